This design comes from an exercise in tuning for low power on the open sky130 flow, not from production work. Where RTL was checked, it was by simulation tests only, not by an equivalence proof against the original. Runs are listed by start time; runs that overlapped did not see each other's results, and the first one shown may already differ from the original design. The series may have gaps, and a smaller design here may also do less where the tests do not look. Only the layout flow was run in runs 6 and 7; the RTL was not checked for function there. In runs 3 to 22 the design's own scripts or RTL, not TritonCTS, make the clock network. The clock port is modelled as an ideal driver, which makes a skipped or thinned clock tree look cheaper than it is; a real chip needs a root buffer or a tree.

### flow/run.sh
#!/bin/bash
# synth_recipe.tcl (not shown) runs the flow's synth.tcl, then flattens the netlist and writes it again
# the make line also repeats each setting of config.mk as NAME=value (left out here)
make -C /OpenROAD-flow-scripts/flow DESIGN_CONFIG=/design/flow/config.mk WORK_HOME=/design/flow/orfs CLKGATE_MAP_FILE= SYNTH_SCRIPT=/design/flow/synth_recipe.tcl finish
### flow/config.mk
export PLATFORM = sky130hd
export DESIGN_NAME = fifo
export DESIGN_NICKNAME = fifo
export VERILOG_FILES = /design/flow/design.v
export SDC_FILE = /design/flow/constraint.sdc
export NUM_CORES = 4
export LEC_CHECK = 0
export CAP_MARGIN = 20
export CORE_MARGIN = 2
export CORE_UTILIZATION = 40
export PLACE_DENSITY = 0.6
export SLEW_MARGIN = 20
### flow/constraint.sdc
create_clock -name core_clock -period 3.3 [get_ports {clk}]
set_input_delay 0.6600 -clock core_clock [delete_from_list [all_inputs] [get_ports {clk}]]
set_output_delay 0.6600 -clock core_clock [all_outputs]
set_load 0.01 [all_outputs]
### flow/design.v
`timescale 1ns / 1ps
module fifo #(
    parameter DATA_WIDTH = 16,
    parameter DEPTH = 64, 
    parameter ALMOST_FULL_THRESH = 56,
    parameter ALMOST_EMPTY_THRESH = 8
)(
    input                   clk,
    input                   rst_n,        
    input                   wr_en,
    input  [DATA_WIDTH-1:0] wr_data,
    input                   rd_en,
    output reg [DATA_WIDTH-1:0] rd_data,
    output                  full,
    output                  empty,
    output                  almost_full,
    output                  almost_empty,
    output                  overflow_err,
    output                  underflow_err,
    output [DATA_WIDTH-1:0] fifo_count
);
    function integer clog2;
        input integer value;
        integer i;
        begin
            clog2 = 0;
            for (i = value-1; i > 0; i = i >> 1)
                clog2 = clog2 + 1;
        end
    endfunction
    localparam ADDR_WIDTH = clog2(DEPTH);
    reg [DATA_WIDTH-1:0] mem [0:DEPTH-1];
    reg [ADDR_WIDTH-1:0] write_pointer;    
    reg [ADDR_WIDTH-1:0] read_pointer;     
    reg [clog2(DEPTH+1)-1:0] count;        
    reg overflow_flag, underflow_flag;
    assign full         = (count == DEPTH);
    assign empty        = (count == 0);
    assign almost_full  = (count >= ALMOST_FULL_THRESH);
    assign almost_empty = (count <= ALMOST_EMPTY_THRESH);
    assign overflow_err = overflow_flag;
    assign underflow_err= underflow_flag;
    assign fifo_count   = count;
    always @(posedge clk) begin
        if (wr_en && !full)
            mem[write_pointer] <= wr_data;
    end
    always @(posedge clk or negedge rst_n) begin
        if (!rst_n) begin
            write_pointer <= 0;
        end else if (wr_en) begin
            if (!full) begin
                write_pointer <= write_pointer + 1'b1;
            end
        end
    end
    always @(posedge clk or negedge rst_n) begin
        if (!rst_n) begin
            read_pointer <= 0;
            rd_data <= 0;
        end else if (rd_en) begin
            if (!empty) begin
                rd_data <= mem[read_pointer];
                read_pointer <= read_pointer + 1'b1;
            end
        end
    end
    always @(posedge clk or negedge rst_n) begin
        if (!rst_n) begin
            count <= 0;
        end else begin
            case ({wr_en && !full, rd_en && !empty})
                2'b10: count <= count + 1'b1; 
                2'b01: count <= count - 1'b1;
                default: count <= count;      
            endcase
        end
    end
    always @(posedge clk or negedge rst_n) begin
        if (!rst_n) begin
            overflow_flag  <= 1'b0;
            underflow_flag <= 1'b0;
        end else begin
            if (wr_en && full)
                overflow_flag <= 1'b1;
            else if (overflow_flag && rd_en && !empty)
                overflow_flag <= 1'b0;
            if (rd_en && empty)
                underflow_flag <= 1'b1;
            else if (underflow_flag && wr_en && !full)
                underflow_flag <= 1'b0;
        end
    end
endmodule
==> run summary, run 1 <==
* GPL Wtd Cong at ~0.87
* Pin slew with the least headroom to its limit at 926 ps
* Arrival @ worst endpoint at approximately 2500 ps
* Die area at around 0.11 mm^2
* # Max-Cap Violations at 0
* Final setup violating endpoints at 0
* Largest net degree at the start of global routing at 65
* Post-cts hold buffer count at 0
* Post-synthesis sequential area ratio at 0.772
* GRT Util Overall at 0.195
* Worst hold-check slack at 96.4 ps
* Endpoint class of the critical path: output port
* Initial Util at 0.403
* Die X at 324 um
* Number of global-route vias before repair at 20.9k
* Floorplan core area at about 0.10 mm^2
* Number of core rows at 117
* Post-synth ARST share at 0.0349
* Drt via density at 5.61
* Crit Path Class: register to output port
* Cell at the root of the clock tree: sky130_fd_sc_hd__clkbuf_16
* Time the final worst path needs with I/O delays and setup at approximately 3100 ps
* Area overhead of the layout relative to synthesis at 17.2%
* Outcome: no timing/DRC/antenna violations
* Proportion of layout cells with a drive suffix above 1 at 0.268
* Register bit count reported by yosys at 1061
* Level count of the clock H-tree at 3
* Global-route met1 utilization at 0.278
* Unrepaired setup endpoints after global routing: no
* Worst-path maximum fanout at 7
* Count of nets left with antenna violations after detail routing at 0
* Resize count post-CTS at 1
* Die Y at approximately 320 um
* DRC violation count after routing at 0
* Routed vias at 20.6k
* Achievable Freq at roughly 320 MHz
* Clock Sinks at 1061
* Cell total after placement at about 3.5k
* Number of endpoints with negative hold slack in the final report at 0
* Max-slew violation count at 0
* Drt first pass iters at 5
* Post-DR wirelength/cell at 27.9 um
* Portion of the clock cycle consumed by the worst path in the final layout at 0.952
* Count of placed standard cells in the final layout, fillers left out at 3678
* Post-CTS clock slew at the launch and capture registers of the worst setup and hold paths at 60 ps
* Post-synthesis instance area at 0.0410 mm^2
* Wire length of the first global-routing pass at 150 mm
* Grt met3 use at 0.0363
* Routing layer with the top usage in global route: met2
* EDFF count, synth at 1024
* Filler instances at 8264
* Gate count of the mapped netlist at between 1.5k and 2k
* Count of boundary I/O pins at 58
* Slew HR at 0.383
* Overflow left after global routing at 0
* TritonCTS buffer count at 105
* Detailed placement HPWL at 65.0 mm
* TritonCTS clock tree: yes
* Maximum clock insertion buffer count at 3
* Class of the tightest hold or removal check: primary input to async pin
* Detailed router's first-iteration violation count at 2426
* Post-route setup TNS at 0 ps
* Warnings, synthesis at 1
* Met2 Resource Use GR at 0.312
* Number of port buffers at 48
* Setup fix buffers added after clock tree synthesis at 0
* Final Net Count at about 2.2k
* Later-pin clock latency in the skew report at about 700 ps
* Synth unique cells at 58
* Total wirelength of the detailed-routed design at 103 mm
* Worst path required time at ~2600 ps
* Most common flop cell mapped by yosys: sky130_fd_sc_hd__edfxtp_1
* Mean cell area of the mapped netlist at a little over 20 um^2
* Startpoint kind of the worst setup timing path: register
* Initial antenna violation count at 3
* Worst clock skew at 40.6 ps
[critical path: stages, from the launching register on]
cell	delay, ps
sky130_fd_sc_hd__dfrtp_1	370
sky130_fd_sc_hd__or4_4	610
sky130_fd_sc_hd__nor2_1	330
sky130_fd_sc_hd__dlygate4sd2_1	490
[stage by stage]
stage | instance area (um^2) | util | setup slack [ps]
2_1_floorplan | 41100 | - | 15.7
3_3_place_gp | 44600 | 0.439 | 165
3_5_place_dp | 44600 | 0.439 | 247
4_1_cts | 48100 | 0.473 | 46.6
5_1_grt | 48100 | 0.473 | 29.0
6_report | 48100 | 0.473 | 157
[cells by family after synthesis]
family / share of synthesized area
flip-flops: 0.772
multiplexers: 0.141
AO/OA/AOI/OAI: 0.0420
AND/OR/NAND/NOR: 0.0229
buffers and inverters: 0.0168
XOR/XNOR: 0.00384
adder cells (fa/ha/maj): 0.00152
other: 0.0000914
[flip-flops by register name (all words and copies together), names as in the netlist]
name,cells
count,7
mem,1024
overflow_flag,1
rd_data,16
read_pointer,6
underflow_flag,1
write_pointer,6
[worst paths after layout]
check / startpoint / to / slack, ps / cells past startpoint
max in group asynchronous: rst_n / read_pointer[1] / 2510 / 1
setup reg to reg: read_pointer[0] / rd_data[4] / 250 / 7
hold reg to reg: overflow_flag / overflow_flag / 500 / 1
setup / recovery: count[3] / empty / 160 / 3
hold / removal: rst_n / count[6] / 100 / 1
min in group core_clock: wr_data[7] / mem[63][7] / 260 / 1
[layer usage]
| metal | vias to the layer above | wire (um) |
|---|---|---|
| li1 | 8751 | - |
| met1 | 11000 | 44400 |
| met2 | 771 | 49100 |
| met3 | 123 | 7380 |
| met4 | 6 | 1770 |
| met5 | - | 41 |
[cells in the final DEF (no fill, tap or decap), types with 14 or more instances in the layout]
cell type,count
sky130_fd_sc_hd__a2bb2oi_1,16
sky130_fd_sc_hd__mux2_2,49
sky130_fd_sc_hd__clkinv_2,20
sky130_fd_sc_hd__a21oi_1,23
sky130_fd_sc_hd__a22oi_1,37
sky130_fd_sc_hd__mux4_2,176
sky130_fd_sc_hd__buf_2,17
sky130_fd_sc_hd__buf_4,149
sky130_fd_sc_hd__a211oi_1,32
sky130_fd_sc_hd__nor2_1,71
sky130_fd_sc_hd__clkbuf_1,17
sky130_fd_sc_hd__mux2i_1,128
sky130_fd_sc_hd__buf_12,48
sky130_fd_sc_hd__o22ai_1,51
sky130_fd_sc_hd__edfxtp_1,1024
sky130_fd_sc_hd__o31ai_1,14
sky130_fd_sc_hd__nand2_1,29
sky130_fd_sc_hd__nand4_1,20
sky130_fd_sc_hd__dfrtp_1,33
sky130_fd_sc_hd__clkdlybuf4s50_1,30
sky130_fd_sc_hd__a22o_1,31
sky130_fd_sc_hd__clkinv_1,26
sky130_fd_sc_hd__clkbuf_16,107
[cells in the mapped netlist, types with 9 or more instances]
cell,n,area (um^2)
sky130_fd_sc_hd__edfxtp_1,1024,30700
sky130_fd_sc_hd__mux4_2,176,3960
sky130_fd_sc_hd__mux2i_1,128,1280
sky130_fd_sc_hd__nor2_1,72,270
sky130_fd_sc_hd__clkbuf_1,51,191
sky130_fd_sc_hd__o22ai_1,51,319
sky130_fd_sc_hd__mux2_2,49,552
sky130_fd_sc_hd__buf_2,44,220
sky130_fd_sc_hd__a22oi_1,37,278
sky130_fd_sc_hd__dfrtp_1,37,926
sky130_fd_sc_hd__a211oi_1,32,240
sky130_fd_sc_hd__a22o_1,31,272
sky130_fd_sc_hd__nand2_1,29,109
sky130_fd_sc_hd__a21oi_1,23,115
sky130_fd_sc_hd__nand4_1,20,125
sky130_fd_sc_hd__buf_4,19,143
sky130_fd_sc_hd__buf_1,17,63.8
sky130_fd_sc_hd__a2bb2oi_1,16,140
sky130_fd_sc_hd__nor4_1,14,87.6
sky130_fd_sc_hd__o31ai_1,14,105
sky130_fd_sc_hd__o221ai_1,13,114
sky130_fd_sc_hd__xnor2_1,13,114
sky130_fd_sc_hd__o21ai_0,9,45.0
[final cells by class]
class / count / area (um^2) / share of cell area
sequential: 1061 / 31700 / 0.659
multi-input combinational: 799 / 8750 / 0.182
clock buffer: 124 / 2740 / 0.0570
timing repair buffer: 245 / 2470 / 0.0514
tap: 1368 / 1710 / 0.0356
clock inverter: 73 / 717 / 0.0149
inverter: 6 / 25.0 / 0.000520
antenna: 2 / 5.00 / 0.000104
Power of run 1 is not shown: the default activity estimate is doubtful for this run.
==> inputs of run 2 (changes only) <==
==> flow/design.v (replaced) <==
`timescale 1ns / 1ps
module fifo #(
    parameter DATA_WIDTH = 16,
    parameter DEPTH = 64,
    parameter ALMOST_FULL_THRESH = 56,
    parameter ALMOST_EMPTY_THRESH = 8
)(
    input                   clk,
    input                   rst_n,
    input                   wr_en,
    input  [DATA_WIDTH-1:0] wr_data,
    input                   rd_en,
    output [DATA_WIDTH-1:0] rd_data,
    output                  full,
    output                  empty,
    output                  almost_full,
    output                  almost_empty,
    output                  overflow_err,
    output                  underflow_err,
    output [DATA_WIDTH-1:0] fifo_count
);
    localparam AW = 6;
    reg [DATA_WIDTH-1:0] mem [0:DEPTH-1];
    reg [AW-1:0] wp;
    reg [AW-1:0] rp;
    reg [AW:0]   cnt_r;
    reg [DATA_WIDTH-1:0] rd_r;
    reg alive;
    reg rd_valid;
    reg overflow_flag, underflow_flag;
    wire [AW:0] count = cnt_r & {(AW+1){alive}};
    assign full         = count[AW];
    assign empty        = (count == 0);
    assign almost_full  = (count >= ALMOST_FULL_THRESH);
    assign almost_empty = (count <= ALMOST_EMPTY_THRESH);
    assign overflow_err = overflow_flag;
    assign underflow_err= underflow_flag;
    assign fifo_count   = {{(DATA_WIDTH-AW-1){1'b0}}, count};
    assign rd_data      = rd_r & {DATA_WIDTH{rd_valid}};
    wire wr_acc = wr_en & ~full;
    wire rd_acc = rd_en & ~empty;
    always @(posedge clk or negedge rst_n) begin
        if (!rst_n) begin
            alive    <= 1'b0;
            rd_valid <= 1'b0;
        end else begin
            alive    <= alive | wr_en | rd_en;
            rd_valid <= rd_valid | rd_acc;
        end
    end
    always @(posedge clk) begin
        if (wr_acc)
            mem[wp] <= wr_data;
    end
    always @(posedge clk) begin
        if (rd_acc)
            rd_r <= mem[rp];
    end
    genvar k;
    generate
        for (k = 0; k < AW; k = k + 1) begin : g_ptr
            wire wcarry, rcarry;
            if (k == 0) begin : g_c0
                assign wcarry = 1'b1;
                assign rcarry = 1'b1;
            end else begin : g_ck
                assign wcarry = &wp[k-1:0];
                assign rcarry = &rp[k-1:0];
            end
            always @(posedge clk)
                if (wr_acc && wcarry)
                    wp[k] <= ~wp[k];
            always @(posedge clk)
                if (empty && wr_en)
                    rp[k] <= wp[k];
                else if (rd_acc && rcarry)
                    rp[k] <= ~rp[k];
        end
    endgenerate
    wire inc = wr_acc & ~rd_acc;
    wire dec = rd_acc & ~wr_acc;
    genvar j;
    generate
        for (j = 0; j <= AW; j = j + 1) begin : g_cnt
            wire tog;
            if (j == 0) begin : g_t0
                assign tog = inc | dec;
            end else begin : g_tj
                assign tog = (inc & (&count[j-1:0])) | (dec & ~(|count[j-1:0]));
            end
            always @(posedge clk)
                if (!alive || tog)
                    cnt_r[j] <= count[j] ^ tog;
        end
    endgenerate
    always @(posedge clk or negedge rst_n) begin
        if (!rst_n) begin
            overflow_flag  <= 1'b0;
            underflow_flag <= 1'b0;
        end else begin
            if (wr_en && full)
                overflow_flag <= 1'b1;
            else if (rd_acc)
                overflow_flag <= 1'b0;
            if (rd_en && empty)
                underflow_flag <= 1'b1;
            else if (wr_acc)
                underflow_flag <= 1'b0;
        end
    end
endmodule
==> flow/config.mk (replaced) <==
export PLATFORM = sky130hd
export DESIGN_NAME = fifo
export DESIGN_NICKNAME = fifo
export VERILOG_FILES = /design/flow/design.v
export SDC_FILE = /design/flow/constraint.sdc
export NUM_CORES = 4
export LEC_CHECK = 0
export CAP_MARGIN = 0
export CORE_MARGIN = 2
export CORE_UTILIZATION = 60
export CTS_BUF_LIST = sky130_fd_sc_hd__clkbuf_16
export CTS_CLUSTER_DIAMETER = 50
export CTS_CLUSTER_SIZE = 50
export PLACE_DENSITY = 0.8
export SLEW_MARGIN = 0
==> run 2 against run 1 <==
Flip-flop and latch count is 2 higher; register-to-register slack worse by 110 ps; fmax is 2.6% lower; non-clock buffer count is 25 lower; critical endpoint unchanged; die area is 33% lower; cell count is 16% lower; core utilization is 22 points higher; clock-buffer cell count is 36 lower; cell area is 3.2% lower; critical path type unchanged; clock skew is 1.8 ps higher; first-iteration DRC count is 52% higher; global-route usage is 9.4 points higher.
==> run summary, run 2 <==
* Most common flop cell mapped by yosys: sky130_fd_sc_hd__edfxtp_1 (unchanged)
* Count of boundary I/O pins at 58 (unchanged)
* Post-Synth Adder-Cell Area at 0.000609 (was 0.00152)
* Drt via density at 6.84 (was 5.61)
* Area overhead of the layout relative to synthesis at 13.3% (was 17.2%)
* Largest net degree at the start of global routing at 65 (unchanged)
* Cell at the root of the clock tree: sky130_fd_sc_hd__clkbuf_16 (unchanged)
* GRT Util Overall at 0.289 (was 0.195)
* Detailed placement HPWL at 60.6 mm (was 65.0 mm)
* Pin slew with the least headroom to its limit at 1080 ps (was 926 ps)
* Portion of the clock cycle consumed by the worst path in the final layout at 0.978 (was 0.952)
* TritonCTS clock tree: yes (unchanged)
* Post-synthesis sequential area ratio at 0.776 (was 0.772)
* Achievable Freq at 310 MHz (was 318 MHz)
* Die Y at 266 um (was 324 um)
* Gate count of the mapped netlist at 1944 (was 1993)
* Slew HR at 0.280 (was 0.383)
* Outcome: no timing/DRC/antenna violations (unchanged)
* Total wirelength of the detailed-routed design at 99.4 mm (was 103 mm)
* Crit path buffers/inverters at 1 (unchanged)
* Number of core rows at 95 (was 117)
* Flip-flop count of the largest register, all copies and words added at 1024 (unchanged)
* Post-DR wirelength/cell at 32.1 um (was 27.9 um)
* Mean cell area of the mapped netlist at 21.1 um^2 (was 20.6 um^2)
* GPL Wtd Cong at 0.909 (was 0.869)
* Startpoint kind of the worst setup timing path: register (unchanged)
* Max-slew violation count at 0 (unchanged)
* Fraction of the mapped netlist area in compound gates at 0.0294 (was 0.0420)
* Proportion of layout cells with a drive suffix above 1 at 0.265 (was 0.268)
* Largest cells by area after synthesis: sky130_fd_sc_hd__edfxtp_1, sky130_fd_sc_hd__mux4_2, sky130_fd_sc_hd__mux2i_1 (unchanged)
* Clock Sinks at 1063 (was 1061)
* # Max-Cap Violations at 0 (unchanged)
* FF-to-FF setup slack at 140 ps (was 250 ps)
* Worst path required time at 2640 ps (about the same)
* Floorplan core area at 0.0675 mm^2 (was 0.102 mm^2)
* Multiplexer share of the synthesized area at 0.147 (was 0.141)
* Post-cts hold buffer count at 0 (unchanged)
* EDFF count, synth at 1059 (was 1024)
* Max stage delay cell, worst path: sky130_fd_sc_hd__or4_4 (unchanged)
* Overflow left after global routing at 0 (unchanged)
* Proportion of netlist area held by the largest area contributor at 0.774 (was 0.749)
* Fraction of synthesized cell area in xor and xnor cells at 0.000640 (was 0.00384)
* Initial Util at 0.609 (was 0.403)
* Unrepaired setup endpoints after global routing: no (unchanged)
* Number of port buffers at 48 (unchanged)
* Detailed router's first-iteration violation count at 3686 (was 2426)
* Level count of the clock H-tree at 3 (unchanged)
* Leading cell type in the layout, fill and taps excluded: sky130_fd_sc_hd__edfxtp_1 (unchanged)
* Later-pin clock latency in the skew report at 670 ps (was 680 ps)
* Synth unique cells at 47 (was 58)
* Post-synth ARST share at 0.00376 (was 0.0349)
* Simple-gate share of the synthesized area at 0.0293 (was 0.0229)
* Crit Path Class: register to output port (unchanged)
* Worst clock skew at 42.4 ps (was 40.6 ps)
* Commonest cells after routing, fill and taps aside: sky130_fd_sc_hd__edfxtp_1, sky130_fd_sc_hd__mux4_2, sky130_fd_sc_hd__buf_4 (unchanged)
* Warnings, synthesis at 1 (unchanged)
* Library cell with the largest summed area after synthesis: sky130_fd_sc_hd__edfxtp_1 (unchanged)
* Class of the tightest hold or removal check: primary input to async pin (unchanged)
* Top reg by flops: mem (unchanged)
* Count of nets left with antenna violations after detail routing at 0 (unchanged)
* Cell chain of the critical path: or4_4 -> o21ai_2 -> clkdlybuf4s50_1 (was or4_4 -> nor2_1 -> dlygate4sd2_1)
* Number of endpoints with negative hold slack in the final report at 0 (unchanged)
* Routed vias at 21.2k (was 20.6k)
* Wire length of the first global-routing pass at 145 mm (was 150 mm)
* Die area at 0.0706 mm^2 (was 0.105 mm^2)
* Maximum clock insertion buffer count at 3 (unchanged)
* Number of global-route vias before repair at 21.0k (was 20.9k)
* Time the final worst path needs with I/O delays and setup at 3230 ps (was 3140 ps)
* Final Net Count at 2172 (was 2243)
* Cell class contributing the biggest share of worst-path delay: simple AND/OR/NAND/NOR gates (unchanged)
* Endpoint class of the critical path: output port (unchanged)
* Die X at 266 um (was 324 um)
* Initial antenna violation count at 6 (was 3)
* Most common cell in the netlist: sky130_fd_sc_hd__edfxtp_1 (unchanged)
* Largest incremental delay on the critical path at 590 ps (was 610 ps)
* Post-route setup TNS at 0 ps (unchanged)
* Largest regs: mem: 1024 flops, rd_r: 16 flops, cnt_r: 7 flops (was mem: 1024 flops, rd_data: 16 flops, count: 7 flops)
* Final setup violating endpoints at 0 (unchanged)
* Worst-path maximum fanout at 7 (unchanged)
* Register bit count reported by yosys at 1063 (was 1061)
* TritonCTS buffer count at 85 (was 105)
* Largest family of logic cells by synthesized area: multiplexers (unchanged)
* Drt first pass iters at 8 (was 5)
* DRC violation count after routing at 0 (unchanged)
* Post-synthesis instance area at 0.0411 mm^2 (was 0.0410 mm^2)
* Synth top cells by count: sky130_fd_sc_hd__edfxtp_1, sky130_fd_sc_hd__mux4_2, sky130_fd_sc_hd__nor2_1, sky130_fd_sc_hd__mux2i_1, sky130_fd_sc_hd__a22oi_1 (was sky130_fd_sc_hd__edfxtp_1, sky130_fd_sc_hd__mux4_2, sky130_fd_sc_hd__mux2i_1, sky130_fd_sc_hd__nor2_1)
* Arrival @ worst endpoint at 2570 ps (was 2480 ps)
* Post-CTS clock slew at the launch and capture registers of the worst setup and hold paths at 80 ps (was 60 ps)
==> run 2: layout make-up <==
| type | instances | area [um^2] |
|---|---|---|
| inverters | 17 | 63.8 |
| diodes | 1 | 2.50 |
| multi-input cells | 763 | 8560 |
| clock buffers | 88 | 2200 |
| clock inverters | 72 | 833 |
| fillers | 3872 | 21000 |
| flip-flops and latches | 1063 | 31900 |
| well taps | 873 | 1090 |
| repair buffers | 220 | 1900 |
==> run 2: worst paths after layout <==
path,startpoint,end,depth (start not counted)
worst min register to register,alive,alive,1
min in group core_clock,wr_data[14],mem[16][14],1
worst min-delay path,rst_n,overflow_flag,1
worst max-delay path,cnt_r[3],empty,3
worst max register to register,rp[2],rd_r[10],6
max in group asynchronous,rst_n,rd_valid,1
==> run 2: metrics by stage <==
stage / util / instances / instance area (um^2) / setup slack, ps / hold WS (ps)
global placement: 0.644 / 2935 / 43500 / 302 / 492
global route: 0.690 / 3097 / 46600 / 14.3 / 214
detailed placement: 0.644 / 2935 / 43500 / 224 / 506
CTS: 0.689 / 3095 / 46500 / 25.5 / 186
finish: 0.690 / 3097 / 46600 / 72.2 / 195
floorplan: - / 1952 / 41100 / 239 / 364
==> run 2: cell families after synthesis <==
family                     after synthesis
AOI/OAI and AO/OA                      181
xor gates and xnor gates                 3
adders and majority gates                2
buffers and inverters                  126
DFF                                   1063
muxes                                  301
other                                    1
and+or+nand+nor                        267
==> run 2: timing repair <==
action / in CTS / in global routing
resized for setup: 1 / 1
buffers inserted: 0 / 1
pin swaps: 0 / 0
endpoints found under the setup margin: 1 / 1
==> run 2: per-layer routing <==
metal,track usage,up-vias,wire [um],part of all wire
met5,0,-,28,0.00028
met4,0.117,4,4500,0.045
met3,0.0575,276,12500,0.13
met2,0.439,1579,46500,0.47
met1,0.421,10900,35800,0.36
li1,-,8484,-,-
Power of run 2 is not shown: the default activity estimate is doubtful for this run.
==> inputs of run 3 (changes only) <==
==> flow/flow/run.sh (new file) <==
#!/bin/bash
# Standard layout (standard.sh) with a custom clock tree: ORFS's cts step
# sources flow/custom_cts.tcl (PRE_CTS_TCL), which builds the tree and stands in
# for TritonCTS. Everything else is the standard flow.
set -euo pipefail
export PRE_CTS_TCL="$(pwd)/flow/custom_cts.tcl"
export CCTS_CLK=clk
export CCTS_LEAF_MAX=24
export CCTS_MID_MAX=6
bash standard.sh > standard.log 2>&1
==> flow/flow/custom_cts.tcl (new file) <==
# Custom clock tree, sourced by ORFS's cts step (PRE_CTS_TCL) before its call to
# clock_tree_synthesis, which it then replaces with a no-op.
# The flip-flops are split into compact groups of at most LEAF_MAX by recursive
# balanced bisection of their placement; each group gets a clkbuf_16 at its centre.
# The leaf buffers are grouped the same way (at most MID_MAX per group) up to one
# root buffer, which is the only cell the clock port drives.
set leaf_max [expr {[info exists ::env(CCTS_LEAF_MAX)] ? $::env(CCTS_LEAF_MAX) : 28}]
set mid_max  [expr {[info exists ::env(CCTS_MID_MAX)] ? $::env(CCTS_MID_MAX) : 6}]
set bufname  [expr {[info exists ::env(CCTS_BUF)] ? $::env(CCTS_BUF) : "sky130_fd_sc_hd__clkbuf_16"}]

set ::ccts_block [ord::get_db_block]
set ::ccts_master [[ord::get_db] findMaster $bufname]
set clk_net [$::ccts_block findNet $::env(CCTS_CLK)]

# items: list of {x y iterm}
proc ccts_split {items nparts} {
  if {$nparts <= 1} { return [list $items] }
  set xs [lmap it $items {lindex $it 0}]
  set ys [lmap it $items {lindex $it 1}]
  set dx [expr {[tcl::mathfunc::max {*}$xs] - [tcl::mathfunc::min {*}$xs]}]
  set dy [expr {[tcl::mathfunc::max {*}$ys] - [tcl::mathfunc::min {*}$ys]}]
  set key [expr {$dx >= $dy ? 0 : 1}]
  set sorted [lsort -real -index $key $items]
  set na [expr {$nparts / 2}]
  set nb [expr {$nparts - $na}]
  set n [llength $sorted]
  set cut [expr {int(round(double($n) * $na / $nparts))}]
  set a [lrange $sorted 0 [expr {$cut - 1}]]
  set b [lrange $sorted $cut end]
  return [concat [ccts_split $a $na] [ccts_split $b $nb]]
}

proc ccts_center {items} {
  set sx 0.0; set sy 0.0
  foreach it $items { set sx [expr {$sx + [lindex $it 0]}]; set sy [expr {$sy + [lindex $it 1]}] }
  set n [llength $items]
  return [list [expr {int($sx / $n)}] [expr {int($sy / $n)}]]
}

set ::ccts_count 0
proc ccts_add_buffer {level x y loads} {
  set name "ccts_${level}_$::ccts_count"
  incr ::ccts_count
  set inst [odb::dbInst_create $::ccts_block $::ccts_master $name]
  set net [odb::dbNet_create $::ccts_block "clknet_$name"]
  $net setSigType CLOCK
  [$inst findITerm X] connect $net
  foreach it $loads {
    set iterm [lindex $it 2]
    $iterm disconnect
    $iterm connect $net
  }
  set w [[$inst getMaster] getWidth]
  set h [[$inst getMaster] getHeight]
  $inst setLocation [expr {$x - $w / 2}] [expr {$y - $h / 2}]
  $inst setPlacementStatus PLACED
  return [list $x $y [$inst findITerm A]]
}

set sinks {}
foreach iterm [$clk_net getITerms] {
  set bb [[$iterm getInst] getBBox]
  lappend sinks [list [expr {([$bb xMin] + [$bb xMax]) / 2}] [expr {([$bb yMin] + [$bb yMax]) / 2}] $iterm]
}
puts "custom cts: [llength $sinks] sinks on [$clk_net getName]"

set level 0
set nodes $sinks
set maxn $leaf_max
while {[llength $nodes] > 1} {
  set ngroups [expr {int(ceil(double([llength $nodes]) / $maxn))}]
  set groups [ccts_split $nodes $ngroups]
  set next {}
  foreach g $groups {
    lassign [ccts_center $g] x y
    lappend next [ccts_add_buffer $level $x $y $g]
  }
  puts "custom cts: level $level: [llength $nodes] loads in [llength $groups] groups"
  set nodes $next
  set maxn $mid_max
  incr level
}
# the clock port now drives only the root buffer
[lindex $nodes 0 2] connect $clk_net
proc ::clock_tree_synthesis {args} { puts "custom clock tree already built; clock_tree_synthesis skipped" }
==> flow/standard.sh (new file) <==
#!/bin/bash
# synth_recipe.tcl (not shown) runs the flow's synth.tcl, then flattens the netlist and writes it again
# the make line also repeats each setting of config.mk as NAME=value (left out here)
make -C /OpenROAD-flow-scripts/flow DESIGN_CONFIG=/design/flow/config.mk WORK_HOME=/design/flow/orfs CLKGATE_MAP_FILE= SYNTH_SCRIPT=/design/flow/synth_recipe.tcl "${@:-finish}"
--- a/flow/config.mk
+++ b/flow/config.mk
@@ -8,8 +8,5 @@
 export CAP_MARGIN = 0
 export CORE_MARGIN = 2
 export CORE_UTILIZATION = 60
-export CTS_BUF_LIST = sky130_fd_sc_hd__clkbuf_16
-export CTS_CLUSTER_DIAMETER = 50
-export CTS_CLUSTER_SIZE = 50
 export PLACE_DENSITY = 0.8
 export SLEW_MARGIN = 0
removed: flow/run.sh
==> run 3 against run 2 <==
Still clean; setup slack worse by 18 ps; cell area decreased by 3.5%; sequential share of layout area increased by 2.5 points; critical path depth is the same; cell count is 3.4% lower; die area did not move; flip-flop and latch count unchanged; synthesized cell count unchanged; fmax fell by 0.56%; synthesized area unchanged; register-to-register slack improved by 60 ps; global-route usage is 1.3 points lower; highest routed layer is now met4.
==> run summary, run 3 <==
* Post-route setup TNS at 0 ps (unchanged)
* Largest regs: mem: 1024 flops, rd_r: 16 flops, cnt_r: 7 flops (unchanged)
* Most common cell in the netlist: sky130_fd_sc_hd__edfxtp_1 (unchanged)
* Die area at 0.0706 mm^2 (unchanged)
* Pin slew with the least headroom to its limit at 1040 ps (was 1080 ps)
* Cell chain of the critical path: or4_1 -> o21ai_2 -> clkdlybuf4s50_1 (was or4_4 -> o21ai_2 -> clkdlybuf4s50_1)
* Endpoint class of the critical path: output port (unchanged)
* Drt first pass iters at 6 (was 8)
* Detailed router's first-iteration violation count at 3561 (was 3686)
* Routed vias at 20.6k (was 21.2k)
* Flip-flop count of the largest register, all copies and words added at 1024 (unchanged)
* Later-pin clock latency in the skew report at 700 ps (was 670 ps)
* Achievable Freq at 308 MHz (was 310 MHz)
* Register bit count reported by yosys at 1063 (unchanged)
* Post-synthesis sequential area ratio at 0.776 (unchanged)
* Post-synthesis instance area at 0.0411 mm^2 (unchanged)
* Overflow left after global routing at 0 (unchanged)
* Post-cts hold buffer count at 0 (unchanged)
* Floorplan core area at 0.0675 mm^2 (unchanged)
* Arrival @ worst endpoint at 2590 ps (was 2570 ps)
* Diode insertion count for antenna repair at 0 (was 1)
* Total wirelength of the detailed-routed design at 96.7 mm (was 99.4 mm)
* Final setup violating endpoints at 0 (unchanged)
* Post-DR wirelength/cell at 32.3 um (was 32.1 um)
* Proportion of layout cells with a drive suffix above 1 at 0.233 (was 0.265)
* Gate count of the mapped netlist at 1944 (unchanged)
* Warnings, synthesis at 1 (unchanged)
* Largest net degree at the start of global routing at 65 (unchanged)
* Commonest cells after routing, fill and taps aside: sky130_fd_sc_hd__edfxtp_1, sky130_fd_sc_hd__mux4_2, sky130_fd_sc_hd__buf_4 (unchanged)
* Post-synth ARST share at 0.00376 (unchanged)
* Final standard cell utilization of the core at 0.665 (was 0.690)
* Max-slew violation count at 0 (unchanged)
* Critical path origin: cnt_r[3] (unchanged)
* Drt via density at 6.89 (was 6.84)
* Startpoint kind of the worst setup timing path: register (unchanged)
* # Max-Cap Violations at 0 (unchanged)
* Die Y at 266 um (unchanged)
* Final Net Count at 2144 (was 2172)
* GPL Wtd Cong at 0.909 (unchanged)
* Initial Util at 0.609 (unchanged)
* Mean cell area of the mapped netlist at 21.1 um^2 (unchanged)
* Detailed placement HPWL at 60.6 mm (unchanged)
* Worst hold-check slack at 188 ps (was 195 ps)
* GRT Util Overall at 0.276 (was 0.289)
* Proportion of netlist area held by the largest area contributor at 0.774 (unchanged)
* Number of core rows at 95 (unchanged)
* Worst r2r path cells at 6 (unchanged)
* Worst clock skew at 37.1 ps (was 42.4 ps)
* Initial antenna violation count at 1 (was 6)
* Die X at 266 um (unchanged)
* Number of global-route vias before repair at 20.3k (was 21.0k)
* Logic depth of the worst path, buffers included at 3 (unchanged)
* Cell area after placement at 0.0435 mm^2 (unchanged)
* Worst flop-to-flop path startpoint: rp[2] (unchanged)
* Crit Path Class: register to output port (unchanged)
* Synth top cells by count: sky130_fd_sc_hd__edfxtp_1, sky130_fd_sc_hd__mux4_2, sky130_fd_sc_hd__nor2_1, sky130_fd_sc_hd__mux2i_1, sky130_fd_sc_hd__a22oi_1 (unchanged)
* Post-CTS clock slew at the launch and capture registers of the worst setup and hold paths at 90 ps (was 80 ps)
* Worst-path maximum fanout at 7 (unchanged)
* Cell class contributing the biggest share of worst-path delay: simple AND/OR/NAND/NOR gates (unchanged)
* Largest cells by area after synthesis: sky130_fd_sc_hd__edfxtp_1, sky130_fd_sc_hd__mux4_2, sky130_fd_sc_hd__mux2i_1 (unchanged)
* Outcome: no timing/DRC/antenna violations (unchanged)
* Synth unique cells at 47 (unchanged)
* Filler instances at 4087 (was 3872)
* DRC violation count after routing at 0 (unchanged)
* Largest incremental delay on the critical path at 610 ps (was 590 ps)
* Library cell with the largest summed area after synthesis: sky130_fd_sc_hd__edfxtp_1 (unchanged)
* Wire length of the first global-routing pass at 140 mm (was 145 mm)
* Crit path buffers/inverters at 1 (unchanged)
* Count of boundary I/O pins at 58 (unchanged)
* EDFF count, synth at 1059 (unchanged)
* Max stage delay cell, worst path: sky130_fd_sc_hd__or4_1 (was sky130_fd_sc_hd__or4_4)
* Top reg by flops: mem (unchanged)
* Leading cell type in the layout, fill and taps excluded: sky130_fd_sc_hd__edfxtp_1 (unchanged)
* Time the final worst path needs with I/O delays and setup at 3250 ps (was 3230 ps)
* Number of port buffers at 48 (unchanged)
* Unrepaired setup endpoints after global routing: no (unchanged)
* Class of the tightest hold or removal check: primary input to async pin (unchanged)
* Number of endpoints with negative hold slack in the final report at 0 (unchanged)
* Portion of the clock cycle consumed by the worst path in the final layout at 0.984 (was 0.978)
* Worst path required time at 2640 ps (about the same)
* Count of nets left with antenna violations after detail routing at 0 (unchanged)
* Slew HR at 0.304 (was 0.280)
* Finished layout cell area at 0.0449 mm^2 (was 0.0466 mm^2)
* Most common flop cell mapped by yosys: sky130_fd_sc_hd__edfxtp_1 (unchanged)
* Area overhead of the layout relative to synthesis at 9.35% (was 13.3%)
run 3: cell counts after synthesis:
No cell type changed its count.
run 3: logic make-up after synthesis:
logic type	Yosys count	synth area share
compound gates	181	0.0294
xor+xnor	3	0.000640
fa+ha+maj	2	0.000609
buf+inv	126	0.0163
flops	1063	0.776
mux	301	0.147
other cells	1	0.0000913
simple gates	267	0.0293
run 3: per-stage QoR:
step	instances	worst slack, ps
floorplan	1952	239
global placement	2935	302
detailed placement	2935	224
CTS	2991	208
global route	2993	6.87
finish	2993	54.1
run 3: final timing paths:
check                      slack, ps             end
setup / recovery                  50           empty
hold / removal                   190  underflow_flag
setup reg to reg                 200         rd_r[1]
hold reg to reg                  520           alive
max in group asynchronous       2930        rd_valid
min in group core_clock          400     mem[27][14]
run 3: what timing repair did:
action	CTS	global route
endpoints found under the hold margin	0	0
endpoints found under the setup margin	0	1
setup buffers	0	2
resized for setup	0	1
run 3: layout make-up:
type | count | area (um^2) | share of cell area
sequential | 1063 | 31900 | 0.710
multi-input combinational | 763 | 8560 | 0.190
timing repair buffer | 221 | 1910 | 0.0426
buffer | 56 | 1400 | 0.0312
tap | 873 | 1090 | 0.0243
inverter | 17 | 63.8 | 0.00142
run 3: per-layer routing:
metal / vias up / global-route usage / part of all wire
met5: - / 0 / 0
met4: 0 / 0.0670 / 0.033
met3: 181 / 0.0471 / 0.12
met2: 1415 / 0.438 / 0.48
met1: 10700 / 0.410 / 0.37
li1: 8317 / - / -
run 3: worst reg2reg max path, stage by stage (launching register included):
cell and delay (ps):
sky130_fd_sc_hd__edfxtp_1 870, sky130_fd_sc_hd__inv_1 130, sky130_fd_sc_hd__nor2_1 830, sky130_fd_sc_hd__buf_4 340
sky130_fd_sc_hd__a22oi_1 140, sky130_fd_sc_hd__a21oi_1 480, sky130_fd_sc_hd__or4_1 190
Power of run 3 is not shown: the default activity estimate is doubtful for this run.
==> inputs of run 4 (changes only) <==
--- a/flow/flow/run.sh
+++ b/flow/flow/run.sh
@@ -5,6 +5,6 @@
 set -euo pipefail
 export PRE_CTS_TCL="$(pwd)/flow/custom_cts.tcl"
 export CCTS_CLK=clk
-export CCTS_LEAF_MAX=24
+export CCTS_LEAF_MAX=28
 export CCTS_MID_MAX=6
 bash standard.sh > standard.log 2>&1
==> run 4 against run 3 <==
Core utilization down 0.24 points; global-route usage down 0.072 points; cell count about the same; synthesized cell count unchanged; critical path type unchanged; critical endpoint unchanged; synthesized area unchanged; fmax up 0.45%; register-to-register slack worse by 70 ps; largest cell class unchanged; setup slack better by 15 ps; die area unchanged; routed wire length down 0.52%; still clean.
==> run summary, run 4 <==
* Outcome: no timing/DRC/antenna violations (unchanged)
* Drt first pass iters at 5 (was 6)
* GRT Util Overall at 0.275 (was 0.276)
* Achievable Freq at 309 MHz (was 308 MHz)
* Die area at 0.0706 mm^2 (unchanged)
* Post-CTS clock slew at the launch and capture registers of the worst setup and hold paths at 100 ps (was 90 ps)
* Finished layout cell area at 0.0448 mm^2 (was 0.0449 mm^2)
* Endpoint class of the critical path: output port (unchanged)
* EDFF count, synth at 1059 (unchanged)
* Crit Path Class: register to output port (unchanged)
* Most common cell in the netlist: sky130_fd_sc_hd__edfxtp_1 (unchanged)
* Post-cts hold buffer count at 0 (unchanged)
* Overflow left after global routing at 0 (unchanged)
* DRC violation count after routing at 0 (unchanged)
* Detailed router's first-iteration violation count at 3423 (was 3561)
* Portion of the clock cycle consumed by the worst path in the final layout at 0.979 (was 0.984)
* Cell chain of the critical path: or4_1 -> o21ai_2 -> clkdlybuf4s50_1 (unchanged)
* Count of boundary I/O pins at 58 (unchanged)
* Largest regs: mem: 1024 flops, rd_r: 16 flops, cnt_r: 7 flops (unchanged)
* # Max-Cap Violations at 0 (unchanged)
* Number of global-route vias before repair at 20.2k (was 20.3k)
* Time the final worst path needs with I/O delays and setup at 3230 ps (was 3250 ps)
* Largest cells by area after synthesis: sky130_fd_sc_hd__edfxtp_1, sky130_fd_sc_hd__mux4_2, sky130_fd_sc_hd__mux2i_1 (unchanged)
* Startpoint kind of the worst setup timing path: register (unchanged)
* Top reg by flops: mem (unchanged)
* Drt via density at 6.87 (was 6.89)
* Count of nets left with antenna violations after detail routing at 0 (unchanged)
* Max-slew violation count at 0 (unchanged)
* Initial Util at 0.609 (unchanged)
* Area overhead of the layout relative to synthesis at 8.95% (was 9.35%)
* Initial antenna violation count at 4 (was 1)
* Post-route setup TNS at 0 ps (unchanged)
* Floorplan core area at 0.0675 mm^2 (unchanged)
* Proportion of layout cells with a drive suffix above 1 at 0.232 (was 0.233)
* Register bit count reported by yosys at 1063 (unchanged)
* Routed vias at 20.5k (was 20.6k)
* Unrepaired setup endpoints after global routing: no (unchanged)
* Final Net Count at 2140 (was 2144)
* Number of port buffers at 48 (unchanged)
* Worst path required time at 2640 ps (about the same)
* Post-synth ARST share at 0.00376 (unchanged)
* Worst-path maximum fanout at 6 (was 7)
* Commonest cells after routing, fill and taps aside: sky130_fd_sc_hd__edfxtp_1, sky130_fd_sc_hd__mux4_2, sky130_fd_sc_hd__buf_4 (unchanged)
* Pin slew with the least headroom to its limit at 1130 ps (was 1040 ps)
* Later-pin clock latency in the skew report at 720 ps (was 700 ps)
* Max stage delay cell, worst path: sky130_fd_sc_hd__or4_1 (unchanged)
* Largest incremental delay on the critical path at 600 ps (was 610 ps)
* Library cell with the largest summed area after synthesis: sky130_fd_sc_hd__edfxtp_1 (unchanged)
* Wire length of the first global-routing pass at 140 mm (about the same)
* Gate count of the mapped netlist at 1944 (unchanged)
* Die Y at 266 um (unchanged)
* Post-synthesis instance area at 0.0411 mm^2 (unchanged)
* Class of the tightest hold or removal check: primary input to async pin (unchanged)
* Slew HR at 0.246 (was 0.304)
* Synth top cells by count: sky130_fd_sc_hd__edfxtp_1, sky130_fd_sc_hd__mux4_2, sky130_fd_sc_hd__nor2_1, sky130_fd_sc_hd__mux2i_1, sky130_fd_sc_hd__a22oi_1 (unchanged)
* Final setup violating endpoints at 0 (unchanged)
* Leading cell type in the layout, fill and taps excluded: sky130_fd_sc_hd__edfxtp_1 (unchanged)
* Proportion of netlist area held by the largest area contributor at 0.774 (unchanged)
* Most common flop cell mapped by yosys: sky130_fd_sc_hd__edfxtp_1 (unchanged)
* Flip-flop count of the largest register, all copies and words added at 1024 (unchanged)
* Arrival @ worst endpoint at 2570 ps (was 2590 ps)
* GPL Wtd Cong at 0.909 (unchanged)
* Total wirelength of the detailed-routed design at 96.2 mm (was 96.7 mm)
* Warnings, synthesis at 1 (unchanged)
* Cell area after placement at 0.0435 mm^2 (unchanged)
* Detailed placement HPWL at 60.6 mm (unchanged)
* Post-synthesis sequential area ratio at 0.776 (unchanged)
* Worst clock skew at 60.2 ps (was 37.1 ps)
* Post-DR wirelength/cell at 32.2 um (was 32.3 um)
* Die X at 266 um (unchanged)
* Number of endpoints with negative hold slack in the final report at 0 (unchanged)
* Number of core rows at 95 (unchanged)
* Largest net degree at the start of global routing at 65 (unchanged)
* Synth unique cells at 47 (unchanged)
* Mean cell area of the mapped netlist at 21.1 um^2 (unchanged)
run 4: cell types whose count changed in the layout (fill, tap and decap cells not counted):
cell                        change
sky130_fd_sc_hd__clkbuf_16      -8
sky130_fd_sc_hd__buf_4          +4
sky130_fd_sc_hd__diode_2        +2
run 4: path summary, 6_finish.rpt:
| check | endpoint | slack, ps | startpoint | cells after the start |
|---|---|---|---|---|
| max | empty | 70 | cnt_r[3] | 3 |
| min | underflow_flag | 160 | rst_n | 1 |
| max reg2reg | rd_r[1] | 130 | rp[2] | 6 |
| min reg2reg | alive | 530 | alive | 1 |
| max in group asynchronous | rd_valid | 2970 | rst_n | 1 |
| min in group core_clock | mem[27][14] | 390 | wr_data[14] | 1 |
run 4: cells by family (layout without fill, tap and decap cells):
group                    count (synthesis)  count (layout)  synth area share
flip-flops                            1063            1063             0.776
adder cells (fa/ha/maj)                  2               2          0.000609
buffers and inverters                  126             290            0.0163
other                                    1              11         0.0000913
AND/OR/NAND/NOR                        267             267            0.0293
multiplexers                           301             301             0.147
XOR/XNOR                                 3               3          0.000640
AO/OA/AOI/OAI                          181             181            0.0294
run 4: layout make-up:
cell class              instances  area (um^2)
diodes                          2         5.00
plain buffers                  48         1200
fillers                      4121        22800
repair buffers                225         1940
multi-input cells             763         8560
well taps                     873         1090
inverters                      17         63.8
flip-flops and latches       1063        31900
run 4: per-layer routing:
metal / vias up / part of all wire / GRT usage
li1: 8314 / - / -
met1: 10700 / 0.37 / 0.411
met2: 1346 / 0.47 / 0.431
met3: 177 / 0.12 / 0.0514
met4: 4 / 0.032 / 0.0665
met5: - / 0.00023 / 0
run 4: what timing repair did:
item                                    in CTS  in global routing
endpoints found under the setup margin       0                  1
gates resized for setup                      0                  1
buffers inserted                             0                  6
run 4: critical path: cells and delay by family, from the launching register on:
kind | cells | cell delay [ps]
DFF | 1 | 470
AOI/OAI and AO/OA | 1 | 220
buffers and inverters | 1 | 590
and+or+nand+nor | 1 | 600
run 4: through the flow:
step	setup slack (ps)	instances	hold WS, ps	utilization
global route	21.5	2989	164	0.663
global placement	302	2935	492	0.644
CTS	217	2983	507	0.662
finish	68.7	2991	160	0.663
detailed placement	224	2935	506	0.644
floorplan	239	1952	364	-
Power of run 4 is not shown: the default activity estimate is doubtful for this run.
==> inputs of run 5 (changes only) <==
--- a/flow/flow/run.sh
+++ b/flow/flow/run.sh
@@ -7,4 +7,6 @@
 export CCTS_CLK=clk
 export CCTS_LEAF_MAX=28
 export CCTS_MID_MAX=6
+export CCTS_MID_BUF=sky130_fd_sc_hd__clkbuf_8
+export MIN_CLK_ROUTING_LAYER=met1
 bash standard.sh > standard.log 2>&1
--- a/flow/flow/custom_cts.tcl
+++ b/flow/flow/custom_cts.tcl
@@ -2,7 +2,7 @@
 # clock_tree_synthesis, which it then replaces with a no-op.
 # The flip-flops are split into compact groups of at most LEAF_MAX by recursive
 # balanced bisection of their placement; each group gets a clkbuf_16 at its centre.
-# The leaf buffers are grouped the same way (at most MID_MAX per group) up to one
+# The leaf buffers are grouped (buffers CCTS_MID_BUF above the leaves) the same way (at most MID_MAX per group) up to one
 # root buffer, which is the only cell the clock port drives.
 set leaf_max [expr {[info exists ::env(CCTS_LEAF_MAX)] ? $::env(CCTS_LEAF_MAX) : 28}]
 set mid_max  [expr {[info exists ::env(CCTS_MID_MAX)] ? $::env(CCTS_MID_MAX) : 6}]
@@ -10,6 +10,8 @@
 
 set ::ccts_block [ord::get_db_block]
 set ::ccts_master [[ord::get_db] findMaster $bufname]
+set midname [expr {[info exists ::env(CCTS_MID_BUF)] ? $::env(CCTS_MID_BUF) : $bufname}]
+set ::ccts_mid_master [[ord::get_db] findMaster $midname]
 set clk_net [$::ccts_block findNet $::env(CCTS_CLK)]
 
 # items: list of {x y iterm}
@@ -41,7 +43,8 @@
 proc ccts_add_buffer {level x y loads} {
   set name "ccts_${level}_$::ccts_count"
   incr ::ccts_count
-  set inst [odb::dbInst_create $::ccts_block $::ccts_master $name]
+  set m [expr {$level == 0 ? $::ccts_master : $::ccts_mid_master}]
+  set inst [odb::dbInst_create $::ccts_block $m $name]
   set net [odb::dbNet_create $::ccts_block "clknet_$name"]
   $net setSigType CLOCK
   [$inst findITerm X] connect $net
==> run 5 against run 4 <==
Worst hold slack lost 83 ps; critical path depth shrank 1; synthesized cell count stayed put; die area stayed put; flip-flop and latch count did not move; core utilization decreased by 0.17 points; largest cell class unchanged.
==> run summary, run 5 <==
* Outcome: no timing/DRC/antenna violations (unchanged)
* Area overhead of the layout relative to synthesis at 8.67% (was 8.95%)
* Largest regs: mem: 1024 flops, rd_r: 16 flops, cnt_r: 7 flops (unchanged)
* Diode insertion count for antenna repair at 0 (was 2)
* Filler instances at 4137 (was 4121)
* Cell chain of the critical path: and2_1 -> clkdlybuf4s50_1 (was or4_1 -> o21ai_2 -> clkdlybuf4s50_1)
* Pin slew with the least headroom to its limit at 1110 ps (was 1130 ps)
* GRT Util Overall at 0.274 (was 0.275)
* Post-synthesis sequential area ratio at 0.776 (unchanged)
* Total wirelength of the detailed-routed design at 96.0 mm (was 96.2 mm)
* Flip-flop count of the largest register, all copies and words added at 1024 (unchanged)
* # Max-Cap Violations at 0 (unchanged)
* Largest cells by area after synthesis: sky130_fd_sc_hd__edfxtp_1, sky130_fd_sc_hd__mux4_2, sky130_fd_sc_hd__mux2i_1 (unchanged)
* Commonest cells after routing, fill and taps aside: sky130_fd_sc_hd__edfxtp_1, sky130_fd_sc_hd__mux4_2, sky130_fd_sc_hd__buf_4 (unchanged)
* Number of core rows at 95 (unchanged)
* Detailed placement HPWL at 60.6 mm (unchanged)
* Overflow left after global routing at 0 (unchanged)
* Slew HR at 0.259 (was 0.246)
* FF-to-FF setup slack at 140 ps (was 130 ps)
* Count of boundary I/O pins at 58 (unchanged)
* Final setup violating endpoints at 0 (unchanged)
* Largest incremental delay on the critical path at 750 ps (was 600 ps)
* Proportion of netlist area held by the largest area contributor at 0.774 (unchanged)
* Die Y at 266 um (unchanged)
* Number of global-route vias before repair at 20.1k (was 20.2k)
* Post-CTS clock slew at the launch and capture registers of the worst setup and hold paths at 100 ps (about the same)
* Startpoint kind of the worst setup timing path: register (unchanged)
* Initial Util at 0.609 (unchanged)
* Final Net Count at 2140 (unchanged)
* Later-pin clock latency in the skew report at 810 ps (was 720 ps)
* Final standard cell utilization of the core at 0.661 (was 0.663)
* Detailed router's first-iteration violation count at 3563 (was 3423)
* Largest net degree at the start of global routing at 65 (unchanged)
* Max-slew violation count at 0 (unchanged)
* DRC violation count after routing at 0 (unchanged)
* Post-synthesis instance area at 0.0411 mm^2 (unchanged)
* Drt via density at 6.85 (was 6.87)
* Worst-path maximum fanout at 17 (was 6)
* Routed vias at 20.5k (about the same)
* Leading cell type in the layout, fill and taps excluded: sky130_fd_sc_hd__edfxtp_1 (unchanged)
* Warnings, synthesis at 1 (unchanged)
* Register bit count reported by yosys at 1063 (unchanged)
* Number of endpoints with negative hold slack in the final report at 0 (unchanged)
* Proportion of layout cells with a drive suffix above 1 at 0.232 (unchanged)
* Crit Path Class: register to output port (unchanged)
* Worst clock skew at 69.7 ps (was 60.2 ps)
* Post-cts hold buffer count at 0 (unchanged)
* Worst path required time at 2640 ps (about the same)
* EDFF count, synth at 1059 (unchanged)
* Portion of the clock cycle consumed by the worst path in the final layout at 0.979 (about the same)
* Wire length of the first global-routing pass at 140 mm (about the same)
* Mean cell area of the mapped netlist at 21.1 um^2 (unchanged)
* Max stage delay cell, worst path: sky130_fd_sc_hd__dfrtp_1 (was sky130_fd_sc_hd__or4_1)
* Time the final worst path needs with I/O delays and setup at 3230 ps (about the same)
* Die X at 266 um (unchanged)
* Count of nets left with antenna violations after detail routing at 0 (unchanged)
* Top reg by flops: mem (unchanged)
* Post-DR wirelength/cell at 32.1 um (was 32.2 um)
* Number of port buffers at 48 (unchanged)
* Die area at 0.0706 mm^2 (unchanged)
* Most common flop cell mapped by yosys: sky130_fd_sc_hd__edfxtp_1 (unchanged)
* Gate count of the mapped netlist at 1944 (unchanged)
* Synth top cells by count: sky130_fd_sc_hd__edfxtp_1, sky130_fd_sc_hd__mux4_2, sky130_fd_sc_hd__nor2_1, sky130_fd_sc_hd__mux2i_1, sky130_fd_sc_hd__a22oi_1 (unchanged)
* Library cell with the largest summed area after synthesis: sky130_fd_sc_hd__edfxtp_1 (unchanged)
* Synth unique cells at 47 (unchanged)
* Achievable Freq at 309 MHz (about the same)
* Endpoint class of the critical path: output port (unchanged)
* Most common cell in the netlist: sky130_fd_sc_hd__edfxtp_1 (unchanged)
* Drt first pass iters at 5 (unchanged)
* Floorplan core area at 0.0675 mm^2 (unchanged)
* GPL Wtd Cong at 0.909 (unchanged)
* Initial antenna violation count at 0 (was 4)
* Post-synth ARST share at 0.00376 (unchanged)
* Arrival @ worst endpoint at 2570 ps (about the same)
* Class of the tightest hold or removal check: primary input to async pin (unchanged)
-- run 5: cell counts after synthesis --
No cell type changed its count.
-- run 5: final cells by class --
cell class | count | area (um^2) | share of cell area
multi-input combinational | 763 | 8560 | 0.192
sequential | 1063 | 31900 | 0.715
tap | 873 | 1090 | 0.0245
buffer | 48 | 1090 | 0.0244
inverter | 17 | 63.8 | 0.00143
timing repair buffer | 225 | 1940 | 0.0436
-- run 5: metal layers --
metal  GRT usage  part of all wire  vias up
met5           0                 0        -
met4      0.0489             0.026        0
met3      0.0379              0.11      137
met2       0.437              0.48     1340
met1       0.420              0.38    10700
li1            -                 -     8308
-- run 5: through the flow --
stage	setup TNS [ps]	hold WS [ps]	area (um^2)	worst slack, ps	cells
finish	0	76.6	44600	67.9	2989
global route	-1.70	91.2	44600	-1.70	2989
CTS	0	507	44600	217	2983
detailed placement	0	506	43500	224	2935
global placement	0	492	43500	302	2935
floorplan	0	364	41100	239	1952
-- run 5: kinds of logic (layout without fill, tap and decap cells) --
kind of cell             Yosys count  after routing  synth area share
AND/OR/NAND/NOR                  267            267            0.0293
AO/OA/AOI/OAI                    181            181            0.0294
buffers and inverters            126            290            0.0163
XOR/XNOR                           3              3          0.000640
flip-flops                      1063           1063             0.776
other                              1              9         0.0000913
adder cells (fa/ha/maj)            2              2          0.000609
multiplexers                     301            301             0.147
-- run 5: worst paths after layout --
check | to | depth (start not counted) | startpoint
worst min-delay path | overflow_flag | 1 | rst_n
worst max register to register | rd_r[10] | 6 | rp[2]
worst min register to register | alive | 1 | alive
max in group asynchronous | alive | 1 | rst_n
worst max-delay path | rd_data[10] | 2 | rd_valid
min in group core_clock | mem[27][14] | 1 | wr_data[14]
-- run 5: worst max-delay path, delay by kind of cell (launching register included) --
| family | cells | cell delay (ps) |
|---|---|---|
| DFF | 1 | 750 |
| buffers and inverters | 1 | 610 |
| and+or+nand+nor | 1 | 420 |
-- run 5: what timing repair did --
item                                    4_1_cts  5_1_grt
setup buffers                                 0        6
endpoints found under the setup margin        0        1
gates resized for setup                       0        2
Power of run 5 is not shown: the default activity estimate is doubtful for this run.
==> inputs of run 6 (changes only) <==
--- a/flow/design.v
+++ b/flow/design.v
@@ -48,13 +48,15 @@
             rd_valid <= rd_valid | rd_acc;
         end
     end
+    wire [AW-1:0] wa = {wp[0], wp[1], wp[2], wp[3], wp[4], wp[5]};
+    wire [AW-1:0] ra = {rp[0], rp[1], rp[2], rp[3], rp[4], rp[5]};
     always @(posedge clk) begin
         if (wr_acc)
-            mem[wp] <= wr_data;
+            mem[wa] <= wr_data;
     end
     always @(posedge clk) begin
         if (rd_acc)
-            rd_r <= mem[rp];
+            rd_r <= mem[ra];
     end
     genvar k;
     generate
--- a/flow/flow/run.sh
+++ b/flow/flow/run.sh
@@ -8,5 +8,4 @@
 export CCTS_LEAF_MAX=28
 export CCTS_MID_MAX=6
 export CCTS_MID_BUF=sky130_fd_sc_hd__clkbuf_8
-export MIN_CLK_ROUTING_LAYER=met1
 bash standard.sh > standard.log 2>&1
==> run 6 against run 5 <==
Clock skew is 29 ps higher; synthesized cell count is 1.6% higher; critical path depth is 2 higher; register-to-register slack better by 50 ps; worst hold slack worse by 44 ps; sequential share of layout area is 0.21 points lower.
==> run summary, run 6 <==
* GPL Wtd Cong at 0.961 (was 0.909)
* Flip-flop count of the largest register, all copies and words added at 1024 (unchanged)
* Most common cell in the netlist: sky130_fd_sc_hd__edfxtp_1 (unchanged)
* Crit Path Class: register to output port (unchanged)
* # Max-Cap Violations at 0 (unchanged)
* Synth top cells by count: sky130_fd_sc_hd__edfxtp_1, sky130_fd_sc_hd__mux4_2, sky130_fd_sc_hd__mux2i_1, sky130_fd_sc_hd__nor2_1, sky130_fd_sc_hd__a22oi_1 (was sky130_fd_sc_hd__edfxtp_1, sky130_fd_sc_hd__mux4_2, sky130_fd_sc_hd__nor2_1, sky130_fd_sc_hd__mux2i_1, sky130_fd_sc_hd__a22oi_1)
* Commonest cells after routing, fill and taps aside: sky130_fd_sc_hd__edfxtp_1, sky130_fd_sc_hd__mux4_2, sky130_fd_sc_hd__buf_4 (unchanged)
* FF-to-FF setup slack at 190 ps (was 140 ps)
* Worst flop-to-flop path startpoint: rp[5] (was rp[2])
* Global-route met1 utilization at 0.387 (was 0.420)
* Outcome: no timing/DRC/antenna violations (unchanged)
* Class of the tightest hold or removal check: primary input to async pin (unchanged)
* Startpoint kind of the worst setup timing path: register (unchanged)
* Initial Util at 0.609 (about the same)
* Largest cells by area after synthesis: sky130_fd_sc_hd__edfxtp_1, sky130_fd_sc_hd__mux4_2, sky130_fd_sc_hd__mux2i_1 (unchanged)
* Area overhead of the layout relative to synthesis at 8.93% (was 8.67%)
* Largest net degree at the start of global routing at 65 (unchanged)
* Post-synthesis sequential area ratio at 0.776 (about the same)
* Max stage delay cell, worst path: sky130_fd_sc_hd__clkdlybuf4s50_1 (was sky130_fd_sc_hd__dfrtp_1)
* Initial antenna violation count at 3 (was 0)
* Top reg by flops: mem (unchanged)
* Number of port buffers at 48 (unchanged)
* Wire length of the first global-routing pass at 135 mm (was 140 mm)
* Final setup violating endpoints at 0 (unchanged)
* Portion of the clock cycle consumed by the worst path in the final layout at 0.969 (was 0.979)
* Proportion of netlist area held by the largest area contributor at 0.774 (about the same)
* Slew HR at 0.270 (was 0.259)
* Finished layout cell area at 0.0448 mm^2 (was 0.0446 mm^2)
* Cell chain of the critical path: nor3_1 -> nor2_1 -> o21ai_0 -> clkdlybuf4s50_1 (was and2_1 -> clkdlybuf4s50_1)
* Arrival @ worst endpoint at 2540 ps (was 2570 ps)
* Largest incremental delay on the critical path at 550 ps (was 750 ps)
* Mean cell area of the mapped netlist at 20.8 um^2 (was 21.1 um^2)
* Capturing point of the worst reg2reg path: rd_r[6] (was rd_r[10])
* Endpoint class of the critical path: output port (unchanged)
* Met2 Resource Use GR at 0.408 (was 0.437)
* Proportion of layout cells with a drive suffix above 1 at 0.211 (was 0.232)
* Cell total after placement at 2951 (was 2935)
* Achievable Freq at 313 MHz (was 309 MHz)
* Die Y at 266 um (about the same)
* Post-synthesis instance area at 0.0411 mm^2 (about the same)
* Routing layer with the top usage in global route: met2 (unchanged)
* Floorplan core area at 0.0675 mm^2 (unchanged)
* Register bit count reported by yosys at 1063 (unchanged)
* Most common flop cell mapped by yosys: sky130_fd_sc_hd__edfxtp_1 (unchanged)
* Max-slew violation count at 0 (unchanged)
* Unrepaired setup endpoints after global routing: yes
* Total wirelength of the detailed-routed design at 92.5 mm (was 96.0 mm)
* Detailed placement HPWL at 58.4 mm (was 60.6 mm)
* Post-DR wirelength/cell at 30.8 um (was 32.1 um)
* Drt via density at 6.82 (was 6.85)
* Routed vias at 20.5k (about the same)
* Time the final worst path needs with I/O delays and setup at 3200 ps (was 3230 ps)
* Worst clock skew at 98.2 ps (was 69.7 ps)
* Number of core rows at 95 (unchanged)
* Gate count of the mapped netlist at 1975 (was 1944)
* Die area at 0.0706 mm^2 (about the same)
* Worst r2r path cells at 8 (was 6)
* Pin slew with the least headroom to its limit at 1090 ps (was 1110 ps)
* Number of endpoints with negative hold slack in the final report at 0 (unchanged)
* Final Net Count at 2152 (was 2140)
* Drt first pass iters at 8 (was 5)
* Largest regs: mem: 1024 flops, rd_r: 16 flops, cnt_r: 7 flops (unchanged)
* Post-synth ARST share at 0.00376 (unchanged)
* Count of boundary I/O pins at 58 (unchanged)
* EDFF count, synth at 1059 (unchanged)
* Count of nets left with antenna violations after detail routing at 0 (unchanged)
* Worst-path maximum fanout at 8 (was 17)
* Synth unique cells at 49 (was 47)
* Overflow left after global routing at 0 (unchanged)
* Die X at 266 um (about the same)
* Warnings, synthesis at 1 (unchanged)
* GRT Util Overall at 0.261 (was 0.274)
* Post-CTS clock slew at the launch and capture registers of the worst setup and hold paths at 110 ps (was 100 ps)
* Cell area after placement at 0.0437 mm^2 (was 0.0435 mm^2)
* Grt met3 use at 0.0435 (was 0.0379)
* Post-route setup TNS at 0 ps (unchanged)
* Leading cell type in the layout, fill and taps excluded: sky130_fd_sc_hd__edfxtp_1 (unchanged)
* Later-pin clock latency in the skew report at 810 ps (about the same)
* Count of placed standard cells in the final layout, fillers left out at 3002 (was 2989)
* Detailed router's first-iteration violation count at 3341 (was 3563)
* Number of global-route vias before repair at 20.2k (was 20.1k)
* Worst path required time at 2640 ps (about the same)
* Library cell with the largest summed area after synthesis: sky130_fd_sc_hd__edfxtp_1 (unchanged)
* DRC violation count after routing at 0 (unchanged)
run 6: cell count changes after synthesis, moves of 14 or more:
cell,delta
sky130_fd_sc_hd__buf_4,-16
sky130_fd_sc_hd__mux4_2,-30
sky130_fd_sc_hd__clkbuf_1,+20
sky130_fd_sc_hd__nor3_1,-14
sky130_fd_sc_hd__a21oi_1,+28
sky130_fd_sc_hd__a22oi_1,+35
sky130_fd_sc_hd__o21ai_0,-19
sky130_fd_sc_hd__mux2i_1,+34
sky130_fd_sc_hd__nor2_1,-47
run 6: cells by family after synthesis:
family	after synthesis	synth area share
compound gates	234	0.0401
buf+inv	134	0.0166
other cells	1	0.0000912
simple gates	236	0.0279
mux	302	0.138
flops	1063	0.776
fa+ha+maj	2	0.000609
xor+xnor	3	0.000639
run 6: worst max path at each step:
stage,from,to,slack [ps],depth (start not counted)
2_1_floorplan,cnt_r[0],cnt_r[2],390,11
3_3_place_gp,wr_en,mem[17][8],280,6
3_5_place_dp,wr_en,mem[17][8],140,6
4_1_cts,wr_en,mem[25][11],110,6
5_1_grt,cnt_r[2],almost_empty,-60,4
6_report,cnt_r[1],almost_empty,100,4
run 6: what timing repair did:
item                                   CTS  global route
hold buffers                             0             0
setup buffers                            0             2
gates resized for setup                  0             3
setup endpoints to repair                0             2
endpoints found under the hold margin    0             0
run 6: layout make-up:
class	count	area [um^2]
buffer	48	1090
sequential	1063	31900
timing repair buffer	214	2040
multi-input combinational	786	8590
tap	873	1090
inverter	17	63.8
antenna	1	2.50
fill	4092	22700
run 6: metrics by stage:
stage          hold WS [ps]   util  setup WS [ps]
6_report               32.8  0.663            101
5_1_grt                47.4  0.663          -60.4
4_1_cts                 480  0.663            105
3_5_place_dp            480  0.647            142
3_3_place_gp            475  0.647            278
2_1_floorplan           364      -            394
run 6: worst max-delay path, delay by kind of cell (launching register included):
family,cells,cell delay [ps]
AND/OR/NAND/NOR,2,480
buffers and inverters,1,550
AO/OA/AOI/OAI,1,160
flip-flops,1,530
run 6: layer usage:
layer  routed length (um)  part of all wire  up-vias
met1                35600              0.39    10600
met3                 9830              0.11      170
met4                 3440             0.037        4
met2                43600              0.47     1297
li1                     -                 -     8422
met5                   23           0.00025        -
Power of run 6 is not shown: the default activity estimate is doubtful for this run.
==> inputs of run 7 (changes only) <==
--- a/flow/flow/run.sh
+++ b/flow/flow/run.sh
@@ -5,7 +5,7 @@
 set -euo pipefail
 export PRE_CTS_TCL="$(pwd)/flow/custom_cts.tcl"
 export CCTS_CLK=clk
-export CCTS_LEAF_MAX=28
+export CCTS_LEAF_MAX=31
 export CCTS_MID_MAX=6
 export CCTS_MID_BUF=sky130_fd_sc_hd__clkbuf_8
 bash standard.sh > standard.log 2>&1
==> run 7 against run 6 <==
Core utilization is 0.16 points lower; sequential share of layout area is 0.17 points higher; setup slack better by 30 ps; register-to-register slack worse by 40 ps; critical path type unchanged; critical endpoint is now empty.
==> run summary, run 7 <==
* Proportion of netlist area held by the largest area contributor at 0.774 (unchanged)
* Largest family of logic cells by synthesized area: multiplexers (unchanged)
* Post-CTS clock slew at the launch and capture registers of the worst setup and hold paths at 110 ps (about the same)
* Top reg by flops: mem (unchanged)
* Area overhead of the layout relative to synthesis at 8.67% (was 8.93%)
* Cell class contributing the biggest share of worst-path delay: simple AND/OR/NAND/NOR gates (was buffers and inverters)
* Startpoint kind of the worst setup timing path: register (unchanged)
* Area of the multi-input gates at 0.00859 mm^2 (about the same)
* Flip-flop count of the largest register, all copies and words added at 1024 (unchanged)
* Wire length of the first global-routing pass at 133 mm (was 135 mm)
* Fraction of synthesized cell area in xor and xnor cells at 0.000639 (unchanged)
* Worst-path maximum fanout at 7 (was 8)
* Proportion of layout cells with a drive suffix above 1 at 0.210 (was 0.211)
* Leading cell type in the layout, fill and taps excluded: sky130_fd_sc_hd__edfxtp_1 (unchanged)
* Endpoint class of the critical path: output port (unchanged)
* Overflow left after global routing at 0 (unchanged)
* Largest cells by area after synthesis: sky130_fd_sc_hd__edfxtp_1, sky130_fd_sc_hd__mux4_2, sky130_fd_sc_hd__mux2i_1 (unchanged)
* Arrival @ worst endpoint at 2510 ps (was 2540 ps)
* Most common cell in the netlist: sky130_fd_sc_hd__edfxtp_1 (unchanged)
* Crit path buffers/inverters at 1 (unchanged)
* GRT Util Overall at 0.257 (was 0.261)
* Post-Synth Adder-Cell Area at 0.000609 (unchanged)
* Post-layout worst setup margin at 131 ps (was 101 ps)
* Portion of the clock cycle consumed by the worst path in the final layout at 0.960 (was 0.969)
* Synth unique cells at 49 (unchanged)
* Final setup violating endpoints at 0 (unchanged)
* Unrepaired setup endpoints after global routing: no (was yes)
* Post-synthesis sequential area ratio at 0.776 (unchanged)
* Post-DR wirelength/cell at 30.3 um (was 30.8 um)
* Total wirelength of the detailed-routed design at 91.0 mm (was 92.5 mm)
* Max-slew violation count at 0 (unchanged)
* Detailed router's first-iteration violation count at 3140 (was 3341)
* Number of core rows at 95 (unchanged)
* Commonest cells after routing, fill and taps aside: sky130_fd_sc_hd__edfxtp_1, sky130_fd_sc_hd__mux4_2, sky130_fd_sc_hd__buf_4 (unchanged)
* # Max-Cap Violations at 0 (unchanged)
* Worst flop-to-flop path startpoint: rp[5] (unchanged)
* Routed vias at 20.5k (about the same)
* Number of port buffers at 48 (unchanged)
* Time the final worst path needs with I/O delays and setup at 3170 ps (was 3200 ps)
* Initial Util at 0.609 (unchanged)
* GPL Wtd Cong at 0.961 (unchanged)
* Cell chain of the critical path: or4_1 -> o21ai_2 -> clkdlybuf4s50_1 (was nor3_1 -> nor2_1 -> o21ai_0 -> clkdlybuf4s50_1)
* Drt via density at 6.82 (about the same)
* Largest incremental delay on the critical path at 610 ps (was 550 ps)
* Detailed placement HPWL at 58.4 mm (unchanged)
* Capturing point of the worst reg2reg path: rd_r[6] (unchanged)
* Gate count of the mapped netlist at 1975 (unchanged)
* Mean cell area of the mapped netlist at 20.8 um^2 (unchanged)
* Die X at 266 um (unchanged)
* Later-pin clock latency in the skew report at 720 ps (was 810 ps)
* Worst r2r path cells at 8 (unchanged)
* Simple-gate share of the synthesized area at 0.0279 (unchanged)
* Crit Path Class: register to output port (unchanged)
* Count of nets left with antenna violations after detail routing at 0 (unchanged)
* Cell total after placement at 2951 (unchanged)
* Most common flop cell mapped by yosys: sky130_fd_sc_hd__edfxtp_1 (unchanged)
* Count of placed standard cells in the final layout, fillers left out at 2999 (was 3002)
* Die Y at 266 um (unchanged)
* Library cell with the largest summed area after synthesis: sky130_fd_sc_hd__edfxtp_1 (unchanged)
* Warnings, synthesis at 1 (unchanged)
* Number of global-route vias before repair at 20.1k (was 20.2k)
* Max stage delay cell, worst path: sky130_fd_sc_hd__or4_1 (was sky130_fd_sc_hd__clkdlybuf4s50_1)
* Setup Slack @ Placement at 142 ps (unchanged)
* Initial antenna violation count at 3 (unchanged)
* EDFF count, synth at 1059 (unchanged)
* Synth top cells by count: sky130_fd_sc_hd__edfxtp_1, sky130_fd_sc_hd__mux4_2, sky130_fd_sc_hd__mux2i_1, sky130_fd_sc_hd__nor2_1, sky130_fd_sc_hd__a22oi_1 (unchanged)
* Floorplan core area at 0.0675 mm^2 (unchanged)
* Multiplexer share of the synthesized area at 0.138 (unchanged)
* FF-to-FF setup slack at 150 ps (was 190 ps)
* Largest regs: mem: 1024 flops, rd_r: 16 flops, cnt_r: 7 flops (unchanged)
* DRC violation count after routing at 0 (unchanged)
* Outcome: no timing/DRC/antenna violations (unchanged)
* Filler instances at 4124 (was 4092)
* Class of the tightest hold or removal check: primary input to async pin (unchanged)
* Worst hold-check slack at 178 ps (was 32.8 ps)
* Die area at 0.0706 mm^2 (unchanged)
* Number of endpoints with negative hold slack in the final report at 0 (unchanged)
* Largest net degree at the start of global routing at 65 (unchanged)
* Achievable Freq at 316 MHz (was 313 MHz)
* Worst path required time at 2640 ps (about the same)
* Final Net Count at 2148 (was 2152)
* Drt first pass iters at 6 (was 8)
* Worst clock skew at 56.5 ps (was 98.2 ps)
* Post-synth ARST share at 0.00376 (unchanged)
* Count of boundary I/O pins at 58 (unchanged)
* Post-synthesis instance area at 0.0411 mm^2 (unchanged)
* Pin slew with the least headroom to its limit at 1120 ps (was 1090 ps)
* Post-route setup TNS at 0 ps (unchanged)
* Sequential standard cell area at 0.0319 mm^2 (unchanged)
* Register bit count reported by yosys at 1063 (unchanged)
* Fraction of the mapped netlist area in compound gates at 0.0401 (unchanged)
* Slew HR at 0.249 (was 0.270)
[run 7: cell types whose count changed in the layout (fill, tap and decap cells not counted)]
cell / change
sky130_fd_sc_hd__buf_4: +2
sky130_fd_sc_hd__or4_1: +1
sky130_fd_sc_hd__clkdlybuf4s50_1: +1
sky130_fd_sc_hd__diode_2: +1
sky130_fd_sc_hd__clkbuf_16: -3
sky130_fd_sc_hd__dlymetal6s2s_1: -1
sky130_fd_sc_hd__or4_4: -1
sky130_fd_sc_hd__clkbuf_8: -3
[run 7: repair_timing]
item                                   in CTS  in global routing
resized for setup                           0                  1
endpoints found under the hold margin       0                  0
hold buffers                                0                  0
setup endpoints to repair                   0                  1
buffers inserted                            0                  4
[run 7: logic make-up after synthesis]
group                    Yosys count
adder cells (fa/ha/maj)            2
multiplexers                     302
XOR/XNOR                           3
AND/OR/NAND/NOR                  236
buffers and inverters            134
AO/OA/AOI/OAI                    234
flip-flops                      1063
other                              1
[run 7: metrics by stage]
step                area [um^2]  utilization
detailed placement        43700        0.647
global placement          43700        0.647
CTS                       44600        0.661
global route              44700        0.662
floorplan                 41100            -
finish                    44700        0.662
[run 7: metal layers]
| metal | GRT usage | vias up | part of all wire |
|---|---|---|---|
| met5 | 0 | - | 0.00011 |
| met4 | 0.0761 | 2 | 0.036 |
| met3 | 0.0408 | 156 | 0.11 |
| met2 | 0.401 | 1346 | 0.47 |
| met1 | 0.384 | 10600 | 0.38 |
| li1 | - | 8412 | - |
[run 7: layout make-up]
type,count,share of cell area
antenna,2,0.000112
tap,873,0.0245
buffer,42,0.0218
multi-input combinational,786,0.192
inverter,17,0.00143
timing repair buffer,216,0.0459
sequential,1063,0.714
[run 7: worst max path at each step]
stage,from,end,depth (start not counted)
3_5_place_dp,wr_en,mem[17][8],6
2_1_floorplan,cnt_r[0],cnt_r[2],11
6_report,cnt_r[2],empty,3
5_1_grt,cnt_r[2],empty,3
3_3_place_gp,wr_en,mem[17][8],6
4_1_cts,wr_en,mem[17][6],6
Power of run 7 is not shown: the default activity estimate is doubtful for this run.
==> inputs of run 8 (changes only) <==
--- a/flow/design.v
+++ b/flow/design.v
@@ -21,14 +21,16 @@
 );
     localparam AW = 6;
     reg [DATA_WIDTH-1:0] mem [0:DEPTH-1];
-    reg [AW-1:0] wp;
-    reg [AW-1:0] rp;
+    reg [AW-1:0] wp_r;
+    reg [AW-1:0] rp_r;
     reg [AW:0]   cnt_r;
     reg [DATA_WIDTH-1:0] rd_r;
     reg alive;
     reg rd_valid;
     reg overflow_flag, underflow_flag;
-    wire [AW:0] count = cnt_r & {(AW+1){alive}};
+    wire [AW:0]   count = cnt_r & {(AW+1){alive}};
+    wire [AW-1:0] wp    = wp_r & {AW{alive}};
+    wire [AW-1:0] rp    = rp_r & {AW{alive}};
     assign full         = count[AW];
     assign empty        = (count == 0);
     assign almost_full  = (count >= ALMOST_FULL_THRESH);
@@ -58,25 +60,26 @@
         if (rd_acc)
             rd_r <= mem[ra];
     end
+    wire rp_load = empty & (wr_en | ~alive);
     genvar k;
     generate
         for (k = 0; k < AW; k = k + 1) begin : g_ptr
-            wire wcarry, rcarry;
+            wire wtog, rtog;
             if (k == 0) begin : g_c0
-                assign wcarry = 1'b1;
-                assign rcarry = 1'b1;
+                assign wtog = wr_acc;
+                assign rtog = rd_acc;
             end else begin : g_ck
-                assign wcarry = &wp[k-1:0];
-                assign rcarry = &rp[k-1:0];
+                assign wtog = wr_acc & (&wp[k-1:0]);
+                assign rtog = rd_acc & (&rp[k-1:0]);
             end
             always @(posedge clk)
-                if (wr_acc && wcarry)
-                    wp[k] <= ~wp[k];
+                if (!alive || wtog)
+                    wp_r[k] <= wp[k] ^ wtog;
             always @(posedge clk)
-                if (empty && wr_en)
-                    rp[k] <= wp[k];
-                else if (rd_acc && rcarry)
-                    rp[k] <= ~rp[k];
+                if (rp_load)
+                    rp_r[k] <= wp[k];
+                else if (rtog)
+                    rp_r[k] <= ~rp[k];
         end
     endgenerate
     wire inc = wr_acc & ~rd_acc;
==> run 8 against run 7 <==
Still clean on timing, DRC and antenna; first-iteration DRC count is 31% higher; global-route usage up 3.4 points; fmax down 3.3%; cell count up 20%; core utilization decreased by 0.23 points; via count rose by 19%; register-to-register slack improved by 40 ps; clock skew is 9.8 ps lower; flip-flop and latch count unchanged; routed wire length rose by 18%; critical path type unchanged.
==> run summary, run 8 <==
* Overflow left after global routing at 0 (unchanged)
* Total wirelength of the detailed-routed design at 108 mm (was 91.0 mm)
* Finished layout cell area at 0.0463 mm^2 (was 0.0447 mm^2)
* Largest cells by area after synthesis: sky130_fd_sc_hd__edfxtp_1, sky130_fd_sc_hd__mux2_2, sky130_fd_sc_hd__mux4_2 (was sky130_fd_sc_hd__edfxtp_1, sky130_fd_sc_hd__mux4_2, sky130_fd_sc_hd__mux2i_1)
* Die Y at 271 um (was 266 um)
* Initial antenna violation count at 3 (unchanged)
* Largest regs: mem: 1024 flops, rd_r: 16 flops, cnt_r: 7 flops (unchanged)
* Number of port buffers at 48 (unchanged)
* Post-cts hold buffer count at 0 (unchanged)
* Post-DR wirelength/cell at 30.0 um (was 30.3 um)
* Post-CTS clock slew at the launch and capture registers of the worst setup and hold paths at 110 ps (about the same)
* Post-route setup TNS at 0 ps (unchanged)
* GPL Wtd Cong at 0.940 (was 0.961)
* Drt via density at 6.80 (was 6.82)
* Max-slew violation count at 0 (unchanged)
* Synth unique cells at 69 (was 49)
* Final standard cell utilization of the core at 0.659 (was 0.662)
* Post-synthesis instance area at 0.0427 mm^2 (was 0.0411 mm^2)
* Most common cell in the netlist: sky130_fd_sc_hd__edfxtp_1 (unchanged)
* Detailed placement HPWL at 69.9 mm (was 58.4 mm)
* Library cell with the largest summed area after synthesis: sky130_fd_sc_hd__edfxtp_1 (unchanged)
* Largest net degree at the start of global routing at 85 (was 65)
* Slew HR at 0.224 (was 0.249)
* Register bit count reported by yosys at 1063 (unchanged)
* Proportion of netlist area held by the largest area contributor at 0.745 (was 0.774)
* Gate count of the mapped netlist at 2510 (was 1975)
* Final Net Count at 2677 (was 2148)
* Area overhead of the layout relative to synthesis at 8.52% (was 8.67%)
* Worst clock skew at 46.6 ps (was 56.5 ps)
* Worst-path maximum fanout at 5 (was 7)
* Initial Util at 0.608 (was 0.609)
* Wire length of the first global-routing pass at 158 mm (was 133 mm)
* Detailed router's first-iteration violation count at 4117 (was 3140)
* Number of global-route vias before repair at 23.8k (was 20.1k)
* Max stage delay cell, worst path: sky130_fd_sc_hd__or4_1 (unchanged)
* Top reg by flops: mem (unchanged)
* Leading cell type in the layout, fill and taps excluded: sky130_fd_sc_hd__edfxtp_1 (unchanged)
* Outcome: no timing/DRC/antenna violations (unchanged)
* Largest incremental delay on the critical path at 590 ps (was 610 ps)
* Cell chain of the critical path: or4_1 -> a21oi_2 -> clkdlybuf4s50_1 (was or4_1 -> o21ai_2 -> clkdlybuf4s50_1)
* GRT Util Overall at 0.291 (was 0.257)
* Commonest cells after routing, fill and taps aside: sky130_fd_sc_hd__edfxtp_1, sky130_fd_sc_hd__buf_4, sky130_fd_sc_hd__nor2_1 (was sky130_fd_sc_hd__edfxtp_1, sky130_fd_sc_hd__mux4_2, sky130_fd_sc_hd__buf_4)
* Proportion of layout cells with a drive suffix above 1 at 0.222 (was 0.210)
* Crit Path Class: register to output port (unchanged)
* Endpoint class of the critical path: output port (unchanged)
* Post-synthesis sequential area ratio at 0.747 (was 0.776)
* Routed vias at 24.4k (was 20.5k)
* Number of endpoints with negative hold slack in the final report at 0 (unchanged)
* Achievable Freq at 305 MHz (was 316 MHz)
* Mean cell area of the mapped netlist at 17.0 um^2 (was 20.8 um^2)
* Synth top cells by count: sky130_fd_sc_hd__edfxtp_1, sky130_fd_sc_hd__nor2_1, sky130_fd_sc_hd__mux2_2, sky130_fd_sc_hd__o21ai_0, sky130_fd_sc_hd__a21oi_1 (was sky130_fd_sc_hd__edfxtp_1, sky130_fd_sc_hd__mux4_2, sky130_fd_sc_hd__mux2i_1, sky130_fd_sc_hd__nor2_1, sky130_fd_sc_hd__a22oi_1)
* Most common flop cell mapped by yosys: sky130_fd_sc_hd__edfxtp_1 (unchanged)
* Unrepaired setup endpoints after global routing: yes (was no)
* EDFF count, synth at 1059 (unchanged)
* Class of the tightest hold or removal check: primary input to async pin (unchanged)
* Post-synth ARST share at 0.00376 (unchanged)
* Floorplan core area at 0.0703 mm^2 (was 0.0675 mm^2)
* Portion of the clock cycle consumed by the worst path in the final layout at 0.993 (was 0.960)
* Pin slew with the least headroom to its limit at 1160 ps (was 1120 ps)
* # Max-Cap Violations at 0 (unchanged)
* Count of nets left with antenna violations after detail routing at 0 (unchanged)
* Warnings, synthesis at 1 (unchanged)
* Arrival @ worst endpoint at 2620 ps (was 2510 ps)
* Count of boundary I/O pins at 58 (unchanged)
* DRC violation count after routing at 0 (unchanged)
* Final setup violating endpoints at 0 (unchanged)
* Number of core rows at 97 (was 95)
* Die X at 271 um (was 266 um)
* Die area at 0.0733 mm^2 (was 0.0706 mm^2)
* Cell area after placement at 0.0453 mm^2 (was 0.0437 mm^2)
* Later-pin clock latency in the skew report at 730 ps (was 720 ps)
* Time the final worst path needs with I/O delays and setup at 3280 ps (was 3170 ps)
* Worst path required time at 2640 ps (about the same)
* Drt first pass iters at 6 (unchanged)
* Flip-flop count of the largest register, all copies and words added at 1024 (unchanged)
* Startpoint kind of the worst setup timing path: register (unchanged)
run 8: worst paths after layout:
kind	start	endpoint	slack, ps	cells past startpoint
worst max-delay path	cnt_r[5]	empty	20	3
worst min-delay path	rst_n	underflow_flag	150	1
worst max register to register	rp_r[5]	rd_r[2]	190	7
worst min register to register	underflow_flag	underflow_flag	550	1
max in group asynchronous	rst_n	alive	2940	1
min in group core_clock	wr_data[9]	mem[17][9]	350	1
run 8: layer usage:
layer,global-route usage,share of wire,up-vias
met5,0,0.00023,-
met2,0.456,0.47,1650
met4,0.103,0.047,4
li1,-,-,10200
met1,0.419,0.37,12300
met3,0.0486,0.12,251
run 8: layout make-up:
class	count	area, um^2
plain buffers	42	972
fillers	4496	23900
diodes	1	2.50
well taps	940	1180
inverters	12	45.0
flip-flops and latches	1063	31900
multi-input cells	1267	9950
repair buffers	268	2280
run 8: critical path: cells and delay by family, from the launching register on:
family | cells | cell delay (ps)
and+or+nand+nor | 1 | 590
buffers and inverters | 1 | 580
DFF | 1 | 490
AOI/OAI and AO/OA | 1 | 230
run 8: metrics by stage:
step	instances	hold WS, ps	worst slack (ps)
CTS	3582	526	325
global route	3593	151	-25.5
global placement	3540	503	387
finish	3593	146	22.5
floorplan	2518	364	-145
detailed placement	3540	517	293
run 8: kinds of logic (layout without fill, tap and decap cells):
family / Yosys count / after routing / synth area share
AO/OA/AOI/OAI: 455 / 455 / 0.0709
XOR/XNOR: 9 / 9 / 0.00185
adder cells (fa/ha/maj): 3 / 3 / 0.000879
buffers and inverters: 188 / 322 / 0.0217
flip-flops: 1063 / 1063 / 0.747
multiplexers: 273 / 273 / 0.0927
other: 1 / 10 / 0.0000878
AND/OR/NAND/NOR: 518 / 518 / 0.0648
run 8: timing repair:
action,in CTS,in global routing
resized for setup,0,1
endpoints found under the setup margin,0,3
buffers inserted,0,10
Power of run 8 is not shown: the default activity estimate is doubtful for this run.
==> inputs of run 9 (changes only) <==
--- a/flow/flow/run.sh
+++ b/flow/flow/run.sh
@@ -5,7 +5,7 @@
 set -euo pipefail
 export PRE_CTS_TCL="$(pwd)/flow/custom_cts.tcl"
 export CCTS_CLK=clk
-export CCTS_LEAF_MAX=31
+export CCTS_LEAF_MAX=33
 export CCTS_MID_MAX=6
 export CCTS_MID_BUF=sky130_fd_sc_hd__clkbuf_8
 bash standard.sh > standard.log 2>&1
==> run 9 against run 8 <==
Synthesized area unchanged; critical path depth did not move; first-iteration DRC count decreased by 0.22%; cell area about the same; global-route usage fell by 0.069 points; flip-flop and latch count stayed put; register-to-register slack better by 70 ps; worst hold slack lost 10 ps; setup slack gained 4.6 ps; fmax up 0.14%; largest cell class unchanged.
==> run summary, run 9 <==
* Initial Util at 0.608 (unchanged)
* Mean cell area of the mapped netlist at 17.0 um^2 (unchanged)
* Wire length of the first global-routing pass at 158 mm (about the same)
* Most common cell in the netlist: sky130_fd_sc_hd__edfxtp_1 (unchanged)
* Portion of the clock cycle consumed by the worst path in the final layout at 0.992 (was 0.993)
* Post-layout worst setup margin at 27.0 ps (was 22.5 ps)
* Cell area after placement at 0.0453 mm^2 (unchanged)
* GRT Util Overall at 0.290 (was 0.291)
* Leading cell type in the layout, fill and taps excluded: sky130_fd_sc_hd__edfxtp_1 (unchanged)
* Startpoint kind of the worst setup timing path: register (unchanged)
* Arrival @ worst endpoint at 2610 ps (was 2620 ps)
* Number of global-route vias before repair at 23.7k (was 23.8k)
* Die Y at 271 um (unchanged)
* Detailed placement HPWL at 69.9 mm (unchanged)
* Post-synth ARST share at 0.00376 (unchanged)
* Library cell with the largest summed area after synthesis: sky130_fd_sc_hd__edfxtp_1 (unchanged)
* Post-CTS clock slew at the launch and capture registers of the worst setup and hold paths at 120 ps (was 110 ps)
* Time the final worst path needs with I/O delays and setup at 3270 ps (was 3280 ps)
* Post-synthesis sequential area ratio at 0.747 (unchanged)
* Drt first pass iters at 6 (unchanged)
* Proportion of netlist area held by the largest area contributor at 0.745 (unchanged)
* Gate count of the mapped netlist at 2510 (unchanged)
* Crit Path Class: register to output port (unchanged)
* Number of endpoints with negative hold slack in the final report at 0 (unchanged)
* Worst r2r path cells at 7 (unchanged)
* DRC violation count after routing at 0 (unchanged)
* Most common flop cell mapped by yosys: sky130_fd_sc_hd__edfxtp_1 (unchanged)
* Finished layout cell area at 0.0463 mm^2 (about the same)
* Drt via density at 6.81 (was 6.80)
* Later-pin clock latency in the skew report at 740 ps (was 730 ps)
* Achievable Freq at 306 MHz (was 305 MHz)
* Post-synthesis instance area at 0.0427 mm^2 (unchanged)
* Routed vias at 24.5k (was 24.4k)
* Proportion of layout cells with a drive suffix above 1 at 0.222 (unchanged)
* Area overhead of the layout relative to synthesis at 8.45% (was 8.52%)
* Worst path required time at 2640 ps (about the same)
* FF-to-FF setup slack at 260 ps (was 190 ps)
* Worst clock skew at 42.2 ps (was 46.6 ps)
* Register bit count reported by yosys at 1063 (unchanged)
* Synth unique cells at 69 (unchanged)
* Flip-flop count of the largest register, all copies and words added at 1024 (unchanged)
* Worst flop-to-flop path startpoint: rp_r[5] (unchanged)
* Outcome: no timing/DRC/antenna violations (unchanged)
* Max-slew violation count at 0 (unchanged)
* Total wirelength of the detailed-routed design at 107 mm (was 108 mm)
* Final Net Count at 2677 (unchanged)
* Endpoint class of the critical path: output port (unchanged)
* Die area at 0.0733 mm^2 (unchanged)
* Floorplan core area at 0.0703 mm^2 (unchanged)
* Count of boundary I/O pins at 58 (unchanged)
* GPL Wtd Cong at 0.940 (unchanged)
* Warnings, synthesis at 1 (unchanged)
* # Max-Cap Violations at 0 (unchanged)
* Largest regs: mem: 1024 flops, rd_r: 16 flops, cnt_r: 7 flops (unchanged)
* Largest cells by area after synthesis: sky130_fd_sc_hd__edfxtp_1, sky130_fd_sc_hd__mux2_2, sky130_fd_sc_hd__mux4_2 (unchanged)
* Filler instances at 4514 (was 4496)
* Number of core rows at 97 (unchanged)
* Initial antenna violation count at 3 (unchanged)
* Pin slew with the least headroom to its limit at 1190 ps (was 1160 ps)
* Top reg by flops: mem (unchanged)
* Class of the tightest hold or removal check: primary input to async pin (unchanged)
* Detailed router's first-iteration violation count at 4108 (was 4117)
* Largest net degree at the start of global routing at 85 (unchanged)
* Setup Slack @ Placement at 293 ps (unchanged)
* Overflow left after global routing at 0 (unchanged)
* Post-DR wirelength/cell at 29.9 um (was 30.0 um)
* Worst-path maximum fanout at 4 (was 5)
* EDFF count, synth at 1059 (unchanged)
* Capturing point of the worst reg2reg path: rd_r[2] (unchanged)
* Slew HR at 0.206 (was 0.224)
* Die X at 271 um (unchanged)
* Commonest cells after routing, fill and taps aside: sky130_fd_sc_hd__edfxtp_1, sky130_fd_sc_hd__buf_4, sky130_fd_sc_hd__nor2_1 (unchanged)
* Number of port buffers at 48 (unchanged)
* Final setup violating endpoints at 0 (unchanged)
* Count of nets left with antenna violations after detail routing at 0 (unchanged)
* Synth top cells by count: sky130_fd_sc_hd__edfxtp_1, sky130_fd_sc_hd__nor2_1, sky130_fd_sc_hd__mux2_2, sky130_fd_sc_hd__o21ai_0, sky130_fd_sc_hd__a21oi_1 (unchanged)
==> run 9: changes by cell type in the layout (fill, tap and decap cells not counted), sizes merged <==
cell | previous run | this run
buf | 236 | 238
diode | 1 | 3
clkbuf | 42 | 40
==> run 9: final cells by class <==
cell class | count | area, um^2 | area share
tap | 940 | 1180 | 0.0254
multi-input combinational | 1267 | 9950 | 0.215
antenna | 3 | 7.51 | 0.000162
inverter | 12 | 45.0 | 0.000973
timing repair buffer | 270 | 2300 | 0.0497
buffer | 40 | 922 | 0.0199
sequential | 1063 | 31900 | 0.689
==> run 9: what timing repair did <==
action	in CTS	in global routing
setup endpoints to repair	0	3
resized for setup	0	1
hold buffers	0	0
buffers inserted	0	12
==> run 9: logic make-up (layout without fill, tap and decap cells) <==
family / count (synthesis) / after routing / share of synthesized area
xor gates and xnor gates: 9 / 9 / 0.00185
adders and majority gates: 3 / 3 / 0.000879
and+or+nand+nor: 518 / 518 / 0.0648
DFF: 1063 / 1063 / 0.747
buffers and inverters: 188 / 322 / 0.0217
other: 1 / 12 / 0.0000878
muxes: 273 / 273 / 0.0927
AOI/OAI and AO/OA: 455 / 455 / 0.0709
==> run 9: how the worst max path moves through the flow <==
stage / startpoint / end / slack (ps)
global placement: wr_en / cnt_r[6] / 390
floorplan: alive / mem[49][0] / -140
CTS: wr_en / cnt_r[6] / 300
detailed placement: rp_r[5] / rd_r[2] / 290
finish: cnt_r[4] / empty / 30
global route: cnt_r[0] / almost_empty / -30
==> run 9: per-layer routing <==
metal	wire length, um	vias to the layer above	part of all wire	GRT usage
met1	40000	12300	0.37	0.422
met5	39	-	0.00036	0
met4	5230	6	0.049	0.106
met2	49600	1719	0.46	0.451
met3	12600	252	0.12	0.0463
li1	-	10200	-	-
==> run 9: metrics by stage <==
stage | cells | utilization | setup TNS [ps] | hold slack [ps]
detailed placement | 3540 | 0.644 | 0 | 517
finish | 3595 | 0.659 | 0 | 136
global placement | 3540 | 0.644 | 0 | 503
CTS | 3580 | 0.657 | 0 | 526
floorplan | 2518 | - | -4620 | 364
global route | 3593 | 0.659 | -54.7 | 144
==> run 9: critical path: stages, from the launching register on <==
cell and delay (ps):
sky130_fd_sc_hd__edfxtp_1 480, sky130_fd_sc_hd__or4_1 600, sky130_fd_sc_hd__a21oi_2 250, sky130_fd_sc_hd__clkdlybuf4s50_1 590
Power of run 9 is not shown: the default activity estimate is doubtful for this run.
==> inputs of run 10 (changes only) <==
--- a/flow/flow/run.sh
+++ b/flow/flow/run.sh
@@ -5,7 +5,7 @@
 set -euo pipefail
 export PRE_CTS_TCL="$(pwd)/flow/custom_cts.tcl"
 export CCTS_CLK=clk
-export CCTS_LEAF_MAX=33
+export CCTS_LEAF_MAX=31
 export CCTS_MID_MAX=6
-export CCTS_MID_BUF=sky130_fd_sc_hd__clkbuf_8
+export CCTS_MID_BUF=sky130_fd_sc_hd__clkbuf_16
 bash standard.sh > standard.log 2>&1
==> run 10 against run 9 <==
Routed wire length about the same; clock skew down 3.6 ps; worst hold slack better by 110 ps; die area unchanged; first-iteration DRC count down 0.93%; synthesized area unchanged; global-route usage up 0.12 points; via count down 0.19%; synthesized cell count unchanged; setup slack better by 45 ps; critical path depth unchanged; core utilization up 0.085 points; critical path type unchanged; critical endpoint unchanged.
==> run summary, run 10 <==
* Final Net Count at 2672 (was 2677)
* Arrival @ worst endpoint at 2570 ps (was 2610 ps)
* # Max-Cap Violations at 0 (unchanged)
* Cell chain of the critical path: or4_1 -> a21oi_1 -> clkdlybuf4s50_1 (was or4_1 -> a21oi_2 -> clkdlybuf4s50_1)
* Total wirelength of the detailed-routed design at 108 mm (was 107 mm)
* Cell total after placement at 3540 (unchanged)
* GPL Wtd Cong at 0.940 (unchanged)
* Routed vias at 24.4k (was 24.5k)
* Number of core rows at 97 (unchanged)
* Pin slew with the least headroom to its limit at 1180 ps (was 1190 ps)
* Library cell with the largest summed area after synthesis: sky130_fd_sc_hd__edfxtp_1 (unchanged)
* Achievable Freq at 310 MHz (was 306 MHz)
* Proportion of netlist area held by the largest area contributor at 0.745 (unchanged)
* Count of placed standard cells in the final layout, fillers left out at 3588 (was 3595)
* Detailed router's first-iteration violation count at 4070 (was 4108)
* Max stage delay cell, worst path: sky130_fd_sc_hd__clkdlybuf4s50_1 (was sky130_fd_sc_hd__or4_1)
* Setup Slack @ Placement at 293 ps (unchanged)
* Die X at 271 um (unchanged)
* Resize count post-CTS at 0 (unchanged)
* Die Y at 271 um (unchanged)
* Outcome: no timing/DRC/antenna violations (unchanged)
* Proportion of layout cells with a drive suffix above 1 at 0.220 (was 0.222)
* Max-slew violation count at 0 (unchanged)
* Class of the tightest hold or removal check: primary input to async pin (unchanged)
* Number of global-route vias before repair at 23.8k (was 23.7k)
* Detailed placement HPWL at 69.9 mm (unchanged)
* Critical path origin: cnt_r[4] (unchanged)
* Post-synthesis sequential area ratio at 0.747 (unchanged)
* Area overhead of the layout relative to synthesis at 8.59% (was 8.45%)
* FF-to-FF setup slack at 220 ps (was 260 ps)
* Largest cells by area after synthesis: sky130_fd_sc_hd__edfxtp_1, sky130_fd_sc_hd__mux2_2, sky130_fd_sc_hd__mux4_2 (unchanged)
* Initial Util at 0.608 (unchanged)
* GRT Util Overall at 0.291 (was 0.290)
* Final standard cell utilization of the core at 0.660 (was 0.659)
* Wire length of the first global-routing pass at 159 mm (was 158 mm)
* Mean cell area of the mapped netlist at 17.0 um^2 (unchanged)
* Drt via density at 6.81 (about the same)
* Gate count of the mapped netlist at 2510 (unchanged)
* Worst flop-to-flop path startpoint: alive (was rp_r[5])
* Top reg by flops: mem (unchanged)
* Worst clock skew at 38.7 ps (was 42.2 ps)
* Post-DR wirelength/cell at 30.0 um (was 29.9 um)
* Top routing layer used: met4 (was met5)
* Synth top cells by count: sky130_fd_sc_hd__edfxtp_1, sky130_fd_sc_hd__nor2_1, sky130_fd_sc_hd__mux2_2, sky130_fd_sc_hd__o21ai_0, sky130_fd_sc_hd__a21oi_1 (unchanged)
* Endpoint class of the critical path: output port (unchanged)
* Worst r2r path cells at 6 (was 7)
* Most common flop cell mapped by yosys: sky130_fd_sc_hd__edfxtp_1 (unchanged)
* Unrepaired setup endpoints after global routing: no
* Largest net degree at the start of global routing at 85 (unchanged)
* Met3 routed WL at 12.1 mm (was 12.6 mm)
* Largest incremental delay on the critical path at 600 ps (about the same)
* Count of nets left with antenna violations after detail routing at 0 (unchanged)
* Overflow left after global routing at 0 (unchanged)
* Filler instances at 4500 (was 4514)
* Post-CTS clock slew at the launch and capture registers of the worst setup and hold paths at 110 ps (was 120 ps)
* Most common cell in the netlist: sky130_fd_sc_hd__edfxtp_1 (unchanged)
* Number of endpoints with negative hold slack in the final report at 0 (unchanged)
* Warnings, synthesis at 1 (unchanged)
* Die area at 0.0733 mm^2 (unchanged)
* Final setup violating endpoints at 0 (unchanged)
* Initial antenna violation count at 1 (was 3)
* Commonest cells after routing, fill and taps aside: sky130_fd_sc_hd__edfxtp_1, sky130_fd_sc_hd__buf_4, sky130_fd_sc_hd__nor2_1 (unchanged)
* Drt first pass iters at 6 (unchanged)
* Post-layout worst setup margin at 72.3 ps (was 27.0 ps)
* Met1 wire length at 40.6 mm (was 40.0 mm)
* Time the final worst path needs with I/O delays and setup at 3230 ps (was 3270 ps)
* EDFF count, synth at 1059 (unchanged)
* Post-cts hold buffer count at 0 (unchanged)
* Portion of the clock cycle consumed by the worst path in the final layout at 0.978 (was 0.992)
* Floorplan core area at 0.0703 mm^2 (unchanged)
* Flip-flop count of the largest register, all copies and words added at 1024 (unchanged)
* Register bit count reported by yosys at 1063 (unchanged)
* Post-synth ARST share at 0.00376 (unchanged)
* Number of port buffers at 48 (unchanged)
* Capturing point of the worst reg2reg path: rd_r[4] (was rd_r[2])
* Post-synthesis instance area at 0.0427 mm^2 (unchanged)
* Sum of met2 wire segment lengths after detailed routing at 50.1 mm (was 49.6 mm)
* Later-pin clock latency in the skew report at 630 ps (was 740 ps)
* Synth unique cells at 69 (unchanged)
* Startpoint kind of the worst setup timing path: register (unchanged)
* Count of boundary I/O pins at 58 (unchanged)
* Leading cell type in the layout, fill and taps excluded: sky130_fd_sc_hd__edfxtp_1 (unchanged)
* Worst-path maximum fanout at 4 (unchanged)
* Worst path required time at 2640 ps (about the same)
* Crit Path Class: register to output port (unchanged)
* Slew HR at 0.210 (was 0.206)
* Worst hold-check slack at 249 ps (was 136 ps)
* Largest regs: mem: 1024 flops, rd_r: 16 flops, cnt_r: 7 flops (unchanged)
* DRC violation count after routing at 0 (unchanged)
run 10: changes by cell type in the layout (fill, tap and decap cells not counted):
cell	previous run	this run
sky130_fd_sc_hd__buf_8	1	0
sky130_fd_sc_hd__a21oi_2	1	0
sky130_fd_sc_hd__diode_2	3	1
sky130_fd_sc_hd__a21oi_1	83	84
sky130_fd_sc_hd__buf_4	203	197
sky130_fd_sc_hd__clkbuf_16	33	42
sky130_fd_sc_hd__clkbuf_8	7	0
run 10: layout make-up:
class | instances | area, um^2 | area share
Tap cell | 940 | 1180 | 0.0254
Antenna cell | 1 | 2.50 | 0.0000540
Sequential cell | 1063 | 31900 | 0.688
Multi-Input combinational cell | 1267 | 9950 | 0.215
Inverter | 12 | 45.0 | 0.000971
Timing Repair Buffer | 263 | 2240 | 0.0483
Buffer | 42 | 1050 | 0.0227
run 10: worst max path at each step:
stage / slack (ps) / end / cells past startpoint
2_1_floorplan: -140 / mem[49][0] / 7
3_3_place_gp: 390 / cnt_r[6] / 9
3_5_place_dp: 290 / rd_r[2] / 7
4_1_cts: 330 / rd_r[2] / 7
5_1_grt: 40 / empty / 3
6_report: 70 / empty / 3
run 10: cell families (layout without fill, tap and decap cells):
kind of cell | count (synthesis) | count (layout) | share of synthesized area
DFF | 1063 | 1063 | 0.747
and+or+nand+nor | 518 | 518 | 0.0648
AOI/OAI and AO/OA | 455 | 455 | 0.0709
muxes | 273 | 273 | 0.0927
buffers and inverters | 188 | 317 | 0.0217
xor gates and xnor gates | 9 | 9 | 0.00185
adders and majority gates | 3 | 3 | 0.000879
other | 1 | 10 | 0.0000878
run 10: repair_timing:
action,4_1_cts,5_1_grt
hold endpoints to repair,0,0
endpoints found under the setup margin,0,1
setup buffers,0,5
run 10: critical path: cells and delay by family (launching register included):
| kind | cells | cell delay [ps] |
|---|---|---|
| flip-flops | 1 | 480 |
| AO/OA/AOI/OAI | 1 | 290 |
| AND/OR/NAND/NOR | 1 | 580 |
| buffers and inverters | 1 | 600 |
run 10: layer usage:
metal | up-vias | track usage
met2 | 1696 | 0.459
met5 | - | 0
met3 | 226 | 0.0451
li1 | 10200 | -
met1 | 12300 | 0.423
met4 | 0 | 0.0978
run 10: through the flow:
stage / TNS, ps / cell area, um^2
2_1_floorplan: -4620 / 42700
4_1_cts: 0 / 46300
6_report: 0 / 46400
3_3_place_gp: 0 / 45300
3_5_place_dp: 0 / 45300
5_1_grt: 0 / 46400
Power of run 10 is not shown: the default activity estimate is doubtful for this run.
==> inputs of run 11 (changes only) <==
==> flow/flow/run.sh (replaced) <==
#!/bin/bash
# Standard layout (standard.sh) with a custom clock tree: ORFS's cts step
# sources flow/custom_cts.tcl (PRE_CTS_TCL), which builds the tree, gives the
# output ports plain buffers instead of delay cells, and stands in for
# repair_clock_inverters and TritonCTS. Everything else is the standard flow.
set -euo pipefail
export PRE_CTS_TCL="$(pwd)/flow/custom_cts.tcl"
export CCTS_CLK=clk
export CCTS_LEVELS="sky130_fd_sc_hd__clkinv_8:30 sky130_fd_sc_hd__clkinv_16:5 sky130_fd_sc_hd__clkbuf_16:4"
export CCTS_OUTBUF=sky130_fd_sc_hd__buf_2
bash standard.sh > standard.log 2>&1
==> flow/flow/custom_cts.tcl (replaced) <==
# Custom clock tree, sourced by ORFS's cts step (PRE_CTS_TCL) before its calls to
# repair_clock_inverters and clock_tree_synthesis, which it then replaces with
# no-ops.
# CCTS_LEVELS lists, from the flip-flops up, "cell:max_loads" for each level of
# the tree; the last entry repeats until one cell remains, and that cell is the
# only load of the clock port. At each level the loads are split into compact
# groups by recursive balanced bisection of their placement, and each group gets
# one cell at its centre. Inverting levels must come in pairs, so every
# flip-flop sees the clock port's polarity.
set ::ccts_block [ord::get_db_block]
set ::ccts_db [ord::get_db]
set clk_net [$::ccts_block findNet $::env(CCTS_CLK)]

proc ccts_split {items nparts} {
  if {$nparts <= 1} { return [list $items] }
  set xs [lmap it $items {lindex $it 0}]
  set ys [lmap it $items {lindex $it 1}]
  set dx [expr {[tcl::mathfunc::max {*}$xs] - [tcl::mathfunc::min {*}$xs]}]
  set dy [expr {[tcl::mathfunc::max {*}$ys] - [tcl::mathfunc::min {*}$ys]}]
  set key [expr {$dx >= $dy ? 0 : 1}]
  set sorted [lsort -real -index $key $items]
  set na [expr {$nparts / 2}]
  set nb [expr {$nparts - $na}]
  set n [llength $sorted]
  set cut [expr {int(round(double($n) * $na / $nparts))}]
  set a [lrange $sorted 0 [expr {$cut - 1}]]
  set b [lrange $sorted $cut end]
  return [concat [ccts_split $a $na] [ccts_split $b $nb]]
}

proc ccts_center {items} {
  set sx 0.0; set sy 0.0
  foreach it $items { set sx [expr {$sx + [lindex $it 0]}]; set sy [expr {$sy + [lindex $it 1]}] }
  set n [llength $items]
  return [list [expr {int($sx / $n)}] [expr {int($sy / $n)}]]
}

proc ccts_pin {master dir} {
  foreach mt [$master getMTerms] {
    if {[$mt getSigType] ne "SIGNAL"} continue
    if {[$mt getIoType] eq $dir} { return [$mt getName] }
  }
  error "custom cts: no $dir pin on [$master getName]"
}

set ::ccts_count 0
proc ccts_add_cell {level master x y loads} {
  set name "ccts_${level}_$::ccts_count"
  incr ::ccts_count
  set inst [odb::dbInst_create $::ccts_block $master $name]
  set net [odb::dbNet_create $::ccts_block "clknet_$name"]
  $net setSigType CLOCK
  [$inst findITerm [ccts_pin $master OUTPUT]] connect $net
  foreach it $loads {
    set iterm [lindex $it 2]
    $iterm disconnect
    $iterm connect $net
  }
  set w [$master getWidth]
  set h [$master getHeight]
  $inst setLocation [expr {$x - $w / 2}] [expr {$y - $h / 2}]
  $inst setPlacementStatus PLACED
  return [list $x $y [$inst findITerm [ccts_pin $master INPUT]]]
}

set sinks {}
foreach iterm [$clk_net getITerms] {
  set bb [[$iterm getInst] getBBox]
  lappend sinks [list [expr {([$bb xMin] + [$bb xMax]) / 2}] [expr {([$bb yMin] + [$bb yMax]) / 2}] $iterm]
}
puts "custom cts: [llength $sinks] sinks on [$clk_net getName]"

set specs $::env(CCTS_LEVELS)
set level 0
set nodes $sinks
set inversions 0
while {1} {
  set spec [lindex $specs [expr {min($level, [llength $specs] - 1)}]]
  lassign [split $spec :] cell maxn
  set master [$::ccts_db findMaster $cell]
  if {$master eq "NULL" || $master eq ""} { error "custom cts: no cell $cell" }
  set ngroups [expr {int(ceil(double([llength $nodes]) / $maxn))}]
  if {$level >= [llength $specs] - 1 && [llength $nodes] > 1 && $ngroups == 1} { set ngroups 1 }
  set groups [ccts_split $nodes $ngroups]
  set next {}
  foreach g $groups {
    lassign [ccts_center $g] x y
    lappend next [ccts_add_cell $level $master $x $y $g]
  }
  if {[string match "*inv*" $cell]} { incr inversions }
  puts "custom cts: level $level: [llength $nodes] loads in [llength $groups] groups of $cell"
  set nodes $next
  incr level
  if {[llength $nodes] == 1 && $level >= [llength $specs]} break
}
if {$inversions % 2} { error "custom cts: odd number of inverting levels" }
[lindex $nodes 0 2] connect $clk_net

# Optionally give the output ports faster buffers than the delay cells the
# standard flow's port buffering picked (CCTS_OUTBUF, same function: a buffer).
if {[info exists ::env(CCTS_OUTBUF)]} {
  set outbuf [$::ccts_db findMaster $::env(CCTS_OUTBUF)]
  set nswap 0
  foreach bt [$::ccts_block getBTerms] {
    if {[$bt getIoType] ne "OUTPUT"} continue
    set net [$bt getNet]
    if {$net eq "NULL"} continue
    foreach it [$net getITerms] {
      if {![$it isOutputSignal]} continue
      set inst [$it getInst]
      if {[[$inst getMaster] getName] eq "sky130_fd_sc_hd__clkdlybuf4s50_1"} {
        $inst swapMaster $outbuf
        incr nswap
      }
    }
  }
  puts "custom cts: $nswap output port buffers now [$outbuf getName]"
}

proc ::repair_clock_inverters {args} { puts "custom clock tree: repair_clock_inverters skipped" }
proc ::clock_tree_synthesis {args} { puts "custom clock tree: clock_tree_synthesis skipped" }
==> run 11 against run 10 <==
Clock skew increased by 7.8 ps; sequential share of layout area is 0.50 points higher; fmax up 3.5%; cell count about the same; critical path type is now register to register; first-iteration DRC count decreased by 1.5%; register-to-register slack worse by 40 ps; flip-flop and latch count is the same; critical endpoint is now rd_r[4]; still clean on timing, DRC and antenna.
==> run summary, run 11 <==
* Outcome: no timing/DRC/antenna violations (unchanged)
* Number of core rows at 97 (unchanged)
* Slew HR at 0.212 (was 0.210)
* Detailed placement HPWL at 69.9 mm (unchanged)
* Leading cell type in the layout, fill and taps excluded: sky130_fd_sc_hd__edfxtp_1 (unchanged)
* Resize count post-CTS at 0 (unchanged)
* Detailed router's first-iteration violation count at 4008 (was 4070)
* Setup fix buffers added after clock tree synthesis at 0 (unchanged)
* Synth unique cells at 69 (unchanged)
* Largest regs: mem: 1024 flops, rd_r: 16 flops, cnt_r: 7 flops (unchanged)
* Unrepaired setup endpoints after global routing: no (unchanged)
* # Max-Cap Violations at 0 (unchanged)
* GRT Util Overall at 0.290 (was 0.291)
* Warnings, synthesis at 1 (unchanged)
* Time the final worst path needs with I/O delays and setup at 3120 ps (was 3230 ps)
* Pin slew with the least headroom to its limit at 1180 ps (about the same)
* Worst flop-to-flop path startpoint: alive (unchanged)
* Cell total after placement at 3540 (unchanged)
* Cell area after placement at 0.0453 mm^2 (unchanged)
* Worst clock skew at 46.5 ps (was 38.7 ps)
* Critical path origin: alive (was cnt_r[4])
* Initial Util at 0.608 (unchanged)
* DRC violation count after routing at 0 (unchanged)
* Class of the tightest hold or removal check: primary input to async pin (unchanged)
* Number of endpoints with negative hold slack in the final report at 0 (unchanged)
* Post-synthesis instance area at 0.0427 mm^2 (unchanged)
* Count of boundary I/O pins at 58 (unchanged)
* Total wirelength of the detailed-routed design at 107 mm (was 108 mm)
* Overflow left after global routing at 0 (unchanged)
* Most common flop cell mapped by yosys: sky130_fd_sc_hd__edfxtp_1 (unchanged)
* Routed vias at 24.4k (about the same)
* Die area at 0.0733 mm^2 (unchanged)
* Register bit count reported by yosys at 1063 (unchanged)
* Post-synth ARST share at 0.00376 (unchanged)
* Most common cell in the netlist: sky130_fd_sc_hd__edfxtp_1 (unchanged)
* Die X at 271 um (unchanged)
* Endpoint class of the critical path: register (was output port)
* Arrival @ worst endpoint at 3660 ps (was 2570 ps)
* Largest cells by area after synthesis: sky130_fd_sc_hd__edfxtp_1, sky130_fd_sc_hd__mux2_2, sky130_fd_sc_hd__mux4_2 (unchanged)
* Final setup violating endpoints at 0 (unchanged)
* Crit Path Class: register to register (was register to output port)
* Count of placed standard cells in the final layout, fillers left out at 3587 (was 3588)
* EDFF count, synth at 1059 (unchanged)
* Filler instances at 4550 (was 4500)
* Commonest cells after routing, fill and taps aside: sky130_fd_sc_hd__edfxtp_1, sky130_fd_sc_hd__nor2_1, sky130_fd_sc_hd__buf_4 (was sky130_fd_sc_hd__edfxtp_1, sky130_fd_sc_hd__buf_4, sky130_fd_sc_hd__nor2_1)
* Final standard cell utilization of the core at 0.655 (was 0.660)
* Count of nets left with antenna violations after detail routing at 0 (unchanged)
* Mean cell area of the mapped netlist at 17.0 um^2 (unchanged)
* Max-slew violation count at 0 (unchanged)
* Wire length of the first global-routing pass at 158 mm (was 159 mm)
* Post-CTS clock slew at the launch and capture registers of the worst setup and hold paths at 110 ps (about the same)
* Library cell with the largest summed area after synthesis: sky130_fd_sc_hd__edfxtp_1 (unchanged)
* Sequential standard cell area at 0.0319 mm^2 (unchanged)
* Proportion of layout cells with a drive suffix above 1 at 0.231 (was 0.220)
* Finished layout cell area at 0.0460 mm^2 (was 0.0464 mm^2)
* Post-DR wirelength/cell at 29.8 um (was 30.0 um)
* Worst path required time at 3840 ps (was 2640 ps)
* Largest net degree at the start of global routing at 85 (unchanged)
* Synth top cells by count: sky130_fd_sc_hd__edfxtp_1, sky130_fd_sc_hd__nor2_1, sky130_fd_sc_hd__mux2_2, sky130_fd_sc_hd__o21ai_0, sky130_fd_sc_hd__a21oi_1 (unchanged)
* Top reg by flops: mem (unchanged)
* Startpoint kind of the worst setup timing path: register (unchanged)
* Worst-path maximum fanout at 27 (was 4)
* Portion of the clock cycle consumed by the worst path in the final layout at 0.945 (was 0.978)
* Die Y at 271 um (unchanged)
* Area overhead of the layout relative to synthesis at 7.81% (was 8.59%)
* Worst hold-check slack at 194 ps (was 249 ps)
* Post-cts hold buffer count at 0 (unchanged)
* Post-synthesis sequential area ratio at 0.747 (unchanged)
* Number of port buffers at 48 (unchanged)
* Drt first pass iters at 6 (unchanged)
* GPL Wtd Cong at 0.940 (unchanged)
* Area of the multi-input gates at 0.00995 mm^2 (unchanged)
* Gate count of the mapped netlist at 2510 (unchanged)
* Achievable Freq at 321 MHz (was 310 MHz)
* Number of global-route vias before repair at 23.7k (was 23.8k)
* Later-pin clock latency in the skew report at 690 ps (was 630 ps)
* Flip-flop count of the largest register, all copies and words added at 1024 (unchanged)
* Final Net Count at 2672 (unchanged)
* Drt via density at 6.79 (was 6.81)
* Proportion of netlist area held by the largest area contributor at 0.745 (unchanged)
* Floorplan core area at 0.0703 mm^2 (unchanged)
* Diode insertion count for antenna repair at 0 (was 1)
* Initial antenna violation count at 2 (was 1)
run 11: cell counts after synthesis:
No cell type changed its count.
run 11: final timing paths:
kind                                   to  slack, ps  cells after the start
max                               rd_r[4]        180                      6
min                        underflow_flag        190                      1
max reg2reg                       rd_r[4]        180                      6
min reg2reg                underflow_flag        550                      1
max in group asynchronous           alive       2890                      1
min in group core_clock        mem[20][9]        420                      1
run 11: cell families after synthesis:
group,share of synthesized area
AO/OA/AOI/OAI,0.0709
XOR/XNOR,0.00185
buffers and inverters,0.0217
AND/OR/NAND/NOR,0.0648
flip-flops,0.747
adder cells (fa/ha/maj),0.000879
multiplexers,0.0927
other,0.0000878
run 11: area by class of cell:
| type | count | share of cell area |
|---|---|---|
| plain buffers | 3 | 0.00163 |
| flip-flops and latches | 1063 | 0.693 |
| repair buffers | 258 | 0.0447 |
| inverters | 56 | 0.0189 |
| well taps | 940 | 0.0256 |
| multi-input cells | 1267 | 0.216 |
run 11: metal layers:
layer  track usage  vias up  share of wire
met5             0        -        0.00022
met4        0.0932        4          0.043
met2         0.459     1644           0.47
met1         0.420    12300           0.38
li1              -    10200              -
met3        0.0470      233           0.11
run 11: per-stage QoR:
stage	setup slack (ps)	TNS, ps
after floorplan	-145	-4620
after global placement	387	0
after detailed placement	293	0
after CTS	313	0
after global routing	128	0
final	181	0
run 11: worst max-delay path: stages (launching register included):
cell	delay, ps
sky130_fd_sc_hd__dfrtp_4	720
sky130_fd_sc_hd__buf_4	250
sky130_fd_sc_hd__and4b_1	710
sky130_fd_sc_hd__o21ai_0	400
sky130_fd_sc_hd__o22ai_1	570
sky130_fd_sc_hd__a221oi_2	160
sky130_fd_sc_hd__nand4b_1	140
Power of run 11 is not shown: the default activity estimate is doubtful for this run.
==> inputs of run 12 (changes only) <==
--- a/flow/flow/run.sh
+++ b/flow/flow/run.sh
@@ -6,6 +6,6 @@
 set -euo pipefail
 export PRE_CTS_TCL="$(pwd)/flow/custom_cts.tcl"
 export CCTS_CLK=clk
-export CCTS_LEVELS="sky130_fd_sc_hd__clkinv_8:30 sky130_fd_sc_hd__clkinv_16:5 sky130_fd_sc_hd__clkbuf_16:4"
+export CCTS_LEVELS="sky130_fd_sc_hd__clkinv_8:30 sky130_fd_sc_hd__clkinv_16:6 sky130_fd_sc_hd__clkbuf_8:3"
 export CCTS_OUTBUF=sky130_fd_sc_hd__buf_2
 bash standard.sh > standard.log 2>&1
==> run 12 against run 11 <==
Still clean; die area stayed put; synthesized area stayed put; flip-flop and latch count stayed put; fmax hardly changed; cell count stayed put; critical path type unchanged; highest routed layer unchanged.
==> run summary, run 12 <==
* Outcome: no timing/DRC/antenna violations (unchanged)
* Post-synthesis sequential area ratio at 0.747 (unchanged)
* Routing layer with the top usage in global route: met2 (unchanged)
* Die Y at 271 um (unchanged)
* Post-layout worst setup margin at 178 ps (was 181 ps)
* Warnings, synthesis at 1 (unchanged)
* Count of nets left with antenna violations after detail routing at 0 (unchanged)
* Overflow left after global routing at 0 (unchanged)
* Final Net Count at 2670 (was 2672)
* Most common flop cell mapped by yosys: sky130_fd_sc_hd__edfxtp_1 (unchanged)
* Largest net degree at the start of global routing at 85 (unchanged)
* Gate count of the mapped netlist at 2510 (unchanged)
* Register bit count reported by yosys at 1063 (unchanged)
* Total wirelength of the detailed-routed design at 107 mm (about the same)
* Startpoint kind of the worst setup timing path: register (unchanged)
* Detailed placement HPWL at 69.9 mm (unchanged)
* Floorplan core area at 0.0703 mm^2 (unchanged)
* Initial Util at 0.608 (unchanged)
* Initial antenna violation count at 2 (unchanged)
* Mean cell area of the mapped netlist at 17.0 um^2 (unchanged)
* Setup fix buffers added after clock tree synthesis at 0 (unchanged)
* Number of port buffers at 48 (unchanged)
* EDFF count, synth at 1059 (unchanged)
* Commonest cells after routing, fill and taps aside: sky130_fd_sc_hd__edfxtp_1, sky130_fd_sc_hd__nor2_1, sky130_fd_sc_hd__buf_4 (unchanged)
* Worst path required time at 3960 ps (was 3840 ps)
* Cell chain of the critical path: buf_4 -> and4b_1 -> o21ai_0 -> o22ai_1 -> a221oi_2 -> nand4b_1 (unchanged)
* Grt met3 use at 0.0465 (was 0.0470)
* Worst-path maximum fanout at 27 (unchanged)
* Time the final worst path needs with I/O delays and setup at 3120 ps (about the same)
* Critical path origin: alive (unchanged)
* Post-synth ARST share at 0.00376 (unchanged)
* Cell class contributing the biggest share of worst-path delay: compound AO/OA/AOI/OAI gates (unchanged)
* Die X at 271 um (unchanged)
* Number of core rows at 97 (unchanged)
* Count of boundary I/O pins at 58 (unchanged)
* Worst r2r path cells at 6 (unchanged)
* Synth unique cells at 69 (unchanged)
* Met2 Resource Use GR at 0.451 (was 0.459)
* Max-slew violation count at 0 (unchanged)
* Filler instances at 4563 (was 4550)
* Achievable Freq at 320 MHz (was 321 MHz)
* Die area at 0.0733 mm^2 (unchanged)
* Global-route met1 utilization at 0.422 (was 0.420)
* Detailed router's first-iteration violation count at 4081 (was 4008)
* # Max-Cap Violations at 0 (unchanged)
* Post-synthesis instance area at 0.0427 mm^2 (unchanged)
* Largest regs: mem: 1024 flops, rd_r: 16 flops, cnt_r: 7 flops (unchanged)
* Most common cell in the netlist: sky130_fd_sc_hd__edfxtp_1 (unchanged)
* Max stage delay cell, worst path: sky130_fd_sc_hd__and4b_1 (was sky130_fd_sc_hd__dfrtp_4)
* GRT Util Overall at 0.290 (about the same)
* Slew HR at 0.200 (was 0.212)
* Wire length of the first global-routing pass at 158 mm (about the same)
* DRC violation count after routing at 0 (unchanged)
* Drt via density at 6.82 (was 6.79)
* Worst flop-to-flop path startpoint: alive (unchanged)
* Drt first pass iters at 6 (unchanged)
* Capturing point of the worst reg2reg path: rd_r[4] (unchanged)
* Class of the tightest hold or removal check: primary input to async pin (unchanged)
* Pin slew with the least headroom to its limit at 1200 ps (was 1180 ps)
* Number of endpoints with negative hold slack in the final report at 0 (unchanged)
* Critical Path End: rd_r[4] (unchanged)
* Post-CTS clock slew at the launch and capture registers of the worst setup and hold paths at 110 ps (about the same)
* Library cell with the largest summed area after synthesis: sky130_fd_sc_hd__edfxtp_1 (unchanged)
* Top reg by flops: mem (unchanged)
* Post-cts hold buffer count at 0 (unchanged)
* Synth top cells by count: sky130_fd_sc_hd__edfxtp_1, sky130_fd_sc_hd__nor2_1, sky130_fd_sc_hd__mux2_2, sky130_fd_sc_hd__o21ai_0, sky130_fd_sc_hd__a21oi_1 (unchanged)
* Routed vias at 24.5k (was 24.4k)
* FF-to-FF setup slack at 180 ps (about the same)
* Crit path buffers/inverters at 1 (unchanged)
* Post-DR wirelength/cell at 29.8 um (about the same)
* Worst clock skew at 28.5 ps (was 46.5 ps)
* Unrepaired setup endpoints after global routing: no (unchanged)
* Largest incremental delay on the critical path at 730 ps (was 720 ps)
* Number of global-route vias before repair at 23.8k (was 23.7k)
* Leading cell type in the layout, fill and taps excluded: sky130_fd_sc_hd__edfxtp_1 (unchanged)
* Final setup violating endpoints at 0 (unchanged)
* GPL Wtd Cong at 0.940 (unchanged)
* Area overhead of the layout relative to synthesis at 7.60% (was 7.81%)
* Proportion of layout cells with a drive suffix above 1 at 0.231 (about the same)
* Proportion of netlist area held by the largest area contributor at 0.745 (unchanged)
* Setup Slack @ Placement at 293 ps (unchanged)
* Worst hold-check slack at 68.9 ps (was 194 ps)
* Arrival @ worst endpoint at 3780 ps (was 3660 ps)
* Resize count post-CTS at 0 (unchanged)
* Crit Path Class: register to register (unchanged)
* Later-pin clock latency in the skew report at 800 ps (was 690 ps)
* Largest cells by area after synthesis: sky130_fd_sc_hd__edfxtp_1, sky130_fd_sc_hd__mux2_2, sky130_fd_sc_hd__mux4_2 (unchanged)
* Endpoint class of the critical path: register (unchanged)
* Post-route setup TNS at 0 ps (unchanged)
* Portion of the clock cycle consumed by the worst path in the final layout at 0.946 (was 0.945)
* Logic depth of the worst path, buffers included at 6 (unchanged)
* Flip-flop count of the largest register, all copies and words added at 1024 (unchanged)
## run 12: cell counts after synthesis
Identical to the previous run, type by type.
## run 12: through the flow
stage | std cells | utilization | area [um^2]
4_1_cts | 3585 | 0.654 | 45900
3_5_place_dp | 3540 | 0.644 | 45300
5_1_grt | 3586 | 0.654 | 45900
6_report | 3587 | 0.654 | 45900
3_3_place_gp | 3540 | 0.644 | 45300
2_1_floorplan | 2518 | - | 42700
## run 12: cell type report
| cell class | instances | area (um^2) | share of cell area |
|---|---|---|---|
| Sequential cell | 1063 | 31900 | 0.694 |
| Buffer | 3 | 41.3 | 0.000899 |
| Antenna cell | 2 | 5.00 | 0.000109 |
| Tap cell | 940 | 1180 | 0.0256 |
| Timing Repair Buffer | 258 | 2060 | 0.0448 |
| Inverter | 54 | 811 | 0.0176 |
| Multi-Input combinational cell | 1267 | 9950 | 0.217 |
## run 12: cell families (layout without fill, tap and decap cells)
group,count (synthesis),in the layout,synth area share
xor+xnor,9,9,0.00185
mux,273,273,0.0927
buf+inv,188,315,0.0217
fa+ha+maj,3,3,0.000879
simple gates,518,518,0.0648
compound gates,455,455,0.0709
other cells,1,11,0.0000878
flops,1063,1063,0.747
## run 12: worst min path at each step
| stage | to | slack (ps) | depth (start not counted) |
|---|---|---|---|
| after floorplan | alive | 360 | 0 |
| after global placement | overflow_flag | 500 | 2 |
| after detailed placement | underflow_flag | 520 | 1 |
| after CTS | underflow_flag | 520 | 1 |
| after global routing | alive | 80 | 1 |
| final | underflow_flag | 70 | 1 |
## run 12: routing by layer
layer,part of all wire,vias up
li1,-,10200
met3,0.11,239
met5,0.00030,-
met1,0.37,12400
met4,0.045,4
met2,0.47,1654
Power of run 12 is not shown: the default activity estimate is doubtful for this run.
==> inputs of run 13 (changes only) <==
==> flow/flow/run.sh (replaced) <==
#!/bin/bash
# Standard layout (standard.sh) with a custom clock tree: ORFS's cts step
# sources flow/custom_cts.tcl (PRE_CTS_TCL), which pulls each group of flip-flops
# together around its clock driver, builds the tree, gives the output ports
# plain buffers instead of delay cells, and stands in for repair_clock_inverters
# and TritonCTS. Everything else is the standard flow.
set -euo pipefail
export PRE_CTS_TCL="$(pwd)/flow/custom_cts.tcl"
export CCTS_CLK=clk
export CCTS_LEVELS="sky130_fd_sc_hd__clkinv_8:32 sky130_fd_sc_hd__clkinv_16:6 sky130_fd_sc_hd__clkbuf_8:3"
export CCTS_OUTBUF=sky130_fd_sc_hd__buf_2
export CCTS_SHRINK=0.1
bash standard.sh > standard.log 2>&1
--- a/flow/flow/custom_cts.tcl
+++ b/flow/flow/custom_cts.tcl
@@ -85,6 +85,18 @@
   set next {}
   foreach g $groups {
     lassign [ccts_center $g] x y
+    if {$level == 0 && [info exists ::env(CCTS_SHRINK)]} {
+      # pull the group's flip-flops towards its centre (detailed placement
+      # legalises them afterwards)
+      set a $::env(CCTS_SHRINK)
+      foreach it $g {
+        set inst [[lindex $it 2] getInst]
+        lassign [$inst getLocation] lx ly
+        set nx [expr {int($x + $a * ([lindex $it 0] - $x)) - ([lindex $it 0] - $lx)}]
+        set ny [expr {int($y + $a * ([lindex $it 1] - $y)) - ([lindex $it 1] - $ly)}]
+        $inst setLocation $nx $ny
+      }
+    }
     lappend next [ccts_add_cell $level $master $x $y $g]
   }
   if {[string match "*inv*" $cell]} { incr inversions }
==> run 13 against run 12 <==
First-iteration DRC count up 50%; synthesized cell count did not move; register-to-register slack worse by 130 ps; still clean on timing, DRC and antenna; critical path depth up 2; flip-flop and latch count unchanged.
==> run summary, run 13 <==
* Warnings, synthesis at 1 (unchanged)
* Final Net Count at 2668 (was 2670)
* Largest regs: mem: 1024 flops, rd_r: 16 flops, cnt_r: 7 flops (unchanged)
* Largest family of logic cells by synthesized area: multiplexers (unchanged)
* Overflow left after global routing at 0 (unchanged)
* Floorplan core area at 0.0703 mm^2 (unchanged)
* Crit path buffers/inverters at 3 (was 1)
* Simple-gate share of the synthesized area at 0.0648 (unchanged)
* Global-route met1 utilization at 0.477 (was 0.422)
* Outcome: no timing/DRC/antenna violations (unchanged)
* Register bit count reported by yosys at 1063 (unchanged)
* Total wirelength of the detailed-routed design at 134 mm (was 107 mm)
* Crit-path most repeated cell: sky130_fd_sc_hd__buf_4
* DRC violation count after routing at 0 (unchanged)
* Number of global-route vias before repair at 25.9k (was 23.8k)
* Proportion of layout cells with a drive suffix above 1 at 0.230 (was 0.231)
* Arrival @ worst endpoint at 3770 ps (was 3780 ps)
* Post-Synth Adder-Cell Area at 0.000879 (unchanged)
* Fraction of synthesized cell area in xor and xnor cells at 0.00185 (unchanged)
* Leading cell type in the layout, fill and taps excluded: sky130_fd_sc_hd__edfxtp_1 (unchanged)
* Setup fix buffers added after clock tree synthesis at 0 (unchanged)
* Filler instances at 4313 (was 4563)
* Library cell with the largest summed area after synthesis: sky130_fd_sc_hd__edfxtp_1 (unchanged)
* Finished layout cell area at 0.0459 mm^2 (about the same)
* Top reg by flops: mem (unchanged)
* Slew HR at 0.0891 (was 0.200)
* Logic depth of the worst path, buffers included at 8 (was 6)
* Drt via density at 7.52 (was 6.82)
* Initial antenna violation count at 5 (was 2)
* Final setup violating endpoints at 0 (unchanged)
* Critical Path End: rd_r[9] (was rd_r[4])
* Count of nets left with antenna violations after detail routing at 0 (unchanged)
* Achievable Freq at 308 MHz (was 320 MHz)
* Die area at 0.0733 mm^2 (unchanged)
* Post-synthesis sequential area ratio at 0.747 (unchanged)
* Max-slew violation count at 0 (unchanged)
* Detailed router's first-iteration violation count at 6125 (was 4081)
* Cell chain of the critical path: buf_12 -> nand3b_2 -> buf_4 -> buf_4 -> o22ai_1 -> nor2_1 -> a221oi_2 -> nand4b_1 (was buf_4 -> and4b_1 -> o21ai_0 -> o22ai_1 -> a221oi_2 -> nand4b_1)
* Capturing point of the worst reg2reg path: rd_r[9] (was rd_r[4])
* Worst clock skew at 29.9 ps (was 28.5 ps)
* Class of the tightest hold or removal check: primary input to async pin (unchanged)
* Detailed placement HPWL at 69.9 mm (unchanged)
* Most common flop cell mapped by yosys: sky130_fd_sc_hd__edfxtp_1 (unchanged)
* Mean cell area of the mapped netlist at 17.0 um^2 (unchanged)
* Unrepaired setup endpoints after global routing: no (unchanged)
* Flip-flop count of the largest register, all copies and words added at 1024 (unchanged)
* Drt first pass iters at 8 (was 6)
* GPL Wtd Cong at 0.940 (unchanged)
* Die Y at 271 um (unchanged)
* Multiplexer share of the synthesized area at 0.0927 (unchanged)
* # Max-Cap Violations at 0 (unchanged)
* Time the final worst path needs with I/O delays and setup at 3250 ps (was 3120 ps)
* Die X at 271 um (unchanged)
* Count of boundary I/O pins at 58 (unchanged)
* Worst hold-check slack at 77.6 ps (was 68.9 ps)
* Proportion of netlist area held by the largest area contributor at 0.745 (unchanged)
* Synth top cells by count: sky130_fd_sc_hd__edfxtp_1, sky130_fd_sc_hd__nor2_1, sky130_fd_sc_hd__mux2_2, sky130_fd_sc_hd__o21ai_0, sky130_fd_sc_hd__a21oi_1 (unchanged)
* Met2 Resource Use GR at 0.572 (was 0.451)
* Initial Util at 0.608 (unchanged)
* Worst r2r path cells at 8 (was 6)
* Gate count of the mapped netlist at 2510 (unchanged)
* Area overhead of the layout relative to synthesis at 7.54% (was 7.60%)
* Number of port buffers at 48 (unchanged)
* Post-route setup TNS at 0 ps (unchanged)
* Cell area after placement at 0.0453 mm^2 (unchanged)
* Routed vias at 27.0k (was 24.5k)
* Post-DR wirelength/cell at 37.3 um (was 29.8 um)
* Portion of the clock cycle consumed by the worst path in the final layout at 0.984 (was 0.946)
* Post-synth ARST share at 0.00376 (unchanged)
* Largest incremental delay on the critical path at 670 ps (was 730 ps)
* Worst path required time at 3820 ps (was 3960 ps)
* EDFF count, synth at 1059 (unchanged)
* Later-pin clock latency in the skew report at 810 ps (was 800 ps)
* Largest net degree at the start of global routing at 85 (unchanged)
* Cell class contributing the biggest share of worst-path delay: compound AO/OA/AOI/OAI gates (unchanged)
* Endpoint class of the critical path: register (unchanged)
* Fraction of the mapped netlist area in compound gates at 0.0709 (unchanged)
* Max stage delay cell, worst path: sky130_fd_sc_hd__a221oi_2 (was sky130_fd_sc_hd__and4b_1)
* GRT Util Overall at 0.361 (was 0.290)
* Most common cell in the netlist: sky130_fd_sc_hd__edfxtp_1 (unchanged)
* Commonest cells after routing, fill and taps aside: sky130_fd_sc_hd__edfxtp_1, sky130_fd_sc_hd__nor2_1, sky130_fd_sc_hd__buf_4 (unchanged)
* Routing layer with the top usage in global route: met2 (unchanged)
* Crit Path Class: register to register (unchanged)
* Pin slew with the least headroom to its limit at 1370 ps (was 1200 ps)
* Area of the multi-input gates at 0.00995 mm^2 (about the same)
* Largest cells by area after synthesis: sky130_fd_sc_hd__edfxtp_1, sky130_fd_sc_hd__mux2_2, sky130_fd_sc_hd__mux4_2 (unchanged)
* Number of core rows at 97 (unchanged)
* Critical path origin: rp_r[3] (was alive)
* Sequential standard cell area at 0.0319 mm^2 (unchanged)
* Worst flop-to-flop path startpoint: rp_r[3] (was alive)
* Synth unique cells at 69 (unchanged)
* Number of endpoints with negative hold slack in the final report at 0 (unchanged)
* Wire length of the first global-routing pass at 191 mm (was 158 mm)
* Startpoint kind of the worst setup timing path: register (unchanged)
* FF-to-FF setup slack at 50 ps (was 180 ps)
* Worst-path maximum fanout at 36 (was 27)
* Post-synthesis instance area at 0.0427 mm^2 (unchanged)
* Post-CTS clock slew at the launch and capture registers of the worst setup and hold paths at 120 ps (was 110 ps)
* Grt met3 use at 0.0828 (was 0.0465)
## run 13: cell counts after synthesis
Identical to the previous run, type by type.
## run 13: how the worst min path moves through the flow
stage	start	end	slack [ps]	depth (start not counted)
global route	rst_n	underflow_flag	80	1
finish	rst_n	alive	80	1
floorplan	rst_n	alive	360	0
global placement	overflow_flag	overflow_flag	500	2
detailed placement	underflow_flag	underflow_flag	520	1
CTS	underflow_flag	underflow_flag	560	1
## run 13: layout make-up
type,instances,area share
tap,940,0.0256
buffer,3,0.000899
timing repair buffer,258,0.0448
sequential,1063,0.695
multi-input combinational,1267,0.217
inverter,52,0.0169
antenna,4,0.000218
## run 13: through the flow
step,instances,setup slack [ps],utilization
2_1_floorplan,2518,-145,-
3_5_place_dp,3540,293,0.644
5_1_grt,3584,41.1,0.653
6_report,3587,51.6,0.653
4_1_cts,3583,148,0.653
3_3_place_gp,3540,387,0.644
## run 13: what timing repair did
| action | 4_1_cts | 5_1_grt |
|---|---|---|
| hold buffers | 0 | 0 |
| setup endpoints to repair | 0 | 1 |
| endpoints found under the hold margin | 0 | 0 |
| gates resized for setup | 0 | 1 |
## run 13: logic make-up after synthesis
group                    Yosys count
multiplexers                     273
adder cells (fa/ha/maj)            3
XOR/XNOR                           9
flip-flops                      1063
other                              1
AO/OA/AOI/OAI                    455
buffers and inverters            188
AND/OR/NAND/NOR                  518
## run 13: layer usage
metal	routed length [um]	vias up
met5	27	-
met4	9400	4
met3	20900	585
met2	61500	3245
met1	42000	13000
li1	-	10200
Power of run 13 is not shown: the default activity estimate is doubtful for this run.
==> inputs of run 14 (changes only) <==
--- a/flow/flow/run.sh
+++ b/flow/flow/run.sh
@@ -7,7 +7,7 @@
 set -euo pipefail
 export PRE_CTS_TCL="$(pwd)/flow/custom_cts.tcl"
 export CCTS_CLK=clk
-export CCTS_LEVELS="sky130_fd_sc_hd__clkinv_8:32 sky130_fd_sc_hd__clkinv_16:6 sky130_fd_sc_hd__clkbuf_8:3"
+export CCTS_LEVELS="sky130_fd_sc_hd__clkinv_8:30 sky130_fd_sc_hd__clkinv_16:6 sky130_fd_sc_hd__clkbuf_8:3"
 export CCTS_OUTBUF=sky130_fd_sc_hd__buf_2
 export CCTS_SHRINK=0.1
 bash standard.sh > standard.log 2>&1
==> run 14 against run 13 <==
Synthesized area stayed put; global-route usage down 0.53 points; largest cell class unchanged; worst hold slack better by 35 ps; sequential share of layout area is essentially flat; clock skew grew 15 ps; flip-flop and latch count stayed put; via count shrank 1.4%; critical path depth is 2 lower; register-to-register slack improved by 20 ps; fmax rose by 0.75%; routed wire length fell by 1.4%; cell count hardly changed.
==> run summary, run 14 <==
* Cell area after placement at 0.0453 mm^2 (unchanged)
* Drt first pass iters at 6 (was 8)
* Post-synthesis instance area at 0.0427 mm^2 (unchanged)
* Number of endpoints with negative hold slack in the final report at 0 (unchanged)
* GPL Wtd Cong at 0.940 (unchanged)
* Number of core rows at 97 (unchanged)
* Proportion of layout cells with a drive suffix above 1 at 0.231 (was 0.230)
* Startpoint kind of the worst setup timing path: register (unchanged)
* Class of the tightest hold or removal check: primary input to async pin (unchanged)
* EDFF count, synth at 1059 (unchanged)
* Synth top cells by count: sky130_fd_sc_hd__edfxtp_1, sky130_fd_sc_hd__nor2_1, sky130_fd_sc_hd__mux2_2, sky130_fd_sc_hd__o21ai_0, sky130_fd_sc_hd__a21oi_1 (unchanged)
* Area overhead of the layout relative to synthesis at 7.59% (was 7.54%)
* Outcome: no timing/DRC/antenna violations (unchanged)
* Area of the multi-input gates at 0.00995 mm^2 (about the same)
* FF-to-FF setup slack at 80 ps (was 50 ps)
* Worst r2r path cells at 6 (was 8)
* Crit Path Class: register to register (unchanged)
* Post-cts hold buffer count at 0 (unchanged)
* Warnings, synthesis at 1 (unchanged)
* Post-route setup TNS at 0 ps (unchanged)
* Final setup violating endpoints at 0 (unchanged)
* # Max-Cap Violations at 0 (unchanged)
* Wire length of the first global-routing pass at 189 mm (was 191 mm)
* Max-slew violation count at 0 (unchanged)
* Post-CTS clock slew at the launch and capture registers of the worst setup and hold paths at 110 ps (was 120 ps)
* Cell total after placement at 3540 (unchanged)
* Commonest cells after routing, fill and taps aside: sky130_fd_sc_hd__edfxtp_1, sky130_fd_sc_hd__nor2_1, sky130_fd_sc_hd__buf_4 (unchanged)
* Initial Util at 0.608 (unchanged)
* Overflow left after global routing at 0 (unchanged)
* Achievable Freq at 310 MHz (was 308 MHz)
* GRT Util Overall at 0.356 (was 0.361)
* Critical path origin: alive (was rp_r[3])
* Unrepaired setup endpoints after global routing: no (unchanged)
* Largest regs: mem: 1024 flops, rd_r: 16 flops, cnt_r: 7 flops (unchanged)
* Sequential standard cell area at 0.0319 mm^2 (unchanged)
* Die X at 271 um (unchanged)
* Post-synth ARST share at 0.00376 (unchanged)
* Post-DR wirelength/cell at 36.8 um (was 37.3 um)
* Worst hold-check slack at 112 ps (was 77.6 ps)
* Later-pin clock latency in the skew report at 820 ps (was 810 ps)
* Initial antenna violation count at 3 (was 5)
* Pin slew with the least headroom to its limit at 1390 ps (was 1370 ps)
* Count of boundary I/O pins at 58 (unchanged)
* Endpoint class of the critical path: register (unchanged)
* Filler instances at 4438 (was 4313)
* Die area at 0.0733 mm^2 (unchanged)
* Most common flop cell mapped by yosys: sky130_fd_sc_hd__edfxtp_1 (unchanged)
* Portion of the clock cycle consumed by the worst path in the final layout at 0.977 (was 0.984)
* Top reg by flops: mem (unchanged)
* Arrival @ worst endpoint at 3770 ps (about the same)
* Gate count of the mapped netlist at 2510 (unchanged)
* Mean cell area of the mapped netlist at 17.0 um^2 (unchanged)
* Final Net Count at 2670 (was 2668)
* Library cell with the largest summed area after synthesis: sky130_fd_sc_hd__edfxtp_1 (unchanged)
* Proportion of netlist area held by the largest area contributor at 0.745 (unchanged)
* Time the final worst path needs with I/O delays and setup at 3220 ps (was 3250 ps)
* Resize count post-CTS at 0 (unchanged)
* Finished layout cell area at 0.0459 mm^2 (about the same)
* Worst path required time at 3840 ps (was 3820 ps)
* Setup fix buffers added after clock tree synthesis at 0 (unchanged)
* Register bit count reported by yosys at 1063 (unchanged)
* DRC violation count after routing at 0 (unchanged)
* Detailed placement HPWL at 69.9 mm (unchanged)
* Worst flop-to-flop path startpoint: alive (was rp_r[3])
* Worst clock skew at 44.9 ps (was 29.9 ps)
* Drt via density at 7.41 (was 7.52)
* Largest cells by area after synthesis: sky130_fd_sc_hd__edfxtp_1, sky130_fd_sc_hd__mux2_2, sky130_fd_sc_hd__mux4_2 (unchanged)
* Number of global-route vias before repair at 25.9k (about the same)
* Count of placed standard cells in the final layout, fillers left out at 3586 (was 3587)
* Leading cell type in the layout, fill and taps excluded: sky130_fd_sc_hd__edfxtp_1 (unchanged)
* Total wirelength of the detailed-routed design at 132 mm (was 134 mm)
* Detailed router's first-iteration violation count at 6306 (was 6125)
* Post-synthesis sequential area ratio at 0.747 (unchanged)
* Worst-path maximum fanout at 27 (was 36)
* Capturing point of the worst reg2reg path: rd_r[6] (was rd_r[9])
* Die Y at 271 um (unchanged)
* Most common cell in the netlist: sky130_fd_sc_hd__edfxtp_1 (unchanged)
* Routed vias at 26.6k (was 27.0k)
* Count of nets left with antenna violations after detail routing at 0 (unchanged)
* Largest net degree at the start of global routing at 85 (unchanged)
* Floorplan core area at 0.0703 mm^2 (unchanged)
* Number of port buffers at 48 (unchanged)
* Synth unique cells at 69 (unchanged)
* Slew HR at 0.0722 (was 0.0891)
* Flip-flop count of the largest register, all copies and words added at 1024 (unchanged)
==> run 14: cell type report <==
| class | count | share of cell area |
|---|---|---|
| antenna | 1 | 0.0000545 |
| sequential | 1063 | 0.694 |
| timing repair buffer | 258 | 0.0448 |
| multi-input combinational | 1267 | 0.217 |
| inverter | 54 | 0.0176 |
| buffer | 3 | 0.000899 |
| tap | 940 | 0.0256 |
==> run 14: per-layer routing <==
metal	wire (um)	up-vias	global-route usage
met5	29	-	0
met4	8900	4	0.168
met3	19700	522	0.0714
met2	61400	3012	0.572
met1	41800	12900	0.472
li1	-	10200	-
==> run 14: how the worst max path moves through the flow <==
stage	to	slack [ps]
detailed placement	rd_r[2]	290
global route	rd_r[4]	40
floorplan	mem[49][0]	-140
CTS	rd_r[4]	220
finish	rd_r[6]	80
global placement	cnt_r[6]	390
==> run 14: cells by family after synthesis <==
group,Yosys count,synth area share
simple gates,518,0.0648
xor+xnor,9,0.00185
flops,1063,0.747
other cells,1,0.0000878
compound gates,455,0.0709
buf+inv,188,0.0217
mux,273,0.0927
fa+ha+maj,3,0.000879
==> run 14: per-stage QoR <==
| step | worst slack [ps] | util |
|---|---|---|
| 3_3_place_gp | 387 | 0.644 |
| 4_1_cts | 217 | 0.654 |
| 3_5_place_dp | 293 | 0.644 |
| 6_report | 75.9 | 0.654 |
| 2_1_floorplan | -145 | - |
| 5_1_grt | 38.5 | 0.654 |
==> run 14: worst max-delay path, stage by stage (launching register included) <==
cell and delay (ps):
sky130_fd_sc_hd__dfrtp_4 740, sky130_fd_sc_hd__o21ai_1 520, sky130_fd_sc_hd__a22oi_1 480, sky130_fd_sc_hd__a211oi_1 230, sky130_fd_sc_hd__buf_4 220, sky130_fd_sc_hd__a221oi_1 560
sky130_fd_sc_hd__nand4b_1 190
Power of run 14 is not shown: the default activity estimate is doubtful for this run.
==> inputs of run 15 (changes only) <==
--- a/flow/flow/run.sh
+++ b/flow/flow/run.sh
@@ -7,7 +7,7 @@
 set -euo pipefail
 export PRE_CTS_TCL="$(pwd)/flow/custom_cts.tcl"
 export CCTS_CLK=clk
-export CCTS_LEVELS="sky130_fd_sc_hd__clkinv_8:30 sky130_fd_sc_hd__clkinv_16:6 sky130_fd_sc_hd__clkbuf_8:3"
+export CCTS_LEVELS="sky130_fd_sc_hd__clkinv_8:32 sky130_fd_sc_hd__clkinv_16:6 sky130_fd_sc_hd__clkbuf_8:3"
 export CCTS_OUTBUF=sky130_fd_sc_hd__buf_2
 export CCTS_SHRINK=0.1
 bash standard.sh > standard.log 2>&1
--- a/flow/flow/custom_cts.tcl
+++ b/flow/flow/custom_cts.tcl
@@ -7,6 +7,11 @@
 # groups by recursive balanced bisection of their placement, and each group gets
 # one cell at its centre. Inverting levels must come in pairs, so every
 # flip-flop sees the clock port's polarity.
+# With CCTS_SHRINK set (0..1), each flip-flop group is first pulled towards its
+# centre, every flip-flop's offset from the centre scaled by CCTS_SHRINK; the
+# cts step's detailed placement then legalises them.
+# With CCTS_OUTBUF set, the delay cells the standard flow put on the output
+# ports are swapped for that buffer.
 set ::ccts_block [ord::get_db_block]
 set ::ccts_db [ord::get_db]
 set clk_net [$::ccts_block findNet $::env(CCTS_CLK)]
==> run 15 against run 14 <==
Still clean on timing, DRC and antenna; sequential share of layout area hardly changed; register-to-register slack worse by 20 ps; clock skew is 15 ps lower; die area stayed put; core utilization hardly changed; cell count hardly changed; routed wire length is 1.5% higher; critical endpoint is now rd_r[9].
==> run summary, run 15 <==
* Worst-path maximum fanout at 36 (was 27)
* Library cell with the largest summed area after synthesis: sky130_fd_sc_hd__edfxtp_1 (unchanged)
* Worst clock skew at 29.9 ps (was 44.9 ps)
* Worst path required time at 3820 ps (was 3840 ps)
* Crit Path Class: register to register (unchanged)
* Floorplan core area at 0.0703 mm^2 (unchanged)
* Post-synth ARST share at 0.00376 (unchanged)
* Count of nets left with antenna violations after detail routing at 0 (unchanged)
* GRT Util Overall at 0.361 (was 0.356)
* Final setup violating endpoints at 0 (unchanged)
* Achievable Freq at 308 MHz (was 310 MHz)
* Later-pin clock latency in the skew report at 810 ps (was 820 ps)
* Endpoint class of the critical path: register (unchanged)
* Initial antenna violation count at 5 (was 3)
* Drt first pass iters at 8 (was 6)
* Largest cells by area after synthesis: sky130_fd_sc_hd__edfxtp_1, sky130_fd_sc_hd__mux2_2, sky130_fd_sc_hd__mux4_2 (unchanged)
* Filler instances at 4313 (was 4438)
* Overflow left after global routing at 0 (unchanged)
* Area of the multi-input gates at 0.00995 mm^2 (about the same)
* Area overhead of the layout relative to synthesis at 7.54% (was 7.59%)
* Leading cell type in the layout, fill and taps excluded: sky130_fd_sc_hd__edfxtp_1 (unchanged)
* Outcome: no timing/DRC/antenna violations (unchanged)
* Number of port buffers at 48 (unchanged)
* Simple-gate share of the synthesized area at 0.0648 (unchanged)
* GPL Wtd Cong at 0.940 (unchanged)
* Portion of the clock cycle consumed by the worst path in the final layout at 0.984 (was 0.977)
* Largest net degree at the start of global routing at 85 (unchanged)
* Wire length of the first global-routing pass at 191 mm (was 189 mm)
* Largest regs: mem: 1024 flops, rd_r: 16 flops, cnt_r: 7 flops (unchanged)
* Number of core rows at 97 (unchanged)
* Unrepaired setup endpoints after global routing: no (unchanged)
* Warnings, synthesis at 1 (unchanged)
* Arrival @ worst endpoint at 3770 ps (about the same)
* Drt via density at 7.52 (was 7.41)
* Synth top cells by count: sky130_fd_sc_hd__edfxtp_1, sky130_fd_sc_hd__nor2_1, sky130_fd_sc_hd__mux2_2, sky130_fd_sc_hd__o21ai_0, sky130_fd_sc_hd__a21oi_1 (unchanged)
* Class of the tightest hold or removal check: primary input to async pin (unchanged)
* Post-layout worst setup margin at 51.6 ps (was 75.9 ps)
* Startpoint kind of the worst setup timing path: register (unchanged)
* Post-DR wirelength/cell at 37.3 um (was 36.8 um)
* Proportion of netlist area held by the largest area contributor at 0.745 (unchanged)
* Post-synthesis sequential area ratio at 0.747 (unchanged)
* Fraction of synthesized cell area in xor and xnor cells at 0.00185 (unchanged)
* Time the final worst path needs with I/O delays and setup at 3250 ps (was 3220 ps)
* Number of global-route vias before repair at 25.9k (about the same)
* Flip-flop count of the largest register, all copies and words added at 1024 (unchanged)
* Pin slew with the least headroom to its limit at 1370 ps (was 1390 ps)
* Post-CTS clock slew at the launch and capture registers of the worst setup and hold paths at 120 ps (was 110 ps)
* Fraction of the mapped netlist area in compound gates at 0.0709 (unchanged)
* Top reg by flops: mem (unchanged)
* Multiplexer share of the synthesized area at 0.0927 (unchanged)
* Count of boundary I/O pins at 58 (unchanged)
* Proportion of layout cells with a drive suffix above 1 at 0.230 (was 0.231)
* Routed vias at 27.0k (was 26.6k)
* Die area at 0.0733 mm^2 (unchanged)
* DRC violation count after routing at 0 (unchanged)
* Die Y at 271 um (unchanged)
* Setup Slack @ Placement at 293 ps (unchanged)
* Largest family of logic cells by synthesized area: multiplexers (unchanged)
* Number of endpoints with negative hold slack in the final report at 0 (unchanged)
* Slew HR at 0.0891 (was 0.0722)
* Post-synthesis instance area at 0.0427 mm^2 (unchanged)
* # Max-Cap Violations at 0 (unchanged)
* Sequential standard cell area at 0.0319 mm^2 (unchanged)
* Synth unique cells at 69 (unchanged)
* Initial Util at 0.608 (unchanged)
* Commonest cells after routing, fill and taps aside: sky130_fd_sc_hd__edfxtp_1, sky130_fd_sc_hd__nor2_1, sky130_fd_sc_hd__buf_4 (unchanged)
* Total wirelength of the detailed-routed design at 134 mm (was 132 mm)
* Gate count of the mapped netlist at 2510 (unchanged)
* Detailed placement HPWL at 69.9 mm (unchanged)
* Max-slew violation count at 0 (unchanged)
* Mean cell area of the mapped netlist at 17.0 um^2 (unchanged)
* EDFF count, synth at 1059 (unchanged)
* Final Net Count at 2668 (was 2670)
* Most common flop cell mapped by yosys: sky130_fd_sc_hd__edfxtp_1 (unchanged)
* Most common cell in the netlist: sky130_fd_sc_hd__edfxtp_1 (unchanged)
* Detailed router's first-iteration violation count at 6125 (was 6306)
* Post-cts hold buffer count at 0 (unchanged)
* Post-Synth Adder-Cell Area at 0.000879 (unchanged)
* Register bit count reported by yosys at 1063 (unchanged)
* Die X at 271 um (unchanged)
-- run 15: cell counts after synthesis --
Identical to the previous run, type by type.
-- run 15: area by class of cell --
type / instances / area share
Sequential cell: 1063 / 0.695
Multi-Input combinational cell: 1267 / 0.217
Timing Repair Buffer: 258 / 0.0448
Tap cell: 940 / 0.0256
Inverter: 52 / 0.0169
Buffer: 3 / 0.000899
Antenna cell: 4 / 0.000218
-- run 15: through the flow --
stage	setup TNS, ps	std cells	util	hold WS (ps)	instance area [um^2]
floorplan	-4620	2518	-	364	42700
global placement	0	3540	0.644	503	45300
detailed placement	0	3540	0.644	517	45300
CTS	0	3583	0.653	558	45900
global route	0	3584	0.653	80.1	45900
finish	0	3587	0.653	77.6	45900
-- run 15: logic make-up after synthesis --
group | count (synthesis)
flip-flops | 1063
AND/OR/NAND/NOR | 518
AO/OA/AOI/OAI | 455
multiplexers | 273
buffers and inverters | 188
XOR/XNOR | 9
adder cells (fa/ha/maj) | 3
other | 1
-- run 15: path summary, 6_finish.rpt --
path | start | depth (start not counted) | to | slack, ps
max reg2reg | rp_r[3] | 8 | rd_r[9] | 50
max | rp_r[3] | 8 | rd_r[9] | 50
max in group asynchronous | rst_n | 1 | alive | 2990
min | rst_n | 1 | alive | 80
min reg2reg | underflow_flag | 1 | underflow_flag | 610
min in group core_clock | wr_data[9] | 1 | mem[16][9] | 310
-- run 15: routing by layer --
metal  GRT usage  vias to the layer above  wire [um]
met5           0                        -         27
met4       0.176                        4       9400
li1            -                    10200          -
met1       0.477                    13000      42000
met2       0.572                     3245      61500
met3      0.0828                      585      20900
-- run 15: what timing repair did --
item                                   in CTS  in global routing
setup endpoints to repair                   0                  1
endpoints found under the hold margin       0                  0
resized for setup                           0                  1
buffers inserted                            0                  0
-- run 15: worst max-delay path: stages (launching register included) --
cell and delay [ps]:
sky130_fd_sc_hd__edfxtp_1 490, sky130_fd_sc_hd__buf_12 230, sky130_fd_sc_hd__nand3b_2 230, sky130_fd_sc_hd__buf_4 290
sky130_fd_sc_hd__buf_4 310, sky130_fd_sc_hd__o22ai_1 380, sky130_fd_sc_hd__nor2_1 110, sky130_fd_sc_hd__a221oi_2 670
sky130_fd_sc_hd__nand4b_1 220
Power of run 15 is not shown: the default activity estimate is doubtful for this run.
==> inputs of run 16 (changes only) <==
--- a/flow/design.v
+++ b/flow/design.v
@@ -30,7 +30,7 @@
     reg overflow_flag, underflow_flag;
     wire [AW:0]   count = cnt_r & {(AW+1){alive}};
     wire [AW-1:0] wp    = wp_r & {AW{alive}};
-    wire [AW-1:0] rp    = rp_r & {AW{alive}};
+    wire [AW-1:0] rp    = rp_r;
     assign full         = count[AW];
     assign empty        = (count == 0);
     assign almost_full  = (count >= ALMOST_FULL_THRESH);
--- a/flow/flow/run.sh
+++ b/flow/flow/run.sh
@@ -7,7 +7,6 @@
 set -euo pipefail
 export PRE_CTS_TCL="$(pwd)/flow/custom_cts.tcl"
 export CCTS_CLK=clk
-export CCTS_LEVELS="sky130_fd_sc_hd__clkinv_8:32 sky130_fd_sc_hd__clkinv_16:6 sky130_fd_sc_hd__clkbuf_8:3"
+export CCTS_LEVELS="sky130_fd_sc_hd__clkinv_8:30 sky130_fd_sc_hd__clkinv_16:6 sky130_fd_sc_hd__clkbuf_8:3"
 export CCTS_OUTBUF=sky130_fd_sc_hd__buf_2
-export CCTS_SHRINK=0.1
 bash standard.sh > standard.log 2>&1
==> run 16 against run 15 <==
Still clean; setup slack improved by 200 ps; fmax rose by 6.5%; first-iteration DRC count fell by 45%; register-to-register slack improved by 200 ps; clock skew fell by 6.0 ps; die area fell by 2.4%; critical path depth fell by 3; critical endpoint is now mem[2][0]; largest cell class unchanged; highest routed layer unchanged.
==> run summary, run 16 <==
* EDFF count, synth at 1059 (unchanged)
* Warnings, synthesis at 1 (unchanged)
* Largest cells by area after synthesis: sky130_fd_sc_hd__edfxtp_1, sky130_fd_sc_hd__mux4_2, sky130_fd_sc_hd__mux2i_1 (was sky130_fd_sc_hd__edfxtp_1, sky130_fd_sc_hd__mux2_2, sky130_fd_sc_hd__mux4_2)
* Most common flop cell mapped by yosys: sky130_fd_sc_hd__edfxtp_1 (unchanged)
* Total wirelength of the detailed-routed design at 97.9 mm (was 134 mm)
* Resize count post-CTS at 0 (unchanged)
* # Max-Cap Violations at 0 (unchanged)
* Leading cell type in the layout, fill and taps excluded: sky130_fd_sc_hd__edfxtp_1 (unchanged)
* Number of endpoints with negative hold slack in the final report at 0 (unchanged)
* Gate count of the mapped netlist at 2025 (was 2510)
* Largest net degree at the start of global routing at 44 (was 85)
* Post-synthesis sequential area ratio at 0.766 (was 0.747)
* Synth unique cells at 53 (was 69)
* Initial antenna violation count at 4 (was 5)
* Die Y at 267 um (was 271 um)
* Proportion of netlist area held by the largest area contributor at 0.764 (was 0.745)
* Arrival @ worst endpoint at 3520 ps (was 3770 ps)
* Slew HR at 0.272 (was 0.0891)
* Crit Path Class: register to register (unchanged)
* Most common cell in the netlist: sky130_fd_sc_hd__edfxtp_1 (unchanged)
* Post-cts hold buffer count at 0 (unchanged)
* Post-CTS clock slew at the launch and capture registers of the worst setup and hold paths at 110 ps (was 120 ps)
* Setup fix buffers added after clock tree synthesis at 0 (unchanged)
* Mean cell area of the mapped netlist at 20.6 um^2 (was 17.0 um^2)
* Portion of the clock cycle consumed by the worst path in the final layout at 0.924 (was 0.984)
* Outcome: no timing/DRC/antenna violations (unchanged)
* Worst r2r path cells at 5 (was 8)
* Drt first pass iters at 6 (was 8)
* Post-synth ARST share at 0.00376 (unchanged)
* Detailed router's first-iteration violation count at 3352 (was 6125)
* Routed vias at 21.1k (was 27.0k)
* Initial Util at 0.606 (was 0.608)
* Max-slew violation count at 0 (unchanged)
* Endpoint class of the critical path: register (unchanged)
* Worst-path maximum fanout at 20 (was 36)
* Top reg by flops: mem (unchanged)
* Area overhead of the layout relative to synthesis at 7.42% (was 7.54%)
* Synth top cells by count: sky130_fd_sc_hd__edfxtp_1, sky130_fd_sc_hd__mux4_2, sky130_fd_sc_hd__nor2_1, sky130_fd_sc_hd__mux2i_1, sky130_fd_sc_hd__nand2_1 (was sky130_fd_sc_hd__edfxtp_1, sky130_fd_sc_hd__nor2_1, sky130_fd_sc_hd__mux2_2, sky130_fd_sc_hd__o21ai_0, sky130_fd_sc_hd__a21oi_1)
* Die X at 267 um (was 271 um)
* Achievable Freq at 328 MHz (was 308 MHz)
* Critical path origin: alive (was rp_r[3])
* Post-DR wirelength/cell at 31.5 um (was 37.3 um)
* Proportion of layout cells with a drive suffix above 1 at 0.236 (was 0.230)
* GPL Wtd Cong at 0.959 (was 0.940)
* FF-to-FF setup slack at 250 ps (was 50 ps)
* Flip-flop count of the largest register, all copies and words added at 1024 (unchanged)
* Number of core rows at 96 (was 97)
* Count of placed standard cells in the final layout, fillers left out at 3105 (was 3587)
* Overflow left after global routing at 0 (unchanged)
* Worst path required time at 3770 ps (was 3820 ps)
* Commonest cells after routing, fill and taps aside: sky130_fd_sc_hd__edfxtp_1, sky130_fd_sc_hd__mux4_2, sky130_fd_sc_hd__buf_4 (was sky130_fd_sc_hd__edfxtp_1, sky130_fd_sc_hd__nor2_1, sky130_fd_sc_hd__buf_4)
* Detailed placement HPWL at 64.3 mm (was 69.9 mm)
* Cell total after placement at 3058 (was 3540)
* GRT Util Overall at 0.275 (was 0.361)
* Library cell with the largest summed area after synthesis: sky130_fd_sc_hd__edfxtp_1 (unchanged)
* Floorplan core area at 0.0687 mm^2 (was 0.0703 mm^2)
* Area of the multi-input gates at 0.00911 mm^2 (was 0.00995 mm^2)
* Count of nets left with antenna violations after detail routing at 0 (unchanged)
* Worst flop-to-flop path startpoint: alive (was rp_r[3])
* Final Net Count at 2197 (was 2668)
* Post-synthesis instance area at 0.0416 mm^2 (was 0.0427 mm^2)
* Register bit count reported by yosys at 1063 (unchanged)
* Pin slew with the least headroom to its limit at 1080 ps (was 1370 ps)
* Worst clock skew at 23.9 ps (was 29.9 ps)
* Largest regs: mem: 1024 flops, rd_r: 16 flops, cnt_r: 7 flops (unchanged)
* Number of port buffers at 48 (unchanged)
* Capturing point of the worst reg2reg path: mem[2][0] (was rd_r[9])
* Final setup violating endpoints at 0 (unchanged)
* Class of the tightest hold or removal check: primary input to async pin (unchanged)
* Cell area after placement at 0.0441 mm^2 (was 0.0453 mm^2)
* Later-pin clock latency in the skew report at 790 ps (was 810 ps)
* Unrepaired setup endpoints after global routing: no (unchanged)
* Number of global-route vias before repair at 20.6k (was 25.9k)
* Wire length of the first global-routing pass at 142 mm (was 191 mm)
* DRC violation count after routing at 0 (unchanged)
* Filler instances at 4400 (was 4313)
* Sequential standard cell area at 0.0319 mm^2 (about the same)
* Die area at 0.0715 mm^2 (was 0.0733 mm^2)
* Count of boundary I/O pins at 58 (unchanged)
* Time the final worst path needs with I/O delays and setup at 3050 ps (was 3250 ps)
* Startpoint kind of the worst setup timing path: register (unchanged)
* Drt via density at 6.79 (was 7.52)
* Finished layout cell area at 0.0447 mm^2 (was 0.0459 mm^2)
run 16: cell types whose count changed in the layout (fill, tap and decap cells not counted), moves of 51 or more:
cell,change
sky130_fd_sc_hd__mux2i_1,+58
sky130_fd_sc_hd__o21ai_0,-63
sky130_fd_sc_hd__nor2_1,-103
sky130_fd_sc_hd__mux4_2,+147
sky130_fd_sc_hd__mux2_2,-156
sky130_fd_sc_hd__a21oi_1,-51
sky130_fd_sc_hd__a211oi_1,-51
run 16: critical path: stages (launching register included):
cell and delay (ps):
sky130_fd_sc_hd__dfrtp_1 760, sky130_fd_sc_hd__clkinv_1 370, sky130_fd_sc_hd__nor2_1 350, sky130_fd_sc_hd__nand3_1 620, sky130_fd_sc_hd__nor2_1 320, sky130_fd_sc_hd__buf_4 290
run 16: worst max-delay path by stage:
stage	end	slack [ps]
6_report	mem[2][0]	250
5_1_grt	mem[2][0]	170
4_1_cts	mem[62][3]	230
3_5_place_dp	mem[62][3]	230
3_3_place_gp	mem[62][0]	250
2_1_floorplan	mem[54][0]	-180
run 16: layout make-up:
type | instances | area share
antenna | 2 | 0.000112
buffer | 3 | 0.000923
inverter | 53 | 0.0180
multi-input combinational | 835 | 0.204
sequential | 1063 | 0.713
tap | 931 | 0.0260
timing repair buffer | 218 | 0.0381
run 16: cells by family (layout without fill, tap and decap cells):
family | after synthesis | count (layout) | share of synthesized area
DFF | 1063 | 1063 | 0.766
AOI/OAI and AO/OA | 200 | 200 | 0.0321
buffers and inverters | 135 | 274 | 0.0170
other | 1 | 11 | 0.0000900
muxes | 326 | 326 | 0.149
xor gates and xnor gates | 9 | 9 | 0.00189
and+or+nand+nor | 288 | 288 | 0.0332
adders and majority gates | 3 | 3 | 0.000901
run 16: through the flow:
| stage | utilization | TNS, ps | worst slack [ps] | hold WS (ps) |
|---|---|---|---|---|
| after floorplan | - | -5910 | -185 | 364 |
| after global placement | 0.641 | 0 | 246 | 489 |
| after detailed placement | 0.641 | 0 | 228 | 532 |
| after CTS | 0.651 | 0 | 226 | 527 |
| after global routing | 0.651 | 0 | 171 | 62.3 |
| final | 0.651 | 0 | 250 | 53.2 |
run 16: per-layer routing:
layer  track usage  routed length [um]  vias up  share of wire
li1              -                   -     8601              -
met1         0.398               35800    11000           0.37
met2         0.447               47900     1313           0.49
met3        0.0408               10600      196           0.11
met4        0.0752                3410        6          0.035
met5             0                  43        -        0.00044
Power of run 16 is not shown: the default activity estimate is doubtful for this run.
==> inputs of run 17 (changes only) <==
==> flow/flow/run.sh (replaced) <==
#!/bin/bash
# Standard layout (standard.sh) with a custom clock tree: ORFS's cts step
# sources flow/custom_cts.tcl (PRE_CTS_TCL), which builds the tree, gives the
# output ports plain buffers instead of delay cells, and stands in for
# repair_clock_inverters and TritonCTS. Everything else is the standard flow.
set -euo pipefail
export PRE_CTS_TCL="$(pwd)/flow/custom_cts.tcl"
export CCTS_CLK=clk
export CCTS_LEVELS="sky130_fd_sc_hd__clkinv_8:30 sky130_fd_sc_hd__clkinv_16:6 sky130_fd_sc_hd__clkbuf_8:3"
export CCTS_OUTBUF=sky130_fd_sc_hd__buf_2
bash standard.sh > standard.log 2>&1
==> run 17 against run 16 <==
Still clean; first-iteration DRC count stayed put; synthesized cell count stayed put; global-route usage unchanged; register-to-register slack about the same; setup slack stayed put; worst hold slack did not move; clock skew unchanged; fmax unchanged; via count unchanged; cell count is the same; routed wire length did not move; flip-flop and latch count stayed put; critical path type unchanged.
==> run summary, run 17 <==
* Worst clock skew at 23.9 ps (unchanged)
* Unrepaired setup endpoints after global routing: no (unchanged)
* Setup fix buffers added after clock tree synthesis at 0 (unchanged)
* GRT Util Overall at 0.275 (unchanged)
* Number of endpoints with negative hold slack in the final report at 0 (unchanged)
* Library cell with the largest summed area after synthesis: sky130_fd_sc_hd__edfxtp_1 (unchanged)
* Worst hold-check slack at 53.2 ps (unchanged)
* Synth top cells by count: sky130_fd_sc_hd__edfxtp_1, sky130_fd_sc_hd__mux4_2, sky130_fd_sc_hd__nor2_1, sky130_fd_sc_hd__mux2i_1, sky130_fd_sc_hd__nand2_1 (unchanged)
* Gate count of the mapped netlist at 2025 (unchanged)
* Drt via density at 6.79 (unchanged)
* Worst-path maximum fanout at 20 (unchanged)
* DRC violation count after routing at 0 (unchanged)
* Startpoint kind of the worst setup timing path: register (unchanged)
* Crit Path Class: register to register (unchanged)
* Routing layer with the top usage in global route: met2 (unchanged)
* Post-DR wirelength/cell at 31.5 um (unchanged)
* EDFF count, synth at 1059 (unchanged)
* Count of boundary I/O pins at 58 (unchanged)
* # Max-Cap Violations at 0 (unchanged)
* Grt met3 use at 0.0408 (unchanged)
* Proportion of layout cells with a drive suffix above 1 at 0.236 (unchanged)
* Post-CTS clock slew at the launch and capture registers of the worst setup and hold paths at 110 ps (about the same)
* Worst path required time at 3770 ps (about the same)
* Class of the tightest hold or removal check: primary input to async pin (unchanged)
* Met2 Resource Use GR at 0.447 (unchanged)
* Count of nets left with antenna violations after detail routing at 0 (unchanged)
* Global-route met1 utilization at 0.398 (unchanged)
* Critical path origin: alive (unchanged)
* Register bit count reported by yosys at 1063 (unchanged)
* Proportion of netlist area held by the largest area contributor at 0.764 (unchanged)
* Arrival @ worst endpoint at 3520 ps (about the same)
* Crit-path most repeated cell: sky130_fd_sc_hd__nor2_1 (unchanged)
* Resize count post-CTS at 0 (unchanged)
* Worst flop-to-flop path startpoint: alive (unchanged)
* Final setup violating endpoints at 0 (unchanged)
* Most common cell in the netlist: sky130_fd_sc_hd__edfxtp_1 (unchanged)
* Number of global-route vias before repair at 20.6k (unchanged)
* Leading cell type in the layout, fill and taps excluded: sky130_fd_sc_hd__edfxtp_1 (unchanged)
* Time the final worst path needs with I/O delays and setup at 3050 ps (unchanged)
* Die Y at 267 um (unchanged)
* Post-layout worst setup margin at 250 ps (unchanged)
* Total wirelength of the detailed-routed design at 97.9 mm (unchanged)
* Top reg by flops: mem (unchanged)
* Post-synthesis sequential area ratio at 0.766 (unchanged)
* Area overhead of the layout relative to synthesis at 7.42% (unchanged)
* Slew HR at 0.272 (unchanged)
* Flip-flop count of the largest register, all copies and words added at 1024 (unchanged)
* Number of core rows at 96 (unchanged)
* Cell area after placement at 0.0441 mm^2 (unchanged)
* Die X at 267 um (unchanged)
* Detailed placement HPWL at 64.3 mm (unchanged)
* Commonest cells after routing, fill and taps aside: sky130_fd_sc_hd__edfxtp_1, sky130_fd_sc_hd__mux4_2, sky130_fd_sc_hd__buf_4 (unchanged)
* GPL Wtd Cong at 0.959 (unchanged)
* Wire length of the first global-routing pass at 142 mm (unchanged)
* Drt first pass iters at 6 (unchanged)
* Cell chain of the critical path: clkinv_1 -> nor2_1 -> nand3_1 -> nor2_1 -> buf_4 (unchanged)
* Synth unique cells at 53 (unchanged)
* Portion of the clock cycle consumed by the worst path in the final layout at 0.924 (unchanged)
* Achievable Freq at 328 MHz (unchanged)
* Post-cts hold buffer count at 0 (unchanged)
* Post-synth ARST share at 0.00376 (unchanged)
* Floorplan core area at 0.0687 mm^2 (unchanged)
* Largest net degree at the start of global routing at 44 (unchanged)
* Overflow left after global routing at 0 (unchanged)
* Initial antenna violation count at 4 (unchanged)
* Largest regs: mem: 1024 flops, rd_r: 16 flops, cnt_r: 7 flops (unchanged)
* Largest incremental delay on the critical path at 760 ps (about the same)
* Mean cell area of the mapped netlist at 20.6 um^2 (unchanged)
* Die area at 0.0715 mm^2 (unchanged)
* Post-synthesis instance area at 0.0416 mm^2 (unchanged)
* Filler instances at 4400 (unchanged)
* Final Net Count at 2197 (unchanged)
* Endpoint class of the critical path: register (unchanged)
* Later-pin clock latency in the skew report at 790 ps (about the same)
* Warnings, synthesis at 1 (unchanged)
* Setup Slack @ Placement at 228 ps (unchanged)
* Max stage delay cell, worst path: sky130_fd_sc_hd__dfrtp_1 (unchanged)
* Max-slew violation count at 0 (unchanged)
* Initial Util at 0.606 (unchanged)
* Outcome: no timing/DRC/antenna violations (unchanged)
* Largest cells by area after synthesis: sky130_fd_sc_hd__edfxtp_1, sky130_fd_sc_hd__mux4_2, sky130_fd_sc_hd__mux2i_1 (unchanged)
* Routed vias at 21.1k (unchanged)
* Final standard cell utilization of the core at 0.651 (unchanged)
* Detailed router's first-iteration violation count at 3352 (unchanged)
* Most common flop cell mapped by yosys: sky130_fd_sc_hd__edfxtp_1 (unchanged)
* Number of port buffers at 48 (unchanged)
* Finished layout cell area at 0.0447 mm^2 (unchanged)
* Pin slew with the least headroom to its limit at 1080 ps (unchanged)
run 17: kinds of logic after synthesis:
family / Yosys count / synth area share
buffers and inverters: 135 / 0.0170
and+or+nand+nor: 288 / 0.0332
AOI/OAI and AO/OA: 200 / 0.0321
adders and majority gates: 3 / 0.000901
xor gates and xnor gates: 9 / 0.00189
DFF: 1063 / 0.766
muxes: 326 / 0.149
other: 1 / 0.0000900
run 17: path summary, 6_finish.rpt:
kind	endpoint	slack (ps)	cells past startpoint
setup reg to reg	mem[2][0]	250	5
setup / recovery	mem[2][0]	250	5
max in group asynchronous	underflow_flag	3090	1
min in group core_clock	mem[26][6]	220	1
hold / removal	overflow_flag	50	1
hold reg to reg	overflow_flag	560	2
run 17: through the flow:
stage,cells,TNS (ps)
floorplan,2033,-5910
global placement,3058,0
detailed placement,3058,0
CTS,3103,0
global route,3104,0
finish,3105,0
run 17: area by class of cell:
cell class | count | area, um^2 | share of cell area
sequential | 1063 | 31900 | 0.713
multi-input combinational | 835 | 9110 | 0.204
timing repair buffer | 218 | 1710 | 0.0381
tap | 931 | 1160 | 0.0260
inverter | 53 | 807 | 0.0180
buffer | 3 | 41.3 | 0.000923
antenna | 2 | 5.00 | 0.000112
run 17: layer usage:
| metal | routed length (um) | up-vias |
|---|---|---|
| li1 | - | 8601 |
| met1 | 35800 | 11000 |
| met2 | 47900 | 1313 |
| met3 | 10600 | 196 |
| met4 | 3410 | 6 |
| met5 | 43 | - |
run 17: worst max-delay path, delay by kind of cell, from the launching register on:
kind / cells / cell delay (ps)
buffers and inverters: 2 / 660
DFF: 1 / 760
and+or+nand+nor: 3 / 1290
Power of run 17 is not shown: the default activity estimate is doubtful for this run.
==> inputs of run 18 (changes only) <==
--- a/flow/flow/run.sh
+++ b/flow/flow/run.sh
@@ -6,6 +6,6 @@
 set -euo pipefail
 export PRE_CTS_TCL="$(pwd)/flow/custom_cts.tcl"
 export CCTS_CLK=clk
-export CCTS_LEVELS="sky130_fd_sc_hd__clkinv_8:30 sky130_fd_sc_hd__clkinv_16:6 sky130_fd_sc_hd__clkbuf_8:3"
+export CCTS_LEVELS="sky130_fd_sc_hd__clkinv_8:32 sky130_fd_sc_hd__clkinv_16:6 sky130_fd_sc_hd__clkbuf_8:3"
 export CCTS_OUTBUF=sky130_fd_sc_hd__buf_2
 bash standard.sh > standard.log 2>&1
==> run 18 against run 17 <==
Flip-flop and latch count stayed put; still clean on timing, DRC and antenna; synthesized cell count stayed put; largest cell class unchanged; critical path type unchanged; critical endpoint is now mem[26][5]; routed wire length is 0.50% lower; highest routed layer unchanged; global-route usage is 0.16 points lower; fmax is 0.71% lower.
==> run summary, run 18 <==
* Final Net Count at 2195 (was 2197)
* Die area at 0.0715 mm^2 (unchanged)
* Commonest cells after routing, fill and taps aside: sky130_fd_sc_hd__edfxtp_1, sky130_fd_sc_hd__mux4_2, sky130_fd_sc_hd__buf_4 (unchanged)
* Synth top cells by count: sky130_fd_sc_hd__edfxtp_1, sky130_fd_sc_hd__mux4_2, sky130_fd_sc_hd__nor2_1, sky130_fd_sc_hd__mux2i_1, sky130_fd_sc_hd__nand2_1 (unchanged)
* Max stage delay cell, worst path: sky130_fd_sc_hd__dfrtp_1 (unchanged)
* Setup fix buffers added after clock tree synthesis at 0 (unchanged)
* Synth unique cells at 53 (unchanged)
* Number of global-route vias before repair at 20.5k (was 20.6k)
* Number of port buffers at 48 (unchanged)
* Area overhead of the layout relative to synthesis at 7.35% (was 7.42%)
* Cell class contributing the biggest share of worst-path delay: simple AND/OR/NAND/NOR gates (unchanged)
* Post-synthesis sequential area ratio at 0.766 (unchanged)
* Endpoint class of the critical path: register (unchanged)
* Post-CTS clock slew at the launch and capture registers of the worst setup and hold paths at 110 ps (about the same)
* Number of endpoints with negative hold slack in the final report at 0 (unchanged)
* Worst-path maximum fanout at 20 (unchanged)
* Outcome: no timing/DRC/antenna violations (unchanged)
* Final standard cell utilization of the core at 0.651 (about the same)
* Post-layout worst setup margin at 229 ps (was 250 ps)
* Warnings, synthesis at 1 (unchanged)
* Post-Synth Adder-Cell Area at 0.000901 (unchanged)
* Cell chain of the critical path: clkinv_1 -> nor2_1 -> nand3_1 -> nor2_1 -> buf_4 (unchanged)
* Setup Slack @ Placement at 228 ps (unchanged)
* Multiplexer share of the synthesized area at 0.149 (unchanged)
* Unrepaired setup endpoints after global routing: no (unchanged)
* Critical Path End: mem[26][5] (was mem[2][0])
* Achievable Freq at 326 MHz (was 328 MHz)
* Worst flop-to-flop path startpoint: alive (unchanged)
* Critical path origin: alive (unchanged)
* Crit path buffers/inverters at 2 (unchanged)
* Top reg by flops: mem (unchanged)
* Post-route setup TNS at 0 ps (unchanged)
* Fraction of the mapped netlist area in compound gates at 0.0321 (unchanged)
* Largest net degree at the start of global routing at 44 (unchanged)
* Logic depth of the worst path, buffers included at 5 (unchanged)
* Time the final worst path needs with I/O delays and setup at 3070 ps (was 3050 ps)
* Max-slew violation count at 0 (unchanged)
* Slew HR at 0.235 (was 0.272)
* Worst r2r path cells at 5 (unchanged)
* Worst clock skew at 43.7 ps (was 23.9 ps)
* Pin slew with the least headroom to its limit at 1140 ps (was 1080 ps)
* Post-cts hold buffer count at 0 (unchanged)
* Overflow left after global routing at 0 (unchanged)
* Portion of the clock cycle consumed by the worst path in the final layout at 0.931 (was 0.924)
* Post-synthesis instance area at 0.0416 mm^2 (unchanged)
* Largest cells by area after synthesis: sky130_fd_sc_hd__edfxtp_1, sky130_fd_sc_hd__mux4_2, sky130_fd_sc_hd__mux2i_1 (unchanged)
* Post-synth ARST share at 0.00376 (unchanged)
* Initial antenna violation count at 5 (was 4)
* Finished layout cell area at 0.0447 mm^2 (about the same)
* Class of the tightest hold or removal check: primary input to async pin (unchanged)
* Final setup violating endpoints at 0 (unchanged)
* Detailed router's first-iteration violation count at 3435 (was 3352)
* Fraction of synthesized cell area in xor and xnor cells at 0.00189 (unchanged)
* Post-DR wirelength/cell at 31.4 um (was 31.5 um)
* GPL Wtd Cong at 0.959 (unchanged)
* Count of nets left with antenna violations after detail routing at 0 (unchanged)
* Resize count post-CTS at 0 (unchanged)
* Initial Util at 0.606 (unchanged)
* Count of boundary I/O pins at 58 (unchanged)
* Largest family of logic cells by synthesized area: multiplexers (unchanged)
* Mean cell area of the mapped netlist at 20.6 um^2 (unchanged)
* Cell area after placement at 0.0441 mm^2 (unchanged)
* Capturing point of the worst reg2reg path: mem[26][5] (was mem[2][0])
* Gate count of the mapped netlist at 2025 (unchanged)
* Library cell with the largest summed area after synthesis: sky130_fd_sc_hd__edfxtp_1 (unchanged)
* Floorplan core area at 0.0687 mm^2 (unchanged)
* Total wirelength of the detailed-routed design at 97.4 mm (was 97.9 mm)
* Proportion of netlist area held by the largest area contributor at 0.764 (unchanged)
* Flip-flop count of the largest register, all copies and words added at 1024 (unchanged)
* Proportion of layout cells with a drive suffix above 1 at 0.235 (was 0.236)
* Number of core rows at 96 (unchanged)
* Later-pin clock latency in the skew report at 790 ps (about the same)
* Arrival @ worst endpoint at 3520 ps (about the same)
* Worst path required time at 3750 ps (was 3770 ps)
* Largest regs: mem: 1024 flops, rd_r: 16 flops, cnt_r: 7 flops (unchanged)
* Crit Path Class: register to register (unchanged)
* DRC violation count after routing at 0 (unchanged)
* FF-to-FF setup slack at 230 ps (was 250 ps)
* Drt first pass iters at 6 (unchanged)
* GRT Util Overall at 0.273 (was 0.275)
* Detailed placement HPWL at 64.3 mm (unchanged)
* EDFF count, synth at 1059 (unchanged)
* Largest incremental delay on the critical path at 760 ps (about the same)
* # Max-Cap Violations at 0 (unchanged)
* Register bit count reported by yosys at 1063 (unchanged)
* Most common cell in the netlist: sky130_fd_sc_hd__edfxtp_1 (unchanged)
* Leading cell type in the layout, fill and taps excluded: sky130_fd_sc_hd__edfxtp_1 (unchanged)
* Routed vias at 21.0k (was 21.1k)
* Startpoint kind of the worst setup timing path: register (unchanged)
* Die X at 267 um (unchanged)
* Simple-gate share of the synthesized area at 0.0332 (unchanged)
* Die Y at 267 um (unchanged)
* Filler instances at 4416 (was 4400)
* Wire length of the first global-routing pass at 141 mm (was 142 mm)
* Crit-path most repeated cell: sky130_fd_sc_hd__nor2_1 (unchanged)
* Most common flop cell mapped by yosys: sky130_fd_sc_hd__edfxtp_1 (unchanged)
* Drt via density at 6.78 (was 6.79)
## run 18: changes by cell type in the layout (fill, tap and decap cells not counted)
| cell | delta |
|---|---|
| sky130_fd_sc_hd__diode_2 | +1 |
| sky130_fd_sc_hd__clkinv_8 | -2 |
## run 18: worst min path at each step
stage / startpoint / to / slack, ps / cells past startpoint
after floorplan: rst_n / alive / 360 / 0
final: rst_n / rd_valid / 60 / 1
after global placement: overflow_flag / overflow_flag / 490 / 2
after CTS: overflow_flag / overflow_flag / 530 / 2
after global routing: rst_n / overflow_flag / 50 / 1
after detailed placement: overflow_flag / overflow_flag / 530 / 2
## run 18: logic make-up after synthesis
kind of cell               count (synthesis)
xor gates and xnor gates                   9
DFF                                     1063
buffers and inverters                    135
other                                      1
adders and majority gates                  3
AOI/OAI and AO/OA                        200
muxes                                    326
and+or+nand+nor                          288
## run 18: layout make-up
cell class,instances,area (um^2),share of cell area
diodes,3,7.51,0.000168
plain buffers,3,41.3,0.000923
inverters,51,774,0.0173
multi-input cells,835,9110,0.204
flip-flops and latches,1063,31900,0.713
well taps,931,1160,0.0261
repair buffers,218,1710,0.0382
## run 18: metrics by stage
step	hold slack [ps]	std cells
finish	56.1	3104
global route	52.1	3102
CTS	527	3101
detailed placement	532	3058
global placement	489	3058
floorplan	364	2033
## run 18: metal layers
metal	part of all wire	global-route usage	wire length, um	vias to the layer above
li1	-	-	-	8587
met3	0.11	0.0419	10700	202
met2	0.49	0.443	47500	1312
met4	0.034	0.0726	3330	4
met5	0.00024	0	23	-
met1	0.37	0.397	35900	10900
Power of run 18 is not shown: the default activity estimate is doubtful for this run.
==> inputs of run 19 (changes only) <==
--- a/flow/flow/run.sh
+++ b/flow/flow/run.sh
@@ -6,6 +6,6 @@
 set -euo pipefail
 export PRE_CTS_TCL="$(pwd)/flow/custom_cts.tcl"
 export CCTS_CLK=clk
-export CCTS_LEVELS="sky130_fd_sc_hd__clkinv_8:32 sky130_fd_sc_hd__clkinv_16:6 sky130_fd_sc_hd__clkbuf_8:3"
+export CCTS_LEVELS="sky130_fd_sc_hd__clkinv_8:33 sky130_fd_sc_hd__clkinv_16:6 sky130_fd_sc_hd__clkbuf_8:3"
 export CCTS_OUTBUF=sky130_fd_sc_hd__buf_2
 bash standard.sh > standard.log 2>&1
==> run 19 against run 18 <==
Die area unchanged; via count decreased by 0.12%; still clean; synthesized cell count is the same; worst hold slack improved by 21 ps; first-iteration DRC count fell by 2.8%; largest cell class unchanged.
==> run summary, run 19 <==
* Outcome: no timing/DRC/antenna violations (unchanged)
* Final standard cell utilization of the core at 0.650 (was 0.651)
* Drt first pass iters at 7 (was 6)
* Synth top cells by count: sky130_fd_sc_hd__edfxtp_1, sky130_fd_sc_hd__mux4_2, sky130_fd_sc_hd__nor2_1, sky130_fd_sc_hd__mux2i_1, sky130_fd_sc_hd__nand2_1 (unchanged)
* DRC violation count after routing at 0 (unchanged)
* Setup Slack @ Placement at 228 ps (unchanged)
* Wire length of the first global-routing pass at 141 mm (about the same)
* Post-synth ARST share at 0.00376 (unchanged)
* Initial Util at 0.606 (unchanged)
* EDFF count, synth at 1059 (unchanged)
* Commonest cells after routing, fill and taps aside: sky130_fd_sc_hd__edfxtp_1, sky130_fd_sc_hd__mux4_2, sky130_fd_sc_hd__buf_4 (unchanged)
* GRT Util Overall at 0.274 (was 0.273)
* Class of the tightest hold or removal check: primary input to async pin (unchanged)
* Time the final worst path needs with I/O delays and setup at 3080 ps (was 3070 ps)
* Routed vias at 21.0k (about the same)
* Post-synthesis sequential area ratio at 0.766 (unchanged)
* Endpoint class of the critical path: register (unchanged)
* Max-slew violation count at 0 (unchanged)
* Synth unique cells at 53 (unchanged)
* Crit-path most repeated cell: sky130_fd_sc_hd__nor2_1 (unchanged)
* Proportion of netlist area held by the largest area contributor at 0.764 (unchanged)
* Post-CTS clock slew at the launch and capture registers of the worst setup and hold paths at 120 ps (was 110 ps)
* Largest regs: mem: 1024 flops, rd_r: 16 flops, cnt_r: 7 flops (unchanged)
* Post-layout worst setup margin at 220 ps (was 229 ps)
* Number of core rows at 96 (unchanged)
* Drt via density at 6.78 (about the same)
* Crit path buffers/inverters at 2 (unchanged)
* Finished layout cell area at 0.0447 mm^2 (about the same)
* Die X at 267 um (unchanged)
* Arrival @ worst endpoint at 3530 ps (was 3520 ps)
* Cell total after placement at 3058 (unchanged)
* Cell class contributing the biggest share of worst-path delay: simple AND/OR/NAND/NOR gates (unchanged)
* Proportion of layout cells with a drive suffix above 1 at 0.235 (about the same)
* Largest net degree at the start of global routing at 44 (unchanged)
* Top reg by flops: mem (unchanged)
* Flip-flop count of the largest register, all copies and words added at 1024 (unchanged)
* Cell area after placement at 0.0441 mm^2 (unchanged)
* Count of placed standard cells in the final layout, fillers left out at 3101 (was 3104)
* Max stage delay cell, worst path: sky130_fd_sc_hd__dfrtp_1 (unchanged)
* Pin slew with the least headroom to its limit at 1060 ps (was 1140 ps)
* Die area at 0.0715 mm^2 (unchanged)
* GPL Wtd Cong at 0.959 (unchanged)
* Number of global-route vias before repair at 20.5k (about the same)
* Final Net Count at 2194 (was 2195)
* Count of boundary I/O pins at 58 (unchanged)
* Library cell with the largest summed area after synthesis: sky130_fd_sc_hd__edfxtp_1 (unchanged)
* Number of port buffers at 48 (unchanged)
* Register bit count reported by yosys at 1063 (unchanged)
* Leading cell type in the layout, fill and taps excluded: sky130_fd_sc_hd__edfxtp_1 (unchanged)
* Initial antenna violation count at 5 (unchanged)
* Cell chain of the critical path: clkinv_1 -> nor2_1 -> nand3_1 -> nor2_1 -> buf_4 (unchanged)
* Portion of the clock cycle consumed by the worst path in the final layout at 0.933 (was 0.931)
* Area overhead of the layout relative to synthesis at 7.30% (was 7.35%)
* Overflow left after global routing at 0 (unchanged)
* Most common cell in the netlist: sky130_fd_sc_hd__edfxtp_1 (unchanged)
* Detailed router's first-iteration violation count at 3339 (was 3435)
* Post-DR wirelength/cell at 31.4 um (about the same)
* Crit Path Class: register to register (unchanged)
* Gate count of the mapped netlist at 2025 (unchanged)
* Startpoint kind of the worst setup timing path: register (unchanged)
* Resize count post-CTS at 0 (unchanged)
* Count of nets left with antenna violations after detail routing at 0 (unchanged)
* Final setup violating endpoints at 0 (unchanged)
* Unrepaired setup endpoints after global routing: no (unchanged)
* Most common flop cell mapped by yosys: sky130_fd_sc_hd__edfxtp_1 (unchanged)
* Floorplan core area at 0.0687 mm^2 (unchanged)
* Number of endpoints with negative hold slack in the final report at 0 (unchanged)
* Achievable Freq at 325 MHz (was 326 MHz)
* Later-pin clock latency in the skew report at 790 ps (about the same)
* Die Y at 267 um (unchanged)
* Largest cells by area after synthesis: sky130_fd_sc_hd__edfxtp_1, sky130_fd_sc_hd__mux4_2, sky130_fd_sc_hd__mux2i_1 (unchanged)
* Worst-path maximum fanout at 20 (unchanged)
* Post-synthesis instance area at 0.0416 mm^2 (unchanged)
* Detailed placement HPWL at 64.3 mm (unchanged)
* Slew HR at 0.286 (was 0.235)
* Worst clock skew at 34.5 ps (was 43.7 ps)
* Warnings, synthesis at 1 (unchanged)
* Total wirelength of the detailed-routed design at 97.5 mm (was 97.4 mm)
* # Max-Cap Violations at 0 (unchanged)
* Mean cell area of the mapped netlist at 20.6 um^2 (unchanged)
* Post-cts hold buffer count at 0 (unchanged)
* Setup fix buffers added after clock tree synthesis at 0 (unchanged)
* Largest incremental delay on the critical path at 760 ps (about the same)
* Worst path required time at 3750 ps (about the same)
run 19: through the flow:
| step | setup TNS, ps | hold WS (ps) |
|---|---|---|
| final | 0 | 77.1 |
| after CTS | 0 | 527 |
| after detailed placement | 0 | 532 |
| after floorplan | -5910 | 364 |
| after global routing | 0 | 71.6 |
| after global placement | 0 | 489 |
run 19: layout make-up:
cell class	instances	area, um^2
well taps	931	1160
multi-input cells	835	9110
fillers	4435	24000
diodes	1	2.50
plain buffers	3	41.3
flip-flops and latches	1063	31900
repair buffers	218	1710
inverters	50	758
run 19: worst paths after layout:
path                                    start  depth (start not counted)  slack, ps       endpoint
min in group core_clock           wr_data[14]                          1        260    mem[10][14]
worst min register to register  overflow_flag                          2        560  overflow_flag
worst min-delay path                    rst_n                          1         80       rd_valid
max in group asynchronous               rst_n                          1       3050  overflow_flag
worst max register to register          alive                          5        220     mem[36][4]
worst max-delay path                    alive                          5        220     mem[36][4]
run 19: metal layers:
metal  global-route usage  vias to the layer above  part of all wire
li1                     -                     8584                 -
met1                0.391                    10900              0.36
met2                0.449                     1309              0.49
met3               0.0499                      195              0.11
met4               0.0661                        6             0.031
met5                    0                        -           0.00041
run 19: logic make-up after synthesis:
| group | after synthesis | synth area share |
|---|---|---|
| AO/OA/AOI/OAI | 200 | 0.0321 |
| flip-flops | 1063 | 0.766 |
| multiplexers | 326 | 0.149 |
| XOR/XNOR | 9 | 0.00189 |
| other | 1 | 0.0000900 |
| buffers and inverters | 135 | 0.0170 |
| AND/OR/NAND/NOR | 288 | 0.0332 |
| adder cells (fa/ha/maj) | 3 | 0.000901 |
Power of run 19 is not shown: the default activity estimate is doubtful for this run.
==> inputs of run 20 (changes only) <==
--- a/flow/flow/run.sh
+++ b/flow/flow/run.sh
@@ -6,6 +6,6 @@
 set -euo pipefail
 export PRE_CTS_TCL="$(pwd)/flow/custom_cts.tcl"
 export CCTS_CLK=clk
-export CCTS_LEVELS="sky130_fd_sc_hd__clkinv_8:33 sky130_fd_sc_hd__clkinv_16:6 sky130_fd_sc_hd__clkbuf_8:3"
+export CCTS_LEVELS="sky130_fd_sc_hd__clkinv_8:32 sky130_fd_sc_hd__clkinv_16:6 sky130_fd_sc_hd__clkbuf_16:6"
 export CCTS_OUTBUF=sky130_fd_sc_hd__buf_2
 bash standard.sh > standard.log 2>&1
==> run 20 against run 19 <==
Cell count is the same; cell area is essentially flat; routed wire length shrank 0.12%; synthesized cell count is the same; critical path depth is the same; via count is essentially flat; worst hold slack gained 89 ps; sequential share of layout area is essentially flat; core utilization is essentially flat; first-iteration DRC count shrank 2.9%.
==> run summary, run 20 <==
* Outcome: no timing/DRC/antenna violations (unchanged)
* Initial antenna violation count at 3 (was 5)
* Achievable Freq at 332 MHz (was 325 MHz)
* Number of endpoints with negative hold slack in the final report at 0 (unchanged)
* Worst path required time at 3630 ps (was 3750 ps)
* Mean cell area of the mapped netlist at 20.6 um^2 (unchanged)
* Crit Path Class: register to register (unchanged)
* Routed vias at 21.0k (about the same)
* GPL Wtd Cong at 0.959 (unchanged)
* Proportion of layout cells with a drive suffix above 1 at 0.234 (was 0.235)
* Post-synthesis instance area at 0.0416 mm^2 (unchanged)
* GRT Util Overall at 0.273 (was 0.274)
* Endpoint class of the critical path: register (unchanged)
* Post-CTS clock slew at the launch and capture registers of the worst setup and hold paths at 110 ps (was 120 ps)
* Max-slew violation count at 0 (unchanged)
* Time the final worst path needs with I/O delays and setup at 3010 ps (was 3080 ps)
* Most common cell in the netlist: sky130_fd_sc_hd__edfxtp_1 (unchanged)
* Max stage delay cell, worst path: sky130_fd_sc_hd__dfrtp_1 (unchanged)
* Die area at 0.0715 mm^2 (unchanged)
* Arrival @ worst endpoint at 3340 ps (was 3530 ps)
* Flip-flop count of the largest register, all copies and words added at 1024 (unchanged)
* Post-route setup TNS at 0 ps (unchanged)
* FF-to-FF setup slack at 290 ps (was 220 ps)
* DRC violation count after routing at 0 (unchanged)
* Largest net degree at the start of global routing at 44 (unchanged)
* Total wirelength of the detailed-routed design at 97.4 mm (was 97.5 mm)
* Gate count of the mapped netlist at 2025 (unchanged)
* Setup fix buffers added after clock tree synthesis at 0 (unchanged)
* Crit-path most repeated cell: sky130_fd_sc_hd__nor2_1 (unchanged)
* Largest incremental delay on the critical path at 750 ps (was 760 ps)
* Detailed router's first-iteration violation count at 3241 (was 3339)
* Cell chain of the critical path: clkinv_1 -> nor2_1 -> nand3_1 -> nor2_1 -> buf_4 (unchanged)
* Largest cells by area after synthesis: sky130_fd_sc_hd__edfxtp_1, sky130_fd_sc_hd__mux4_2, sky130_fd_sc_hd__mux2i_1 (unchanged)
* Critical path origin: alive (unchanged)
* Sequential standard cell area at 0.0319 mm^2 (unchanged)
* EDFF count, synth at 1059 (unchanged)
* Die Y at 267 um (unchanged)
* Register bit count reported by yosys at 1063 (unchanged)
* Post-DR wirelength/cell at 31.4 um (about the same)
* Worst clock skew at 51.3 ps (was 34.5 ps)
* Most common flop cell mapped by yosys: sky130_fd_sc_hd__edfxtp_1 (unchanged)
* Overflow left after global routing at 0 (unchanged)
* Drt first pass iters at 5 (was 7)
* Slew HR at 0.231 (was 0.286)
* Pin slew with the least headroom to its limit at 1150 ps (was 1060 ps)
* Count of nets left with antenna violations after detail routing at 0 (unchanged)
* Worst-path maximum fanout at 20 (unchanged)
* Proportion of netlist area held by the largest area contributor at 0.764 (unchanged)
* # Max-Cap Violations at 0 (unchanged)
* Wire length of the first global-routing pass at 141 mm (about the same)
* Detailed placement HPWL at 64.3 mm (unchanged)
* Post-cts hold buffer count at 0 (unchanged)
* Synth unique cells at 53 (unchanged)
* Initial Util at 0.606 (unchanged)
* Count of placed standard cells in the final layout, fillers left out at 3101 (unchanged)
* Worst flop-to-flop path startpoint: alive (unchanged)
* Final setup violating endpoints at 0 (unchanged)
* Startpoint kind of the worst setup timing path: register (unchanged)
* Leading cell type in the layout, fill and taps excluded: sky130_fd_sc_hd__edfxtp_1 (unchanged)
* Portion of the clock cycle consumed by the worst path in the final layout at 0.912 (was 0.933)
* Resize count post-CTS at 0 (unchanged)
* Drt via density at 6.77 (was 6.78)
* Setup Slack @ Placement at 228 ps (unchanged)
* Cell total after placement at 3058 (unchanged)
* Synth top cells by count: sky130_fd_sc_hd__edfxtp_1, sky130_fd_sc_hd__mux4_2, sky130_fd_sc_hd__nor2_1, sky130_fd_sc_hd__mux2i_1, sky130_fd_sc_hd__nand2_1 (unchanged)
* Number of core rows at 96 (unchanged)
* Warnings, synthesis at 1 (unchanged)
* Class of the tightest hold or removal check: primary input to async pin (unchanged)
* Floorplan core area at 0.0687 mm^2 (unchanged)
* Commonest cells after routing, fill and taps aside: sky130_fd_sc_hd__edfxtp_1, sky130_fd_sc_hd__mux4_2, sky130_fd_sc_hd__buf_4 (unchanged)
* Post-synth ARST share at 0.00376 (unchanged)
* Number of global-route vias before repair at 20.5k (about the same)
* Area of the multi-input gates at 0.00911 mm^2 (unchanged)
* Die X at 267 um (unchanged)
* Count of boundary I/O pins at 58 (unchanged)
* Post-synthesis sequential area ratio at 0.766 (unchanged)
* Number of port buffers at 48 (unchanged)
* Final Net Count at 2193 (was 2194)
* Area overhead of the layout relative to synthesis at 7.30% (about the same)
* Post-layout worst setup margin at 290 ps (was 220 ps)
* Library cell with the largest summed area after synthesis: sky130_fd_sc_hd__edfxtp_1 (unchanged)
* Top reg by flops: mem (unchanged)
* Unrepaired setup endpoints after global routing: no (unchanged)
* Later-pin clock latency in the skew report at 680 ps (was 790 ps)
* Largest regs: mem: 1024 flops, rd_r: 16 flops, cnt_r: 7 flops (unchanged)
* Filler instances at 4420 (was 4435)
run 20: cell counts after synthesis:
No cell type changed its count.
run 20: final timing paths:
check	to	cells past startpoint
max in group asynchronous	overflow_flag	1
max reg2reg	mem[36][4]	5
min in group core_clock	mem[4][14]	1
max	mem[36][4]	5
min	rd_valid	1
min reg2reg	overflow_flag	2
run 20: cells by family after synthesis:
family / Yosys count / share of synthesized area
xor+xnor: 9 / 0.00189
other cells: 1 / 0.0000900
flops: 1063 / 0.766
buf+inv: 135 / 0.0170
fa+ha+maj: 3 / 0.000901
compound gates: 200 / 0.0321
simple gates: 288 / 0.0332
mux: 326 / 0.149
run 20: cell type report:
| type | count | share of cell area |
|---|---|---|
| Tap cell | 931 | 0.0261 |
| Timing Repair Buffer | 218 | 0.0382 |
| Multi-Input combinational cell | 835 | 0.204 |
| Antenna cell | 2 | 0.000112 |
| Inverter | 51 | 0.0173 |
| Buffer | 1 | 0.000560 |
| Sequential cell | 1063 | 0.714 |
run 20: metrics by stage:
| stage | utilization | cell area [um^2] | hold WS, ps |
|---|---|---|---|
| final | 0.650 | 44700 | 166 |
| after global routing | 0.650 | 44700 | 168 |
| after CTS | 0.650 | 44700 | 527 |
| after detailed placement | 0.641 | 44100 | 532 |
| after global placement | 0.641 | 44100 | 489 |
| after floorplan | - | 41700 | 364 |
run 20: routing by layer:
metal / vias to the layer above / wire length (um) / GRT usage
met2: 1259 / 47900 / 0.446
met1: 11000 / 35900 / 0.393
li1: 8580 / - / -
met5: - / 13 / 0
met3: 180 / 10400 / 0.0424
met4: 2 / 3130 / 0.0716
run 20: worst max-delay path, delay by kind of cell (launching register included):
family / cells / cell delay (ps)
flip-flops: 1 / 750
buffers and inverters: 2 / 680
AND/OR/NAND/NOR: 3 / 1210
Power of run 20 is not shown: the default activity estimate is doubtful for this run.
==> inputs of run 21 (changes only) <==
--- a/flow/flow/run.sh
+++ b/flow/flow/run.sh
@@ -6,6 +6,6 @@
 set -euo pipefail
 export PRE_CTS_TCL="$(pwd)/flow/custom_cts.tcl"
 export CCTS_CLK=clk
-export CCTS_LEVELS="sky130_fd_sc_hd__clkinv_8:32 sky130_fd_sc_hd__clkinv_16:6 sky130_fd_sc_hd__clkbuf_16:6"
+export CCTS_LEVELS="sky130_fd_sc_hd__clkinv_8:32 sky130_fd_sc_hd__clkinv_16:5 sky130_fd_sc_hd__clkbuf_16:7"
 export CCTS_OUTBUF=sky130_fd_sc_hd__buf_2
 bash standard.sh > standard.log 2>&1
==> run 21 against run 20 <==
Worst hold slack got worse by 24 ps; critical endpoint is now rd_r[10]; global-route usage fell by 0.080 points; fmax down 0.56%; flip-flop and latch count unchanged; critical path type unchanged; routed wire length shrank 0.56%; synthesized area stayed put; first-iteration DRC count grew 1.8%.
==> run summary, run 21 <==
* Detailed router's first-iteration violation count at 3300 (was 3241)
* Outcome: no timing/DRC/antenna violations (unchanged)
* Synth unique cells at 53 (unchanged)
* Post-CTS clock slew at the launch and capture registers of the worst setup and hold paths at 120 ps (was 110 ps)
* Floorplan core area at 0.0687 mm^2 (unchanged)
* Worst-path maximum fanout at 38 (was 20)
* Die area at 0.0715 mm^2 (unchanged)
* Crit-path most repeated cell: sky130_fd_sc_hd__buf_12 (was sky130_fd_sc_hd__nor2_1)
* Post-synthesis instance area at 0.0416 mm^2 (unchanged)
* Most common cell in the netlist: sky130_fd_sc_hd__edfxtp_1 (unchanged)
* Wire length of the first global-routing pass at 141 mm (about the same)
* Class of the tightest hold or removal check: primary input to async pin (unchanged)
* Gate count of the mapped netlist at 2025 (unchanged)
* Max-slew violation count at 0 (unchanged)
* Cell class contributing the biggest share of worst-path delay: buffers and inverters (was simple AND/OR/NAND/NOR gates)
* Proportion of layout cells with a drive suffix above 1 at 0.235 (was 0.234)
* Post-cts hold buffer count at 0 (unchanged)
* FF-to-FF setup slack at 270 ps (was 290 ps)
* Warnings, synthesis at 1 (unchanged)
* Die Y at 267 um (unchanged)
* Leading cell type in the layout, fill and taps excluded: sky130_fd_sc_hd__edfxtp_1 (unchanged)
* Endpoint class of the critical path: register (unchanged)
* Library cell with the largest summed area after synthesis: sky130_fd_sc_hd__edfxtp_1 (unchanged)
* Count of boundary I/O pins at 58 (unchanged)
* Initial Util at 0.606 (unchanged)
* Portion of the clock cycle consumed by the worst path in the final layout at 0.917 (was 0.912)
* Cell chain of the critical path: buf_12 -> buf_12 -> mux4_2 -> a21oi_1 -> o21ai_0 -> a211oi_1 -> buf_4 -> a31oi_1 (was clkinv_1 -> nor2_1 -> nand3_1 -> nor2_1 -> buf_4)
* Synth top cells by count: sky130_fd_sc_hd__edfxtp_1, sky130_fd_sc_hd__mux4_2, sky130_fd_sc_hd__nor2_1, sky130_fd_sc_hd__mux2i_1, sky130_fd_sc_hd__nand2_1 (unchanged)
* Post-DR wirelength/cell at 31.2 um (was 31.4 um)
* Detailed placement HPWL at 64.3 mm (unchanged)
* Startpoint kind of the worst setup timing path: register (unchanged)
* Resize count post-CTS at 0 (unchanged)
* Final setup violating endpoints at 0 (unchanged)
* GPL Wtd Cong at 0.959 (unchanged)
* Worst hold-check slack at 143 ps (was 166 ps)
* Arrival @ worst endpoint at 3420 ps (was 3340 ps)
* Number of global-route vias before repair at 20.5k (about the same)
* Number of port buffers at 48 (unchanged)
* Slew HR at 0.298 (was 0.231)
* Drt via density at 6.79 (was 6.77)
* GRT Util Overall at 0.272 (was 0.273)
* Mean cell area of the mapped netlist at 20.6 um^2 (unchanged)
* Initial antenna violation count at 3 (unchanged)
* Pin slew with the least headroom to its limit at 1050 ps (was 1150 ps)
* Count of nets left with antenna violations after detail routing at 0 (unchanged)
* Post-synthesis sequential area ratio at 0.766 (unchanged)
* Routed vias at 21.0k (about the same)
* Number of endpoints with negative hold slack in the final report at 0 (unchanged)
* Worst clock skew at 51.3 ps (about the same)
* Worst path required time at 3690 ps (was 3630 ps)
* Achievable Freq at 330 MHz (was 332 MHz)
* Worst flop-to-flop path startpoint: rp_r[5] (was alive)
* Drt first pass iters at 5 (unchanged)
* Most common flop cell mapped by yosys: sky130_fd_sc_hd__edfxtp_1 (unchanged)
* Register bit count reported by yosys at 1063 (unchanged)
* Overflow left after global routing at 0 (unchanged)
* Max stage delay cell, worst path: sky130_fd_sc_hd__mux4_2 (was sky130_fd_sc_hd__dfrtp_1)
* Proportion of netlist area held by the largest area contributor at 0.764 (unchanged)
* # Max-Cap Violations at 0 (unchanged)
* Post-synth ARST share at 0.00376 (unchanged)
* Unrepaired setup endpoints after global routing: no (unchanged)
* Largest regs: mem: 1024 flops, rd_r: 16 flops, cnt_r: 7 flops (unchanged)
* Final Net Count at 2194 (was 2193)
* Largest cells by area after synthesis: sky130_fd_sc_hd__edfxtp_1, sky130_fd_sc_hd__mux4_2, sky130_fd_sc_hd__mux2i_1 (unchanged)
* Worst r2r path cells at 8 (was 5)
* Flip-flop count of the largest register, all copies and words added at 1024 (unchanged)
* Largest incremental delay on the critical path at 540 ps (was 750 ps)
* Crit path buffers/inverters at 3 (was 2)
* Crit Path Class: register to register (unchanged)
* Largest net degree at the start of global routing at 44 (unchanged)
* Total wirelength of the detailed-routed design at 96.8 mm (was 97.4 mm)
* Setup fix buffers added after clock tree synthesis at 0 (unchanged)
* EDFF count, synth at 1059 (unchanged)
* Commonest cells after routing, fill and taps aside: sky130_fd_sc_hd__edfxtp_1, sky130_fd_sc_hd__mux4_2, sky130_fd_sc_hd__buf_4 (unchanged)
* Die X at 267 um (unchanged)
* Area overhead of the layout relative to synthesis at 7.37% (was 7.30%)
* Number of core rows at 96 (unchanged)
* Capturing point of the worst reg2reg path: rd_r[10] (was mem[36][4])
* Filler instances at 4415 (was 4420)
* Later-pin clock latency in the skew report at 700 ps (was 680 ps)
* Top reg by flops: mem (unchanged)
* Critical path origin: rp_r[5] (was alive)
* DRC violation count after routing at 0 (unchanged)
* Time the final worst path needs with I/O delays and setup at 3030 ps (was 3010 ps)
## run 21: cell counts after synthesis
No cell type changed its count.
## run 21: cell families (layout without fill, tap and decap cells)
kind of cell,count (synthesis),in the layout,share of synthesized area
buffers and inverters,135,271,0.0170
DFF,1063,1063,0.766
muxes,326,326,0.149
adders and majority gates,3,3,0.000901
AOI/OAI and AO/OA,200,200,0.0321
xor gates and xnor gates,9,9,0.00189
and+or+nand+nor,288,288,0.0332
other,1,10,0.0000900
## run 21: worst max-delay path by stage
stage | to | slack, ps | depth (start not counted)
2_1_floorplan | mem[54][0] | -180 | 6
3_3_place_gp | mem[62][0] | 250 | 7
3_5_place_dp | mem[62][3] | 230 | 7
4_1_cts | mem[59][11] | 230 | 7
5_1_grt | rd_r[10] | 110 | 8
6_report | rd_r[10] | 270 | 8
## run 21: cell type report
type	instances	area, um^2	area share
plain buffers	1	25.0	0.000560
repair buffers	218	1710	0.0382
inverters	52	805	0.0180
diodes	1	2.50	0.0000560
multi-input cells	835	9110	0.204
flip-flops and latches	1063	31900	0.713
well taps	931	1160	0.0260
## run 21: worst reg2reg max path, stage by stage, from the launching register on
cell and delay (ps):
sky130_fd_sc_hd__edfxtp_1 470, sky130_fd_sc_hd__buf_12 330, sky130_fd_sc_hd__buf_12 330, sky130_fd_sc_hd__mux4_2 570
sky130_fd_sc_hd__a21oi_1 330, sky130_fd_sc_hd__o21ai_0 150, sky130_fd_sc_hd__a211oi_1 260, sky130_fd_sc_hd__buf_4 200
sky130_fd_sc_hd__a31oi_1 80
## run 21: per-layer routing
layer	GRT usage	routed length, um	share of wire	vias up
li1	-	-	-	8581
met1	0.394	35200	0.36	10800
met2	0.442	47200	0.49	1406
met3	0.0428	11100	0.11	201
met4	0.0729	3270	0.034	4
met5	0	27	0.00028	-
## run 21: stage by stage
step / instances / util / cell area [um^2] / setup slack (ps) / setup TNS, ps
final: 3101 / 0.651 / 44700 / 274 / 0
after global routing: 3100 / 0.651 / 44700 / 106 / 0
after CTS: 3100 / 0.651 / 44700 / 234 / 0
after detailed placement: 3058 / 0.641 / 44100 / 228 / 0
after global placement: 3058 / 0.641 / 44100 / 246 / 0
after floorplan: 2033 / - / 41700 / -185 / -5910
Power of run 21 is not shown: the default activity estimate is doubtful for this run.
==> inputs of run 22 (changes only) <==
--- a/flow/flow/run.sh
+++ b/flow/flow/run.sh
@@ -6,6 +6,6 @@
 set -euo pipefail
 export PRE_CTS_TCL="$(pwd)/flow/custom_cts.tcl"
 export CCTS_CLK=clk
-export CCTS_LEVELS="sky130_fd_sc_hd__clkinv_8:32 sky130_fd_sc_hd__clkinv_16:5 sky130_fd_sc_hd__clkbuf_16:7"
+export CCTS_LEVELS="sky130_fd_sc_hd__clkinv_8:31 sky130_fd_sc_hd__clkinv_16:6 sky130_fd_sc_hd__clkbuf_16:6"
 export CCTS_OUTBUF=sky130_fd_sc_hd__buf_2
 bash standard.sh > standard.log 2>&1
==> run 22 against run 21 <==
Highest routed layer unchanged; global-route usage up 0.086 points; still clean on timing, DRC and antenna; register-to-register slack lost 30 ps; via count shrank 0.11%.
==> run summary, run 22 <==
* Largest net degree at the start of global routing at 44 (unchanged)
* Library cell with the largest summed area after synthesis: sky130_fd_sc_hd__edfxtp_1 (unchanged)
* Sequential standard cell area at 0.0319 mm^2 (unchanged)
* Final Net Count at 2194 (unchanged)
* Worst clock skew at 38.1 ps (was 51.3 ps)
* Flip-flop count of the largest register, all copies and words added at 1024 (unchanged)
* Number of port buffers at 48 (unchanged)
* Fraction of the mapped netlist area in compound gates at 0.0321 (unchanged)
* Crit Path Class: register to register (unchanged)
* GPL Wtd Cong at 0.959 (unchanged)
* Finished layout cell area at 0.0447 mm^2 (about the same)
* Portion of the clock cycle consumed by the worst path in the final layout at 0.927 (was 0.917)
* Most common flop cell mapped by yosys: sky130_fd_sc_hd__edfxtp_1 (unchanged)
* Time the final worst path needs with I/O delays and setup at 3060 ps (was 3030 ps)
* Number of global-route vias before repair at 20.4k (was 20.5k)
* Final setup violating endpoints at 0 (unchanged)
* Slew HR at 0.218 (was 0.298)
* Worst hold-check slack at 166 ps (was 143 ps)
* Max-slew violation count at 0 (unchanged)
* Leading cell type in the layout, fill and taps excluded: sky130_fd_sc_hd__edfxtp_1 (unchanged)
* DRC violation count after routing at 0 (unchanged)
* Detailed placement HPWL at 64.3 mm (unchanged)
* Overflow left after global routing at 0 (unchanged)
* Achievable Freq at 327 MHz (was 330 MHz)
* Post-synth ARST share at 0.00376 (unchanged)
* Unrepaired setup endpoints after global routing: no (unchanged)
* Setup fix buffers added after clock tree synthesis at 0 (unchanged)
* Wire length of the first global-routing pass at 141 mm (about the same)
* Total wirelength of the detailed-routed design at 97.2 mm (was 96.8 mm)
* Commonest cells after routing, fill and taps aside: sky130_fd_sc_hd__edfxtp_1, sky130_fd_sc_hd__mux4_2, sky130_fd_sc_hd__buf_4 (unchanged)
* Simple-gate share of the synthesized area at 0.0332 (unchanged)
* Outcome: no timing/DRC/antenna violations (unchanged)
* Count of nets left with antenna violations after detail routing at 0 (unchanged)
* Most common cell in the netlist: sky130_fd_sc_hd__edfxtp_1 (unchanged)
* Cell area after placement at 0.0441 mm^2 (unchanged)
* Warnings, synthesis at 1 (unchanged)
* Post-DR wirelength/cell at 31.4 um (was 31.2 um)
* Largest family of logic cells by synthesized area: multiplexers (unchanged)
* Detailed router's first-iteration violation count at 3336 (was 3300)
* Initial Util at 0.606 (unchanged)
* Count of boundary I/O pins at 58 (unchanged)
* Class of the tightest hold or removal check: primary input to async pin (unchanged)
* GRT Util Overall at 0.273 (was 0.272)
* Initial antenna violation count at 3 (unchanged)
* Number of endpoints with negative hold slack in the final report at 0 (unchanged)
* Drt via density at 6.78 (was 6.79)
* Pin slew with the least headroom to its limit at 1160 ps (was 1050 ps)
* Top reg by flops: mem (unchanged)
* Die X at 267 um (unchanged)
* Final standard cell utilization of the core at 0.651 (about the same)
* Post-CTS clock slew at the launch and capture registers of the worst setup and hold paths at 110 ps (was 120 ps)
* Worst path required time at 3640 ps (was 3690 ps)
* Proportion of netlist area held by the largest area contributor at 0.764 (unchanged)
* Gate count of the mapped netlist at 2025 (unchanged)
* Proportion of layout cells with a drive suffix above 1 at 0.235 (unchanged)
* Arrival @ worst endpoint at 3400 ps (was 3420 ps)
* Worst-path maximum fanout at 20 (was 38)
* Largest cells by area after synthesis: sky130_fd_sc_hd__edfxtp_1, sky130_fd_sc_hd__mux4_2, sky130_fd_sc_hd__mux2i_1 (unchanged)
* Number of core rows at 96 (unchanged)
* Area overhead of the layout relative to synthesis at 7.34% (was 7.37%)
* Mean cell area of the mapped netlist at 20.6 um^2 (unchanged)
* Floorplan core area at 0.0687 mm^2 (unchanged)
* Post-cts hold buffer count at 0 (unchanged)
* Post-synthesis sequential area ratio at 0.766 (unchanged)
* Later-pin clock latency in the skew report at 680 ps (was 700 ps)
* Routed vias at 21.0k (about the same)
* Fraction of synthesized cell area in xor and xnor cells at 0.00189 (unchanged)
* Filler instances at 4416 (was 4415)
* Die Y at 267 um (unchanged)
* Register bit count reported by yosys at 1063 (unchanged)
* Resize count post-CTS at 0 (unchanged)
* Synth unique cells at 53 (unchanged)
* Area of the multi-input gates at 0.00911 mm^2 (unchanged)
* Drt first pass iters at 7 (was 5)
* # Max-Cap Violations at 0 (unchanged)
* Largest regs: mem: 1024 flops, rd_r: 16 flops, cnt_r: 7 flops (unchanged)
* Post-synthesis instance area at 0.0416 mm^2 (unchanged)
* Post-Synth Adder-Cell Area at 0.000901 (unchanged)
* Die area at 0.0715 mm^2 (unchanged)
* Startpoint kind of the worst setup timing path: register (unchanged)
* Multiplexer share of the synthesized area at 0.149 (unchanged)
* Endpoint class of the critical path: register (unchanged)
* Synth top cells by count: sky130_fd_sc_hd__edfxtp_1, sky130_fd_sc_hd__mux4_2, sky130_fd_sc_hd__nor2_1, sky130_fd_sc_hd__mux2i_1, sky130_fd_sc_hd__nand2_1 (unchanged)
* EDFF count, synth at 1059 (unchanged)
## run 22: changes by cell type in the layout (fill, tap and decap cells not counted)
cell	before	now
sky130_fd_sc_hd__clkinv_8	34	35
sky130_fd_sc_hd__clkinv_16	7	6
## run 22: per-layer routing
layer / part of all wire / vias to the layer above / global-route usage
li1: - / 8584 / -
met1: 0.37 / 10900 / 0.394
met2: 0.49 / 1323 / 0.445
met3: 0.11 / 180 / 0.0451
met4: 0.032 / 4 / 0.0687
met5: 0.00029 / - / 0
## run 22: worst paths after layout
kind | startpoint | endpoint | slack [ps] | cells after the start
max | alive | mem[26][10] | 240 | 5
min | rst_n | overflow_flag | 170 | 1
max reg2reg | alive | mem[26][10] | 240 | 5
min reg2reg | overflow_flag | overflow_flag | 560 | 2
max in group asynchronous | rst_n | alive | 2980 | 1
min in group core_clock | wr_data[14] | mem[4][14] | 350 | 1
## run 22: layout make-up
type | instances | share of cell area
flip-flops and latches | 1063 | 0.714
multi-input cells | 835 | 0.204
repair buffers | 218 | 0.0382
well taps | 931 | 0.0261
inverters | 52 | 0.0177
plain buffers | 1 | 0.000560
diodes | 1 | 0.0000560
## run 22: logic make-up (layout without fill, tap and decap cells)
family / Yosys count / in the layout
fa+ha+maj: 3 / 3
buf+inv: 135 / 271
xor+xnor: 9 / 9
flops: 1063 / 1063
other cells: 1 / 10
simple gates: 288 / 288
mux: 326 / 326
compound gates: 200 / 200
## run 22: worst max-delay path: stages (launching register included)
cell and delay, ps:
sky130_fd_sc_hd__dfrtp_1 760, sky130_fd_sc_hd__clkinv_1 360, sky130_fd_sc_hd__nor2_1 350, sky130_fd_sc_hd__nand3_1 620
sky130_fd_sc_hd__nor2_1 310, sky130_fd_sc_hd__buf_4 300
## run 22: through the flow
step	TNS [ps]	std cells	worst slack, ps
after floorplan	-5910	2033	-185
after global placement	0	3058	246
after detailed placement	0	3058	228
after CTS	0	3100	236
after global routing	0	3100	160
final	0	3101	240
Power of run 22 is not shown: the default activity estimate is doubtful for this run.

afterwards: timing with drivers on the ports:
In the flow no input, the clock included, has a driving cell. The finished layouts below were timed again as built, in two steps.
Step 1 assumes that a clkbuf_16 drives the clock port and a buf_2 every other input.
Step 2, shift: input delay + t, output delay - t, t = (earliest + latest rising clock arrival at the registers) / 2. This alone moves slack from input paths to output paths.
Slacks: no drivers / after step 1 / after step 2; pairs: no drivers / after step 1.
run | t (ns) | setup slack, ns | worst register clock-pin slew, ns | worst slew at a driven data input, ns | pins driven straight from the clock port
run 1 | 0.722 | 0.157 / 0.092 / 0.221 | 0.07 / 0.07 | 0.05 | 1
run 2 | 0.720 | 0.072 / 0.003 / 0.053 | 0.09 / 0.09 | 0.03 | 1
run 3 | 0.744 | 0.054 / -0.008 / 0.103 | 0.10 / 0.10 | 0.04 | 1
run 4 | 0.746 | 0.069 / 0.010 / 0.047 | 0.11 / 0.11 | 0.04 | 1
run 5 | 0.835 | 0.068 / 0.010 / 0.062 | 0.11 / 0.11 | 0.04 | 1
run 6 | 0.826 | 0.101 / 0.043 / -0.015 | 0.11 / 0.11 | 0.04 | 1
run 7 | 0.759 | 0.131 / 0.067 / -0.019 | 0.12 / 0.12 | 0.04 | 1
run 8 | 0.777 | 0.022 / -0.041 / 0.191 | 0.12 / 0.12 | 0.03 | 1
run 9 | 0.784 | 0.027 / -0.040 / 0.154 | 0.12 / 0.12 | 0.03 | 1
run 10 | 0.677 | 0.072 / 0.008 / 0.216 | 0.12 / 0.12 | 0.03 | 1
run 11 | 0.731 | 0.181 / 0.181 / 0.181 | 0.11 / 0.11 | 0.03 | 1
run 12 | 0.849 | 0.178 / 0.178 / 0.178 | 0.12 / 0.12 | 0.03 | 1
run 13 | 0.865 | 0.052 / 0.052 / 0.052 | 0.12 / 0.12 | 0.04 | 1
run 14 | 0.863 | 0.076 / 0.076 / 0.076 | 0.12 / 0.12 | 0.03 | 1
run 15 | 0.865 | 0.052 / 0.052 / 0.052 | 0.12 / 0.12 | 0.04 | 1
run 16 | 0.843 | 0.250 / 0.250 / 0.205 | 0.12 / 0.12 | 0.09 | 1
run 17 | 0.843 | 0.250 / 0.250 / 0.205 | 0.12 / 0.12 | 0.09 | 1
run 18 | 0.827 | 0.229 / 0.229 / 0.194 | 0.12 / 0.12 | 0.09 | 1
run 19 | 0.831 | 0.220 / 0.220 / 0.153 | 0.12 / 0.12 | 0.09 | 1
run 20 | 0.716 | 0.290 / 0.290 / 0.201 | 0.12 / 0.12 | 0.08 | 1
run 21 | 0.734 | 0.274 / 0.274 / 0.185 | 0.12 / 0.12 | 0.09 | 1
run 22 | 0.719 | 0.240 / 0.240 / 0.190 | 0.12 / 0.12 | 0.09 | 1
With both steps, setup timing fails in run 6 and run 7, where it was met with ideal ports. For run 7, which loses most, drivers alone change the setup slack by -0.064 ns; drivers and shift together by -0.150 ns.
